Source: an optimization exercise on an open RTL-to-GDS flow (aim: small area). Production flows keep margins and buffers that such runs may drop. RTL that was checked went through simulation tests only; none was proved equivalent to the original. Order is by start time. A run may have started before the one above it ended, and the first run may already hold edits. Not every run is shown, and edits may drop behaviour that the tests do not exercise. The RTL of run 1 was laid out without a check of its function. Power is estimated from default activity; no workload was simulated.

==> design/flow/design.v <==
module 
    rectangle  
    (
        input [10:0] y,
        input [10:0] x,
        output [10:0] start_h,
        output [10:0] end_h,
        output [10:0] start_w,    
        output [10:0] end_w    
    );
	 parameter size_x=3,size_y=3, WIDTH=639, HEIGHT=479;
    assign start_h = y<size_y?0:y-size_y;
    assign end_h = (y + size_y>HEIGHT?HEIGHT:y + size_y);
    assign start_w = x<size_x?0:x-size_x;
    assign end_w = (x + size_x>WIDTH?WIDTH:x + size_x);
endmodule
module paddle_move  (
		 input clk,
		 input reset,
		 input en,
		 input rst,
		 input move_up,
		 input move_down,
		 input wire [12:0] size,
		 input wire [12:0] init_x,
		 input wire [12:0] init_y,
		 output wire [12:0] x_out,
		 output wire [12:0] y_out
	);
   wire [12:0] move_speed= 13'd16;
	reg [12:0] x;
	reg [12:0] y;
	assign x_out = x;
	assign y_out = y;
	always @(posedge clk) begin
		if (reset) begin
			x <= init_x;
			y <= init_y;
		end
		else if (en) begin
		if (rst) begin
			x <= init_x;
			y <= init_y;
		end
		else
		if (move_up)
			y <= ((y-move_speed<size)?size:y-move_speed);
		else if (move_down)
			y <= (y+move_speed>13'd1920-size?13'd1920-size:y+move_speed);
		else begin
			y <= y;		
		end
		end
	end
endmodule    
module ball_move  (
		 input clk,
		 input reset,
		 input en,
		 input rst,
		 input wire [12:0] size,
		 input wire [3:0] direction,
		 input move,
		 output wire [12:0] x_out,
		 output wire [12:0] y_out,
		 output wire [12:0] ms
	);
   parameter move_speed=6;
	reg [12:0] x;
	reg [12:0] y;
	assign ms = move_speed;
	assign x_out = x;
	assign y_out = y;
	always @(posedge clk) begin
		if (reset) begin
			x <= 320*4;
			y <= 240*4;
		end
		else if (en) begin
		if (rst) begin
			x <= 320*4;
			y <= 240*4;
		end
		else
		if (move)
			case(direction)
			4'd0    : begin x<=((x+0*move_speed>=size)&&(x+0*move_speed<=13'd2560-size)?x+0*move_speed:13'd2560-size); y<=((y-4*move_speed>=size)&&(y-4*move_speed<=13'd1920-size)?y-4*move_speed:size); end
			4'd1    : begin x<=((x+1*move_speed>=size)&&(x+1*move_speed<=13'd2560-size)?x+1*move_speed:13'd2560-size); y<=((y-3*move_speed>=size)&&(y-3*move_speed<=13'd1920-size)?y-3*move_speed:size); end
			4'd2    : begin x<=((x+2*move_speed>=size)&&(x+2*move_speed<=13'd2560-size)?x+2*move_speed:13'd2560-size); y<=((y-2*move_speed>=size)&&(y-2*move_speed<=13'd1920-size)?y-2*move_speed:size); end
			4'd3    : begin x<=((x+3*move_speed>=size)&&(x+3*move_speed<=13'd2560-size)?x+3*move_speed:13'd2560-size); y<=((y-1*move_speed>=size)&&(y-1*move_speed<=13'd1920-size)?y-1*move_speed:size); end
			4'd4    : begin x<=((x+4*move_speed>=size)&&(x+4*move_speed<=13'd2560-size)?x+4*move_speed:13'd2560-size); y<=((y+0*move_speed>=size)&&(y+0*move_speed<=13'd1920-size)?y+0*move_speed:13'd1920-size); end
			4'd5    : begin x<=((x+3*move_speed>=size)&&(x+3*move_speed<=13'd2560-size)?x+3*move_speed:13'd2560-size); y<=((y+1*move_speed>=size)&&(y+1*move_speed<=13'd1920-size)?y+1*move_speed:13'd1920-size); end
			4'd6    : begin x<=((x+2*move_speed>=size)&&(x+2*move_speed<=13'd2560-size)?x+2*move_speed:13'd2560-size); y<=((y+2*move_speed>=size)&&(y+2*move_speed<=13'd1920-size)?y+2*move_speed:13'd1920-size); end
			4'd7    : begin x<=((x+1*move_speed>=size)&&(x+1*move_speed<=13'd2560-size)?x+1*move_speed:13'd2560-size); y<=((y+3*move_speed>=size)&&(y+3*move_speed<=13'd1920-size)?y+3*move_speed:13'd1920-size); end
			4'd8    : begin x<=((x+0*move_speed>=size)&&(x+0*move_speed<=13'd2560-size)?x+0*move_speed:13'd2560-size); y<=((y+4*move_speed>=size)&&(y+4*move_speed<=13'd1920-size)?y+4*move_speed:13'd1920-size); end
			4'd9    : begin x<=((x-1*move_speed>=size)&&(x-1*move_speed<=13'd2560-size)?x-1*move_speed:size); y<=((y+3*move_speed>=size)&&(y+3*move_speed<=13'd1920-size)?y+3*move_speed:13'd1920-size); end
			4'd10   : begin x<=((x-2*move_speed>=size)&&(x-2*move_speed<=13'd2560-size)?x-2*move_speed:size); y<=((y+2*move_speed>=size)&&(y+2*move_speed<=13'd1920-size)?y+2*move_speed:13'd1920-size); end
			4'd11   : begin x<=((x-3*move_speed>=size)&&(x-3*move_speed<=13'd2560-size)?x-3*move_speed:size); y<=((y+1*move_speed>=size)&&(y+1*move_speed<=13'd1920-size)?y+1*move_speed:13'd1920-size); end
			4'd12   : begin x<=((x-4*move_speed>=size)&&(x-4*move_speed<=13'd2560-size)?x-4*move_speed:size); y<=((y+0*move_speed>=size)&&(y+0*move_speed<=13'd1920-size)?y+0*move_speed:13'd1920-size); end
			4'd13   : begin x<=((x-3*move_speed>=size)&&(x-3*move_speed<=13'd2560-size)?x-3*move_speed:size); y<=((y-1*move_speed>=size)&&(y-1*move_speed<=13'd1920-size)?y-1*move_speed:size); end
			4'd14   : begin x<=((x-2*move_speed>=size)&&(x-2*move_speed<=13'd2560-size)?x-2*move_speed:size); y<=((y-2*move_speed>=size)&&(y-2*move_speed<=13'd1920-size)?y-2*move_speed:size); end
			4'd15   : begin x<=((x-1*move_speed>=size)&&(x-1*move_speed<=13'd2560-size)?x-1*move_speed:size); y<=((y-3*move_speed>=size)&&(y-3*move_speed<=13'd1920-size)?y-3*move_speed:size); end
			endcase
		else begin
			x <= x;
			y <= y;		
		end
		end
	end
endmodule    
module ball_direction  (
		 input clk,
		 input reset,
		 input en,
		 input rst,
		 input wire [12:0] size,
		 input wire [12:0] x,
		 input wire [12:0] y,
		 input wire [12:0] paddle_size,
		 input wire [12:0] paddle_width,
		 input wire [12:0] y_p1,
		 input wire [12:0] y_p2,
		 input wire [12:0] x_p1,
		 input wire [12:0] x_p2,
		 input wire [12:0] move_speed,
		 output wire [3:0] direction_out,
		 output reg goal_p1,
		 output reg goal_p2,
		 output wire [4:0] cool
	);
	reg [4:0] cnt;
	reg [4:0] cooldown;
	reg [4:0] cooldown_paddle;
	reg [3:0] direction;
	reg [3:0] r_direction;
	reg [3:0] p1_ref_direction;
	reg [3:0] p2_ref_direction;
	reg [2:0] p1_cluster_num;
	reg [2:0] p2_cluster_num;
	wire [12:0] diff_p1;
	wire [12:0] diff_p2;
	wire [12:0] paddle_step;
	wire [12:0] paddle_half;
	assign diff_p1 = y+paddle_size-y_p1;
	assign diff_p2 = y+paddle_size-y_p2;
	assign cool = cooldown_paddle;
	assign paddle_step = (2*paddle_size)/7;
	assign paddle_half = paddle_size;
	assign direction_out = direction;
	always @(posedge clk) begin
		if (reset) begin
			cnt <= 0;
			direction <= 4;
			goal_p1 <= 0;
			goal_p2 <= 0;
			cooldown <= 4'd0;
			cooldown_paddle <= 4'd0;
		end
		else if (en) begin
		if (cnt==29) cnt<=0;
		else cnt <= cnt+4'd1;
		if (rst) begin
			goal_p1 <= 0;
			goal_p2 <= 0;
			direction <= (cnt==0||cnt==16)?4:(cnt==8||cnt==24?12:cnt);
			cooldown <= 4'd0;
			cooldown_paddle <= 4'd0;
		end
		else if ((y==(size)||y==(13'd1920-size))&&cooldown==4'd0) begin
			direction<=r_direction;
			cooldown <= 4'd15;
			if (cooldown_paddle!=0) cooldown_paddle <= cooldown_paddle - 1;
			if (cooldown_paddle==0) begin goal_p1<=0; goal_p2<=0; end
			end
		else if (x<=x_p1+paddle_width+2*size+move_speed&&cooldown_paddle==4'd0) begin
			if (direction==p1_ref_direction) goal_p1 <= 1;
			if (cooldown!=0) cooldown <= cooldown - 1;
			direction<=p1_ref_direction;
			cooldown_paddle <= 4'd15;
		end
		else if (x>=x_p2-paddle_width-size-move_speed&&cooldown_paddle==4'd0) begin
			if (direction==p2_ref_direction) goal_p2 <= 1;
			if (cooldown!=0) cooldown <= cooldown - 1;
			direction<=p2_ref_direction;
			cooldown_paddle <= 4'd15;
		end
		else begin
			direction<=direction;
			if (cooldown_paddle==0) begin goal_p1<=0; goal_p2<=0; end
 			if (cooldown!=0) cooldown <= cooldown - 1;
			if (cooldown_paddle!=0) cooldown_paddle <= cooldown_paddle - 1;
		end
		end
	end
	always @* begin
		case(direction)
		4'd0    : begin r_direction = 4'd8; end
		4'd1    : begin r_direction = 4'd7; end
		4'd2    : begin r_direction = 4'd6; end
		4'd3    : begin r_direction = 4'd5; end
		4'd4    : begin r_direction = 4'd4; end
		4'd5    : begin r_direction = 4'd3; end
		4'd6    : begin r_direction = 4'd2; end
		4'd7    : begin r_direction = 4'd1; end
		4'd8    : begin r_direction = 4'd0; end
		4'd9    : begin r_direction = 4'd15; end
		4'd10   : begin r_direction = 4'd14; end
		4'd11   : begin r_direction = 4'd13; end
		4'd12   : begin r_direction = 4'd12; end
		4'd13   : begin r_direction = 4'd11; end
		4'd14   : begin r_direction = 4'd10; end
		4'd15   : begin r_direction = 4'd9; end
		endcase	
	end
	always @* begin
		p1_cluster_num = 3'd7;
		if (y >= y_p1-paddle_size) begin
			if (diff_p1 < paddle_step) 
				p1_cluster_num = 0;
			else if (diff_p1 < 2*paddle_step) 
				p1_cluster_num = 1;
			else if (diff_p1 < 3 * paddle_step) 
				p1_cluster_num = 2;
			else if (diff_p1 < 4 * paddle_step+4) 
				p1_cluster_num = 3;
			else if (diff_p1 < 5 * paddle_step + 4) 
				p1_cluster_num = 4;
			else if (diff_p1 < 6 * paddle_step + 4) 
				p1_cluster_num = 5;
			else if (diff_p1 < 7 * paddle_step + 4) 
				p1_cluster_num = 6;
		end
	end
	always @* begin
		p2_cluster_num = 3'd7;
		if (y >= y_p2-paddle_size) begin
			if (diff_p2 < paddle_step)
				p2_cluster_num = 0;
			else if (diff_p2 < 2*paddle_step)
				p2_cluster_num = 1;
			else if (diff_p2 < 3 * paddle_step)
				p2_cluster_num = 2;
			else if (diff_p2 < 4 * paddle_step+4)
				p2_cluster_num = 3;
			else if (diff_p2 < 5 * paddle_step + 4)
				p2_cluster_num = 4;
			else if (diff_p2 < 6 * paddle_step + 4)
				p2_cluster_num = 5;
			else if (diff_p2 < 7 * paddle_step + 4) 
				p2_cluster_num = 6;
		end
	end
	always @* begin
		p1_ref_direction = direction;
		case(p1_cluster_num)
		3'd0:
			case(direction)
			4'd9    : begin p1_ref_direction = 4'd4; end
			4'd10   : begin p1_ref_direction = 4'd3; end
			4'd11   : begin p1_ref_direction = 4'd2; end
			4'd12   : begin p1_ref_direction = 4'd1; end
			4'd13   : begin p1_ref_direction = 4'd1; end
			4'd14   : begin p1_ref_direction = 4'd1; end
			4'd15   : begin p1_ref_direction = 4'd1; end
			endcase	
		3'd1:
			case(direction)
			4'd9    : begin p1_ref_direction = 4'd5; end
			4'd10   : begin p1_ref_direction = 4'd4; end
			4'd11   : begin p1_ref_direction = 4'd3; end
			4'd12   : begin p1_ref_direction = 4'd2; end
			4'd13   : begin p1_ref_direction = 4'd1; end
			4'd14   : begin p1_ref_direction = 4'd1; end
			4'd15   : begin p1_ref_direction = 4'd1; end
			endcase	
		3'd2:
			case(direction)
			4'd9    : begin p1_ref_direction = 4'd6; end
			4'd10   : begin p1_ref_direction = 4'd5; end
			4'd11   : begin p1_ref_direction = 4'd4; end
			4'd12   : begin p1_ref_direction = 4'd3; end
			4'd13   : begin p1_ref_direction = 4'd2; end
			4'd14   : begin p1_ref_direction = 4'd1; end
			4'd15   : begin p1_ref_direction = 4'd1; end
			endcase	
		3'd3:
			case(direction)
			4'd9    : begin p1_ref_direction = 4'd7; end
			4'd10   : begin p1_ref_direction = 4'd6; end
			4'd11   : begin p1_ref_direction = 4'd5; end
			4'd12   : begin p1_ref_direction = 4'd4; end
			4'd13   : begin p1_ref_direction = 4'd3; end
			4'd14   : begin p1_ref_direction = 4'd2; end
			4'd15   : begin p1_ref_direction = 4'd1; end
			endcase	
		3'd4:
			case(direction)
			4'd9    : begin p1_ref_direction = 4'd7; end
			4'd10   : begin p1_ref_direction = 4'd7; end
			4'd11   : begin p1_ref_direction = 4'd6; end
			4'd12   : begin p1_ref_direction = 4'd5; end
			4'd13   : begin p1_ref_direction = 4'd4; end
			4'd14   : begin p1_ref_direction = 4'd3; end
			4'd15   : begin p1_ref_direction = 4'd2; end
			endcase	
		3'd5:
			case(direction)
			4'd9    : begin p1_ref_direction = 4'd7; end
			4'd10   : begin p1_ref_direction = 4'd7; end
			4'd11   : begin p1_ref_direction = 4'd7; end
			4'd12   : begin p1_ref_direction = 4'd6; end
			4'd13   : begin p1_ref_direction = 4'd5; end
			4'd14   : begin p1_ref_direction = 4'd4; end
			4'd15   : begin p1_ref_direction = 4'd3; end
			endcase	
		3'd6:
			case(direction)
			4'd9    : begin p1_ref_direction = 4'd7; end
			4'd10   : begin p1_ref_direction = 4'd7; end
			4'd11   : begin p1_ref_direction = 4'd7; end
			4'd12   : begin p1_ref_direction = 4'd7; end
			4'd13   : begin p1_ref_direction = 4'd6; end
			4'd14   : begin p1_ref_direction = 4'd5; end
			4'd15   : begin p1_ref_direction = 4'd4; end
			endcase	
		endcase
	end
	always @* begin
		p2_ref_direction = direction;
		case(p2_cluster_num)
		3'd0:
			case(direction)
			4'd1   : begin p2_ref_direction = 4'd15; end
			4'd2   : begin p2_ref_direction = 4'd15; end
			4'd3   : begin p2_ref_direction = 4'd15; end
			4'd4   : begin p2_ref_direction = 4'd15; end
			4'd5   : begin p2_ref_direction = 4'd14; end
			4'd6   : begin p2_ref_direction = 4'd13; end
			4'd7   : begin p2_ref_direction = 4'd12; end
			endcase	
		3'd1:
			case(direction)
			4'd1   : begin p2_ref_direction = 4'd15; end
			4'd2   : begin p2_ref_direction = 4'd15; end
			4'd3   : begin p2_ref_direction = 4'd15; end
			4'd4   : begin p2_ref_direction = 4'd14; end
			4'd5   : begin p2_ref_direction = 4'd13; end
			4'd6   : begin p2_ref_direction = 4'd12; end
			4'd7   : begin p2_ref_direction = 4'd11; end
			endcase	
		3'd2:
			case(direction)
			4'd1   : begin p2_ref_direction = 4'd15; end
			4'd2   : begin p2_ref_direction = 4'd15; end
			4'd3   : begin p2_ref_direction = 4'd14; end
			4'd4   : begin p2_ref_direction = 4'd13; end
			4'd5   : begin p2_ref_direction = 4'd12; end
			4'd6   : begin p2_ref_direction = 4'd11; end
			4'd7   : begin p2_ref_direction = 4'd10; end
			endcase	
		3'd3:
			case(direction)
			4'd1   : begin p2_ref_direction = 4'd15; end
			4'd2   : begin p2_ref_direction = 4'd14; end
			4'd3   : begin p2_ref_direction = 4'd13; end
			4'd4   : begin p2_ref_direction = 4'd12; end
			4'd5   : begin p2_ref_direction = 4'd11; end
			4'd6   : begin p2_ref_direction = 4'd10; end
			4'd7   : begin p2_ref_direction = 4'd9 ; end
			endcase	
		3'd4:
			case(direction)
			4'd1   : begin p2_ref_direction = 4'd14; end
			4'd2   : begin p2_ref_direction = 4'd13; end
			4'd3   : begin p2_ref_direction = 4'd12; end
			4'd4   : begin p2_ref_direction = 4'd11; end
			4'd5   : begin p2_ref_direction = 4'd10; end
			4'd6   : begin p2_ref_direction = 4'd9; end
			4'd7   : begin p2_ref_direction = 4'd9; end
			endcase	
		3'd5:
			case(direction)
			4'd1   : begin p2_ref_direction = 4'd13; end
			4'd2   : begin p2_ref_direction = 4'd12; end
			4'd3   : begin p2_ref_direction = 4'd11; end
			4'd4   : begin p2_ref_direction = 4'd10; end
			4'd5   : begin p2_ref_direction = 4'd9; end
			4'd6   : begin p2_ref_direction = 4'd9; end
			4'd7   : begin p2_ref_direction = 4'd9; end
			endcase
		3'd6:
			case(direction)
			4'd1   : begin p2_ref_direction = 4'd12; end
			4'd2   : begin p2_ref_direction = 4'd11; end
			4'd3   : begin p2_ref_direction = 4'd10; end
			4'd4   : begin p2_ref_direction = 4'd9; end
			4'd5   : begin p2_ref_direction = 4'd9; end
			4'd6   : begin p2_ref_direction = 4'd9; end
			4'd7   : begin p2_ref_direction = 4'd9; end
			endcase
		endcase
	end
endmodule    
module 
    neural_p1  
    (
		  input wire clk,
		  input wire reset,
		  input wire en,
		  input wire en_late,
        input wire [3:0] direction,
        input wire [12:0] ball_x,
        input wire [12:0] ball_y,
        input wire [12:0] p1_y,
        input wire [12:0] p2_y,
        output reg up,
        output reg down,
		  output test
    );
	 reg enable_mul;
	 reg signed [7:0] mem[0:74];
	 initial begin
	    $readmemh("nn1_hdl.hex",mem);
	 end
	 wire signed [31:0] RND,Max;
	 assign RND = (64);
	 reg [15:0] counter;
    wire signed [15:0] i[0:4];
    wire [12:0] bx_q = ball_x / 13'd10;             
    wire [13:0] by_q = {ball_y,1'b0} / 14'd15;   
    wire [13:0] p1_q = {p1_y,1'b0} / 14'd15;
    wire [13:0] p2_q = {p2_y,1'b0} / 14'd15;
    assign i[0] = $signed({1'b0,direction,4'b0}) - 128; 
    assign i[1] = $signed({2'b0,bx_q}) - 128; 
    assign i[2] = $signed({1'b0,by_q}) - 128; 
    assign i[3] = $signed({1'b0,p1_q}) - 128; 
    assign i[4] = $signed({1'b0,p2_q}) - 128; 
    reg signed [7:0] n[0:7];
    reg signed [31:0] w[0:7],bias;
    reg signed [31:0] l[0:2];
	 always @(posedge clk) begin
		 if (reset) begin
				counter<=0;
				up <= 0;
				down <= 0;
		 end
		 else if (en) begin
		 if (counter==9) begin
				counter<=0;
				if (l[0]>=l[2]) begin
					up <= 1;
					down <= 0;
				end
				else begin
					up <= 0;
					down <= 1;
				end
		 end
		 else begin
				if (counter>=9) counter <= 0;
				else counter <= counter + 1;
		 end
		 end
	 end
	integer k;
	reg signed [31:0] h;
	always @(posedge clk) begin
		if (reset) begin
			for (k=0;k<8;k=k+1) n[k] = 0;
			l[0] = 0;
			l[2] = 0;
		end
		else if (en_late) begin
		if (counter<8) begin
			h = (mem[counter*6+0]*i[0]+mem[counter*6+1]*i[1]+mem[counter*6+2]*i[2]
					+mem[counter*6+3]*i[3]+mem[counter*6+4]*i[4]+(mem[counter*6+5]<<<7))>>>7;
			if (h<0) n[counter]=0;
			else if (h>127) n[counter]=127;
			else n[counter]=h[7:0];
		end
		else if (counter==8) begin
			l[0] = (mem[8*6+0]*n[0]
								+mem[8*6+1]*n[1]
								+mem[8*6+2]*n[2]
								+mem[8*6+3]*n[3]
								+mem[8*6+4]*n[4]
								+mem[8*6+5]*n[5]
								+mem[8*6+6]*n[6]
								+mem[8*6+7]*n[7]
								+(mem[8*6+8]<<<7))>>>7;
			if (l[0]<0) l[0]=0;
			else if (l[0]>127) l[0]=127;
			l[2] =         (mem[8*6+(2)*9+0]*n[0]
								+mem[8*6+(2)*9+1]*n[1]
								+mem[8*6+(2)*9+2]*n[2]
								+mem[8*6+(2)*9+3]*n[3]
								+mem[8*6+(2)*9+4]*n[4]
								+mem[8*6+(2)*9+5]*n[5]
								+mem[8*6+(2)*9+6]*n[6]
								+mem[8*6+(2)*9+7]*n[7]
								+(mem[8*6+(2)*9+8]<<<7))>>>7;
			if (l[2]<0) l[2]=0;
			else if (l[2]>127) l[2]=127;
		end
		end
	end
	assign test = (l[2]<l[0]);
endmodule
module pong_core(
	input			clk,
	input			rst,					 
	input			frame_tick,			 
	input			game_reset,			 
	input			p2_up,				 
	input			p2_down,				 
	input	[9:0]	hpos,					 
	input	[9:0]	vpos,
	input			active,				 
	output reg		pixel,				 
	output [12:0]	ball_x,				 
	output [12:0]	ball_y,
	output [12:0]	p1_y,
	output [12:0]	p2_y,
	output [3:0]	direction,
	output			goal_p1,
	output			goal_p2,
	output			nn_up,
	output			nn_down,
	output			nn_test
);
	 reg tick_d;
	 always @(posedge clk) begin
		if (rst) tick_d <= 1'b0;
		else tick_d <= frame_tick;
	 end
	 wire [4:0]reset_cd;
	 wire nn_p1_up;
	 wire nn_p1_down;
	 assign nn_up = nn_p1_up;
	 assign nn_down = nn_p1_down;
    wire game_rst = game_reset || (goal_p1|goal_p2)&&(reset_cd<=1);
	 wire player1_move_up = nn_p1_up;
	 wire player1_move_down = nn_p1_down;
	 wire player2_move_up = p2_up;
	 wire player2_move_down = p2_down;
    wire signed [12:0] movespeed;
    wire signed [12:0] ball_x_extended;
    wire signed [12:0] ball_y_extended;
    wire signed [10:0] ball_xs;
    wire signed [10:0] ball_ys;
    wire signed [10:0] ball_start_h;
    wire signed [10:0] ball_end_h;
    wire signed [10:0] ball_start_w;
    wire signed [10:0] ball_end_w;
    assign ball_xs = ball_x_extended[12:2];
    assign ball_ys = ball_y_extended[12:2];
    assign ball_x = ball_x_extended;
    assign ball_y = ball_y_extended;
    localparam ball_size=5;
    rectangle #(.size_y(ball_size),.size_x(ball_size)) ball(
            .x(ball_xs), 
            .y(ball_ys), 
            .start_h(ball_start_h),
            .start_w(ball_start_w),
            .end_h(ball_end_h),
            .end_w(ball_end_w)
    );
    ball_move ball_movement_block(
        .clk(clk),
        .reset(rst),
        .en(frame_tick),
		  .rst(game_rst),
		  .size(ball_size*4),
        .direction(direction),
		  .move(1'b1),
		  .x_out(ball_x_extended),
		  .y_out(ball_y_extended),
		  .ms(movespeed)
    );
    wire signed [12:0] p1_x_extended;
    wire signed [12:0] p1_y_extended;
	 wire signed [12:0] p1_x_extended_init;
    wire signed [12:0] p1_y_extended_init;
    wire signed [10:0] p1_x;
    wire signed [10:0] p1_ys;
    wire signed [10:0] p1_start_h;
    wire signed [10:0] p1_end_h;
    wire signed [10:0] p1_start_w;
    wire signed [10:0] p1_end_w;
    assign p1_x_extended_init = 13'd120;
	 assign p1_y_extended_init = 13'd960;
    assign p1_x = p1_x_extended[12:2];
    assign p1_ys = p1_y_extended[12:2];
    assign p1_y = p1_y_extended;
    localparam paddle_width=4;
    localparam paddle_height=70;
    rectangle #(.size_y(paddle_height),.size_x(paddle_width)) p1(
            .x(p1_x), 
            .y(p1_ys), 
            .start_h(p1_start_h),
            .start_w(p1_start_w),
            .end_h(p1_end_h),
            .end_w(p1_end_w)
    );
	 paddle_move p1_movement(
		  .clk(clk),
		  .reset(rst),
		  .en(frame_tick),
		  .rst(game_rst),
		  .move_up(player1_move_up),
		  .move_down(player1_move_down),
		  .size(paddle_height*4),
		  .init_x(p1_x_extended_init),
		  .init_y(p1_y_extended_init),
		  .x_out(p1_x_extended),
		  .y_out(p1_y_extended)
	 );
    wire signed [12:0] p2_x_extended;
    wire signed [12:0] p2_y_extended;
	 wire signed [12:0] p2_x_extended_init;
    wire signed [12:0] p2_y_extended_init;
    wire signed [10:0] p2_x;
    wire signed [10:0] p2_ys;
    wire signed [10:0] p2_start_h;
    wire signed [10:0] p2_end_h;
    wire signed [10:0] p2_start_w;
    wire signed [10:0] p2_end_w;
    assign p2_x_extended_init = 13'd2436;
	 assign p2_y_extended_init = 13'd960;
    assign p2_x = p2_x_extended[12:2];
    assign p2_ys = p2_y_extended[12:2];
    assign p2_y = p2_y_extended;
    rectangle #(.size_y(paddle_height),.size_x(paddle_width)) p2(
            .x(p2_x), 
            .y(p2_ys), 
            .start_h(p2_start_h),
            .start_w(p2_start_w),
            .end_h(p2_end_h),
            .end_w(p2_end_w)
    );
	 paddle_move p2_movement(
		  .clk(clk),
		  .reset(rst),
		  .en(frame_tick),
		  .rst(game_rst),
		  .move_up(player2_move_up),
		  .move_down(player2_move_down),
		  .size(paddle_height*4),
		  .init_x(p2_x_extended_init),
		  .init_y(p2_y_extended_init),
		  .x_out(p2_x_extended),
		  .y_out(p2_y_extended)
	 );
	 ball_direction ball_direction_block(
	     .clk(clk),
	     .reset(rst),
	     .en(frame_tick),
		  .rst(game_rst),
		  .size(ball_size*4),
		  .x(ball_x_extended),
		  .y(ball_y_extended),
		  .paddle_size(paddle_height*4),
		  .paddle_width(paddle_width*4),
		  .y_p1(p1_y_extended),
		  .y_p2(p2_y_extended),
		  .x_p1(p1_x_extended),
		  .x_p2(p2_x_extended),
		  .direction_out(direction),
		  .goal_p1(goal_p1),
		  .goal_p2(goal_p2),
		  .cool(reset_cd),
		  .move_speed(movespeed)
	 );
	 neural_p1 nn_p1(
		  .clk(clk),
		  .reset(rst),
		  .en(frame_tick),
		  .en_late(tick_d),
		  .direction(direction),
		  .ball_x(ball_x_extended),
		  .ball_y(ball_y_extended),
		  .p1_y(p1_y_extended),
		  .p2_y(p2_y_extended),
		  .up(nn_p1_up),
		  .down(nn_p1_down),
		  .test(nn_test)
	 );
	always @(posedge clk) begin
		if (rst)
			pixel <= 1'b0;
		else if (! active)
			pixel <= 1'b0;
		else begin
            if ((hpos >= ball_start_w) & (hpos <= ball_end_w) & (vpos >= ball_start_h) & (vpos <= ball_end_h)) begin
                pixel <= 1'b1;
            end	
            else  
            if ((hpos >= p1_start_w) & (hpos <= p1_end_w) & (vpos >= p1_start_h) & (vpos <= p1_end_h)) begin
                pixel <= 1'b1;
            end
				else  
            if ((hpos >= p2_start_w) & (hpos <= p2_end_w) & (vpos >= p2_start_h) & (vpos <= p2_end_h)) begin
                pixel <= 1'b1;
            end	
            else begin
                pixel <= 1'b0;
            end
		end
	end
endmodule
==> design/flow/nn1_hdl.hex <==
80
7f
61
22
63
07
49
0f
7f
80
07
0a
d9
7f
34
7f
41
18
85
45
30
80
43
91
80
15
b9
b8
80
df
7f
cb
fe
bf
03
7f
71
80
80
7f
00
d9
80
7f
80
b4
d2
39
b2
b0
7f
7f
7f
6f
7f
b0
80
80
7f
7f
e5
7f
7f
80
1b
80
80
7f
f5
7f
80
7f
80
f9
1f
==> design/flow/run.sh <==
#!/bin/bash
# synth_recipe.tcl (not shown) runs the flow's synth.tcl, then flattens the netlist and writes it again
# the make line also repeats each setting of config.mk as NAME=value (left out here)
make -C /OpenROAD-flow-scripts/flow DESIGN_CONFIG=/design/flow/config.mk WORK_HOME=/design/flow/orfs CLKGATE_MAP_FILE= SYNTH_SCRIPT=/design/flow/synth_recipe.tcl finish
==> design/flow/config.mk <==
export PLATFORM = sky130hd
export DESIGN_NAME = pong_core
export DESIGN_NICKNAME = pong_core
export VERILOG_FILES = /design/flow/design.v
export SDC_FILE = /design/flow/constraint.sdc
export NUM_CORES = 4
export LEC_CHECK = 0
export CAP_MARGIN = 20
export CORE_MARGIN = 2
export CORE_UTILIZATION = 40
export SLEW_MARGIN = 20
==> design/flow/constraint.sdc <==
create_clock -name core_clock -period 25.0 [get_ports {clk}]
set_input_delay 5.0000 -clock core_clock [delete_from_list [all_inputs] [get_ports {clk}]]
set_output_delay 5.0000 -clock core_clock [all_outputs]
set_load 0.01 [all_outputs]
==> impl_metrics.py, run 1 <==
metrics = {
    "outcome": {
        "status": "no timing/DRC/antenna violations",
    },
    "timing": {
        "fin_crit_sh_pct": 74.01,
        "tightest_slew_ns": 1.113,
        "fmax_mhz": 54.05,
        "fin_setup_tns_ns": 0,
        "setup_viol": 0,
        "fin_skew_ns": 0.03604,
        "slew_headroom_pct": 25.16,
        "layout_min_cycle_time_ns": 18.50,
        "final_hold_viol_count": 0,
        "slew_violations": 0,
        "rsz0062_at_grt": "false",
    },
    "clock_tree": {
        "clockRootBuffer": "clkbuf_16",
        "clk_path_buf_depth": 3,
        "post-cts-setup-buffer-count": 0,
        "cts_tree": "done",
        "cts_max_level": 1,
        "cts_hold_buf": 0,
        "clkSlewWorstSetupHoldPaths_ns": 0.07,
        "numCtsBuffers": 28,
        "clk_latency_ns": 0.67,
        "cts_sinks": 201,
        "cts_resized": 0,
    },
    "grt": {
        "grt_pass1_wl_microns": 360100,
        "grt_overflow": 0,
        "grt_util_all_layers_pct": 25.61,
        "first_global_vias": 61772,
        "grt_antenna_before_repair": 3,
        "grt_max_degree": 47,
    },
    "setup_path": {
        "start_kind": "register",
        "worstRegToRegCells": 69,
        "critPathMaxFanout": 18,
        "cpMostUsedCell": "a21oi_1",
        "worstSetupPathType": "register to register",
        "critical_path_arrival_ns": 18.99,
        "slowest_stage": "nor4_2",
        "cp.required_ns": 25.49,
        "cp-end-kind": "register",
        "max_stage_delay_ns": 0.89,
    },
    "yosys": {
        "synth_area_sq_um": 69580,
        "seq_area_frac_synth_pct": 5.783,
        "async_flop_share_pct": 0,
        "synth_edf_count": 0,
        "syn_avg_cell_area_sq_um": 8.060,
        "yosysUniqueCellTypes": 102,
        "netlist_instances": 8632,
        "synth_warnings": 13,
        "synth-seq-cells": 201,
        "ys.flop_type": "dfxtp_1",
    },
    "floorplanning": {
        "fp.coreArea_sq_um": 173400,
        "die_w_microns": 421.1,
        "fp.dieArea_sq_um": 177300,
        "num_rows": 153,
        "start_util_pct": 40.12,
        "ios": 89,
        "fp.dieH_microns": 421.1,
    },
    "min_path": {
        "holdPathStages": 2,
        "min_path_type": "register to register",
    },
    "routing": {
        "viasPerCell": 5.644,
        "vias": 61479,
        "drtIter0Drc": 5549,
        "drtPass1Iterations": 7,
        "routedWlPerCell_microns": 21.15,
        "drc": 0,
        "totalWireLength_microns": 230400,
        "ant_nets": 0,
    },
    "finish": {
        "antennaDiodeCount": 0,
        "fillerInstances": 17575,
        "syn_to_final_growth_pct": 6.407,
        "drive_gt1_share_pct": 3.759,
        "nets": 10466,
        "fin_util_pct": 42.69,
    },
    "place": {
        "place.port_buffers": 80,
        "dp_hpwl_microns": 190100,
        "gp_congestion": 1.022,
    },
    "job": {
        "maxCapViolations": 0,
    },
}
## state kept, by name, summed over array words and instances, names as in the netlist, 4 cells and up
register / flops
nn_p1.n: 64
p1_movement.y: 10
ball_direction_block.cooldown_paddle: 5
nn_p1.l: 48
ball_direction_block.cnt: 5
ball_movement_block.y: 12
ball_direction_block.cooldown: 5
p2_movement.y: 10
ball_direction_block.r_direction: 4
ball_movement_block.x: 12
ball_direction_block.direction: 4
nn_p1.counter: 16
## worst max-delay path, delay by kind of cell, from the launching register on
family,cells,cell delay (ns)
fa+ha+maj,12,5.13
xor+xnor,2,0.49
flops,1,0.76
mux,1,0.17
simple gates,17,4.23
compound gates,31,6.88
buf+inv,6,0.65
## metrics by stage
| stage | setup slack, ns | instances | hold slack [ns] | instance area [sq um] |
|---|---|---|---|---|
| global route | 4.928 | 10892 | 0.4618 | 74040 |
| finish | 6.497 | 10892 | 0.4343 | 74040 |
| global placement | 7.189 | 10840 | 0.4152 | 73030 |
| detailed placement | 6.836 | 10840 | 0.4286 | 73040 |
| CTS | 6.759 | 10892 | 0.4367 | 74010 |
| floorplan | 9.243 | 8643 | 0.4081 | 69620 |
## area by class of cell
cell class,count,area (sq um),share of cell area (%)
Multi-Input combinational cell,6700,59120,79.86
Inverter,1414,5308,7.169
Sequential cell,201,4028,5.440
Tap cell,2325,2909,3.929
Timing Repair Buffer,200,1694,2.288
Clock buffer,33,739.5,0.9988
Clock inverter,19,236.5,0.3194
## cells in the final DEF, fill, tap and decap left out, types with 19 or more instances in the layout
cell and instances:
a211oi_1 52, a21o_1 81, a21oi_1 552, a22o_1 40
a22oi_1 25, a31oi_1 83, and2_1 77, and3_1 38
buf_4 121, clkbuf_16 28, clkdlybuf4s50_1 78, dfxtp_1 198
fa_1 946, ha_1 948, inv_1 1393, mux2i_1 27
nand2_1 582, nand2b_1 152, nand3_1 143, nand4_1 62
nor2_1 801, nor2b_1 70, nor3_1 207, nor4_1 38
o2111ai_1 21, o211ai_1 44, o21a_1 59, o21ai_0 384
o21bai_1 132, o221ai_1 30, o22ai_1 46, o31a_1 19
o31ai_1 45, or2_2 64, or3_1 40, xnor2_1 399
xor2_1 104
## cells by family after synthesis
kind of cell / share of synthesized area, %
and+or+nand+nor: 15.96
other: 0.01079
muxes: 0.5665
adders and majority gates: 44.47
AOI/OAI and AO/OA: 17.33
buffers and inverters: 9.477
xor gates and xnor gates: 6.407
DFF: 5.783
## per-layer routing
layer  vias up  wire (microns)  global-route usage, %
met2      2450          103000                  41.01
met3       440           18550                  4.527
met4         0            9782                  9.349
met5         -               0                      0
li1      28634               -                      -
met1     29955           99070                  34.52
## worst paths after layout
path | slack [ns] | from | end
worst min-delay path | 0.43 | ball_direction_block.cooldown[4] | ball_direction_block.cooldown[4]
worst max-delay path | 6.50 | p2_movement.y[4] | nn_p1.n[6][4]
worst min register to register | 0.43 | ball_direction_block.cooldown[4] | ball_direction_block.cooldown[4]
worst max register to register | 6.50 | p2_movement.y[4] | nn_p1.n[6][4]
## synthesized netlist by cell type, drive strengths merged, types with 64 or more instances
master	instances	share of area, %
o21bai	133	1.4
xnor2	404	5.1
a21oi	554	4.0
clkbuf	268	1.4
fa	946	27
nand2	582	3.1
inv	1400	7.6
ha	948	17
nand2b	152	1.4
nand3	143	1.0
o21ai	402	2.9
dfxtp	201	5.8
and2	82	0.74
nor2	802	4.3
or2	64	0.58
nor3	208	1.5
a31oi	84	0.76
xor2	105	1.3
a21o	81	0.87
nor2b	70	0.63
Power of run 1 is not shown: default switching activity piles up to over one toggle a cycle in this logic, so the estimate is an artifact.
==> run 2: changes to the inputs <==
==> design/flow/design.v (replaced) <==
module pong_core(
	input			clk,
	input			rst,
	input			frame_tick,
	input			game_reset,
	input			p2_up,
	input			p2_down,
	input	[9:0]	hpos,
	input	[9:0]	vpos,
	input			active,
	output reg		pixel,
	output [12:0]	ball_x,
	output [12:0]	ball_y,
	output [12:0]	p1_y,
	output [12:0]	p2_y,
	output [3:0]	direction,
	output reg		goal_p1,
	output reg		goal_p2,
	output reg		nn_up,
	output reg		nn_down,
	output			nn_test
);
	reg [11:0] bx;		 
	reg [10:0] by;		 
	reg [7:0]  pa;		 
	reg [7:0]  pb;		 
	reg [3:0]  dir;
	reg [4:0]  cnt;		 
	reg [3:0]  cd;		 
	reg [3:0]  cdp;		 
	assign ball_x = {1'b0, bx};
	assign ball_y = {2'b0, by};
	assign p1_y = {2'b0, pa, 3'b0};
	assign p2_y = {2'b0, pb, 3'b0};
	assign direction = dir;
	wire game_rst = game_reset | ((goal_p1 | goal_p2) & (cdp <= 4'd1));
	wire [7:0] pa_up = (pa <= 8'd36) ? 8'd35 : pa - 8'd2;
	wire [7:0] pa_dn = (pa >= 8'd204) ? 8'd205 : pa + 8'd2;
	wire [7:0] pb_up = (pb <= 8'd36) ? 8'd35 : pb - 8'd2;
	wire [7:0] pb_dn = (pb >= 8'd204) ? 8'd205 : pb + 8'd2;
	reg [4:0] dxm, dym;	 
	always @* begin
		case (dir)
		4'd0:  begin dxm = 5'sd0;  dym = -5'sd4; end
		4'd1:  begin dxm = 5'sd1;  dym = -5'sd3; end
		4'd2:  begin dxm = 5'sd2;  dym = -5'sd2; end
		4'd3:  begin dxm = 5'sd3;  dym = -5'sd1; end
		4'd4:  begin dxm = 5'sd4;  dym = 5'sd0;  end
		4'd5:  begin dxm = 5'sd3;  dym = 5'sd1;  end
		4'd6:  begin dxm = 5'sd2;  dym = 5'sd2;  end
		4'd7:  begin dxm = 5'sd1;  dym = 5'sd3;  end
		4'd8:  begin dxm = 5'sd0;  dym = 5'sd4;  end
		4'd9:  begin dxm = -5'sd1; dym = 5'sd3;  end
		4'd10: begin dxm = -5'sd2; dym = 5'sd2;  end
		4'd11: begin dxm = -5'sd3; dym = 5'sd1;  end
		4'd12: begin dxm = -5'sd4; dym = 5'sd0;  end
		4'd13: begin dxm = -5'sd3; dym = -5'sd1; end
		4'd14: begin dxm = -5'sd2; dym = -5'sd2; end
		default: begin dxm = -5'sd1; dym = -5'sd3; end
		endcase
	end
	wire signed [13:0] bx_s = $signed({2'b0, bx}) + $signed(dxm) * 6;
	wire signed [12:0] by_s = $signed({2'b0, by}) + $signed(dym) * 6;
	wire [11:0] bx_n = (bx_s < 20) ? 12'd20 : (bx_s > 2540) ? 12'd2540 : bx_s[11:0];
	wire [10:0] by_n = (by_s < 20) ? 11'd20 : (by_s > 1900) ? 11'd1900 : by_s[10:0];
	wire hit1 = (bx <= 12'd182);
	wire hit2 = (bx >= 12'd2394);
	wire [7:0] psel = hit1 ? pa : pb;
	wire signed [12:0] dy = $signed({2'b0, by}) - $signed({2'b0, psel, 3'b0});
	reg [2:0] clu;
	always @* begin
		if (dy < -280)      clu = 3'd7;
		else if (dy < -200) clu = 3'd0;
		else if (dy < -120) clu = 3'd1;
		else if (dy < -40)  clu = 3'd2;
		else if (dy < 44)   clu = 3'd3;
		else if (dy < 124)  clu = 3'd4;
		else if (dy < 204)  clu = 3'd5;
		else if (dy < 284)  clu = 3'd6;
		else                clu = 3'd7;
	end
	wire signed [5:0] r1 = 6'sd13 + $signed({3'b0, clu}) - $signed({2'b0, dir});
	wire signed [5:0] r2 = 6'sd19 - $signed({3'b0, clu}) - $signed({2'b0, dir});
	wire [3:0] ref1 = (r1 < 1) ? 4'd1 : (r1 > 7) ? 4'd7 : r1[3:0];
	wire [3:0] ref2 = (r2 < 9) ? 4'd9 : (r2 > 15) ? 4'd15 : r2[3:0];
	wire ok1 = (clu != 3'd7) & dir[3] & (dir != 4'd8);
	wire ok2 = (clu != 3'd7) & ~dir[3] & (dir != 4'd0);
	wire wall = ((by == 11'd20) | (by == 11'd1900)) & (cd == 4'd0);
	wire [3:0] cd_dec = (cd != 4'd0) ? cd - 4'd1 : cd;
	wire [3:0] cdp_dec = (cdp != 4'd0) ? cdp - 4'd1 : cdp;
	always @(posedge clk) begin
		if (rst) begin
			bx <= 12'd1280; by <= 11'd960; pa <= 8'd120; pb <= 8'd120;
			dir <= 4'd4; cnt <= 5'd0; cd <= 4'd0; cdp <= 4'd0;
			goal_p1 <= 1'b0; goal_p2 <= 1'b0;
		end else if (frame_tick) begin
			cnt <= (cnt == 5'd29) ? 5'd0 : cnt + 5'd1;
			if (game_rst) begin
				bx <= 12'd1280; by <= 11'd960; pa <= 8'd120; pb <= 8'd120;
				goal_p1 <= 1'b0; goal_p2 <= 1'b0;
				dir <= (cnt == 5'd0 || cnt == 5'd16) ? 4'd4 : (cnt == 5'd8 || cnt == 5'd24) ? 4'd12 : cnt[3:0];
				cd <= 4'd0; cdp <= 4'd0;
			end else begin
				bx <= bx_n; by <= by_n;
				if (nn_up) pa <= pa_up; else if (nn_down) pa <= pa_dn;
				if (p2_up) pb <= pb_up; else if (p2_down) pb <= pb_dn;
				if (wall) begin
					dir <= 4'd8 - dir;
					cd <= 4'd15;
					cdp <= cdp_dec;
					if (cdp == 4'd0) begin goal_p1 <= 1'b0; goal_p2 <= 1'b0; end
				end else if (hit1 && cdp == 4'd0) begin
					if (!ok1) goal_p1 <= 1'b1;
					cd <= cd_dec;
					dir <= ok1 ? ref1 : dir;
					cdp <= 4'd15;
				end else if (hit2 && cdp == 4'd0) begin
					if (!ok2) goal_p2 <= 1'b1;
					cd <= cd_dec;
					dir <= ok2 ? ref2 : dir;
					cdp <= 4'd15;
				end else begin
					if (cdp == 4'd0) begin goal_p1 <= 1'b0; goal_p2 <= 1'b0; end
					cd <= cd_dec;
					cdp <= cdp_dec;
				end
			end
		end
	end
	wire [9:0] bxs = bx[11:2];
	wire [9:0] bys = by[10:2];
	wire [10:0] ux = {1'b0, hpos} + 11'd5 - {1'b0, bxs};
	wire [10:0] uy = {1'b0, vpos} + 11'd5 - {1'b0, bys};
	wire ball_on = (ux <= 11'd10) & (uy <= 11'd10) & (hpos != 10'd640) & (vpos != 10'd480);
	wire in1 = (hpos >= 10'd26) & (hpos <= 10'd34);
	wire in2 = (hpos >= 10'd605) & (hpos <= 10'd613);
	wire [7:0] pq = in1 ? pa : pb;
	wire [10:0] up_ = {1'b0, vpos} + 11'd70 - {2'b0, pq, 1'b0};
	wire pad_on = (in1 | in2) & (up_ <= 11'd140) & (vpos != 10'd480);
	always @(posedge clk) begin
		if (rst) pixel <= 1'b0;
		else pixel <= active & (ball_on | pad_on);
	end
	function [7:0] rom(input [5:0] a);
		case (a)
			6'd0: rom = 8'h80;
			6'd1: rom = 8'h7f;
			6'd2: rom = 8'h61;
			6'd3: rom = 8'h22;
			6'd4: rom = 8'h63;
			6'd5: rom = 8'h07;
			6'd6: rom = 8'hb2;
			6'd7: rom = 8'h80;
			6'd8: rom = 8'h49;
			6'd9: rom = 8'h0f;
			6'd10: rom = 8'h7f;
			6'd11: rom = 8'h80;
			6'd12: rom = 8'h07;
			6'd13: rom = 8'h0a;
			6'd14: rom = 8'hb0;
			6'd15: rom = 8'h7f;
			6'd16: rom = 8'hd9;
			6'd17: rom = 8'h7f;
			6'd18: rom = 8'h34;
			6'd19: rom = 8'h7f;
			6'd20: rom = 8'h41;
			6'd21: rom = 8'h18;
			6'd22: rom = 8'h7f;
			6'd23: rom = 8'hf5;
			6'd24: rom = 8'h85;
			6'd25: rom = 8'h45;
			6'd26: rom = 8'h30;
			6'd27: rom = 8'h80;
			6'd28: rom = 8'h43;
			6'd29: rom = 8'h91;
			6'd30: rom = 8'h7f;
			6'd31: rom = 8'h7f;
			6'd32: rom = 8'h80;
			6'd33: rom = 8'h15;
			6'd34: rom = 8'hb9;
			6'd35: rom = 8'hb8;
			6'd36: rom = 8'h80;
			6'd37: rom = 8'hdf;
			6'd38: rom = 8'h7f;
			6'd39: rom = 8'h80;
			6'd40: rom = 8'h7f;
			6'd41: rom = 8'hcb;
			6'd42: rom = 8'hfe;
			6'd43: rom = 8'hbf;
			6'd44: rom = 8'h03;
			6'd45: rom = 8'h7f;
			6'd46: rom = 8'h6f;
			6'd47: rom = 8'h7f;
			6'd48: rom = 8'h71;
			6'd49: rom = 8'h80;
			6'd50: rom = 8'h80;
			6'd51: rom = 8'h7f;
			6'd52: rom = 8'h00;
			6'd53: rom = 8'hd9;
			6'd54: rom = 8'h7f;
			6'd55: rom = 8'h80;
			6'd56: rom = 8'h80;
			6'd57: rom = 8'h7f;
			6'd58: rom = 8'h80;
			6'd59: rom = 8'hb4;
			6'd60: rom = 8'hd2;
			6'd61: rom = 8'h39;
			6'd62: rom = 8'hb0;
			6'd63: rom = 8'hf9;
			default: rom = 8'h00;
		endcase
	endfunction
	reg [3:0] nc;		 
	reg [5:0] s;		 
	reg signed [17:0] S;
	reg [6:0] H;
	reg signed [16:0] A0, A2;
	reg [3:0] rx, ry, r1q, r2q;	 
	reg tst;		 
	reg dge;		 
	assign nn_test = tst;
	localparam signed [16:0] A0_INIT = -17'sd24576;	 
	localparam signed [16:0] A2_INIT = -17'sd4224;	 
	wire nrun = (nc[3] == 1'b0);	 
	wire s_init = (s == 6'd0);
	wire s_neu = (s >= 6'd1) && (s <= 6'd40);
	wire [5:0] k = s - 6'd1;
	wire [2:0] gb = 3'd7 - k / 5;	 
	wire [2:0] gj = k % 5;			 
	wire s_hld = (s == 6'd41);
	wire s_mul0 = (s >= 6'd42) && (s <= 6'd49);
	wire s_acc0 = (s == 6'd50);
	wire s_mul2 = (s >= 6'd51) && (s <= 6'd58);
	wire s_acc2 = (s == 6'd59);
	wire [2:0] mb = s_mul0 ? 3'd1 - s[2:0] : 3'd2 - s[2:0];	 
	function [4:0] dstep(input [3:0] r, input b, input [3:0] d);
		reg [4:0] t;
		begin
			t = {r, b};
			dstep = (t >= {1'b0, d}) ? {1'b1, t[3:0] - d} : {1'b0, t[3:0]};
		end
	endfunction
	wire [4:0] dx_ = dstep(rx, bx[gb], 4'd10);
	wire [4:0] dy_ = dstep(ry, (gb == 3'd0) ? 1'b0 : by[gb - 3'd1], 4'd15);
	wire pab = gb[2] ? pa[gb[1:0]] : 1'b0;
	wire pbb = gb[2] ? pb[gb[1:0]] : 1'b0;
	wire [4:0] d1_ = dstep(r1q, pab, 4'd15);
	wire [4:0] d2_ = dstep(r2q, pbb, 4'd15);
	reg qb;
	always @* begin
		case (gj)
		3'd0: qb = gb[2] ? dir[gb[1:0]] : 1'b0;
		3'd1: qb = dx_[4];
		3'd2: qb = dy_[4];
		3'd3: qb = d1_[4];
		default: qb = d2_[4];
		endcase
	end
	wire [5:0] ra = {nc[2:0], s_init ? 3'd5 : s_mul0 ? 3'd6 : s_mul2 ? 3'd7 : gj};
	wire [7:0] W = rom(ra);
	wire hb = H[mb[2:0]] & (mb != 3'd7);
	wire neg = s_neu & (gb == 3'd7);
	wire sel = s_init | (s_neu & (qb ^ neg)) | ((s_mul0 | s_mul2) & hb);
	wire zero = s_init | ((s_mul0 | s_mul2) & (mb == 3'd7));
	wire dbl = (s_neu & (gj == 3'd0) & (gb != 3'd7)) | s_mul0 | s_mul2;
	wire signed [17:0] Aop = zero ? 18'sd0 : dbl ? (S <<< 1) : S;
	wire signed [17:0] Bop = sel ? $signed({{10{W[7]}}, W} ^ {18{neg}}) : 18'sd0;
	wire signed [17:0] Snext = Aop + Bop + {17'd0, neg & sel};
	function [6:0] clampo(input [16:0] a);
		clampo = (a[16:13] == 4'b0000 || a[16:13] == 4'b1111) ? {~a[13], a[12:7]} : (a[16] ? 7'd0 : 7'd127);
	endfunction
	wire [6:0] l0 = clampo(A0);
	wire [6:0] l2 = clampo(A2);
	wire [6:0] hc = S[17] ? 7'd0 : (S[16:14] != 3'd0) ? 7'd127 : S[13:7];
	always @(posedge clk) begin
		if (rst) begin
			nc <= 4'd0; s <= 6'd60;
			nn_up <= 1'b0; nn_down <= 1'b0;
			A0 <= A0_INIT; A2 <= A2_INIT;
			tst <= 1'b0; dge <= 1'b0;
		end else begin
			if (frame_tick) begin
				s <= 6'd0;
				nc <= (nc == 4'd9) ? 4'd0 : nc + 4'd1;
				if (nc == 4'd9) begin nn_up <= dge; nn_down <= ~dge; end
			end else if (s != 6'd60) s <= s + 6'd1;
			if (nrun) begin
				S <= Snext;
				if (s_init) begin rx <= bx[11:8]; ry <= by[10:7]; r1q <= pa[7:4]; r2q <= pb[7:4]; end
				if (s_neu && gj == 3'd4) begin rx <= dx_[3:0]; ry <= dy_[3:0]; r1q <= d1_[3:0]; r2q <= d2_[3:0]; end
				if (s_hld) H <= hc;
				if (s_acc0 | s_acc2) begin A0 <= A2; A2 <= A0 + S[16:0]; end
			end else if (nc == 4'd8 && s_init) begin
				tst <= (l2 < l0);
				dge <= (l0 >= l2);
				A0 <= A0_INIT; A2 <= A2_INIT;
			end
		end
	end
endmodule
removed: design/flow/nn1_hdl.hex
==> run 2 against run 1 <==
Effect of this change: register-to-register slack better by 4.9 ns; cell area is 76% lower; clock-buffer cell count is 14 lower; still clean on timing, DRC and antenna; hold slack better by 0.024 ns; critical path depth is 10 lower; sequential share of layout area is 14 points higher.
==> impl_metrics.py, run 2 <==
metrics = {
    "outcome": {
        "status": "no timing/DRC/antenna violations",
    },
    "routing": {
        "vias": 15166,
        "routedWlPerCell_microns": 17.60,
        "drc": 0,
        "totalWireLength_microns": 46360,
        "drtPass1Iterations": 7,
        "ant_nets": 0,
        "drtIter0Drc": 1014,
        "viasPerCell": 5.758,
    },
    "clock_tree": {
        "post-cts-setup-buffer-count": 0,
        "cts_hold_buf": 0,
        "clk_latency_ns": 0.45,
        "cts_sinks": 153,
        "clk_path_buf_depth": 2,
        "clockRootBuffer": "clkbuf_16",
        "numCtsBuffers": 17,
        "cts_resized": 0,
        "cts_max_level": 4,
        "cts_tree": "done",
        "clkSlewWorstSetupHoldPaths_ns": 0.07,
    },
    "pwr": {
        "power_leakage_nw": 7.452,
        "sw_frac_of_total_pct": 48.65,
        "total_power_w": 0.002062,
        "pwr-share-seq_pct": 18.7,
        "ir_worst_vdd_mv": 0.07544,
        "combPwrFrac_pct": 67.9,
        "power.density_nw_per_um2": 114.5,
        "p_clk_share_pct": 13.5,
        "netSwitchingPower_w": 0.001003,
        "power.internal_w": 0.001059,
    },
    "timing": {
        "final_hold_viol_count": 0,
        "slew_headroom_pct": 18.28,
        "fin_crit_sh_pct": 54.50,
        "rsz0062_at_grt": "false",
        "fin_skew_ns": 0.01432,
        "fin_setup_tns_ns": 0,
        "setup_viol": 0,
        "slew_violations": 0,
        "tightest_slew_ns": 1.215,
        "layout_min_cycle_time_ns": 13.62,
        "fmax_mhz": 73.40,
    },
    "setup_path": {
        "start_kind": "register",
        "critical_path_arrival_ns": 13.82,
        "cp-end-kind": "register",
        "cp.required_ns": 25.20,
        "crit_family": "compound AO/OA/AOI/OAI gates",
        "worstSetupPathType": "register to register",
        "critPathMaxFanout": 18,
        "cpMostUsedCell": "a21oi_1",
        "slowest_stage": "dfxtp_1",
        "cp_num_buf_inv": 6,
        "max_stage_delay_ns": 0.72,
    },
    "place": {
        "dp_hpwl_microns": 35650,
        "place.port_buffers": 73,
        "gp_congestion": 0.9387,
    },
    "yosys": {
        "synth_area_leader_cell": "ha_1",
        "synth_warnings": 1,
        "yosys-top-cells-area": "ha_1, dfxtp_1, edfxtp_1",
        "synth_common_cells": "ha_1, nor2_1, a21oi_1",
        "yosysUniqueCellTypes": 98,
        "netlist_instances": 2071,
        "synth_area_sq_um": 16250,
        "async_flop_share_pct": 0,
        "synth-seq-cells": 153,
        "synth.top_cell.area_share_pct": 15.32,
        "synth_edf_count": 41,
        "seq_area_frac_synth_pct": 21.37,
        "syn_avg_cell_area_sq_um": 7.847,
        "ys.flop_type": "dfxtp_1",
    },
    "floorplanning": {
        "num_rows": 73,
        "start_util_pct": 40.72,
        "fp.coreArea_sq_um": 39910,
        "fp.dieH_microns": 205.6,
        "fp.dieArea_sq_um": 42260,
        "ios": 89,
        "die_w_microns": 205.6,
    },
    "grt": {
        "grt_pass1_wl_microns": 74980,
        "grt_max_degree": 71,
        "grt_overflow": 0,
        "first_global_vias": 14348,
        "grt_util_all_layers_pct": 22.11,
        "grt_antenna_before_repair": 0,
    },
    "finish": {
        "layout_common_cells": "ha_1, nor2_1, a21oi_1, inv_1, nand2_1",
        "syn_to_final_growth_pct": 10.82,
        "nets": 2335,
        "largest_register_ffs": 18,
        "antennaDiodeCount": 0,
        "drive_gt1_share_pct": 6.022,
        "final_common_cell": "ha_1",
    },
    "min_path": {
        "min_path_type": "register to register",
    },
    "job": {
        "maxCapViolations": 0,
    },
}
run 2: changes by cell type after synthesis, moves of 82 or more:
cell	previous run	this run
inv_1	1393	162
fa_1	946	13
ha_1	948	199
nor2_1	801	199
nand2_1	582	138
a21oi_1	554	189
xnor2_1	404	78
o21ai_0	388	132
clkbuf_1	268	70
nor3_1	208	42
nand2b_1	152	32
o21bai_1	133	38
dfxtp_1	201	112
nand3_1	143	61
run 2: path summary, 6_finish.rpt:
| kind | from | endpoint | slack (ns) | cells after the start |
|---|---|---|---|---|
| worst max register to register | s[2] | S[16] | 11.38 | 59 |
| worst max-delay path | s[2] | S[16] | 11.38 | 59 |
| worst min-delay path | A2[4] | A0[4] | 0.46 | 2 |
| worst min register to register | A2[4] | A0[4] | 0.46 | 2 |
run 2: area by class of cell:
cell class / instances / area (sq um)
Multi-Input combinational cell: 1663 / 11750
Timing Repair Buffer: 94 / 883.3
Tap cell: 525 / 656.9
Clock inverter: 13 / 166.4
Fill cell: 3961 / 21900
Clock buffer: 19 / 442.9
Sequential cell: 153 / 3473
Inverter: 167 / 639.4
run 2: worst min-delay path: cells and delay by family (launching register included):
| kind | cells | cell delay (ns) |
|---|---|---|
| and+or+nand+nor | 1 | 0.05 |
| AOI/OAI and AO/OA | 1 | 0.05 |
| DFF | 1 | 0.31 |
run 2: kinds of logic (layout without fill, tap and decap cells):
family	Yosys count	count (layout)	share of synthesized area, %
other	1	15	0.02307
xor gates and xnor gates	116	116	6.390
muxes	64	64	4.496
AOI/OAI and AO/OA	629	629	24.99
adders and majority gates	212	212	16.92
buffers and inverters	269	293	6.952
DFF	153	153	21.37
and+or+nand+nor	627	627	18.85
run 2: power by group through the flow:
stage / Combinational [W] / Clock, W / Sequential (W)
3_5_place_dp: 0.00138 / 0 / 0.000391
3_3_place_gp: 0.00135 / 0 / 0.000389
2_1_floorplan: 0.00109 / 0 / 0.000363
5_1_grt: 0.00157 / 0.000290 / 0.000391
4_1_cts: 0.00139 / 0.000282 / 0.000385
6_report: 0.00140 / 0.000278 / 0.000385
run 2: metal layers:
layer  share of wire (%)  wire, microns  global-route usage (%)
met5                   0              0                       0
met4                 2.3           1081                   7.271
met3                 6.4           2952                   3.500
met2                  44          20560                   34.75
met1                  47          21760                   30.78
run 2: stage by stage:
step	worst slack [ns]	std cells	hold WS [ns]	instance area, sq um	util [%]
floorplan	13.27	2085	0.4321	16300	-
finish	11.38	2634	0.4578	18010	45.12
detailed placement	11.51	2602	0.4497	17390	43.58
global route	10.26	2634	0.4798	18010	45.12
global placement	11.92	2602	0.4367	17390	43.58
CTS	11.45	2634	0.4608	18000	45.10
==> run 3: changes to the inputs <==
--- a/design/flow/config.mk
+++ b/design/flow/config.mk
@@ -5,6 +5,7 @@
 export SDC_FILE = /design/flow/constraint.sdc
 export NUM_CORES = 4
 export LEC_CHECK = 0
+export ABC_AREA = 1
 export CAP_MARGIN = 20
 export CORE_MARGIN = 2
 export CORE_UTILIZATION = 40
==> run 3 against run 2 <==
Effect of this change: worst setup slack gained 3.3 ns; hold slack gained 0.0041 ns; critical path depth increased by 7; clock skew is 0.0039 ns higher; clock-buffer cell count is 2 lower; cell area fell by 2.1%; sequential share of layout area up 0.41 points; synthesized cell count rose by 14%; non-clock buffer count shrank 11; via count is 1.7% higher; critical endpoint is now S[17]; largest power group unchanged.
==> impl_metrics.py, run 3 <==
metrics = {
    "clock_tree": {
        "clockRootBuffer": "clkbuf_16",
        "cts_sinks": 153,
        "clkSlewWorstSetupHoldPaths_ns": 0.08,
        "cts_resized": 0,
        "clk_latency_ns": 0.47,
        "post-cts-setup-buffer-count": 0,
        "cts_tree": "done",
        "clk_path_buf_depth": 2,
        "numCtsBuffers": 17,
        "cts_max_level": 4,
        "cts_hold_buf": 0,
    },
    "place": {
        "gp_congestion": 0.9250,
        "place_area_sq_um": 17050,
        "preCtsSetupSlack_ns": 14.81,
        "place.port_buffers": 73,
        "dp_hpwl_microns": 35860,
    },
    "grt": {
        "first_global_vias": 14589,
        "grt_antenna_before_repair": 1,
        "grt_util_all_layers_pct": 22.30,
        "grt_pass1_wl_microns": 74580,
        "grt_max_degree": 54,
        "grt_overflow": 0,
    },
    "yosys": {
        "synth_area_leader_cell": "ha_1",
        "synth.top_cell.area_share_pct": 15.68,
        "synth_warnings": 1,
        "yosysUniqueCellTypes": 66,
        "async_flop_share_pct": 0,
        "yosys-top-cells-area": "ha_1, dfxtp_1, nand2_1",
        "synth_edf_count": 41,
        "ys.flop_type": "dfxtp_1",
        "synth_area_sq_um": 15880,
        "seq_area_frac_synth_pct": 21.87,
        "syn_avg_cell_area_sq_um": 6.753,
        "synth_common_cells": "nand2_1, inv_1, ha_1",
        "synth.most_common_cell": "nand2_1",
        "synth-seq-cells": 153,
        "netlist_instances": 2352,
    },
    "finish": {
        "fillerInstances": 4038,
        "syn_to_final_growth_pct": 11.04,
        "largest_register_ffs": 18,
        "layout_common_cells": "nand2_1, inv_1, ha_1, o21ai_0, a21oi_1",
        "fin_area_sq_um": 17640,
        "final_common_cell": "nand2_1",
        "drive_gt1_share_pct": 4.421,
        "nets": 2646,
    },
    "timing": {
        "hold_ws_ns": 0.4620,
        "layout_min_cycle_time_ns": 10.28,
        "setup_ws_ns": 14.72,
        "rsz0062_at_grt": "false",
        "slew_headroom_pct": 42.27,
        "fin_skew_ns": 0.01824,
        "fmax_mhz": 97.30,
        "tightest_slew_ns": 0.8627,
        "slew_violations": 0,
        "final_hold_viol_count": 0,
        "setup_viol": 0,
        "fin_crit_sh_pct": 41.11,
        "fin_setup_tns_ns": 0,
    },
    "pwr": {
        "power.density_nw_per_um2": 101.0,
        "power_leakage_nw": 8.685,
        "total_power_w": 0.001781,
        "ir_worst_vdd_mv": 0.06661,
    },
    "routing": {
        "vias": 15417,
        "drtIter0Drc": 1032,
        "ant_nets": 0,
        "totalWireLength_microns": 45790,
        "routedWlPerCell_microns": 15.58,
        "viasPerCell": 5.246,
        "drtPass1Iterations": 6,
        "drc": 0,
    },
    "setup_path": {
        "worstSetupPathType": "register to register",
        "cpMostUsedCell": "nand2_1",
        "start_kind": "register",
        "max_stage_delay_ns": 0.61,
        "reg2reg_slack_ns": 14.72,
        "critical_path_arrival_ns": 10.51,
        "cp.required_ns": 25.24,
        "cp-end-kind": "register",
        "critPathMaxFanout": 23,
        "slowest_stage": "dfxtp_1",
    },
    "floorplanning": {
        "start_util_pct": 40.81,
        "num_rows": 72,
        "fp.coreArea_sq_um": 38920,
        "ios": 89,
        "fp.dieArea_sq_um": 41320,
        "die_w_microns": 203.3,
        "fp.dieH_microns": 203.3,
    },
    "job": {
        "maxCapViolations": 0,
    },
    "outcome": {
        "status": "no timing/DRC/antenna violations",
    },
    "min_path": {
        "min_path_type": "register to register",
    },
}
[run 3: cell types whose count changed in the layout (fill, tap and decap cells not counted), moves of 23 or more]
| cell | before | now |
|---|---|---|
| nand2_1 | 138 | 478 |
| a211oi_1 | 29 | 6 |
| a21o_1 | 34 | 5 |
| xor2_1 | 35 | 70 |
| nor2b_1 | 23 | 0 |
| nand3_1 | 61 | 125 |
| nand2b_1 | 32 | 0 |
| xnor2_1 | 78 | 25 |
| inv_1 | 162 | 379 |
| mux2i_1 | 46 | 0 |
| o21ai_0 | 132 | 187 |
[run 3: layout make-up]
type	instances	area [sq um]	share of cell area (%)
Timing Repair Buffer	83	800.8	4.540
Sequential cell	153	3473	19.69
Tap cell	518	648.1	3.675
Clock buffer	17	425.4	2.412
Inverter	396	1489	8.442
Antenna cell	1	2.502	0.01419
Clock inverter	15	155.1	0.8797
Multi-Input combinational cell	1756	10640	60.34
[run 3: worst max-delay path, delay by kind of cell (launching register included)]
kind	cells	cell delay (ns)
AND/OR/NAND/NOR	32	3.34
XOR/XNOR	4	0.90
buffers and inverters	8	0.87
adder cells (fa/ha/maj)	6	1.74
flip-flops	1	0.61
AO/OA/AOI/OAI	16	2.60
[run 3: kinds of logic (layout without fill, tap and decap cells)]
family	count (synthesis)	in the layout	share of synthesized area, %
adders and majority gates	212	212	17.31
xor gates and xnor gates	97	97	5.514
buffers and inverters	457	511	11.51
other	1	16	0.02361
and+or+nand+nor	901	901	24.67
AOI/OAI and AO/OA	531	531	19.10
DFF	153	153	21.87
[run 3: layer usage]
metal	share of wire [%]	global-route usage (%)	vias up
li1	-	-	7893
met1	49	31.45	7094
met2	44	35.54	385
met3	4.9	3.052	45
met4	1.5	6.230	0
met5	0	0	-
[run 3: power by group]
part / internal, W / total, W / switching (W)
logic: 0.000418 / 0.00114 / 0.000719
registers: 0.000324 / 0.000376 / 0.0000522
clock network: 0.000141 / 0.000268 / 0.000126
[run 3: worst paths after layout]
check	to	cells past startpoint	start
worst max register to register	S[17]	66	s[0]
worst min-delay path	A0[4]	2	A2[4]
worst max-delay path	S[17]	66	s[0]
worst min register to register	A0[4]	2	A2[4]
[run 3: stage by stage]
stage               cells  utilization [%]
finish               2939            45.32
global route         2938            45.31
CTS                  2938            45.30
detailed placement   2906            43.81
global placement     2906            43.81
floorplan            2366                -
==> run 4: changes to the inputs <==
==> design/flow/design.v (replaced) <==
module pong_core(
	input			clk,
	input			rst,
	input			frame_tick,
	input			game_reset,
	input			p2_up,
	input			p2_down,
	input	[9:0]	hpos,
	input	[9:0]	vpos,
	input			active,
	output reg		pixel,
	output [12:0]	ball_x,
	output [12:0]	ball_y,
	output [12:0]	p1_y,
	output [12:0]	p2_y,
	output [3:0]	direction,
	output reg		goal_p1,
	output reg		goal_p2,
	output reg		nn_up,
	output reg		nn_down,
	output			nn_test
);
	reg [10:0] bx;		 
	reg [9:0]  by;		 
	reg [7:0]  pa;		 
	reg [7:0]  pb;		 
	reg [3:0]  dir;
	reg [4:0]  cnt;		 
	reg [3:0]  cd;		 
	reg [3:0]  cdp;		 
	assign ball_x = {1'b0, bx, 1'b0};
	assign ball_y = {2'b0, by, 1'b0};
	assign p1_y = {2'b0, pa, 3'b0};
	assign p2_y = {2'b0, pb, 3'b0};
	assign direction = dir;
	wire game_rst = game_reset | ((goal_p1 | goal_p2) & (cdp[3:1] == 3'd0));
	wire [7:0] pa_up = (pa <= 8'd36) ? 8'd35 : pa - 8'd2;
	wire [7:0] pa_dn = (pa >= 8'd204) ? 8'd205 : pa + 8'd2;
	wire [7:0] pb_up = (pb <= 8'd36) ? 8'd35 : pb - 8'd2;
	wire [7:0] pb_dn = (pb >= 8'd204) ? 8'd205 : pb + 8'd2;
	wire signed [4:0] dxh = (dir == 4'd0) ? 5'sd0 : (dir == 4'd1) ? 5'sd3 : (dir == 4'd2) ? 5'sd6 : (dir == 4'd3) ? 5'sd9 : (dir == 4'd4) ? 5'sd12 : (dir == 4'd5) ? 5'sd9 : (dir == 4'd6) ? 5'sd6 : (dir == 4'd7) ? 5'sd3 : (dir == 4'd8) ? 5'sd0 : (dir == 4'd9) ? -5'sd3 : (dir == 4'd10) ? -5'sd6 : (dir == 4'd11) ? -5'sd9 : (dir == 4'd12) ? -5'sd12 : (dir == 4'd13) ? -5'sd9 : (dir == 4'd14) ? -5'sd6 : -5'sd3;
	wire signed [4:0] dyh = (dir == 4'd0) ? -5'sd12 : (dir == 4'd1) ? -5'sd9 : (dir == 4'd2) ? -5'sd6 : (dir == 4'd3) ? -5'sd3 : (dir == 4'd4) ? 5'sd0 : (dir == 4'd5) ? 5'sd3 : (dir == 4'd6) ? 5'sd6 : (dir == 4'd7) ? 5'sd9 : (dir == 4'd8) ? 5'sd12 : (dir == 4'd9) ? 5'sd9 : (dir == 4'd10) ? 5'sd6 : (dir == 4'd11) ? 5'sd3 : (dir == 4'd12) ? 5'sd0 : (dir == 4'd13) ? -5'sd3 : (dir == 4'd14) ? -5'sd6 : -5'sd9;
	wire signed [11:0] bx_s = $signed({1'b0, bx}) + dxh;
	wire signed [10:0] by_s = $signed({1'b0, by}) + dyh;
	wire [10:0] bx_n = (bx_s < 10) ? 11'd10 : (bx_s > 1270) ? 11'd1270 : bx_s[10:0];
	wire [9:0]  by_n = (by_s < 10) ? 10'd10 : (by_s > 950) ? 10'd950 : by_s[9:0];
	wire hit1 = (bx <= 11'd91);
	wire hit2 = (bx >= 11'd1197);
	wire [7:0] psel = hit1 ? pa : pb;
	wire signed [10:0] dh = $signed({1'b0, by}) - $signed({1'b0, psel, 2'b0});	 
	reg [2:0] clu;
	always @* begin
		if (dh < -140)      clu = 3'd7;
		else if (dh < -100) clu = 3'd0;
		else if (dh < -60)  clu = 3'd1;
		else if (dh < -20)  clu = 3'd2;
		else if (dh < 22)   clu = 3'd3;
		else if (dh < 62)   clu = 3'd4;
		else if (dh < 102)  clu = 3'd5;
		else if (dh < 142)  clu = 3'd6;
		else                clu = 3'd7;
	end
	wire signed [5:0] r1 = 6'sd13 + $signed({3'b0, clu}) - $signed({2'b0, dir});
	wire signed [5:0] r2 = 6'sd19 - $signed({3'b0, clu}) - $signed({2'b0, dir});
	wire [3:0] ref1 = (r1 < 1) ? 4'd1 : (r1 > 7) ? 4'd7 : r1[3:0];
	wire [3:0] ref2 = (r2 < 9) ? 4'd9 : (r2 > 15) ? 4'd15 : r2[3:0];
	wire ok1 = (clu != 3'd7) & dir[3] & (dir != 4'd8);
	wire ok2 = (clu != 3'd7) & ~dir[3] & (dir != 4'd0);
	wire wall = ((by == 10'd10) | (by == 10'd950)) & (cd == 4'd0);
	wire [3:0] cd_dec = (cd != 4'd0) ? cd - 4'd1 : cd;
	wire [3:0] cdp_dec = (cdp != 4'd0) ? cdp - 4'd1 : cdp;
	always @(posedge clk) begin
		if (rst) begin
			bx <= 11'd640; by <= 10'd480; pa <= 8'd120; pb <= 8'd120;
			dir <= 4'd4; cnt <= 5'd0; cd <= 4'd0; cdp <= 4'd0;
			goal_p1 <= 1'b0; goal_p2 <= 1'b0;
		end else if (frame_tick) begin
			cnt <= (cnt == 5'd29) ? 5'd0 : cnt + 5'd1;
			if (game_rst) begin
				bx <= 11'd640; by <= 10'd480; pa <= 8'd120; pb <= 8'd120;
				goal_p1 <= 1'b0; goal_p2 <= 1'b0;
				dir <= (cnt == 5'd0 || cnt == 5'd16) ? 4'd4 : (cnt == 5'd8 || cnt == 5'd24) ? 4'd12 : cnt[3:0];
				cd <= 4'd0; cdp <= 4'd0;
			end else begin
				bx <= bx_n; by <= by_n;
				if (nn_up) pa <= pa_up; else if (nn_down) pa <= pa_dn;
				if (p2_up) pb <= pb_up; else if (p2_down) pb <= pb_dn;
				if (wall) begin
					dir <= 4'd8 - dir;
					cd <= 4'd15;
					cdp <= cdp_dec;
					if (cdp == 4'd0) begin goal_p1 <= 1'b0; goal_p2 <= 1'b0; end
				end else if (hit1 && cdp == 4'd0) begin
					if (!ok1) goal_p1 <= 1'b1;
					cd <= cd_dec;
					dir <= ok1 ? ref1 : dir;
					cdp <= 4'd15;
				end else if (hit2 && cdp == 4'd0) begin
					if (!ok2) goal_p2 <= 1'b1;
					cd <= cd_dec;
					dir <= ok2 ? ref2 : dir;
					cdp <= 4'd15;
				end else begin
					if (cdp == 4'd0) begin goal_p1 <= 1'b0; goal_p2 <= 1'b0; end
					cd <= cd_dec;
					cdp <= cdp_dec;
				end
			end
		end
	end
	wire [9:0] bxs = bx[10:1];
	wire [9:0] bys = {1'b0, by[9:1]};
	wire [10:0] ux = {1'b0, hpos} + 11'd5 - {1'b0, bxs};
	wire [10:0] uy = {1'b0, vpos} + 11'd5 - {1'b0, bys};
	wire ball_on = (ux <= 11'd10) & (uy <= 11'd10) & (hpos != 10'd640) & (vpos != 10'd480);
	wire in1 = (hpos >= 10'd26) & (hpos <= 10'd34);
	wire in2 = (hpos >= 10'd605) & (hpos <= 10'd613);
	wire [7:0] pq = in1 ? pa : pb;
	wire [10:0] up_ = {1'b0, vpos} + 11'd70 - {2'b0, pq, 1'b0};
	wire pad_on = (in1 | in2) & (up_ <= 11'd140) & (vpos != 10'd480);
	always @(posedge clk) begin
		if (rst) pixel <= 1'b0;
		else pixel <= active & (ball_on | pad_on);
	end
	function [7:0] rom(input [5:0] a);
		case (a)
			6'd0: rom = 8'h80;
			6'd1: rom = 8'h7f;
			6'd2: rom = 8'h61;
			6'd3: rom = 8'h22;
			6'd4: rom = 8'h63;
			6'd5: rom = 8'h07;
			6'd6: rom = 8'hb2;
			6'd7: rom = 8'h80;
			6'd8: rom = 8'h49;
			6'd9: rom = 8'h0f;
			6'd10: rom = 8'h7f;
			6'd11: rom = 8'h80;
			6'd12: rom = 8'h07;
			6'd13: rom = 8'h0a;
			6'd14: rom = 8'hb0;
			6'd15: rom = 8'h7f;
			6'd16: rom = 8'hd9;
			6'd17: rom = 8'h7f;
			6'd18: rom = 8'h34;
			6'd19: rom = 8'h7f;
			6'd20: rom = 8'h41;
			6'd21: rom = 8'h18;
			6'd22: rom = 8'h7f;
			6'd23: rom = 8'hf5;
			6'd24: rom = 8'h85;
			6'd25: rom = 8'h45;
			6'd26: rom = 8'h30;
			6'd27: rom = 8'h80;
			6'd28: rom = 8'h43;
			6'd29: rom = 8'h91;
			6'd30: rom = 8'h7f;
			6'd31: rom = 8'h7f;
			6'd32: rom = 8'h80;
			6'd33: rom = 8'h15;
			6'd34: rom = 8'hb9;
			6'd35: rom = 8'hb8;
			6'd36: rom = 8'h80;
			6'd37: rom = 8'hdf;
			6'd38: rom = 8'h7f;
			6'd39: rom = 8'h80;
			6'd40: rom = 8'h7f;
			6'd41: rom = 8'hcb;
			6'd42: rom = 8'hfe;
			6'd43: rom = 8'hbf;
			6'd44: rom = 8'h03;
			6'd45: rom = 8'h7f;
			6'd46: rom = 8'h6f;
			6'd47: rom = 8'h7f;
			6'd48: rom = 8'h71;
			6'd49: rom = 8'h80;
			6'd50: rom = 8'h80;
			6'd51: rom = 8'h7f;
			6'd52: rom = 8'h00;
			6'd53: rom = 8'hd9;
			6'd54: rom = 8'h7f;
			6'd55: rom = 8'h80;
			6'd56: rom = 8'h80;
			6'd57: rom = 8'h7f;
			6'd58: rom = 8'h80;
			6'd59: rom = 8'hb4;
			6'd60: rom = 8'hd2;
			6'd61: rom = 8'h39;
			6'd62: rom = 8'hb0;
			6'd63: rom = 8'hf9;
			default: rom = 8'h00;
		endcase
	endfunction
	wire [4:0] cm = (cnt >= 5'd20) ? cnt - 5'd20 : (cnt >= 5'd10) ? cnt - 5'd10 : cnt;
	wire [3:0] nc = cm[3:0];
	reg [5:0] s;		 
	reg signed [17:0] S;	 
	reg [6:0] H;		 
	reg [3:0] R0, R1, R2, R3, R4;	 
	reg [16:0] P, Q;	 
	reg ph;				 
	reg tst;			 
	assign nn_test = tst;
	wire nrun = ~nc[3];			 
	wire s_init = (s == 6'd0);
	wire s_neu = (s >= 6'd1) && (s <= 6'd40);
	wire [5:0] k = s - 6'd1;
	wire [2:0] gb = 3'd7 - k / 5;	 
	wire [2:0] gj = k % 5;			 
	wire s_z0 = (s == 6'd41);		 
	wire s_m0 = (s >= 6'd42) && (s <= 6'd48);
	wire s_a0 = (s == 6'd49);
	wire s_z2 = (s == 6'd50);
	wire s_m2 = (s >= 6'd51) && (s <= 6'd57);
	wire s_a2 = (s == 6'd58);
	wire osel = (s_z0 | s_m0) ? ph ^ ~s[0] : ph ^ s[0];
	reg [3:0] rin;
	reg dbit;
	always @* begin
		case (gj)
		3'd0: begin rin = dir;        dbit = 1'b0; end
		3'd1: begin rin = bx[10:7];   dbit = (gb == 3'd0) ? 1'b0 : bx[gb - 3'd1]; end
		3'd2: begin rin = by[9:6];    dbit = (gb[2:1] == 2'd0) ? 1'b0 : by[gb - 3'd2]; end
		3'd3: begin rin = pa[7:4];    dbit = gb[2] ? pa[gb[1:0]] : 1'b0; end
		default: begin rin = pb[7:4]; dbit = gb[2] ? pb[gb[1:0]] : 1'b0; end
		endcase
		if (gb != 3'd7) rin = R0;
	end
	wire [4:0] t = {rin, dbit};
	wire [4:0] dv = (gj == 3'd0) ? 5'd16 : (gj == 3'd1) ? 5'd10 : 5'd15;
	wire qb = (t >= dv);
	wire [4:0] tr = qb ? t - dv : t;
	wire [5:0] ra = {nc[2:0], s_init ? 3'd5 : (s_m0 | s_m2) ? {2'b11, osel} : gj};
	wire [7:0] W = (s_z0 | s_z2) ? (osel ? 8'd31 : 8'h80) : rom(ra);
	wire hb = s_m0 ? H[6] : H[1];
	wire neg = s_neu & (gb == 3'd7);
	wire sel = s_init | (s_neu & (qb ^ neg)) | ((s_z0 | s_z2) & (nc == 4'd0)) | ((s_m0 | s_m2) & hb);
	wire zero = s_init | s_z0 | s_z2;
	wire dbl = (s_neu & (gj == 3'd0) & (gb != 3'd7)) | s_m0 | s_m2;
	wire signed [17:0] Aop = zero ? 18'sd0 : dbl ? (S <<< 1) : S;
	wire acc = nrun & (s_a0 | s_a2);		 
	wire clr = nc == 4'd0;				 
	wire ld = nrun & (s_z2 | (s == 6'd59));	 
	wire signed [17:0] Bop = (sel ? $signed({{10{W[7]}}, W} ^ {18{neg}}) : 18'sd0)
		| ((acc & ~clr) ? $signed({P[16], P}) : 18'sd0);
	wire signed [17:0] Snext = Aop + Bop + {17'd0, neg & sel};
	function [6:0] clampv(input [16:0] a);
		clampv = a[16] ? 7'd0 : (a[15:14] != 2'd0) ? 7'd127 : a[13:7];
	endfunction
	wire [6:0] lp = clampv(P);
	wire [6:0] lq = clampv(Q);
	wire pq_lt = (lp < lq);
	wire qp_lt = (lq < lp);
	wire l0_lt_l2 = ph ? qp_lt : pq_lt;
	wire l2_lt_l0 = ph ? pq_lt : qp_lt;
	wire [6:0] hc = S[17] ? 7'd0 : (S[16:14] != 3'd0) ? 7'd127 : S[13:7];
	always @(posedge clk) begin
		S <= Snext;
		R0 <= R1; R1 <= R2; R2 <= R3; R3 <= R4; R4 <= tr[3:0];
		H <= s_z0 ? hc : {H[5:0], H[6]};
		if (rst) begin
			s <= 6'd63;
			nn_up <= 1'b0; nn_down <= 1'b0;
			P <= -17'sd16384; Q <= 17'sd3968; ph <= 1'b0;
			tst <= 1'b0;
		end else begin
			ph <= ~ph;
			P <= ld ? S[16:0] : Q;
			Q <= P;
			if (frame_tick) begin
				s <= 6'd0;
				if (nc == 4'd9) begin nn_up <= ~l0_lt_l2; nn_down <= l0_lt_l2; end
			end else if (s != 6'd63) s <= s + 6'd1;
			if (nc == 4'd8 && s_init) tst <= l2_lt_l0;
		end
	end
endmodule
==> design/flow/flow/run.sh (new file) <==
#!/bin/bash
# The standard layout (standard.sh), with one change to synthesis:
# arithmetic is left to ABC as plain logic (no extracted half/full-adder cells,
# no Kogge-Stone carry map) and ABC maps for area (flow/area.abc).
# Registers, their names and cell types are those of the standard synthesis.
set -euo pipefail
WORK=$(pwd)
FLOWDIR=$WORK/flow

# synthesis script: the standard flow's own, with ABC's script swapped for flow/area.abc
{
  printf 'proc abc {args} {\n'
  printf '  set i [lsearch -exact $args -script]\n'
  printf '  if {$i >= 0} { lset args [expr {$i + 1}] {%s} }\n' "$FLOWDIR/area.abc"
  printf '  yosys abc {*}$args\n'
  printf '}\n'
  cat "$WORK/synth_recipe.tcl"
} > "$WORK/area_synth.tcl"

# standard.sh with that script and without the adder maps
sed -e "s#SYNTH_SCRIPT=[^ ]*synth_recipe.tcl#SYNTH_SCRIPT=$WORK/area_synth.tcl#" \
    -e "s#CLKGATE_MAP_FILE= #CLKGATE_MAP_FILE= ADDER_MAP_FILE= SYNTH_OPERATIONS_ARGS=-noshare #" \
    "$WORK/standard.sh" > "$WORK/area_standard.sh"
grep -q "area_synth.tcl" "$WORK/area_standard.sh"
grep -q "ADDER_MAP_FILE= " "$WORK/area_standard.sh"

bash "$WORK/area_standard.sh" > "$WORK/flow_make.log" 2>&1
==> design/flow/flow/area.abc (new file) <==
strash
dch -f
amap
strash
dc2
dch -f
amap
strash
dch -f
amap
topo
stime -c
==> design/flow/standard.sh (new file) <==
#!/bin/bash
# synth_recipe.tcl (not shown) runs the flow's synth.tcl, then flattens the netlist and writes it again
# the make line also repeats each setting of config.mk as NAME=value (left out here)
make -C /OpenROAD-flow-scripts/flow DESIGN_CONFIG=/design/flow/config.mk WORK_HOME=/design/flow/orfs CLKGATE_MAP_FILE= SYNTH_SCRIPT=/design/flow/synth_recipe.tcl "${@:-finish}"
--- a/design/flow/config.mk
+++ b/design/flow/config.mk
@@ -9,4 +9,5 @@
 export CAP_MARGIN = 20
 export CORE_MARGIN = 2
 export CORE_UTILIZATION = 40
+export CTS_BUF_LIST = sky130_fd_sc_hd__clkbuf_8
 export SLEW_MARGIN = 20
removed: design/flow/run.sh
==> run 4 against run 3 <==
Effect of this change: non-clock buffer count rose by 7; area after synthesis fell by 34%; largest cell class unchanged; core utilization rose by 1.5 points; synthesized cell count fell by 30%; global-route usage rose by 2.5 points; sequential power fell by 14%; critical path type unchanged; combinational power fell by 53%; die area fell by 33%; sequential share of layout area rose by 4.4 points; critical endpoint is now S[17].
==> impl_metrics.py, run 4 <==
metrics = {
    "outcome": {
        "status": "no timing/DRC/antenna violations",
    },
    "finish": {
        "antennaDiodeCount": 0,
        "final_common_cell": "nor2_1",
        "layoutNonFillerInstCount": 2112,
        "fin_util_pct": 46.78,
        "drive_gt1_share_pct": 2.870,
        "largest_register_ffs": 18,
        "layout_common_cells": "nor2_1, clkinv_1, o21ai_0, nand2_1, dfxtp_1",
        "fillerInstances": 2707,
        "syn_to_final_growth_pct": 15.36,
        "nets": 1792,
    },
    "clock_tree": {
        "cts_tree": "done",
        "cts_hold_buf": 0,
        "clkSlewWorstSetupHoldPaths_ns": 0.11,
        "post-cts-setup-buffer-count": 0,
        "cts_sinks": 146,
        "numCtsBuffers": 17,
        "clk_latency_ns": 0.49,
        "clk_path_buf_depth": 2,
        "clockRootBuffer": "clkbuf_8",
        "cts_resized": 0,
        "cts_max_level": 4,
    },
    "min_path": {
        "holdPathStages": 0,
        "holdPathEnd": "R0[0]",
        "min_from": "R1[0]",
        "min_path_type": "register to register",
    },
    "yosys": {
        "yosys-top-cells-area": "dfxtp_1, nor2_1, o21ai_0",
        "seq_area_frac_synth_pct": 27.82,
        "synth.top_cell.area_share_pct": 27.82,
        "synth_edf_count": 0,
        "async_flop_share_pct": 0,
        "synth.most_common_cell": "nor2_1",
        "synth_warnings": 1,
        "yosysUniqueCellTypes": 49,
        "syn_avg_cell_area_sq_um": 6.341,
        "netlist_instances": 1657,
        "synth_common_cells": "nor2_1, clkinv_1, o21ai_0",
        "ys.flop_type": "dfxtp_1",
        "synth_area_sq_um": 10510,
        "synth-seq-cells": 146,
        "synth_area_leader_cell": "dfxtp_1",
    },
    "floorplanning": {
        "ios": 89,
        "num_rows": 59,
        "die_w_microns": 166.1,
        "fp.dieH_microns": 166.1,
        "fp.coreArea_sq_um": 25910,
        "start_util_pct": 40.55,
        "fp.dieArea_sq_um": 27580,
    },
    "setup_path": {
        "cp.required_ns": 25.43,
        "cp-end-kind": "register",
        "max_stage_delay_ns": 0.52,
        "reg2reg_to": "S[17]",
        "worstRegToRegCells": 75,
        "r2r_start": "s[0]",
        "slowest_stage": "o21ai_0",
        "start_kind": "register",
        "reg2reg_slack_ns": 11.62,
        "worstSetupPathType": "register to register",
        "cpMostUsedCell": "nor2_1",
        "critPathMaxFanout": 10,
        "critical_path_arrival_ns": 13.81,
    },
    "timing": {
        "slew_headroom_pct": 29.38,
        "hold_ws_ns": 0.3325,
        "setup_viol": 0,
        "rsz0062_at_grt": "false",
        "final_hold_viol_count": 0,
        "fin_skew_ns": 0.01897,
        "fin_crit_sh_pct": 53.53,
        "tightest_slew_ns": 1.033,
        "slew_violations": 0,
        "layout_min_cycle_time_ns": 13.38,
        "fmax_mhz": 74.72,
        "fin_setup_tns_ns": 0,
    },
    "place": {
        "gp_congestion": 0.9244,
        "place.port_buffers": 73,
        "numPlacedInstances": 2080,
        "dp_hpwl_microns": 26920,
    },
    "job": {
        "maxCapViolations": 0,
    },
    "routing": {
        "routedWlPerCell_microns": 16.59,
        "drtPass1Iterations": 6,
        "viasPerCell": 5.771,
        "vias": 12189,
        "drc": 0,
        "totalWireLength_microns": 35040,
        "drtIter0Drc": 899,
        "ant_nets": 0,
    },
    "grt": {
        "grt_util_all_layers_pct": 24.85,
        "grt_pass1_wl_microns": 56280,
        "grt_antenna_before_repair": 1,
        "grt_overflow": 0,
        "grt_max_degree": 49,
        "first_global_vias": 11137,
    },
    "pwr": {
        "power.internal_w": 0.0005655,
        "total_power_w": 0.001052,
        "power.density_nw_per_um2": 86.82,
        "netSwitchingPower_w": 0.0004869,
        "sw_frac_of_total_pct": 46.26,
        "p_clk_share_pct": 18.7,
        "pwr-share-seq_pct": 30.8,
        "ir_worst_vdd_mv": 0.05158,
        "power_leakage_nw": 4.286,
        "combPwrFrac_pct": 50.4,
    },
}
## run 4: power by group through the flow
stage	combinational, W	clock (W)	sequential (W)
after floorplan	0.000402	0	0.000315
after global placement	0.000520	0	0.000329
after CTS	0.000524	0.000200	0.000325
after detailed placement	0.000521	0	0.000330
final	0.000531	0.000197	0.000325
after global routing	0.000600	0.000210	0.000330
## run 4: layout make-up
class	count	area [sq um]	area share (%)
clock buffers	17	234.0	1.930
clock inverters	14	161.4	1.332
inverters	196	735.7	6.069
multi-input cells	1314	6798	56.08
flip-flops and latches	146	2923	24.11
well taps	335	419.2	3.458
repair buffers	90	850.8	7.019
## run 4: cell families (layout without fill, tap and decap cells)
family                 after synthesis  count (layout)  synth area share [%]
other                                1              15               0.03569
AO/OA/AOI/OAI                      625             625                 37.68
buffers and inverters              211             317                 8.073
flip-flops                         146             146                 27.82
AND/OR/NAND/NOR                    674             674                 26.40
## run 4: through the flow
step	worst slack (ns)	instance area [sq um]
2_1_floorplan	13.80	10560
4_1_cts	11.55	12120
6_report	11.62	12120
5_1_grt	9.977	12120
3_3_place_gp	12.37	11720
3_5_place_dp	11.62	11720
## run 4: metal layers
layer / part of all wire, % / GRT usage [%] / vias to the layer above
met2: 48 / 43.37 / 365
met3: 5.1 / 3.765 / 75
met4: 2.8 / 10.13 / 0
met5: 0 / 0 / -
met1: 44 / 30.58 / 5570
li1: - / - / 6179
## run 4: worst max path at each step
stage | start | cells after the start | slack (ns) | endpoint
CTS | s[0] | 75 | 11.55 | S[17]
global route | s[0] | 76 | 9.98 | S[17]
floorplan | s[0] | 74 | 13.80 | S[17]
finish | s[0] | 75 | 11.62 | S[17]
detailed placement | s[0] | 75 | 11.62 | S[17]
global placement | s[0] | 76 | 12.37 | S[17]
## run 4: worst max-delay path, delay by kind of cell (launching register included)
family	cells	cell delay (ns)
AO/OA/AOI/OAI	29	5.99
buffers and inverters	11	2.46
flip-flops	1	0.47
AND/OR/NAND/NOR	35	4.39
==> run 5: changes to the inputs <==
==> design/flow/flow/run.sh (replaced) <==
#!/bin/bash
# The standard layout (standard.sh) with these changes:
#  - synthesis leaves arithmetic to ABC as plain logic (no extracted
#    half/full-adder cells, no Kogge-Stone carry map) and ABC maps for
#    area (flow/area.abc); registers, their names and cell types are those
#    of the standard synthesis;
#  - the port buffers are the smallest buffer (buf_1) instead of
#    clkdlybuf4s50_1; every port still gets its own buffer;
#  - clock tree synthesis uses clkbuf_8 and no dummy loads.
set -euo pipefail
WORK=$(pwd)
FLOWDIR=$WORK/flow

# synthesis script: the standard flow's own, with ABC's script swapped for flow/area.abc
{
  printf 'proc abc {args} {\n'
  printf '  set i [lsearch -exact $args -script]\n'
  printf '  if {$i >= 0} { lset args [expr {$i + 1}] {%s} }\n' "$FLOWDIR/area.abc"
  printf '  yosys abc {*}$args\n'
  printf '}\n'
  cat "$WORK/synth_recipe.tcl"
} > "$WORK/area_synth.tcl"

EXTRA="ADDER_MAP_FILE= SYNTH_OPERATIONS_ARGS=-noshare"
EXTRA="$EXTRA 'BUFFER_PORTS_ARGS=-buffer_cell sky130_fd_sc_hd__buf_1'"
EXTRA="$EXTRA 'CTS_ARGS=-sink_clustering_enable -repair_clock_nets -dont_use_dummy_load -buf_list sky130_fd_sc_hd__clkbuf_8'"

sed -e "s#SYNTH_SCRIPT=[^ ]*synth_recipe.tcl#SYNTH_SCRIPT=$WORK/area_synth.tcl#" \
    -e "s#CLKGATE_MAP_FILE= #CLKGATE_MAP_FILE= $EXTRA #" \
    "$WORK/standard.sh" > "$WORK/area_standard.sh"
grep -q "area_synth.tcl" "$WORK/area_standard.sh"
grep -q "dont_use_dummy_load" "$WORK/area_standard.sh"

bash "$WORK/area_standard.sh" > "$WORK/flow_make.log" 2>&1
==> design/flow/config.mk (replaced) <==
export PLATFORM = sky130hd
export DESIGN_NAME = pong_core
export DESIGN_NICKNAME = pong_core
export VERILOG_FILES = /design/flow/design.v
export SDC_FILE = /design/flow/constraint.sdc
export NUM_CORES = 4
export LEC_CHECK = 0
export CAP_MARGIN = 20
export CORE_MARGIN = 2
export CORE_UTILIZATION = 40
export SLEW_MARGIN = 20
==> run 5 against run 4 <==
Effect of this change: combinational power down 1%; global-route usage down 0.082 points; via count up 0.11%; clock-buffer cell count unchanged; largest cell class unchanged; largest power group unchanged; critical path depth unchanged.
==> impl_metrics.py, run 5 <==
metrics = {
    "outcome": {
        "status": "no timing/DRC/antenna violations",
    },
    "yosys": {
        "seq_area_frac_synth_pct": 27.82,
        "synth_warnings": 1,
        "yosysUniqueCellTypes": 49,
        "synth_edf_count": 0,
        "async_flop_share_pct": 0,
        "synth_common_cells": "nor2_1, clkinv_1, o21ai_0",
        "synth_area_sq_um": 10510,
        "synth-seq-cells": 146,
        "yosys-top-cells-area": "dfxtp_1, nor2_1, o21ai_0",
        "synth.most_common_cell": "nor2_1",
        "syn_avg_cell_area_sq_um": 6.341,
        "synth.top_cell.area_share_pct": 27.82,
        "ys.flop_type": "dfxtp_1",
        "netlist_instances": 1657,
        "synth_area_leader_cell": "dfxtp_1",
    },
    "setup_path": {
        "worstRegToRegCells": 75,
        "critPathMaxFanout": 10,
        "cp-end-kind": "register",
        "max_stage_delay_ns": 0.50,
        "reg2reg_slack_ns": 11.20,
        "r2r_start": "s[0]",
        "start_kind": "register",
        "cpMostUsedCell": "nor2_1",
        "cp.required_ns": 25.42,
        "cp-startpoint": "s[0]",
        "slowest_stage": "o21ai_0",
        "critical_path_arrival_ns": 14.22,
        "worstSetupPathType": "register to register",
        "cp-endpoint": "S[17]",
        "reg2reg_to": "S[17]",
    },
    "finish": {
        "layout_common_cells": "nor2_1, clkinv_1, o21ai_0, nand2_1, dfxtp_1",
        "multi_input_area_sq_um": 6797,
        "layoutNonFillerInstCount": 2093,
        "area.sequential_sq_um": 2923,
        "fillerInstances": 2772,
        "largest_register_ffs": 18,
        "antennaDiodeCount": 0,
        "nets": 1787,
        "final_common_cell": "nor2_1",
        "syn_to_final_growth_pct": 9.193,
        "drive_gt1_share_pct": 1.820,
    },
    "pwr": {
        "p_clk_share_pct": 14.4,
        "total_power_w": 0.0009901,
        "power.internal_w": 0.0005325,
        "netSwitchingPower_w": 0.0004576,
        "power.density_nw_per_um2": 86.29,
        "power_leakage_nw": 4.003,
        "pwr-share-seq_pct": 32.7,
        "sw_frac_of_total_pct": 46.22,
        "combPwrFrac_pct": 52.9,
        "ir_worst_vdd_mv": 0.05345,
    },
    "routing": {
        "wl_met3_microns": 1735,
        "drc": 0,
        "routedWlPerCell_microns": 16.68,
        "vias": 12203,
        "ant_nets": 0,
        "totalWireLength_microns": 34910,
        "m1WireLength_microns": 15560,
        "top_layer": "met4",
        "drtIter0Drc": 1036,
        "viasPerCell": 5.830,
        "drtPass1Iterations": 5,
        "wl_met2_microns": 16490,
    },
    "grt": {
        "first_global_vias": 11035,
        "grt_util_all_layers_pct": 24.76,
        "grt_overflow": 0,
        "grt_pass1_wl_microns": 56480,
        "grt_max_degree": 52,
        "grt_antenna_before_repair": 0,
    },
    "clock_tree": {
        "clkSlewWorstSetupHoldPaths_ns": 0.11,
        "cts_hold_buf": 0,
        "post-cts-setup-buffer-count": 0,
        "numCtsBuffers": 17,
        "cts_tree": "done",
        "clk_latency_ns": 0.48,
        "cts_sinks": 146,
        "clockRootBuffer": "clkbuf_8",
        "clk_path_buf_depth": 2,
        "cts_max_level": 4,
        "cts_resized": 0,
    },
    "timing": {
        "setup_ws_ns": 11.20,
        "final_hold_viol_count": 0,
        "tightest_slew_ns": 1.023,
        "rsz0062_at_grt": "false",
        "slew_violations": 0,
        "fmax_mhz": 72.47,
        "fin_crit_sh_pct": 55.19,
        "layout_min_cycle_time_ns": 13.80,
        "fin_setup_tns_ns": 0,
        "slew_headroom_pct": 31.56,
        "setup_viol": 0,
        "fin_skew_ns": 0.04753,
    },
    "place": {
        "preCtsSetupSlack_ns": 11.72,
        "place.port_buffers": 73,
        "gp_congestion": 0.9505,
        "numPlacedInstances": 2076,
        "dp_hpwl_microns": 26660,
    },
    "floorplanning": {
        "die_w_microns": 166.1,
        "ios": 89,
        "fp.dieArea_sq_um": 27580,
        "fp.dieH_microns": 166.1,
        "start_util_pct": 40.55,
        "fp.coreArea_sq_um": 25910,
        "num_rows": 59,
    },
    "job": {
        "maxCapViolations": 0,
    },
    "min_path": {
        "min_path_type": "register to register",
    },
}
run 5: power groups by stage:
stage,logic [W],registers [W],clock network [W]
final,0.000524,0.000324,0.000142
after floorplan,0.000402,0.000315,0
after global placement,0.000510,0.000328,0
after global routing,0.000593,0.000330,0.000154
after CTS,0.000515,0.000324,0.000147
after detailed placement,0.000512,0.000329,0
run 5: layer usage:
metal / GRT usage, % / up-vias
li1: - / 6151
met1: 31.63 / 5579
met2: 42.79 / 402
met3: 3.432 / 71
met4: 8.582 / 0
met5: 0 / -
run 5: worst min path at each step:
stage,start,to,cells past startpoint
finish,R3[0],R2[0],0
CTS,R1[0],R0[0],0
global placement,R4[0],R3[0],0
floorplan,R1[0],R0[0],0
detailed placement,R1[1],R0[1],0
global route,R3[0],R2[0],0
run 5: final cells by class:
type | instances | area share, %
Multi-Input combinational cell | 1314 | 59.24
Clock buffer | 17 | 2.039
Sequential cell | 146 | 25.47
Timing Repair Buffer | 85 | 3.184
Tap cell | 335 | 3.653
Inverter | 196 | 6.412
run 5: cell families after synthesis:
family / Yosys count / synth area share (%)
and+or+nand+nor: 674 / 26.40
AOI/OAI and AO/OA: 625 / 37.68
buffers and inverters: 211 / 8.073
DFF: 146 / 27.82
other: 1 / 0.03569
run 5: worst max-delay path, delay by kind of cell, from the launching register on:
kind | cells | cell delay [ns]
DFF | 1 | 0.47
and+or+nand+nor | 35 | 4.48
AOI/OAI and AO/OA | 29 | 6.29
buffers and inverters | 11 | 2.54
run 5: per-stage QoR:
stage	area [sq um]	hold slack, ns	utilization, %
after floorplan	10560	0.3096	-
after global placement	11240	0.3116	43.37
after detailed placement	11240	0.3143	43.37
after CTS	11470	0.3137	44.27
after global routing	11470	0.3142	44.28
final	11470	0.3114	44.28
==> run 6: changes to the inputs <==
--- a/design/flow/flow/run.sh
+++ b/design/flow/flow/run.sh
@@ -23,7 +23,7 @@
 
 EXTRA="ADDER_MAP_FILE= SYNTH_OPERATIONS_ARGS=-noshare"
 EXTRA="$EXTRA 'BUFFER_PORTS_ARGS=-buffer_cell sky130_fd_sc_hd__buf_1'"
-EXTRA="$EXTRA 'CTS_ARGS=-sink_clustering_enable -repair_clock_nets -dont_use_dummy_load -buf_list sky130_fd_sc_hd__clkbuf_8'"
+EXTRA="$EXTRA 'CTS_ARGS=-sink_clustering_enable -repair_clock_nets -dont_use_dummy_load -buf_list sky130_fd_sc_hd__clkbuf_8 -sink_clustering_size 24'"
 
 sed -e "s#SYNTH_SCRIPT=[^ ]*synth_recipe.tcl#SYNTH_SCRIPT=$WORK/area_synth.tcl#" \
     -e "s#CLKGATE_MAP_FILE= #CLKGATE_MAP_FILE= $EXTRA #" \
==> run 6 against run 5 <==
Effect of this change: still clean; clock power barely moved; hold slack did not move; sequential share of layout area did not move; register-to-register slack barely moved; non-clock buffer count did not move; via count did not move; largest cell class unchanged.
==> impl_metrics.py, run 6 <==
metrics = {
    "setup_path": {
        "start_kind": "register",
        "critical_path_arrival_ns": 14.22,
        "cp-startpoint": "s[0]",
        "cpMostUsedCell": "nor2_1",
        "worstSetupPathType": "register to register",
        "slowest_stage": "o21ai_0",
        "critPathMaxFanout": 10,
        "cp.required_ns": 25.42,
        "cp-end-kind": "register",
        "r2r_start": "s[0]",
        "max_stage_delay_ns": 0.50,
    },
    "min_path": {
        "min_path_type": "register to register",
        "min_from": "R3[0]",
    },
    "timing": {
        "fin_skew_ns": 0.04753,
        "rsz0062_at_grt": "false",
        "layout_min_cycle_time_ns": 13.80,
        "fmax_mhz": 72.47,
        "setup_viol": 0,
        "fin_crit_sh_pct": 55.19,
        "hold_ws_ns": 0.3114,
        "final_hold_viol_count": 0,
        "slew_violations": 0,
        "slew_headroom_pct": 31.56,
        "tightest_slew_ns": 1.023,
        "setup_ws_ns": 11.20,
        "fin_setup_tns_ns": 0,
    },
    "clock_tree": {
        "cts_hold_buf": 0,
        "clk_latency_ns": 0.48,
        "numCtsBuffers": 17,
        "cts_resized": 0,
        "clk_path_buf_depth": 2,
        "clockRootBuffer": "clkbuf_8",
        "cts_sinks": 146,
        "cts_max_level": 4,
        "post-cts-setup-buffer-count": 0,
        "clkSlewWorstSetupHoldPaths_ns": 0.11,
        "cts_tree": "done",
    },
    "pwr": {
        "combPwrFrac_pct": 52.9,
        "power.density_nw_per_um2": 86.29,
        "p_clk_share_pct": 14.4,
        "power.internal_w": 0.0005325,
        "netSwitchingPower_w": 0.0004576,
        "power_leakage_nw": 4.003,
        "pwr-share-seq_pct": 32.7,
        "ir_worst_vdd_mv": 0.05345,
        "sw_frac_of_total_pct": 46.22,
        "total_power_w": 0.0009901,
    },
    "finish": {
        "multi_input_area_sq_um": 6797,
        "fin_util_pct": 44.28,
        "drive_gt1_share_pct": 1.820,
        "nets": 1787,
        "fillerInstances": 2772,
        "final_common_cell": "nor2_1",
        "syn_to_final_growth_pct": 9.193,
        "largest_register_ffs": 18,
        "layout_common_cells": "nor2_1, clkinv_1, o21ai_0, nand2_1, dfxtp_1",
        "antennaDiodeCount": 0,
        "area.sequential_sq_um": 2923,
    },
    "floorplanning": {
        "fp.coreArea_sq_um": 25910,
        "ios": 89,
        "die_w_microns": 166.1,
        "fp.dieArea_sq_um": 27580,
        "start_util_pct": 40.55,
        "num_rows": 59,
        "fp.dieH_microns": 166.1,
    },
    "outcome": {
        "status": "no timing/DRC/antenna violations",
    },
    "grt": {
        "grt_overflow": 0,
        "grt_max_degree": 52,
        "first_global_vias": 11035,
        "grt_pass1_wl_microns": 56480,
        "grt_antenna_before_repair": 0,
        "grt_util_all_layers_pct": 24.76,
    },
    "yosys": {
        "ys.flop_type": "dfxtp_1",
        "async_flop_share_pct": 0,
        "yosysUniqueCellTypes": 49,
        "synthSimpleGateAreaFrac_pct": 26.40,
        "synth_warnings": 1,
        "synth.top_cell.area_share_pct": 27.82,
        "synth_fa_ha_area_share_pct": 0,
        "synth_top_family_by_area": "compound AO/OA/AOI/OAI gates",
        "synth_compound_area_share_pct": 37.68,
        "synth-seq-cells": 146,
        "syn_avg_cell_area_sq_um": 6.341,
        "synth_common_cells": "nor2_1, clkinv_1, o21ai_0",
        "synth_xor_area_share_pct": 0,
        "netlist_instances": 1657,
        "synth_edf_count": 0,
        "yosys-top-cells-area": "dfxtp_1, nor2_1, o21ai_0",
        "synth_area_sq_um": 10510,
        "synth.most_common_cell": "nor2_1",
        "synth_area_leader_cell": "dfxtp_1",
        "synth.area.mux_share_pct": 0,
        "seq_area_frac_synth_pct": 27.82,
    },
    "place": {
        "place.port_buffers": 73,
        "dp_hpwl_microns": 26660,
        "preCtsSetupSlack_ns": 11.72,
        "gp_congestion": 0.9505,
    },
    "routing": {
        "routedWlPerCell_microns": 16.68,
        "totalWireLength_microns": 34910,
        "drtPass1Iterations": 5,
        "drc": 0,
        "vias": 12203,
        "drtIter0Drc": 1036,
        "viasPerCell": 5.830,
        "ant_nets": 0,
    },
    "job": {
        "maxCapViolations": 0,
    },
}
[run 6: layout make-up]
cell class	instances	share of cell area, %
timing repair buffer	85	3.184
sequential	146	25.47
multi-input combinational	1314	59.24
tap	335	3.653
clock buffer	17	2.039
inverter	196	6.412
[run 6: power by group through the flow]
| stage | sequential, W | combinational [W] | clock [W] |
|---|---|---|---|
| 2_1_floorplan | 0.000315 | 0.000402 | 0 |
| 6_report | 0.000324 | 0.000524 | 0.000142 |
| 5_1_grt | 0.000330 | 0.000593 | 0.000154 |
| 3_3_place_gp | 0.000328 | 0.000510 | 0 |
| 3_5_place_dp | 0.000329 | 0.000512 | 0 |
| 4_1_cts | 0.000324 | 0.000515 | 0.000147 |
[run 6: worst max-delay path, delay by kind of cell (launching register included)]
kind            cells  cell delay (ns)
compound gates     29             6.29
simple gates       35             4.48
flops               1             0.47
buf+inv            11             2.54
[run 6: final timing paths]
check	slack, ns	cells after the start	to
worst max-delay path	11.20	75	S[17]
worst max register to register	11.20	75	S[17]
worst min register to register	0.31	0	R2[0]
worst min-delay path	0.31	0	R2[0]
[run 6: cell families after synthesis]
kind of cell           after synthesis
AND/OR/NAND/NOR                    674
AO/OA/AOI/OAI                      625
buffers and inverters              211
flip-flops                         146
other                                1
[run 6: layer usage]
metal  GRT usage (%)  up-vias  routed length [microns]
li1                -     6151                        -
met1           31.63     5579                    15560
met2           42.79      402                    16490
met3           3.432       71                     1735
met4           8.582        0                     1118
met5               0        -                        0
[run 6: metrics by stage]
stage | cells | cell area, sq um
final | 2093 | 11470
after global routing | 2093 | 11470
after detailed placement | 2076 | 11240
after global placement | 2076 | 11240
after floorplan | 1671 | 10560
after CTS | 2093 | 11470
==> run 7: changes to the inputs <==
--- a/design/flow/flow/run.sh
+++ b/design/flow/flow/run.sh
@@ -21,9 +21,9 @@
   cat "$WORK/synth_recipe.tcl"
 } > "$WORK/area_synth.tcl"
 
-EXTRA="ADDER_MAP_FILE= SYNTH_OPERATIONS_ARGS=-noshare"
+EXTRA="ADDER_MAP_FILE= SYNTH_OPERATIONS_ARGS=-noshare REMOVE_ABC_BUFFERS=1 'MIN_BUF_CELL_AND_PORTS=sky130_fd_sc_hd__buf_1 A X'"
 EXTRA="$EXTRA 'BUFFER_PORTS_ARGS=-buffer_cell sky130_fd_sc_hd__buf_1'"
-EXTRA="$EXTRA 'CTS_ARGS=-sink_clustering_enable -repair_clock_nets -dont_use_dummy_load -buf_list sky130_fd_sc_hd__clkbuf_8 -sink_clustering_size 24'"
+EXTRA="$EXTRA 'CTS_ARGS=-sink_clustering_enable -repair_clock_nets -dont_use_dummy_load -buf_list sky130_fd_sc_hd__clkbuf_8'"
 
 sed -e "s#SYNTH_SCRIPT=[^ ]*synth_recipe.tcl#SYNTH_SCRIPT=$WORK/area_synth.tcl#" \
     -e "s#CLKGATE_MAP_FILE= #CLKGATE_MAP_FILE= $EXTRA #" \
==> run 7 against run 6 <==
Effect of this change: hold slack gained 0.0047 ns; total power grew 0.13%; combinational power is essentially flat; worst setup slack gained 0.13 ns; still clean; non-clock buffer count grew 2; die area shrank 0.52%; area after synthesis shrank 0.54%.
==> impl_metrics.py, run 7 <==
metrics = {
    "timing": {
        "fin_crit_sh_pct": 54.69,
        "slew_violations": 0,
        "rsz0062_at_grt": "false",
        "hold_ws_ns": 0.3160,
        "final_hold_viol_count": 0,
        "fin_setup_tns_ns": 0,
        "setup_viol": 0,
        "layout_min_cycle_time_ns": 13.67,
        "fmax_mhz": 73.14,
        "tightest_slew_ns": 1.001,
        "slew_headroom_pct": 32.78,
        "fin_skew_ns": 0.04850,
    },
    "setup_path": {
        "critPathMaxFanout": 10,
        "start_kind": "register",
        "cp.required_ns": 25.40,
        "cpMostUsedCell": "nor2_1",
        "worstSetupPathType": "register to register",
        "slowest_stage": "o21ai_0",
        "critical_path_arrival_ns": 14.08,
        "cp_num_buf_inv": 11,
        "cp-end-kind": "register",
        "crit_family": "compound AO/OA/AOI/OAI gates",
        "max_stage_delay_ns": 0.51,
    },
    "grt": {
        "grt_pass1_wl_microns": 56280,
        "grt_util_all_layers_pct": 24.80,
        "grt_max_degree": 71,
        "grt_antenna_before_repair": 1,
        "grt_overflow": 0,
        "grt-busiest-layer": "met2",
        "first_global_vias": 11022,
        "use_met1_pct": 31.62,
        "grt_util_met2_pct": 41.49,
        "use_met3_pct": 4.421,
    },
    "routing": {
        "drtIter0Drc": 916,
        "routedWlPerCell_microns": 16.59,
        "totalWireLength_microns": 34760,
        "drc": 0,
        "vias": 12204,
        "ant_nets": 0,
        "drtPass1Iterations": 5,
        "viasPerCell": 5.823,
    },
    "yosys": {
        "synth.top_cell.area_share_pct": 27.97,
        "syn_avg_cell_area_sq_um": 6.307,
        "yosysUniqueCellTypes": 49,
        "yosys-top-cells-area": "dfxtp_1, nor2_1, o21ai_0",
        "synth-seq-cells": 146,
        "synth_warnings": 1,
        "synth_area_sq_um": 10450,
        "netlist_instances": 1657,
        "synth.most_common_cell": "nor2_1",
        "seq_area_frac_synth_pct": 27.97,
        "synth_common_cells": "nor2_1, clkinv_1, o21ai_0",
        "async_flop_share_pct": 0,
        "ys.flop_type": "dfxtp_1",
        "synth_area_leader_cell": "dfxtp_1",
        "synth_edf_count": 0,
    },
    "floorplanning": {
        "num_rows": 59,
        "start_util_pct": 40.45,
        "fp.dieH_microns": 165.6,
        "fp.dieArea_sq_um": 27440,
        "die_w_microns": 165.6,
        "ios": 89,
        "fp.coreArea_sq_um": 25840,
    },
    "clock_tree": {
        "cts_tree": "done",
        "clk_latency_ns": 0.48,
        "cts_resized": 0,
        "cts_hold_buf": 0,
        "clkSlewWorstSetupHoldPaths_ns": 0.09,
        "numCtsBuffers": 17,
        "post-cts-setup-buffer-count": 0,
        "clk_path_buf_depth": 2,
        "clockRootBuffer": "clkbuf_8",
        "cts_max_level": 4,
        "cts_sinks": 146,
    },
    "place": {
        "gp_congestion": 0.9357,
        "dp_hpwl_microns": 26660,
        "place.port_buffers": 73,
    },
    "pwr": {
        "power_leakage_nw": 4.012,
        "ir_worst_vdd_mv": 0.06050,
        "power.density_nw_per_um2": 86.28,
    },
    "finish": {
        "largest_register_ffs": 18,
        "final_common_cell": "nor2_1",
        "drive_gt1_share_pct": 1.875,
        "nets": 1789,
        "fillerInstances": 2826,
        "layout_common_cells": "nor2_1, clkinv_1, o21ai_0, nand2_1, dfxtp_1",
        "syn_to_final_growth_pct": 9.937,
    },
    "job": {
        "maxCapViolations": 0,
    },
    "min_path": {
        "min_path_type": "register to register",
    },
    "outcome": {
        "status": "no timing/DRC/antenna violations",
    },
}
## run 7: cell types whose count changed in the layout (fill, tap and decap cells not counted)
| cell | before | now |
|---|---|---|
| o21ai_1 | 1 | 2 |
| buf_4 | 12 | 14 |
| a2111oi_0 | 4 | 3 |
| a2111oi_1 | 0 | 1 |
| nor2_2 | 1 | 0 |
| o21ai_0 | 191 | 190 |
| nor2_1 | 387 | 388 |
| diode_2 | 0 | 1 |
## run 7: area by class of cell
type	instances	area (sq um)	area share, %
well taps	335	419.2	3.648
clock buffers	17	234.0	2.036
multi-input cells	1314	6795	59.14
inverters	196	735.7	6.403
flip-flops and latches	146	2923	25.44
repair buffers	87	380.4	3.310
diodes	1	2.502	0.02178
## run 7: cells by family after synthesis
logic type / Yosys count / synth area share, %
buf+inv: 211 / 7.578
other cells: 1 / 0.03588
simple gates: 674 / 26.54
flops: 146 / 27.97
compound gates: 625 / 37.88
## run 7: through the flow
step | std cells | area (sq um) | setup WS, ns | utilization (%) | total power, W
after floorplan | 1656 | 10450 | 13.80 | - | 0.0007152
after CTS | 2095 | 11490 | 11.43 | 44.46 | 0.0009885
after detailed placement | 2078 | 11250 | 11.47 | 43.55 | 0.0008441
after global routing | 2095 | 11490 | 9.490 | 44.46 | 0.001081
after global placement | 2077 | 11240 | 12.42 | 43.52 | 0.0008405
final | 2096 | 11490 | 11.33 | 44.47 | 0.0009914
## run 7: per-layer routing
metal,vias to the layer above,share of wire (%)
met5,-,0
met4,0,3.4
met3,78,5.8
met2,453,47
met1,5517,44
li1,6156,-
## run 7: worst paths after layout
check	startpoint	endpoint	slack (ns)	cells past startpoint
setup / recovery	s[0]	S[17]	11.33	75
hold / removal	R3[2]	R2[2]	0.32	0
setup reg to reg	s[0]	S[17]	11.33	75
hold reg to reg	R3[2]	R2[2]	0.32	0
## run 7: where the power goes
part / switching [W] / internal [W]
logic: 0.000336 / 0.000188
clock network: 0.0000829 / 0.0000599
registers: 0.0000391 / 0.000285
==> run 8: changes to the inputs <==
--- a/design/flow/design.v
+++ b/design/flow/design.v
@@ -42,22 +42,22 @@
 	wire signed [4:0] dyh = (dir == 4'd0) ? -5'sd12 : (dir == 4'd1) ? -5'sd9 : (dir == 4'd2) ? -5'sd6 : (dir == 4'd3) ? -5'sd3 : (dir == 4'd4) ? 5'sd0 : (dir == 4'd5) ? 5'sd3 : (dir == 4'd6) ? 5'sd6 : (dir == 4'd7) ? 5'sd9 : (dir == 4'd8) ? 5'sd12 : (dir == 4'd9) ? 5'sd9 : (dir == 4'd10) ? 5'sd6 : (dir == 4'd11) ? 5'sd3 : (dir == 4'd12) ? 5'sd0 : (dir == 4'd13) ? -5'sd3 : (dir == 4'd14) ? -5'sd6 : -5'sd9;
 	wire signed [11:0] bx_s = $signed({1'b0, bx}) + dxh;
 	wire signed [10:0] by_s = $signed({1'b0, by}) + dyh;
-	wire [10:0] bx_n = (bx_s < 10) ? 11'd10 : (bx_s > 1270) ? 11'd1270 : bx_s[10:0];
-	wire [9:0]  by_n = (by_s < 10) ? 10'd10 : (by_s > 950) ? 10'd950 : by_s[9:0];
+	wire [10:0] bx_n = dxh[4] ? ((bx_s < 10) ? 11'd10 : bx_s[10:0]) : ((bx_s > 1270) ? 11'd1270 : bx_s[10:0]);
+	wire [9:0]  by_n = dyh[4] ? ((by_s < 10) ? 10'd10 : by_s[9:0]) : ((by_s > 950) ? 10'd950 : by_s[9:0]);
 	wire hit1 = (bx <= 11'd91);
 	wire hit2 = (bx >= 11'd1197);
 	wire [7:0] psel = hit1 ? pa : pb;
-	wire signed [10:0] dh = $signed({1'b0, by}) - $signed({1'b0, psel, 2'b0});	 
+	wire signed [11:0] e = $signed({2'b0, by}) + 12'sd140 - $signed({2'b0, psel, 2'b0});	 
 	reg [2:0] clu;
 	always @* begin
-		if (dh < -140)      clu = 3'd7;
-		else if (dh < -100) clu = 3'd0;
-		else if (dh < -60)  clu = 3'd1;
-		else if (dh < -20)  clu = 3'd2;
-		else if (dh < 22)   clu = 3'd3;
-		else if (dh < 62)   clu = 3'd4;
-		else if (dh < 102)  clu = 3'd5;
-		else if (dh < 142)  clu = 3'd6;
+		if (e < 0)          clu = 3'd7;
+		else if (e < 40)    clu = 3'd0;
+		else if (e < 80)    clu = 3'd1;
+		else if (e < 120)   clu = 3'd2;
+		else if (e < 162)   clu = 3'd3;
+		else if (e < 202)   clu = 3'd4;
+		else if (e < 242)   clu = 3'd5;
+		else if (e < 282)   clu = 3'd6;
 		else                clu = 3'd7;
 	end
 	wire signed [5:0] r1 = 6'sd13 + $signed({3'b0, clu}) - $signed({2'b0, dir});
--- a/design/flow/flow/run.sh
+++ b/design/flow/flow/run.sh
@@ -2,7 +2,7 @@
 # The standard layout (standard.sh) with these changes:
 #  - synthesis leaves arithmetic to ABC as plain logic (no extracted
 #    half/full-adder cells, no Kogge-Stone carry map) and ABC maps for
-#    area (flow/area.abc); registers, their names and cell types are those
+#    area (flow/area.abc: &deepsyn then amap); registers, their names and cell types are those
 #    of the standard synthesis;
 #  - the port buffers are the smallest buffer (buf_1) instead of
 #    clkdlybuf4s50_1; every port still gets its own buffer;
@@ -21,7 +21,7 @@
   cat "$WORK/synth_recipe.tcl"
 } > "$WORK/area_synth.tcl"
 
-EXTRA="ADDER_MAP_FILE= SYNTH_OPERATIONS_ARGS=-noshare REMOVE_ABC_BUFFERS=1 'MIN_BUF_CELL_AND_PORTS=sky130_fd_sc_hd__buf_1 A X'"
+EXTRA="ADDER_MAP_FILE= SYNTH_OPERATIONS_ARGS=-noshare"
 EXTRA="$EXTRA 'BUFFER_PORTS_ARGS=-buffer_cell sky130_fd_sc_hd__buf_1'"
 EXTRA="$EXTRA 'CTS_ARGS=-sink_clustering_enable -repair_clock_nets -dont_use_dummy_load -buf_list sky130_fd_sc_hd__clkbuf_8'"
 
==> design/flow/flow/area.abc (replaced) <==
strash
&get -n
&deepsyn -T 180
&put
dch -f
amap
topo
stime -c
==> run 8 against run 7 <==
Effect of this change: wire length grew 0.57%; clock-buffer cell count is the same; sequential cell count is the same; clock skew shrank 0.0046 ns; fmax grew 14%; register-to-register slack gained 1.7 ns; still clean; core utilization shrank 0.13 points.
==> impl_metrics.py, run 8 <==
metrics = {
    "grt": {
        "grt_util_all_layers_pct": 26.71,
        "first_global_vias": 10531,
        "grt_max_degree": 30,
        "grt_overflow": 0,
        "grt_pass1_wl_microns": 55660,
        "grt_antenna_before_repair": 0,
    },
    "routing": {
        "drc": 0,
        "vias": 11537,
        "routedWlPerCell_microns": 17.83,
        "totalWireLength_microns": 34960,
        "drtPass1Iterations": 6,
        "viasPerCell": 5.883,
        "drtIter0Drc": 1235,
        "ant_nets": 0,
    },
    "clock_tree": {
        "clockRootBuffer": "clkbuf_8",
        "cts_tree": "done",
        "cts_max_level": 4,
        "cts_sinks": 146,
        "cts_resized": 0,
        "clkSlewWorstSetupHoldPaths_ns": 0.10,
        "clk_path_buf_depth": 2,
        "numCtsBuffers": 17,
        "clk_latency_ns": 0.48,
        "post-cts-setup-buffer-count": 0,
        "cts_hold_buf": 0,
    },
    "yosys": {
        "netlist_instances": 1542,
        "synth_area_sq_um": 9852,
        "yosysUniqueCellTypes": 48,
        "async_flop_share_pct": 0,
        "ys.flop_type": "dfxtp_1",
        "synth.most_common_cell": "nor2_1",
        "seq_area_frac_synth_pct": 29.67,
        "synth_common_cells": "nor2_1, clkinv_1, o21ai_0",
        "synth-seq-cells": 146,
        "synth_edf_count": 0,
        "syn_avg_cell_area_sq_um": 6.389,
        "synth_area_leader_cell": "dfxtp_1",
        "yosys-top-cells-area": "dfxtp_1, nor2_1, clkinv_1",
        "synth.top_cell.area_share_pct": 29.67,
        "synth_warnings": 1,
    },
    "timing": {
        "rsz0062_at_grt": "false",
        "fin_skew_ns": 0.04394,
        "final_hold_viol_count": 0,
        "fin_crit_sh_pct": 47.84,
        "setup_viol": 0,
        "fmax_mhz": 83.61,
        "layout_min_cycle_time_ns": 11.96,
        "fin_setup_tns_ns": 0,
        "slew_headroom_pct": 35.90,
        "tightest_slew_ns": 0.9556,
        "slew_violations": 0,
    },
    "pwr": {
        "sw_frac_of_total_pct": 45.90,
        "p_clk_share_pct": 15.0,
        "pwr-share-seq_pct": 32.9,
        "combPwrFrac_pct": 52.1,
        "total_power_w": 0.0009651,
        "power.internal_w": 0.0005221,
        "netSwitchingPower_w": 0.0004430,
        "power.density_nw_per_um2": 89.77,
        "power_leakage_nw": 3.709,
        "ir_worst_vdd_mv": 0.07539,
    },
    "floorplanning": {
        "start_util_pct": 40.63,
        "fp.dieH_microns": 160.9,
        "num_rows": 57,
        "die_w_microns": 160.9,
        "fp.coreArea_sq_um": 24250,
        "fp.dieArea_sq_um": 25900,
        "ios": 89,
    },
    "place": {
        "place.port_buffers": 73,
        "place_area_sq_um": 10520,
        "dp_hpwl_microns": 27240,
        "gp_congestion": 0.9821,
    },
    "finish": {
        "layout_common_cells": "nor2_1, clkinv_1, o21ai_0, dfxtp_1, nand2_1",
        "antennaDiodeCount": 0,
        "drive_gt1_share_pct": 1.405,
        "fin_area_sq_um": 10750,
        "final_common_cell": "nor2_1",
        "largest_register_ffs": 18,
        "syn_to_final_growth_pct": 9.132,
        "nets": 1666,
    },
    "setup_path": {
        "worstSetupPathType": "register to register",
        "max_stage_delay_ns": 0.79,
        "cp.required_ns": 25.37,
        "critical_path_arrival_ns": 12.33,
        "start_kind": "register",
        "cp-end-kind": "register",
        "cpMostUsedCell": "nand2_1",
        "slowest_stage": "o311ai_0",
        "critPathMaxFanout": 13,
    },
    "min_path": {
        "min_path_type": "register to register",
    },
    "job": {
        "maxCapViolations": 0,
    },
    "outcome": {
        "status": "no timing/DRC/antenna violations",
    },
}
==> run 8: changes by cell type in the layout (fill, tap and decap cells not counted), sizes merged, moves of 11 or more <==
cell,previous run,this run
a21oi,145,82
nor2,388,337
o22ai,44,78
o21ai,192,160
a22oi,34,7
clkinv,196,221
a31oi,16,37
nand3,19,39
nand2,159,144
o221ai,30,19
==> run 8: logic make-up (layout without fill, tap and decap cells) <==
logic type / Yosys count / after routing / share of synthesized area [%]
AOI/OAI and AO/OA: 524 / 524 / 33.78
buffers and inverters: 236 / 317 / 9.563
DFF: 146 / 146 / 29.67
other: 1 / 15 / 0.03806
and+or+nand+nor: 635 / 635 / 26.95
==> run 8: worst max-delay path: cells and delay by family, from the launching register on <==
kind | cells | cell delay, ns
AO/OA/AOI/OAI | 28 | 5.90
AND/OR/NAND/NOR | 35 | 3.93
flip-flops | 1 | 0.59
buffers and inverters | 5 | 1.46
==> run 8: area by class of cell <==
type,instances,area [sq um]
fillers,2627,13500
multi-input cells,1174,6041
flip-flops and latches,146,2923
inverters,221,829.5
well taps,324,405.4
repair buffers,79,319.1
clock buffers,17,234.0
==> run 8: worst paths after layout <==
path | depth (start not counted) | slack [ns] | to | from
max | 68 | 13.04 | S[17] | s[1]
min | 0 | 0.33 | R1[0] | R2[0]
max reg2reg | 68 | 13.04 | S[17] | s[1]
min reg2reg | 0 | 0.33 | R1[0] | R2[0]
==> run 8: per-stage QoR <==
step                setup slack, ns  cells  util, %  hold WS (ns)
floorplan                     15.61   1556        -        0.3096
global route                  11.29   1961    44.34        0.3297
finish                        13.04   1961    44.34        0.3260
global placement              13.70   1944    43.37        0.3109
CTS                           13.14   1961    44.33        0.3287
detailed placement            13.11   1944    43.37        0.3121
==> run 8: layer usage <==
metal | global-route usage, % | vias to the layer above | share of wire (%)
met4 | 9.334 | 0 | 2.9
met3 | 3.616 | 83 | 6.7
met5 | 0 | - | 0
met1 | 34.13 | 5241 | 43
li1 | - | 5697 | -
met2 | 46.16 | 516 | 48
==> run 8: power groups by stage <==
stage | clock (W) | sequential (W) | combinational (W)
2_1_floorplan | 0 | 0.000311 | 0.000385
3_3_place_gp | 0 | 0.000323 | 0.000496
3_5_place_dp | 0 | 0.000322 | 0.000495
4_1_cts | 0.000149 | 0.000317 | 0.000496
5_1_grt | 0.000158 | 0.000323 | 0.000572
6_report | 0.000144 | 0.000318 | 0.000503
==> run 9: changes to the inputs <==
--- a/design/flow/flow/run.sh
+++ b/design/flow/flow/run.sh
@@ -2,7 +2,7 @@
 # The standard layout (standard.sh) with these changes:
 #  - synthesis leaves arithmetic to ABC as plain logic (no extracted
 #    half/full-adder cells, no Kogge-Stone carry map) and ABC maps for
-#    area (flow/area.abc: &deepsyn then amap); registers, their names and cell types are those
+#    area (flow/area.abc); registers, their names and cell types are those
 #    of the standard synthesis;
 #  - the port buffers are the smallest buffer (buf_1) instead of
 #    clkdlybuf4s50_1; every port still gets its own buffer;
@@ -23,7 +23,7 @@
 
 EXTRA="ADDER_MAP_FILE= SYNTH_OPERATIONS_ARGS=-noshare"
 EXTRA="$EXTRA 'BUFFER_PORTS_ARGS=-buffer_cell sky130_fd_sc_hd__buf_1'"
-EXTRA="$EXTRA 'CTS_ARGS=-sink_clustering_enable -repair_clock_nets -dont_use_dummy_load -buf_list sky130_fd_sc_hd__clkbuf_8'"
+EXTRA="$EXTRA 'CTS_ARGS=-sink_clustering_enable -repair_clock_nets -dont_use_dummy_load -buf_list sky130_fd_sc_hd__clkbuf_16 -sink_buffer_max_cap_derate 0.5'"
 
 sed -e "s#SYNTH_SCRIPT=[^ ]*synth_recipe.tcl#SYNTH_SCRIPT=$WORK/area_synth.tcl#" \
     -e "s#CLKGATE_MAP_FILE= #CLKGATE_MAP_FILE= $EXTRA #" \
==> design/flow/flow/area.abc (replaced) <==
strash
dch -f
amap
strash
dc2
dch -f
amap
strash
dch -f
amap
topo
stime -c
==> run 9 against run 8 <==
Effect of this change: sequential cell count stayed put; via count is 4.0% higher; cell area is 7.3% higher; clock-buffer cell count stayed put; non-clock buffer count is 9 higher; fmax is 3.7% lower; highest routed layer unchanged; clock power is 46% higher; register-to-register slack worse by 0.46 ns; total power is 16% higher; critical path type unchanged; sequential power is 2% higher; synthesized cell count is 6.4% higher; core utilization is 1.2 points higher; critical endpoint unchanged.
==> impl_metrics.py, run 9 <==
metrics = {
    "yosys": {
        "async_flop_share_pct": 0,
        "seq_area_frac_synth_pct": 28.19,
        "synth_area_sq_um": 10370,
        "synth_edf_count": 0,
        "yosys-top-cells-area": "dfxtp_1, nor2_1, o21ai_0",
        "synth.most_common_cell": "nor2_1",
        "synth_area_leader_cell": "dfxtp_1",
        "synth.top_cell.area_share_pct": 28.19,
        "netlist_instances": 1641,
        "ys.flop_type": "dfxtp_1",
        "synth-seq-cells": 146,
        "yosysUniqueCellTypes": 49,
        "synth_warnings": 1,
        "synth_common_cells": "nor2_1, o21ai_0, clkinv_1",
        "syn_avg_cell_area_sq_um": 6.319,
    },
    "finish": {
        "layoutNonFillerInstCount": 2075,
        "antennaDiodeCount": 0,
        "layout_common_cells": "nor2_1, o21ai_0, clkinv_1, nand2_1, a21oi_1",
        "drive_gt1_share_pct": 1.891,
        "nets": 1774,
        "largest_register_ffs": 18,
        "syn_to_final_growth_pct": 11.25,
        "final_common_cell": "nor2_1",
        "fin_util_pct": 45.55,
        "fillerInstances": 2684,
    },
    "timing": {
        "slew_headroom_pct": 24.57,
        "fin_setup_tns_ns": 0,
        "slew_violations": 0,
        "layout_min_cycle_time_ns": 12.42,
        "tightest_slew_ns": 1.117,
        "rsz0062_at_grt": "false",
        "fin_skew_ns": 0.02723,
        "hold_ws_ns": 0.3051,
        "setup_viol": 0,
        "final_hold_viol_count": 0,
        "fin_crit_sh_pct": 49.67,
        "fmax_mhz": 80.54,
    },
    "setup_path": {
        "worstSetupPathType": "register to register",
        "max_stage_delay_ns": 0.59,
        "critPathMaxFanout": 11,
        "reg2reg_slack_ns": 12.58,
        "cp-end-kind": "register",
        "slowest_stage": "o21ai_0",
        "reg2reg_to": "S[17]",
        "cp-startpoint": "s[0]",
        "start_kind": "register",
        "critical_path_arrival_ns": 12.74,
        "cpMostUsedCell": "nor2_1",
        "worstRegToRegCells": 80,
        "cp.required_ns": 25.32,
        "r2r_start": "s[0]",
    },
    "routing": {
        "drtPass1Iterations": 8,
        "vias": 11997,
        "viasPerCell": 5.782,
        "drtIter0Drc": 890,
        "drc": 0,
        "ant_nets": 0,
        "routedWlPerCell_microns": 16.75,
        "totalWireLength_microns": 34750,
    },
    "floorplanning": {
        "start_util_pct": 40.94,
        "ios": 89,
        "num_rows": 58,
        "die_w_microns": 165.0,
        "fp.dieArea_sq_um": 27230,
        "fp.coreArea_sq_um": 25330,
        "fp.dieH_microns": 165.0,
    },
    "clock_tree": {
        "post-cts-setup-buffer-count": 0,
        "cts_sinks": 146,
        "numCtsBuffers": 17,
        "clk_latency_ns": 0.43,
        "clkSlewWorstSetupHoldPaths_ns": 0.07,
        "clk_path_buf_depth": 2,
        "cts_hold_buf": 0,
        "cts_tree": "done",
        "cts_max_level": 4,
        "clockRootBuffer": "clkbuf_16",
        "cts_resized": 0,
    },
    "grt": {
        "grt_util_all_layers_pct": 25.31,
        "grt-busiest-layer": "met2",
        "grt_util_met2_pct": 42.59,
        "use_met3_pct": 3.541,
        "use_met1_pct": 32.85,
        "grt_overflow": 0,
        "grt_max_degree": 61,
        "grt_antenna_before_repair": 0,
        "grt_pass1_wl_microns": 54460,
        "first_global_vias": 10715,
    },
    "place": {
        "gp_congestion": 0.9315,
        "dp_hpwl_microns": 26060,
        "place.port_buffers": 73,
        "numPlacedInstances": 2058,
    },
    "job": {
        "maxCapViolations": 0,
    },
    "min_path": {
        "holdPathStages": 0,
        "holdPathEnd": "R1[3]",
        "min_path_type": "register to register",
        "min_from": "R2[3]",
    },
    "pwr": {
        "total_power_w": 0.001117,
        "ir_worst_vdd_mv": 0.05941,
        "power.density_nw_per_um2": 96.79,
        "power_leakage_nw": 4.089,
    },
    "outcome": {
        "status": "no timing/DRC/antenna violations",
    },
}
-- run 9: cell type report --
cell class | count | area (sq um) | share of cell area [%]
Inverter | 182 | 683.2 | 5.922
Clock buffer | 17 | 425.4 | 3.688
Sequential cell | 146 | 2923 | 25.34
Multi-Input combinational cell | 1312 | 6704 | 58.11
Timing Repair Buffer | 88 | 387.9 | 3.362
Tap cell | 330 | 412.9 | 3.579
-- run 9: logic make-up after synthesis --
kind of cell           share of synthesized area, %
other                                       0.03616
flip-flops                                    28.19
AND/OR/NAND/NOR                               26.06
buffers and inverters                         7.674
AO/OA/AOI/OAI                                 38.04
-- run 9: metrics by stage --
step	setup WS [ns]	area, sq um
floorplan	13.79	10420
global placement	13.38	11110
detailed placement	12.71	11110
CTS	12.69	11540
global route	10.63	11540
finish	12.58	11540
-- run 9: worst max-delay path by stage --
| stage | endpoint | cells after the start |
|---|---|---|
| finish | S[17] | 80 |
| global route | S[17] | 80 |
| CTS | S[17] | 80 |
| detailed placement | S[17] | 80 |
| global placement | S[17] | 80 |
| floorplan | S[17] | 78 |
-- run 9: worst max-delay path, delay by kind of cell, from the launching register on --
kind / cells / cell delay, ns
AO/OA/AOI/OAI: 23 / 4.40
buffers and inverters: 11 / 2.27
flip-flops: 1 / 0.44
AND/OR/NAND/NOR: 46 / 5.18
-- run 9: power by group --
part / switching (W) / internal (W)
registers: 0.0000371 / 0.000287
logic: 0.000367 / 0.000216
clock network: 0.0000919 / 0.000118
-- run 9: layer usage --
| metal | share of wire, % | wire [microns] | up-vias |
|---|---|---|---|
| met4 | 3.0 | 1043 | 0 |
| met2 | 46 | 15920 | 412 |
| met3 | 5.4 | 1861 | 65 |
| met1 | 46 | 15920 | 5422 |
| li1 | - | - | 6098 |
| met5 | 0 | 0 | - |
==> run 10: changes to the inputs <==
--- a/design/flow/design.v
+++ b/design/flow/design.v
@@ -60,12 +60,11 @@
 		else if (e < 282)   clu = 3'd6;
 		else                clu = 3'd7;
 	end
-	wire signed [5:0] r1 = 6'sd13 + $signed({3'b0, clu}) - $signed({2'b0, dir});
-	wire signed [5:0] r2 = 6'sd19 - $signed({3'b0, clu}) - $signed({2'b0, dir});
-	wire [3:0] ref1 = (r1 < 1) ? 4'd1 : (r1 > 7) ? 4'd7 : r1[3:0];
-	wire [3:0] ref2 = (r2 < 9) ? 4'd9 : (r2 > 15) ? 4'd15 : r2[3:0];
-	wire ok1 = (clu != 3'd7) & dir[3] & (dir != 4'd8);
-	wire ok2 = (clu != 3'd7) & ~dir[3] & (dir != 4'd0);
+	wire [2:0] cm6 = hit1 ? clu : 3'd6 - clu;
+	wire signed [4:0] rr = 5'sd5 + $signed({2'b0, cm6}) - $signed({2'b0, dir[2:0]});
+	wire [2:0] rc = (rr < 1) ? 3'd1 : (rr > 7) ? 3'd7 : rr[2:0];
+	wire [3:0] refd = {~hit1, rc};
+	wire okd = (clu != 3'd7) & (dir[3] == hit1) & (dir[2:0] != 3'd0);
 	wire wall = ((by == 10'd10) | (by == 10'd950)) & (cd == 4'd0);
 	wire [3:0] cd_dec = (cd != 4'd0) ? cd - 4'd1 : cd;
 	wire [3:0] cdp_dec = (cdp != 4'd0) ? cdp - 4'd1 : cdp;
@@ -90,15 +89,12 @@
 					cd <= 4'd15;
 					cdp <= cdp_dec;
 					if (cdp == 4'd0) begin goal_p1 <= 1'b0; goal_p2 <= 1'b0; end
-				end else if (hit1 && cdp == 4'd0) begin
-					if (!ok1) goal_p1 <= 1'b1;
+				end else if ((hit1 | hit2) && cdp == 4'd0) begin
+					if (!okd) begin
+						if (hit1) goal_p1 <= 1'b1; else goal_p2 <= 1'b1;
+					end
 					cd <= cd_dec;
-					dir <= ok1 ? ref1 : dir;
-					cdp <= 4'd15;
-				end else if (hit2 && cdp == 4'd0) begin
-					if (!ok2) goal_p2 <= 1'b1;
-					cd <= cd_dec;
-					dir <= ok2 ? ref2 : dir;
+					dir <= okd ? refd : dir;
 					cdp <= 4'd15;
 				end else begin
 					if (cdp == 4'd0) begin goal_p1 <= 1'b0; goal_p2 <= 1'b0; end
--- a/design/flow/flow/run.sh
+++ b/design/flow/flow/run.sh
@@ -2,7 +2,7 @@
 # The standard layout (standard.sh) with these changes:
 #  - synthesis leaves arithmetic to ABC as plain logic (no extracted
 #    half/full-adder cells, no Kogge-Stone carry map) and ABC maps for
-#    area (flow/area.abc); registers, their names and cell types are those
+#    area (flow/area.abc: &deepsyn then amap); registers, their names and cell types are those
 #    of the standard synthesis;
 #  - the port buffers are the smallest buffer (buf_1) instead of
 #    clkdlybuf4s50_1; every port still gets its own buffer;
@@ -23,7 +23,7 @@
 
 EXTRA="ADDER_MAP_FILE= SYNTH_OPERATIONS_ARGS=-noshare"
 EXTRA="$EXTRA 'BUFFER_PORTS_ARGS=-buffer_cell sky130_fd_sc_hd__buf_1'"
-EXTRA="$EXTRA 'CTS_ARGS=-sink_clustering_enable -repair_clock_nets -dont_use_dummy_load -buf_list sky130_fd_sc_hd__clkbuf_16 -sink_buffer_max_cap_derate 0.5'"
+EXTRA="$EXTRA 'CTS_ARGS=-sink_clustering_enable -repair_clock_nets -dont_use_dummy_load -buf_list sky130_fd_sc_hd__clkbuf_8'"
 
 sed -e "s#SYNTH_SCRIPT=[^ ]*synth_recipe.tcl#SYNTH_SCRIPT=$WORK/area_synth.tcl#" \
     -e "s#CLKGATE_MAP_FILE= #CLKGATE_MAP_FILE= $EXTRA #" \
==> design/flow/flow/area.abc (replaced) <==
strash
&get -n
&deepsyn -T 400
&put
dch -f
amap
topo
stime -c
==> run 10 against run 9 <==
Effect of this change: core utilization is 1.3 points lower; worst setup slack better by 2.0 ns; cell area is 7.6% lower; critical path type unchanged; sequential power is 1% lower; still clean; synthesized cell count is 7.6% lower; wire length hardly changed; sequential cell count stayed put; fmax is 19% higher; clock power is 31% lower.
==> impl_metrics.py, run 10 <==
metrics = {
    "yosys": {
        "yosys-top-cells-area": "dfxtp_1, nor2_1, o21ai_0",
        "yosysUniqueCellTypes": 49,
        "synth.top_cell.area_share_pct": 30.04,
        "synth_area_leader_cell": "dfxtp_1",
        "syn_avg_cell_area_sq_um": 6.414,
        "synth_area_sq_um": 9729,
        "synth_common_cells": "nor2_1, clkinv_1, o21ai_0",
        "async_flop_share_pct": 0,
        "synth-seq-cells": 146,
        "ys.flop_type": "dfxtp_1",
        "synth.most_common_cell": "nor2_1",
        "netlist_instances": 1517,
        "synth_edf_count": 0,
        "synth_warnings": 1,
        "seq_area_frac_synth_pct": 30.04,
    },
    "setup_path": {
        "critical_path_arrival_ns": 10.82,
        "max_stage_delay_ns": 0.53,
        "cp_num_buf_inv": 6,
        "cp.required_ns": 25.39,
        "crit_family": "compound AO/OA/AOI/OAI gates",
        "worstSetupPathType": "register to register",
        "slowest_stage": "dfxtp_1",
        "critPathMaxFanout": 10,
        "start_kind": "register",
        "cpMostUsedCell": "nor2_1",
        "cp-end-kind": "register",
    },
    "floorplanning": {
        "fp.dieH_microns": 160.0,
        "start_util_pct": 40.36,
        "die_w_microns": 160.0,
        "fp.coreArea_sq_um": 24110,
        "fp.dieArea_sq_um": 25590,
        "num_rows": 57,
        "ios": 89,
    },
    "timing": {
        "fin_setup_tns_ns": 0,
        "layout_min_cycle_time_ns": 10.43,
        "setup_viol": 0,
        "slew_violations": 0,
        "rsz0062_at_grt": "false",
        "fmax_mhz": 95.92,
        "slew_headroom_pct": 33.33,
        "fin_crit_sh_pct": 41.70,
        "final_hold_viol_count": 0,
        "fin_skew_ns": 0.02855,
        "tightest_slew_ns": 0.9939,
    },
    "clock_tree": {
        "cts_resized": 0,
        "cts_max_level": 4,
        "cts_hold_buf": 0,
        "clk_latency_ns": 0.46,
        "cts_tree": "done",
        "clkSlewWorstSetupHoldPaths_ns": 0.09,
        "cts_sinks": 146,
        "clk_path_buf_depth": 2,
        "clockRootBuffer": "clkbuf_8",
        "numCtsBuffers": 17,
        "post-cts-setup-buffer-count": 0,
    },
    "grt": {
        "grt_overflow": 0,
        "grt_antenna_before_repair": 0,
        "grt_max_degree": 30,
        "grt_util_all_layers_pct": 26.66,
        "grt_pass1_wl_microns": 54530,
        "first_global_vias": 10289,
    },
    "routing": {
        "totalWireLength_microns": 34720,
        "viasPerCell": 5.823,
        "drtIter0Drc": 988,
        "ant_nets": 0,
        "routedWlPerCell_microns": 17.91,
        "vias": 11291,
        "drc": 0,
        "drtPass1Iterations": 7,
    },
    "place": {
        "gp_congestion": 0.9352,
        "place_area_sq_um": 10420,
        "numPlacedInstances": 1922,
        "dp_hpwl_microns": 26860,
        "place.port_buffers": 73,
    },
    "finish": {
        "largest_register_ffs": 18,
        "fin_util_pct": 44.21,
        "syn_to_final_growth_pct": 9.530,
        "antennaDiodeCount": 0,
        "fin_area_sq_um": 10660,
        "layoutNonFillerInstCount": 1939,
        "nets": 1644,
        "layout_common_cells": "nor2_1, clkinv_1, o21ai_0, dfxtp_1, nand2_1",
        "drive_gt1_share_pct": 1.672,
        "final_common_cell": "nor2_1",
    },
    "pwr": {
        "ir_worst_vdd_mv": 0.08148,
        "power_leakage_nw": 3.699,
        "power.density_nw_per_um2": 93.73,
        "total_power_w": 0.0009988,
    },
    "job": {
        "maxCapViolations": 0,
    },
    "min_path": {
        "min_path_type": "register to register",
    },
    "outcome": {
        "status": "no timing/DRC/antenna violations",
    },
}
-- run 10: cell count changes after synthesis, moves of 9 or more --
cell / delta
o21a_1: -32
nand2_1: -57
o21ai_0: -22
a22oi_1: -16
clkinv_1: +25
nand3_1: +21
o32ai_1: +12
nor3_1: +9
o221a_1: -9
a21oi_1: -63
o221ai_1: -12
nor2_1: -14
-- run 10: final cells by class --
| type | instances | area [sq um] |
|---|---|---|
| Fill cell | 2661 | 13450 |
| Multi-Input combinational cell | 1163 | 5976 |
| Sequential cell | 146 | 2923 |
| Inverter | 207 | 777.0 |
| Tap cell | 324 | 405.4 |
| Timing Repair Buffer | 82 | 341.6 |
| Clock buffer | 17 | 234.0 |
-- run 10: per-stage QoR --
| step | hold slack (ns) | worst slack (ns) |
|---|---|---|
| global route | 0.3380 | 12.89 |
| global placement | 0.3111 | 15.16 |
| detailed placement | 0.3121 | 14.71 |
| finish | 0.3276 | 14.57 |
| CTS | 0.3303 | 14.71 |
| floorplan | 0.3096 | 16.35 |
-- run 10: worst paths after layout --
check                to  slack, ns  cells after the start  startpoint
setup / recovery  S[17]      14.57                     63        s[2]
hold / removal    R0[0]       0.33                      0       R1[0]
setup reg to reg  S[17]      14.57                     63        s[2]
hold reg to reg   R0[0]       0.33                      0       R1[0]
-- run 10: where the power goes --
group | internal (W) | total (W) | switching [W] | leakage, nW
clock | 0.0000601 | 0.000145 | 0.0000845 | 0.122
combinational | 0.000178 | 0.000534 | 0.000357 | 2.37
sequential | 0.000287 | 0.000320 | 0.0000325 | 1.20
total | 0.000525 | 0.000999 | 0.000474 | 3.70
-- run 10: layer usage --
layer	share of wire (%)	GRT usage [%]	up-vias
li1	-	-	5599
met1	42	32.99	5117
met2	47	45.65	481
met3	6.1	3.299	94
met4	4.6	13.55	0
met5	0	0	-
-- run 10: kinds of logic after synthesis --
| family | count (synthesis) | share of synthesized area (%) |
|---|---|---|
| AO/OA/AOI/OAI | 519 | 33.96 |
| other | 1 | 0.03854 |
| buffers and inverters | 222 | 9.144 |
| flip-flops | 146 | 30.04 |
| AND/OR/NAND/NOR | 629 | 26.81 |
-- run 10: worst reg2reg max path, delay by kind of cell, from the launching register on --
family / cells / cell delay, ns
buffers and inverters: 6 / 1.13
DFF: 1 / 0.53
and+or+nand+nor: 33 / 4.18
AOI/OAI and AO/OA: 24 / 4.56
==> run 11: changes to the inputs <==
--- a/design/flow/design.v
+++ b/design/flow/design.v
@@ -195,6 +195,7 @@
 	reg [3:0] R0, R1, R2, R3, R4;	 
 	reg [16:0] P, Q;	 
 	reg ph;				 
+	reg fresh;			 
 	reg tst;			 
 	assign nn_test = tst;
 	wire nrun = ~nc[3];			 
@@ -230,12 +231,12 @@
 	wire [7:0] W = (s_z0 | s_z2) ? (osel ? 8'd31 : 8'h80) : rom(ra);
 	wire hb = s_m0 ? H[6] : H[1];
 	wire neg = s_neu & (gb == 3'd7);
-	wire sel = s_init | (s_neu & (qb ^ neg)) | ((s_z0 | s_z2) & (nc == 4'd0)) | ((s_m0 | s_m2) & hb);
+	wire clr = (nc == 4'd0) | fresh;	 
+	wire sel = s_init | (s_neu & (qb ^ neg)) | ((s_z0 | s_z2) & clr) | ((s_m0 | s_m2) & hb);
 	wire zero = s_init | s_z0 | s_z2;
 	wire dbl = (s_neu & (gj == 3'd0) & (gb != 3'd7)) | s_m0 | s_m2;
 	wire signed [17:0] Aop = zero ? 18'sd0 : dbl ? (S <<< 1) : S;
 	wire acc = nrun & (s_a0 | s_a2);		 
-	wire clr = nc == 4'd0;				 
 	wire ld = nrun & (s_z2 | (s == 6'd59));	 
 	wire signed [17:0] Bop = (sel ? $signed({{10{W[7]}}, W} ^ {18{neg}}) : 18'sd0)
 		| ((acc & ~clr) ? $signed({P[16], P}) : 18'sd0);
@@ -254,15 +255,16 @@
 		S <= Snext;
 		R0 <= R1; R1 <= R2; R2 <= R3; R3 <= R4; R4 <= tr[3:0];
 		H <= s_z0 ? hc : {H[5:0], H[6]};
+		P <= ld ? S[16:0] : Q;
+		Q <= P;
 		if (rst) begin
 			s <= 6'd63;
 			nn_up <= 1'b0; nn_down <= 1'b0;
-			P <= -17'sd16384; Q <= 17'sd3968; ph <= 1'b0;
+			ph <= 1'b0; fresh <= 1'b1;
 			tst <= 1'b0;
 		end else begin
 			ph <= ~ph;
-			P <= ld ? S[16:0] : Q;
-			Q <= P;
+			if (nrun & s_a2) fresh <= 1'b0;
 			if (frame_tick) begin
 				s <= 6'd0;
 				if (nc == 4'd9) begin nn_up <= ~l0_lt_l2; nn_down <= l0_lt_l2; end
==> run 11 against run 10 <==
Effect of this change: clock skew grew 0.014 ns; sequential share of layout area grew 0.79 points; critical path depth grew 20.
==> impl_metrics.py, run 11 <==
metrics = {
    "timing": {
        "fin_crit_sh_pct": 51.29,
        "slew_headroom_pct": 35.80,
        "fin_skew_ns": 0.04260,
        "final_hold_viol_count": 0,
        "fmax_mhz": 77.99,
        "rsz0062_at_grt": "false",
        "fin_setup_tns_ns": 0,
        "setup_viol": 0,
        "layout_min_cycle_time_ns": 12.82,
        "tightest_slew_ns": 0.9529,
        "slew_violations": 0,
    },
    "yosys": {
        "synth.most_common_cell": "nor2_1",
        "yosysUniqueCellTypes": 51,
        "synth.top_cell.area_share_pct": 31.02,
        "syn_avg_cell_area_sq_um": 6.624,
        "netlist_instances": 1432,
        "yosys-top-cells-area": "dfxtp_1, nor2_1, o21ai_0",
        "seq_area_frac_synth_pct": 31.02,
        "ys.flop_type": "dfxtp_1",
        "synth_edf_count": 0,
        "synth-seq-cells": 147,
        "synth_area_sq_um": 9485,
        "synth_area_leader_cell": "dfxtp_1",
        "synth_common_cells": "nor2_1, clkinv_1, dfxtp_1",
        "synth_warnings": 1,
        "async_flop_share_pct": 0,
    },
    "setup_path": {
        "cpMostUsedCell": "nor2_1",
        "cp-startpoint": "s[3]",
        "cp.required_ns": 25.31,
        "max_stage_delay_ns": 0.66,
        "reg2reg_slack_ns": 12.18,
        "r2r_start": "s[3]",
        "critPathMaxFanout": 8,
        "critical_path_arrival_ns": 13.14,
        "cp-end-kind": "register",
        "worstSetupPathType": "register to register",
        "slowest_stage": "nor4_1",
        "start_kind": "register",
        "crit_family": "simple AND/OR/NAND/NOR gates",
        "cp_num_buf_inv": 6,
    },
    "finish": {
        "drive_gt1_share_pct": 1.957,
        "fillerInstances": 2508,
        "nets": 1562,
        "layoutNonFillerInstCount": 1852,
        "final_common_cell": "nor2_1",
        "antennaDiodeCount": 0,
        "layout_common_cells": "nor2_1, clkinv_1, dfxtp_1, o21ai_0, nand2_1",
        "syn_to_final_growth_pct": 9.946,
        "largest_register_ffs": 18,
    },
    "floorplanning": {
        "ios": 89,
        "fp.dieH_microns": 158.0,
        "num_rows": 56,
        "fp.coreArea_sq_um": 23400,
        "start_util_pct": 40.53,
        "fp.dieArea_sq_um": 24960,
        "die_w_microns": 158.0,
    },
    "routing": {
        "viasPerCell": 5.919,
        "totalWireLength_microns": 34010,
        "drtPass1Iterations": 5,
        "vias": 10962,
        "drtIter0Drc": 759,
        "drc": 0,
        "routedWlPerCell_microns": 18.36,
        "ant_nets": 0,
    },
    "place": {
        "dp_hpwl_microns": 26480,
        "numPlacedInstances": 1835,
        "place.port_buffers": 73,
        "gp_congestion": 0.9724,
    },
    "grt": {
        "grt_max_degree": 20,
        "grt_pass1_wl_microns": 52950,
        "first_global_vias": 9828,
        "grt_overflow": 0,
        "grt_antenna_before_repair": 0,
        "grt_util_all_layers_pct": 27.31,
    },
    "outcome": {
        "status": "no timing/DRC/antenna violations",
    },
    "clock_tree": {
        "clkSlewWorstSetupHoldPaths_ns": 0.08,
        "cts_max_level": 4,
        "clockRootBuffer": "clkbuf_8",
        "cts_sinks": 147,
        "cts_hold_buf": 0,
        "cts_tree": "done",
        "cts_resized": 0,
        "post-cts-setup-buffer-count": 0,
        "numCtsBuffers": 17,
        "clk_latency_ns": 0.46,
        "clk_path_buf_depth": 2,
    },
    "pwr": {
        "power.internal_w": 0.0005214,
        "sw_frac_of_total_pct": 42.96,
        "power_leakage_nw": 3.665,
        "power.density_nw_per_um2": 87.64,
        "ir_worst_vdd_mv": 0.05641,
        "total_power_w": 0.0009140,
        "p_clk_share_pct": 15.8,
        "combPwrFrac_pct": 44.4,
        "pwr-share-seq_pct": 39.8,
        "netSwitchingPower_w": 0.0003926,
    },
    "job": {
        "maxCapViolations": 0,
    },
    "min_path": {
        "min_from": "R4[3]",
        "min_path_type": "register to register",
    },
}
## run 11: cell count changes after synthesis, moves of 7 or more
cell / delta
nor2_1: -49
clkinv_1: -24
o21ai_0: -20
nand3_1: -16
a22oi_1: +15
nor3_1: -13
o21a_1: +11
a31oi_1: -8
nand2_1: +8
a221o_1: -7
a311oi_1: +7
or3_1: +7
## run 11: layout make-up
class                      instances  area, sq um  area share [%]
timing repair buffer              85        364.1           3.491
multi-input combinational       1101         5802           55.63
sequential                       147         2943           28.22
tap                              319        399.1           3.827
clock buffer                      17        234.0           2.244
inverter                         183        686.9           6.587
## run 11: power by group through the flow
stage	Sequential, W	Clock [W]	Combinational [W]
2_1_floorplan	0.000349	0	0.000311
3_3_place_gp	0.000369	0	0.000401
3_5_place_dp	0.000369	0	0.000399
4_1_cts	0.000364	0.000148	0.000401
5_1_grt	0.000372	0.000156	0.000463
6_report	0.000364	0.000144	0.000406
## run 11: per-stage QoR
step           cell area (sq um)  setup slack [ns]  utilization (%)  hold WS [ns]
3_3_place_gp               10190             12.70            43.56        0.3105
3_5_place_dp               10190             12.45            43.56        0.3121
6_report                   10430             12.18            44.56        0.3115
2_1_floorplan               9538             14.36                -        0.3096
5_1_grt                    10430             10.11            44.56        0.3216
4_1_cts                    10430             12.35            44.56        0.3130
## run 11: kinds of logic (layout without fill, tap and decap cells)
group | after synthesis | in the layout | synth area share, %
compound gates | 522 | 522 | 35.77
buf+inv | 198 | 285 | 8.429
flops | 147 | 147 | 31.02
other cells | 1 | 15 | 0.03953
simple gates | 564 | 564 | 24.73
## run 11: layer usage
layer,vias up,part of all wire [%],track usage [%]
li1,5371,-,-
met1,5077,45,37.13
met2,446,45,43.75
met3,68,7.3,4.572
met4,0,2.9,9.567
met5,-,0,0
## run 11: worst register-to-register path: cells and delay by family, from the launching register on
kind,cells,cell delay [ns]
AO/OA/AOI/OAI,30,5.29
AND/OR/NAND/NOR,47,5.94
buffers and inverters,6,1.01
flip-flops,1,0.41
## run 11: path summary, 6_finish.rpt
path         endpoint  cells after the start
max             S[17]                     83
max reg2reg     S[17]                     83
min reg2reg     R3[3]                      0
min             R3[3]                      0

==> port drivers added, routing unchanged <==
No port has a modelled driver above. Below, the same layouts with a new extraction and two added sets of constraints. Step 1: set_driving_cell puts a clkbuf_16 on clk and a buf_2 on each other input, an assumption about the parent block. Step 2 adds t to the input delays and takes it off the output delays; t is the mean of the earliest and latest rising clock arrival at the registers after step 1. Input paths then give back, and output paths get back, about the clock's delay inside the block. Slacks: ideal / step 1 / step 2; pairs: ideal / step 1.
run	t (ns)	setup slack, ns	worst setup path at the end	cell pins on the clock port's net
run 1	0.728	6.497 / 6.497 / 6.497	register to register	1
run 2	0.497	11.376 / 11.376 / 11.376	register to register	1
run 3	0.513	14.722 / 14.722 / 14.722	register to register	1
run 4	0.524	11.617 / 11.617 / 11.617	register to register	1
run 5	0.495	11.202 / 11.202 / 11.202	register to register	1
run 6	0.495	11.202 / 11.202 / 11.202	register to register	1
run 7	0.498	11.328 / 11.328 / 11.328	register to register	1
run 8	0.501	13.039 / 13.039 / 13.039	register to register	1
run 9	0.469	12.583 / 12.583 / 12.583	register to register	1
run 10	0.483	14.575 / 14.575 / 14.575	register to register	1
run 11	0.481	12.179 / 12.179 / 12.179	register to register	1
After both steps every run listed still meets setup and hold.
